Background: an optimization exercise with open tools, aiming at small area, a short achievable clock period and few clock cycles per item. Do not read the settings as production practice.
At most, simulation tests tie the RTL to the original design; equivalence was not proved.
Order is by start time. A run may have started before the one above it ended, and the first run may already hold edits.
Not every run is shown, and edits may drop behaviour that the tests do not exercise.
Function not checked in runs 3 and 4: the RTL went through the layout flow alone.

<file path="flow/config.mk">
export PLATFORM = sky130hd
export DESIGN_NAME = MulDiv
export DESIGN_NICKNAME = MulDiv
export VERILOG_FILES = /design/flow/design.v
export SDC_FILE = /design/flow/constraint.sdc
export NUM_CORES = 4
export LEC_CHECK = 0
export CAP_MARGIN = 20
export CORE_MARGIN = 2
export CORE_UTILIZATION = 40
export SLEW_MARGIN = 20
</file>
<file path="flow/constraint.sdc">
create_clock -name core_clock -period 10.0 [get_ports {clk}]
set_input_delay 2.0000 -clock core_clock [delete_from_list [all_inputs] [get_ports {clk}]]
set_output_delay 2.0000 -clock core_clock [all_outputs]
set_load 0.01 [all_outputs]
</file>
<file path="flow/design.v">
module MulDiv(input clk, input reset,
    output io_req_ready,
    input  io_req_valid,
    input [3:0] io_req_bits_fn,
    input  io_req_bits_dw,
    input [63:0] io_req_bits_in1,
    input [63:0] io_req_bits_in2,
    input [4:0] io_req_bits_tag,
    input  io_kill,
    input  io_resp_ready,
    output io_resp_valid,
    output[63:0] io_resp_bits_data,
    output[4:0] io_resp_bits_tag
);
  reg [4:0] req_tag;
  wire[4:0] T0;
  wire T1;
  wire[63:0] T2;
  wire[63:0] T3;
  reg [129:0] remainder;
  wire[129:0] T4;
  wire[129:0] T5;
  wire[129:0] T6;
  wire[129:0] T7;
  wire[129:0] T8;
  wire[129:0] T9;
  wire[129:0] T10;
  wire[129:0] T188;
  wire[63:0] negated_remainder;
  wire[63:0] T126;
  wire T11;
  wire T12;
  reg  isMul;
  wire T13;
  wire cmdMul;
  wire T14;
  wire T15;
  wire[3:0] T16;
  wire T17;
  wire[3:0] T18;
  wire T19;
  wire T20;
  reg [2:0] state;
  wire[2:0] T189;
  wire[2:0] T21;
  wire[2:0] T22;
  wire[2:0] T23;
  wire[2:0] T24;
  wire[2:0] T25;
  wire[2:0] T26;
  wire[2:0] T27;
  wire[2:0] T28;
  reg  neg_out;
  wire T29;
  wire T30;
  wire T31;
  wire T32;
  wire T33;
  reg  isHi;
  wire T34;
  wire cmdHi;
  wire T35;
  wire T36;
  wire T37;
  wire[3:0] T38;
  wire T39;
  wire[3:0] T40;
  wire T41;
  wire T42;
  wire less;
  wire[64:0] subtractor;
  reg [64:0] divisor;
  wire[64:0] T43;
  wire[64:0] T44;
  wire T45;
  wire T46;
  wire T47;
  wire[64:0] T48;
  wire[63:0] rhs_in;
  wire[31:0] T49;
  wire[31:0] T50;
  wire[31:0] T51;
  wire[31:0] T190;
  wire[31:0] T52;
  wire T53;
  wire T54;
  wire rhs_sign;
  wire T55;
  wire T56;
  wire T57;
  wire T58;
  wire T59;
  wire rhsSigned;
  wire T60;
  wire T61;
  wire[3:0] T62;
  wire[64:0] T63;
  wire T64;
  reg [6:0] count;
  wire[6:0] T65;
  wire[6:0] T66;
  wire[6:0] T67;
  wire[6:0] T68;
  wire[6:0] T69;
  wire[6:0] T70;
  wire[6:0] T191;
  wire[5:0] T71;
  wire[5:0] T72;
  wire[5:0] T73;
  wire[5:0] T192;
  wire[5:0] T193;
  wire[5:0] T194;
  wire[5:0] T195;
  wire[5:0] T196;
  wire[5:0] T197;
  wire[5:0] T198;
  wire[5:0] T199;
  wire[5:0] T200;
  wire[5:0] T201;
  wire[5:0] T202;
  wire[5:0] T203;
  wire[5:0] T204;
  wire[5:0] T205;
  wire[5:0] T206;
  wire[5:0] T207;
  wire[5:0] T208;
  wire[5:0] T209;
  wire[5:0] T210;
  wire[5:0] T211;
  wire[5:0] T212;
  wire[5:0] T213;
  wire[5:0] T214;
  wire[5:0] T215;
  wire[5:0] T216;
  wire[5:0] T217;
  wire[5:0] T218;
  wire[5:0] T219;
  wire[5:0] T220;
  wire[5:0] T221;
  wire[5:0] T222;
  wire[5:0] T223;
  wire[4:0] T224;
  wire[4:0] T225;
  wire[4:0] T226;
  wire[4:0] T227;
  wire[4:0] T228;
  wire[4:0] T229;
  wire[4:0] T230;
  wire[4:0] T231;
  wire[4:0] T232;
  wire[4:0] T233;
  wire[4:0] T234;
  wire[4:0] T235;
  wire[4:0] T236;
  wire[4:0] T237;
  wire[4:0] T238;
  wire[4:0] T239;
  wire[3:0] T240;
  wire[3:0] T241;
  wire[3:0] T242;
  wire[3:0] T243;
  wire[3:0] T244;
  wire[3:0] T245;
  wire[3:0] T246;
  wire[3:0] T247;
  wire[2:0] T248;
  wire[2:0] T249;
  wire[2:0] T250;
  wire[2:0] T251;
  wire[1:0] T252;
  wire[1:0] T253;
  wire T254;
  wire[63:0] T75;
  wire[63:0] T76;
  wire T255;
  wire T256;
  wire T257;
  wire T258;
  wire T259;
  wire T260;
  wire T261;
  wire T262;
  wire T263;
  wire T264;
  wire T265;
  wire T266;
  wire T267;
  wire T268;
  wire T269;
  wire T270;
  wire T271;
  wire T272;
  wire T273;
  wire T274;
  wire T275;
  wire T276;
  wire T277;
  wire T278;
  wire T279;
  wire T280;
  wire T281;
  wire T282;
  wire T283;
  wire T284;
  wire T285;
  wire T286;
  wire T287;
  wire T288;
  wire T289;
  wire T290;
  wire T291;
  wire T292;
  wire T293;
  wire T294;
  wire T295;
  wire T296;
  wire T297;
  wire T298;
  wire T299;
  wire T300;
  wire T301;
  wire T302;
  wire T303;
  wire T304;
  wire T305;
  wire T306;
  wire T307;
  wire T308;
  wire T309;
  wire T310;
  wire T311;
  wire T312;
  wire T313;
  wire T314;
  wire T315;
  wire T316;
  wire[5:0] T77;
  wire[5:0] T317;
  wire[5:0] T318;
  wire[5:0] T319;
  wire[5:0] T320;
  wire[5:0] T321;
  wire[5:0] T322;
  wire[5:0] T323;
  wire[5:0] T324;
  wire[5:0] T325;
  wire[5:0] T326;
  wire[5:0] T327;
  wire[5:0] T328;
  wire[5:0] T329;
  wire[5:0] T330;
  wire[5:0] T331;
  wire[5:0] T332;
  wire[5:0] T333;
  wire[5:0] T334;
  wire[5:0] T335;
  wire[5:0] T336;
  wire[5:0] T337;
  wire[5:0] T338;
  wire[5:0] T339;
  wire[5:0] T340;
  wire[5:0] T341;
  wire[5:0] T342;
  wire[5:0] T343;
  wire[5:0] T344;
  wire[5:0] T345;
  wire[5:0] T346;
  wire[5:0] T347;
  wire[5:0] T348;
  wire[4:0] T349;
  wire[4:0] T350;
  wire[4:0] T351;
  wire[4:0] T352;
  wire[4:0] T353;
  wire[4:0] T354;
  wire[4:0] T355;
  wire[4:0] T356;
  wire[4:0] T357;
  wire[4:0] T358;
  wire[4:0] T359;
  wire[4:0] T360;
  wire[4:0] T361;
  wire[4:0] T362;
  wire[4:0] T363;
  wire[4:0] T364;
  wire[3:0] T365;
  wire[3:0] T366;
  wire[3:0] T367;
  wire[3:0] T368;
  wire[3:0] T369;
  wire[3:0] T370;
  wire[3:0] T371;
  wire[3:0] T372;
  wire[2:0] T373;
  wire[2:0] T374;
  wire[2:0] T375;
  wire[2:0] T376;
  wire[1:0] T377;
  wire[1:0] T378;
  wire T379;
  wire[63:0] T79;
  wire[63:0] T80;
  wire T380;
  wire T381;
  wire T382;
  wire T383;
  wire T384;
  wire T385;
  wire T386;
  wire T387;
  wire T388;
  wire T389;
  wire T390;
  wire T391;
  wire T392;
  wire T393;
  wire T394;
  wire T395;
  wire T396;
  wire T397;
  wire T398;
  wire T399;
  wire T400;
  wire T401;
  wire T402;
  wire T403;
  wire T404;
  wire T405;
  wire T406;
  wire T407;
  wire T408;
  wire T409;
  wire T410;
  wire T411;
  wire T412;
  wire T413;
  wire T414;
  wire T415;
  wire T416;
  wire T417;
  wire T418;
  wire T419;
  wire T420;
  wire T421;
  wire T422;
  wire T423;
  wire T424;
  wire T425;
  wire T426;
  wire T427;
  wire T428;
  wire T429;
  wire T430;
  wire T431;
  wire T432;
  wire T433;
  wire T434;
  wire T435;
  wire T436;
  wire T437;
  wire T438;
  wire T439;
  wire T440;
  wire T441;
  wire T81;
  wire T82;
  wire T83;
  wire T84;
  wire lhs_sign;
  wire T85;
  wire T86;
  wire T87;
  wire T88;
  wire T89;
  wire lhsSigned;
  wire T90;
  wire T91;
  wire[3:0] T92;
  wire T93;
  wire T94;
  wire[2:0] T95;
  wire T96;
  wire T97;
  wire T98;
  wire T99;
  wire T100;
  wire[63:0] T101;
  wire[63:0] T102;
  wire[63:0] T103;
  wire[64:0] T104;
  wire[5:0] T105;
  wire[10:0] T106;
  wire[63:0] T107;
  wire[128:0] T108;
  wire[63:0] T109;
  wire[64:0] T110;
  wire T111;
  wire T112;
  wire T113;
  wire T114;
  wire T115;
  wire[2:0] T116;
  wire[2:0] T117;
  wire T118;
  wire T119;
  wire T120;
  wire T121;
  wire[2:0] T122;
  wire T123;
  wire T124;
  wire T125;
  wire[129:0] T442;
  wire T127;
  wire[129:0] T443;
  wire[63:0] T128;
  wire T129;
  wire[129:0] T130;
  wire[64:0] T131;
  wire[63:0] T132;
  wire[128:0] T133;
  wire[63:0] T134;
  wire[128:0] T135;
  wire[128:0] T136;
  wire[128:0] T137;
  wire[55:0] T138;
  wire[72:0] T139;
  wire[72:0] T444;
  wire[64:0] T140;
  wire[64:0] T141;
  wire[7:0] T445;
  wire T446;
  wire[72:0] T142;
  wire[8:0] T143;
  wire[8:0] T144;
  wire[7:0] T145;
  wire[64:0] T146;
  wire[128:0] T147;
  wire[5:0] T148;
  wire[10:0] T149;
  wire[10:0] T150;
  wire[64:0] T151;
  wire[64:0] T152;
  wire T153;
  wire T154;
  wire[129:0] T447;
  wire[128:0] T155;
  wire[64:0] T156;
  wire T157;
  wire[63:0] T158;
  wire[63:0] T159;
  wire[63:0] T160;
  wire[63:0] T161;
  wire T162;
  wire T163;
  wire T164;
  wire[129:0] T448;
  wire[126:0] T165;
  wire[63:0] T166;
  wire T167;
  wire T168;
  wire T169;
  wire T170;
  wire T171;
  wire T172;
  wire[129:0] T449;
  wire[63:0] lhs_in;
  wire[31:0] T173;
  wire[31:0] T174;
  wire[31:0] T175;
  wire[31:0] T450;
  wire[31:0] T176;
  wire T177;
  wire T178;
  wire[63:0] T179;
  wire[31:0] T180;
  wire[31:0] T181;
  wire[31:0] T451;
  wire T182;
  wire T183;
  wire T184;
  reg  req_dw;
  wire T185;
  wire T186;
  wire T187;
  assign io_resp_bits_tag = req_tag;
  assign T0 = T1 ? io_req_bits_tag : req_tag;
  assign T1 = io_req_ready & io_req_valid;
  assign io_resp_bits_data = T2;
  assign T2 = T183 ? T179 : T3;
  assign T3 = remainder[63:0];
  assign T4 = T1 ? T449 : T5;
  assign T5 = T167 ? T448 : T6;
  assign T6 = T162 ? T447 : T7;
  assign T7 = T153 ? T130 : T8;
  assign T8 = T129 ? T443 : T9;
  assign T9 = T127 ? T442 : T10;
  assign T10 = T11 ? T188 : remainder;
  assign T188 = {66'h0, negated_remainder};
  assign negated_remainder = 64'h0 - T126;
  assign T126 = remainder[63:0];
  assign T11 = T20 & T12;
  assign T12 = T19 | isMul;
  assign T13 = T1 ? cmdMul : isMul;
  assign cmdMul = T14;
  assign T14 = T17 | T15;
  assign T15 = T16 == 4'h8;
  assign T16 = io_req_bits_fn & 4'h8;
  assign T17 = T18 == 4'h0;
  assign T18 = io_req_bits_fn & 4'h4;
  assign T19 = remainder[63];
  assign T20 = state == 3'h1;
  assign T189 = reset ? 3'h0 : T21;
  assign T21 = T1 ? T122 : T22;
  assign T22 = T120 ? 3'h0 : T23;
  assign T23 = T118 ? T116 : T24;
  assign T24 = T96 ? T95 : T25;
  assign T25 = T129 ? T28 : T26;
  assign T26 = T127 ? 3'h5 : T27;
  assign T27 = T20 ? 3'h2 : state;
  assign T28 = neg_out ? 3'h4 : 3'h5;
  assign T29 = T1 ? T82 : T30;
  assign T30 = T31 ? 1'h0 : neg_out;
  assign T31 = T162 & T32;
  assign T32 = T41 & T33;
  assign T33 = isHi ^ 1'h1;
  assign T34 = T1 ? cmdHi : isHi;
  assign cmdHi = T35;
  assign T35 = T36 | T15;
  assign T36 = T39 | T37;
  assign T37 = T38 == 4'h2;
  assign T38 = io_req_bits_fn & 4'h2;
  assign T39 = T40 == 4'h1;
  assign T40 = io_req_bits_fn & 4'h5;
  assign T41 = T64 & T42;
  assign T42 = less ^ 1'h1;
  assign less = subtractor[64];
  assign subtractor = T63 - divisor;
  assign T43 = T1 ? T48 : T44;
  assign T44 = T45 ? subtractor : divisor;
  assign T45 = T20 & T46;
  assign T46 = T47 | isMul;
  assign T47 = divisor[63];
  assign T48 = {rhs_sign, rhs_in};
  assign rhs_in = {T50, T49};
  assign T49 = io_req_bits_in2[31:0];
  assign T50 = T53 ? T52 : T51;
  assign T51 = 32'h0 - T190;
  assign T190 = {31'h0, rhs_sign};
  assign T52 = io_req_bits_in2[63:32];
  assign T53 = 1'h1 == T54;
  assign T54 = io_req_bits_dw & 1'h1;
  assign rhs_sign = rhsSigned & T55;
  assign T55 = T58 ? T57 : T56;
  assign T56 = io_req_bits_in2[31];
  assign T57 = io_req_bits_in2[63];
  assign T58 = 1'h1 == T59;
  assign T59 = io_req_bits_dw & 1'h1;
  assign rhsSigned = T60;
  assign T60 = T61 | T17;
  assign T61 = T62 == 4'h0;
  assign T62 = io_req_bits_fn & 4'h9;
  assign T63 = remainder[128:64];
  assign T64 = count == 7'h0;
  assign T65 = T1 ? 7'h0 : T66;
  assign T66 = T167 ? T191 : T67;
  assign T67 = T162 ? T70 : T68;
  assign T68 = T153 ? T69 : count;
  assign T69 = count + 7'h1;
  assign T70 = count + 7'h1;
  assign T191 = {1'h0, T71};
  assign T71 = T81 ? 6'h3f : T72;
  assign T72 = T73;
  assign T73 = T77 - T192;
  assign T192 = T316 ? 6'h3f : T193;
  assign T193 = T315 ? 6'h3e : T194;
  assign T194 = T314 ? 6'h3d : T195;
  assign T195 = T313 ? 6'h3c : T196;
  assign T196 = T312 ? 6'h3b : T197;
  assign T197 = T311 ? 6'h3a : T198;
  assign T198 = T310 ? 6'h39 : T199;
  assign T199 = T309 ? 6'h38 : T200;
  assign T200 = T308 ? 6'h37 : T201;
  assign T201 = T307 ? 6'h36 : T202;
  assign T202 = T306 ? 6'h35 : T203;
  assign T203 = T305 ? 6'h34 : T204;
  assign T204 = T304 ? 6'h33 : T205;
  assign T205 = T303 ? 6'h32 : T206;
  assign T206 = T302 ? 6'h31 : T207;
  assign T207 = T301 ? 6'h30 : T208;
  assign T208 = T300 ? 6'h2f : T209;
  assign T209 = T299 ? 6'h2e : T210;
  assign T210 = T298 ? 6'h2d : T211;
  assign T211 = T297 ? 6'h2c : T212;
  assign T212 = T296 ? 6'h2b : T213;
  assign T213 = T295 ? 6'h2a : T214;
  assign T214 = T294 ? 6'h29 : T215;
  assign T215 = T293 ? 6'h28 : T216;
  assign T216 = T292 ? 6'h27 : T217;
  assign T217 = T291 ? 6'h26 : T218;
  assign T218 = T290 ? 6'h25 : T219;
  assign T219 = T289 ? 6'h24 : T220;
  assign T220 = T288 ? 6'h23 : T221;
  assign T221 = T287 ? 6'h22 : T222;
  assign T222 = T286 ? 6'h21 : T223;
  assign T223 = T285 ? 6'h20 : T224;
  assign T224 = T284 ? 5'h1f : T225;
  assign T225 = T283 ? 5'h1e : T226;
  assign T226 = T282 ? 5'h1d : T227;
  assign T227 = T281 ? 5'h1c : T228;
  assign T228 = T280 ? 5'h1b : T229;
  assign T229 = T279 ? 5'h1a : T230;
  assign T230 = T278 ? 5'h19 : T231;
  assign T231 = T277 ? 5'h18 : T232;
  assign T232 = T276 ? 5'h17 : T233;
  assign T233 = T275 ? 5'h16 : T234;
  assign T234 = T274 ? 5'h15 : T235;
  assign T235 = T273 ? 5'h14 : T236;
  assign T236 = T272 ? 5'h13 : T237;
  assign T237 = T271 ? 5'h12 : T238;
  assign T238 = T270 ? 5'h11 : T239;
  assign T239 = T269 ? 5'h10 : T240;
  assign T240 = T268 ? 4'hf : T241;
  assign T241 = T267 ? 4'he : T242;
  assign T242 = T266 ? 4'hd : T243;
  assign T243 = T265 ? 4'hc : T244;
  assign T244 = T264 ? 4'hb : T245;
  assign T245 = T263 ? 4'ha : T246;
  assign T246 = T262 ? 4'h9 : T247;
  assign T247 = T261 ? 4'h8 : T248;
  assign T248 = T260 ? 3'h7 : T249;
  assign T249 = T259 ? 3'h6 : T250;
  assign T250 = T258 ? 3'h5 : T251;
  assign T251 = T257 ? 3'h4 : T252;
  assign T252 = T256 ? 2'h3 : T253;
  assign T253 = T255 ? 2'h2 : T254;
  assign T254 = T75[1];
  assign T75 = T76;
  assign T76 = remainder[63:0];
  assign T255 = T75[2];
  assign T256 = T75[3];
  assign T257 = T75[4];
  assign T258 = T75[5];
  assign T259 = T75[6];
  assign T260 = T75[7];
  assign T261 = T75[8];
  assign T262 = T75[9];
  assign T263 = T75[10];
  assign T264 = T75[11];
  assign T265 = T75[12];
  assign T266 = T75[13];
  assign T267 = T75[14];
  assign T268 = T75[15];
  assign T269 = T75[16];
  assign T270 = T75[17];
  assign T271 = T75[18];
  assign T272 = T75[19];
  assign T273 = T75[20];
  assign T274 = T75[21];
  assign T275 = T75[22];
  assign T276 = T75[23];
  assign T277 = T75[24];
  assign T278 = T75[25];
  assign T279 = T75[26];
  assign T280 = T75[27];
  assign T281 = T75[28];
  assign T282 = T75[29];
  assign T283 = T75[30];
  assign T284 = T75[31];
  assign T285 = T75[32];
  assign T286 = T75[33];
  assign T287 = T75[34];
  assign T288 = T75[35];
  assign T289 = T75[36];
  assign T290 = T75[37];
  assign T291 = T75[38];
  assign T292 = T75[39];
  assign T293 = T75[40];
  assign T294 = T75[41];
  assign T295 = T75[42];
  assign T296 = T75[43];
  assign T297 = T75[44];
  assign T298 = T75[45];
  assign T299 = T75[46];
  assign T300 = T75[47];
  assign T301 = T75[48];
  assign T302 = T75[49];
  assign T303 = T75[50];
  assign T304 = T75[51];
  assign T305 = T75[52];
  assign T306 = T75[53];
  assign T307 = T75[54];
  assign T308 = T75[55];
  assign T309 = T75[56];
  assign T310 = T75[57];
  assign T311 = T75[58];
  assign T312 = T75[59];
  assign T313 = T75[60];
  assign T314 = T75[61];
  assign T315 = T75[62];
  assign T316 = T75[63];
  assign T77 = 6'h3f + T317;
  assign T317 = T441 ? 6'h3f : T318;
  assign T318 = T440 ? 6'h3e : T319;
  assign T319 = T439 ? 6'h3d : T320;
  assign T320 = T438 ? 6'h3c : T321;
  assign T321 = T437 ? 6'h3b : T322;
  assign T322 = T436 ? 6'h3a : T323;
  assign T323 = T435 ? 6'h39 : T324;
  assign T324 = T434 ? 6'h38 : T325;
  assign T325 = T433 ? 6'h37 : T326;
  assign T326 = T432 ? 6'h36 : T327;
  assign T327 = T431 ? 6'h35 : T328;
  assign T328 = T430 ? 6'h34 : T329;
  assign T329 = T429 ? 6'h33 : T330;
  assign T330 = T428 ? 6'h32 : T331;
  assign T331 = T427 ? 6'h31 : T332;
  assign T332 = T426 ? 6'h30 : T333;
  assign T333 = T425 ? 6'h2f : T334;
  assign T334 = T424 ? 6'h2e : T335;
  assign T335 = T423 ? 6'h2d : T336;
  assign T336 = T422 ? 6'h2c : T337;
  assign T337 = T421 ? 6'h2b : T338;
  assign T338 = T420 ? 6'h2a : T339;
  assign T339 = T419 ? 6'h29 : T340;
  assign T340 = T418 ? 6'h28 : T341;
  assign T341 = T417 ? 6'h27 : T342;
  assign T342 = T416 ? 6'h26 : T343;
  assign T343 = T415 ? 6'h25 : T344;
  assign T344 = T414 ? 6'h24 : T345;
  assign T345 = T413 ? 6'h23 : T346;
  assign T346 = T412 ? 6'h22 : T347;
  assign T347 = T411 ? 6'h21 : T348;
  assign T348 = T410 ? 6'h20 : T349;
  assign T349 = T409 ? 5'h1f : T350;
  assign T350 = T408 ? 5'h1e : T351;
  assign T351 = T407 ? 5'h1d : T352;
  assign T352 = T406 ? 5'h1c : T353;
  assign T353 = T405 ? 5'h1b : T354;
  assign T354 = T404 ? 5'h1a : T355;
  assign T355 = T403 ? 5'h19 : T356;
  assign T356 = T402 ? 5'h18 : T357;
  assign T357 = T401 ? 5'h17 : T358;
  assign T358 = T400 ? 5'h16 : T359;
  assign T359 = T399 ? 5'h15 : T360;
  assign T360 = T398 ? 5'h14 : T361;
  assign T361 = T397 ? 5'h13 : T362;
  assign T362 = T396 ? 5'h12 : T363;
  assign T363 = T395 ? 5'h11 : T364;
  assign T364 = T394 ? 5'h10 : T365;
  assign T365 = T393 ? 4'hf : T366;
  assign T366 = T392 ? 4'he : T367;
  assign T367 = T391 ? 4'hd : T368;
  assign T368 = T390 ? 4'hc : T369;
  assign T369 = T389 ? 4'hb : T370;
  assign T370 = T388 ? 4'ha : T371;
  assign T371 = T387 ? 4'h9 : T372;
  assign T372 = T386 ? 4'h8 : T373;
  assign T373 = T385 ? 3'h7 : T374;
  assign T374 = T384 ? 3'h6 : T375;
  assign T375 = T383 ? 3'h5 : T376;
  assign T376 = T382 ? 3'h4 : T377;
  assign T377 = T381 ? 2'h3 : T378;
  assign T378 = T380 ? 2'h2 : T379;
  assign T379 = T79[1];
  assign T79 = T80;
  assign T80 = divisor[63:0];
  assign T380 = T79[2];
  assign T381 = T79[3];
  assign T382 = T79[4];
  assign T383 = T79[5];
  assign T384 = T79[6];
  assign T385 = T79[7];
  assign T386 = T79[8];
  assign T387 = T79[9];
  assign T388 = T79[10];
  assign T389 = T79[11];
  assign T390 = T79[12];
  assign T391 = T79[13];
  assign T392 = T79[14];
  assign T393 = T79[15];
  assign T394 = T79[16];
  assign T395 = T79[17];
  assign T396 = T79[18];
  assign T397 = T79[19];
  assign T398 = T79[20];
  assign T399 = T79[21];
  assign T400 = T79[22];
  assign T401 = T79[23];
  assign T402 = T79[24];
  assign T403 = T79[25];
  assign T404 = T79[26];
  assign T405 = T79[27];
  assign T406 = T79[28];
  assign T407 = T79[29];
  assign T408 = T79[30];
  assign T409 = T79[31];
  assign T410 = T79[32];
  assign T411 = T79[33];
  assign T412 = T79[34];
  assign T413 = T79[35];
  assign T414 = T79[36];
  assign T415 = T79[37];
  assign T416 = T79[38];
  assign T417 = T79[39];
  assign T418 = T79[40];
  assign T419 = T79[41];
  assign T420 = T79[42];
  assign T421 = T79[43];
  assign T422 = T79[44];
  assign T423 = T79[45];
  assign T424 = T79[46];
  assign T425 = T79[47];
  assign T426 = T79[48];
  assign T427 = T79[49];
  assign T428 = T79[50];
  assign T429 = T79[51];
  assign T430 = T79[52];
  assign T431 = T79[53];
  assign T432 = T79[54];
  assign T433 = T79[55];
  assign T434 = T79[56];
  assign T435 = T79[57];
  assign T436 = T79[58];
  assign T437 = T79[59];
  assign T438 = T79[60];
  assign T439 = T79[61];
  assign T440 = T79[62];
  assign T441 = T79[63];
  assign T81 = T192 < T317;
  assign T82 = T94 & T83;
  assign T83 = cmdHi ? lhs_sign : T84;
  assign T84 = lhs_sign != rhs_sign;
  assign lhs_sign = lhsSigned & T85;
  assign T85 = T88 ? T87 : T86;
  assign T86 = io_req_bits_in1[31];
  assign T87 = io_req_bits_in1[63];
  assign T88 = 1'h1 == T89;
  assign T89 = io_req_bits_dw & 1'h1;
  assign lhsSigned = T90;
  assign T90 = T93 | T91;
  assign T91 = T92 == 4'h0;
  assign T92 = io_req_bits_fn & 4'h3;
  assign T93 = T61 | T17;
  assign T94 = cmdMul ^ 1'h1;
  assign T95 = isHi ? 3'h3 : 3'h5;
  assign T96 = T153 & T97;
  assign T97 = T99 | T98;
  assign T98 = count == 7'h7;
  assign T99 = 1'h0;  
  assign T100 = T101 == 64'h0;
  assign T101 = T107 & T102;
  assign T102 = ~ T103;
  assign T103 = T104[63:0];
  assign T104 = $signed(65'h10000000000000000) >>> T105;
  assign T105 = T106[5:0];
  assign T106 = count * 4'h8;
  assign T107 = T108[63:0];
  assign T108 = {T110, T109};
  assign T109 = remainder[63:0];
  assign T110 = remainder[129:65];
  assign T111 = T113 & T112;
  assign T112 = isHi ^ 1'h1;
  assign T113 = T115 & T114;
  assign T114 = count != 7'h0;
  assign T115 = count != 7'h7;
  assign T116 = isHi ? 3'h3 : T117;
  assign T117 = neg_out ? 3'h4 : 3'h5;
  assign T118 = T162 & T119;
  assign T119 = count == 7'h40;
  assign T120 = T121 | io_kill;
  assign T121 = io_resp_ready & io_resp_valid;
  assign T122 = T123 ? 3'h1 : 3'h2;
  assign T123 = lhs_sign | T124;
  assign T124 = rhs_sign & T125;
  assign T125 = cmdMul ^ 1'h1;
  assign T442 = {66'h0, negated_remainder};
  assign T127 = state == 3'h4;
  assign T443 = {66'h0, T128};
  assign T128 = remainder[128:65];
  assign T129 = state == 3'h3;
  assign T130 = {T152, T131};
  assign T131 = {1'h0, T132};
  assign T132 = T133[63:0];
  assign T133 = {T151, T134};
  assign T134 = T135[63:0];
  assign T135 = T99 ? T147 : T136;
  assign T136 = T137;
  assign T137 = {T139, T138};
  assign T138 = T107[63:8];
  assign T139 = T142 + T444;
  assign T444 = {T445, T140};
  assign T140 = T141;
  assign T141 = T108[128:64];
  assign T445 = T446 ? 8'hff : 8'h0;
  assign T446 = T140[64];
  assign T142 = $signed(T146) * $signed(T143);
  assign T143 = T144;
  assign T144 = {1'h0, T145};
  assign T145 = T107[7:0];
  assign T146 = divisor;
  assign T147 = T108 >> T148;
  assign T148 = T149[5:0];
  assign T149 = 11'h40 - T150;
  assign T150 = count * 4'h8;
  assign T151 = T136[128:64];
  assign T152 = T133 >> 7'h40;
  assign T153 = T154 & isMul;
  assign T154 = state == 3'h2;
  assign T447 = {1'h0, T155};
  assign T155 = {T159, T156};
  assign T156 = {T158, T157};
  assign T157 = less ^ 1'h1;
  assign T158 = remainder[63:0];
  assign T159 = less ? T161 : T160;
  assign T160 = subtractor[63:0];
  assign T161 = remainder[127:64];
  assign T162 = T164 & T163;
  assign T163 = isMul ^ 1'h1;
  assign T164 = state == 3'h2;
  assign T448 = {3'h0, T165};
  assign T165 = T166 << T71;
  assign T166 = remainder[63:0];
  assign T167 = 1'h0;  
  assign T168 = T171 & T169;
  assign T169 = T170 | T81;
  assign T170 = 6'h0 < T73;
  assign T171 = T172 & less;
  assign T172 = count == 7'h0;
  assign T449 = {66'h0, lhs_in};
  assign lhs_in = {T174, T173};
  assign T173 = io_req_bits_in1[31:0];
  assign T174 = T177 ? T176 : T175;
  assign T175 = 32'h0 - T450;
  assign T450 = {31'h0, lhs_sign};
  assign T176 = io_req_bits_in1[63:32];
  assign T177 = 1'h1 == T178;
  assign T178 = io_req_bits_dw & 1'h1;
  assign T179 = {T181, T180};
  assign T180 = remainder[31:0];
  assign T181 = 32'h0 - T451;
  assign T451 = {31'h0, T182};
  assign T182 = remainder[31];
  assign T183 = 1'h0 == T184;
  assign T184 = req_dw & 1'h1;
  assign T185 = T1 ? io_req_bits_dw : req_dw;
  assign io_resp_valid = T186;
  assign T186 = state == 3'h5;
  assign io_req_ready = T187;
  assign T187 = state == 3'h0;
  always @(posedge clk) begin
    if(T1) begin
      req_tag <= io_req_bits_tag;
    end
    if(T1) begin
      remainder <= T449;
    end else if(T167) begin
      remainder <= T448;
    end else if(T162) begin
      remainder <= T447;
    end else if(T153) begin
      remainder <= T130;
    end else if(T129) begin
      remainder <= T443;
    end else if(T127) begin
      remainder <= T442;
    end else if(T11) begin
      remainder <= T188;
    end
    if(T1) begin
      isMul <= cmdMul;
    end
    if(reset) begin
      state <= 3'h0;
    end else if(T1) begin
      state <= T122;
    end else if(T120) begin
      state <= 3'h0;
    end else if(T118) begin
      state <= T116;
    end else if(T96) begin
      state <= T95;
    end else if(T129) begin
      state <= T28;
    end else if(T127) begin
      state <= 3'h5;
    end else if(T20) begin
      state <= 3'h2;
    end
    if(T1) begin
      neg_out <= T82;
    end else if(T31) begin
      neg_out <= 1'h0;
    end
    if(T1) begin
      isHi <= cmdHi;
    end
    if(T1) begin
      divisor <= T48;
    end else if(T45) begin
      divisor <= subtractor;
    end
    if(T1) begin
      count <= 7'h0;
    end else if(T167) begin
      count <= T191;
    end else if(T162) begin
      count <= T70;
    end else if(T153) begin
      count <= T69;
    end
    if(T1) begin
      req_dw <= io_req_bits_dw;
    end
  end
endmodule
</file>
<file path="flow/run.sh">
#!/bin/bash
# synth_recipe.tcl (not shown) runs the flow's synth.tcl, then flattens the netlist and writes it again
# the make line also repeats each setting of config.mk as NAME=value (left out here)
make -C /OpenROAD-flow-scripts/flow DESIGN_CONFIG=/design/flow/config.mk WORK_HOME=/design/flow/orfs CLKGATE_MAP_FILE= SYNTH_SCRIPT=/design/flow/synth_recipe.tcl finish
</file>
==> flow_summary.yaml, run 1 <==
run_status:
  status: "timing/DRC/antenna clean"
drt:
  vias: 32000
  vias_per_cell: 5.68
  dr.pass1.iters: 6
  postRouteAntennaNets: 0
  wl_um: 128000
  wl_per_cell_um: 22.7
  drt-initial-drc-count: 3036
  drc_errors: 0
yosys:
  ys_types: 79
  ys_ff_latch: 214
  synth_enable_flop_cells: 138
  yosysTopAreaCell: "fa_1"
  syn_nets: 5258
  synth_async_sr_flop_share: 0
  synth_xor_area_frac: 0.0470
  synth_area_leaders: "fa_1 26%, edfxtp_1 11%, ha_1 7.5%"
  yosysTopAreaCellShare: 0.255
  synth_top_family_by_area: "adder cells"
  synth.area.mux_share: 0.0267
  synth_commonest_cells: "645 x inv_1, 596 x nand2_1, 463 x fa_1"
  synth_compound_area_frac: 0.161
  syn_inst: 4433
  synth_area_um2: 36300
  syn_avg_cell_area_um2: 8.19
  synth.yosys.warnings: 1
  synth.most_common_cell: "inv_1"
  synthAdderAreaFrac: 0.331
  yosysSeqAreaShare: 0.156
  synth-simple-area-share: 0.178
  synth_ff_type: "edfxtp_1"
timing:
  clock_skew_ps: 11.8
  worst_slew_pin_slew_ps: 1060
  rsz0062_at_grt: "false"
  setup_viol: 0
  fin_crit_ps: 7840
  slew_headroom: 0.289
  final-hold-violation-count: 0
  period_share: 0.784
  fin_setup_tns_ps: 0
  fmax_mhz: 128
  finalMaxSlewViolations: 0
clock_tree:
  root_buffer: "clkbuf_16"
  cts_tree: "yes"
  numCtsBuffers: 31
  cts_hold_buffers: 0
  postCtsSetupBuffers: 0
  clockBufferDepth: 3
  clock-sinks: 214
  htreeDepth: 1
  cts-resized-gates: 0
  clk_pin_slew_worst_paths_ps: 70
  clk-insertion-delay-late_ps: 620
job:
  max_cap_viol_count: 0
global_routing:
  grt_pass1_wl_um: 199000
  grt_pass1_vias: 32300
  grt_max_degree: 83
  overflow: 0
  antenna_found_initial: 2
  globalRouteTotalUtil: 0.273
floorplanning:
  initial_core_util: 0.403
  num_rows: 110
  die_w_um: 305
  die-height_um: 305
  pin_count: 214
  die-area_um2: 93200
  core_area_um2: 90000
critical_path:
  path_cells: "buf_4 -> nand2_1 -> fa_1 -> inv_1 -> fa_1 -> fa_1 -> fa_1 -> inv_1 -> fa_1 -> inv_1 -> ha_1 -> a21oi_1 -> inv_1 -> a211o_1 -> a21o_1 -> a2111oi_0 -> o21ai_0 -> a2111oi_0 -> nor2_1 -> a21boi_0 -> xor2_1 -> o22ai_1"
  slowest_delay_ps: 700
  end_kind: "flop"
  path_buf_inv: 5
  crit_family: "adder cells"
  worstPathArrival_ps: 8310
  required_ps: 10470
  cp_slowest_cell: "a2111oi_0"
  worstSetupStartpointType: "flop"
  path_common_cell: "fa_1"
  critPathMaxFanout: 35
  worstSetupPathType: "flop to flop"
layout:
  final_area_um2: 40100
  fin_nets: 5261
  nFillCells: 9111
  areaGrowthSynthToFinish_pct: 10.5
  stdcell_count: 5638
  drive_above_1_share: 0.0330
placement:
  dp_hpwl_um: 101000
  place.gp.congestion: 0.978
  placed_area_um2: 39100
  dp.cells: 5578
  port_buffers: 213
worst_hold_path:
  min_path_type: "flop to flop"
## per-stage QoR
step | util | worst slack, ps | hold slack (ps)
finish | 0.446 | 2160 | 512
global route | 0.446 | 1550 | 555
CTS | 0.446 | 1950 | 503
detailed placement | 0.434 | 1970 | 494
global placement | 0.434 | 2220 | 482
floorplan | - | 159 | 459
## sequential cells by signal, indices dropped and copies added (netlist names)
signal	count
req_tag	5
state	3
req_dw	1
count	7
isHi	1
divisor	65
isMul	1
neg_out	1
remainder	130
## per-layer routing
layer  GRT usage  vias up  share of wire
met1       0.387    15800           0.44
li1            -    14600              -
met2       0.426     1421           0.45
met4      0.0705        2          0.028
met5           0        -        0.00013
met3      0.0519      181          0.088
## tightest hold or removal path, stage by stage, from the launching register on
cell and delay [ps]:
dfxtp_1 310, inv_1 70, o21ai_0 80
## logic make-up (layout without fill, tap and decap cells)
family / Yosys count / after routing
and+or+nand+nor: 1375 / 1375
AOI/OAI and AO/OA: 942 / 942
buffers and inverters: 930 / 958
adders and majority gates: 682 / 682
DFF: 214 / 214
xor gates and xnor gates: 195 / 195
muxes: 95 / 95
other: 0 / 1
## layout make-up
class,count,area (um^2),share of cell area
timing repair buffer,255,2470,0.0614
clock inverter,21,220,0.00549
clock buffer,37,798,0.0199
antenna,1,2.50,0.0000624
inverter,645,2430,0.0604
tap,1176,1470,0.0367
multi-input combinational,3289,27100,0.675
sequential,214,5670,0.141
## worst paths after layout
kind / startpoint / end / slack, ps / cells past startpoint
max: remainder[0] / remainder[119] / 2160 / 22
min: remainder[64] / remainder[64] / 510 / 2
min reg2reg: remainder[64] / remainder[64] / 510 / 2
max reg2reg: remainder[0] / remainder[119] / 2160 / 22
## placed cells by master, fill, tap and decap left out, drive strengths merged, types with 16 or more instances in the layout
cell type / count
xnor2: 117
buf: 43
mux2: 16
a31oi: 24
nor2b: 19
fa: 463
edfxtp: 138
clkdlybuf4s50: 212
a21o: 54
a221oi: 19
nand4: 48
dfxtp: 76
nand3: 25
a21oi: 354
a222oi: 32
o21ai: 199
ha: 219
nand2: 597
nand2b: 23
nor2: 267
and2: 267
o21a: 22
clkbuf: 37
xor2: 78
a22oi: 22
nor3: 50
o21bai: 37
o211ai: 65
or3: 20
a211oi: 17
mux2i: 79
inv: 646
Testbench counts, summed over its fixed seeds: cycles 533,606, ops 16,000.
Power of run 1 is not shown: default switching activity piles up to over one toggle a cycle in this logic, so the estimate is an artifact.
==> inputs of run 2 (changes only) <==
==> flow/design.v (replaced) <==
module MulDiv(input clk, input reset,
    output io_req_ready,
    input  io_req_valid,
    input [3:0] io_req_bits_fn,
    input  io_req_bits_dw,
    input [63:0] io_req_bits_in1,
    input [63:0] io_req_bits_in2,
    input [4:0] io_req_bits_tag,
    input  io_kill,
    input  io_resp_ready,
    output io_resp_valid,
    output[63:0] io_resp_bits_data,
    output[4:0] io_resp_bits_tag
);
  localparam S_IDLE = 3'd0, S_MUL = 3'd1, S_MFIN = 3'd2, S_MCOR = 3'd3,
             S_NORM = 3'd4, S_DIV = 3'd5, S_FIX = 3'd6, S_DONE = 3'd7;
  reg [2:0] state;
  reg [65:0] R;      
  reg [65:0] C;      
  reg [64:0] D;      
  reg [63:0] Q;      
  reg [6:0] cnt;
  reg [4:0] tag;
  reg cl;            
  reg mprev;         
  reg isHi, isW, mulW, corr, negA, negB, divCin, outQ, needFix;
  reg [6:0] la, lb;   
  wire [3:0] fn = io_req_bits_fn;
  wire dw = io_req_bits_dw;
  wire cmdMul = fn[3] | ~fn[2];
  wire cmdHi = ((fn & 4'h5) == 4'h1) | fn[1] | fn[3];
  wire rhsSigned = ((fn & 4'h9) == 4'h0) | ~fn[2];
  wire lhsSigned = rhsSigned | ((fn & 4'h3) == 4'h0);
  wire [63:0] a_ext = dw ? io_req_bits_in1 : {{32{lhsSigned & io_req_bits_in1[31]}}, io_req_bits_in1[31:0]};
  wire [63:0] b_ext = dw ? io_req_bits_in2 : {{32{rhsSigned & io_req_bits_in2[31]}}, io_req_bits_in2[31:0]};
  wire sA = lhsSigned & a_ext[63];
  wire sB = rhsSigned & b_ext[63];
  function [6:0] bitlen;
    input [63:0] x;
    reg [31:0] v1, p1; reg [15:0] v2; reg [31:0] p2; reg [7:0] v3; reg [23:0] p3;
    reg [3:0] v4; reg [15:0] p4; reg [1:0] v5; reg [9:0] p5; reg [5:0] p6;
    integer i;
    begin
      for (i = 0; i < 32; i = i + 1) begin v1[i] = x[2*i+1] | x[2*i]; p1[i] = x[2*i+1]; end
      for (i = 0; i < 16; i = i + 1) begin
        v2[i] = v1[2*i+1] | v1[2*i];
        p2[2*i+1] = v1[2*i+1]; p2[2*i] = v1[2*i+1] ? p1[2*i+1] : p1[2*i];
      end
      for (i = 0; i < 8; i = i + 1) begin
        v3[i] = v2[2*i+1] | v2[2*i];
        p3[3*i+2] = v2[2*i+1]; p3[3*i+:2] = v2[2*i+1] ? p2[4*i+2+:2] : p2[4*i+:2];
      end
      for (i = 0; i < 4; i = i + 1) begin
        v4[i] = v3[2*i+1] | v3[2*i];
        p4[4*i+3] = v3[2*i+1]; p4[4*i+:3] = v3[2*i+1] ? p3[6*i+3+:3] : p3[6*i+:3];
      end
      for (i = 0; i < 2; i = i + 1) begin
        v5[i] = v4[2*i+1] | v4[2*i];
        p5[5*i+4] = v4[2*i+1]; p5[5*i+:4] = v4[2*i+1] ? p4[8*i+4+:4] : p4[8*i+:4];
      end
      p6 = {v5[1], v5[1] ? p5[9:5] : p5[4:0]};
      bitlen = (v5[1] | v5[0]) ? {1'b0, p6} + 7'd1 : 7'd0;
    end
  endfunction
  wire [6:0] laIn = bitlen(a_ext ^ {64{sA}}) + {6'd0, sA};
  wire [6:0] lbIn = bitlen(b_ext ^ {64{sB}});
  wire done = state == S_DONE;
  assign io_req_ready = (state == S_IDLE) | (done & io_resp_ready);
  assign io_resp_valid = done;
  wire fire = io_req_valid & io_req_ready;
  wire [66:0] Dx = {D[64], D[64], D};    
  wire [8:0] mb = {Q[7:0], mprev};
  reg [73:0] pp [0:3];
  reg [73:0] nk;
  integer k;
  always @* begin
    nk = 74'd0;
    nk[65] = 1'b1; nk[67] = 1'b1; nk[69] = 1'b1; nk[71] = 1'b1;    
    for (k = 0; k < 4; k = k + 1) begin : booth
      reg b0, b1, b2, one, two;
      reg [66:0] mag, row;
      b0 = mb[2*k]; b1 = mb[2*k+1]; b2 = mb[2*k+2];
      one = b1 ^ b0;
      two = (b2 & ~b1 & ~b0) | (~b2 & b1 & b0);
      mag = one ? Dx : (two ? {Dx[65:0], 1'b0} : 67'd0);
      row = mag ^ {67{b2}};
      row[66] = ~row[66];
      pp[k] = {7'd0, row} << (2*k);
      nk[2*k] = b2;
    end
  end
  function [147:0] csa;    
    input [73:0] a, b, c;
    begin
      csa[73:0] = a ^ b ^ c;
      csa[147:74] = {((a & b) | (a & c) | (b & c)), 1'b0};
    end
  endfunction
  wire [147:0] l1a = csa({8'd0, R}, {8'd0, C}, nk);
  wire [147:0] l1b = csa(pp[0], pp[1], pp[2]);
  wire [147:0] l2a = csa(l1a[73:0], l1a[147:74], pp[3]);
  wire [147:0] l3a = csa(l2a[73:0], l2a[147:74], l1b[73:0]);
  wire [147:0] l4a = csa(l3a[73:0], l3a[147:74], l1b[147:74]);
  wire [73:0] S  = l4a[73:0];
  wire [73:0] Cy = l4a[147:74];
  wire [8:0] lowsum = {1'b0, S[7:0]} + {1'b0, Cy[7:0]} + {8'd0, cl};
  wire mulLast = mulW ? (cnt[2:0] == 3'd3) : (cnt[2:0] == 3'd7);
  wire selC = state == S_MFIN;
  wire [64:0] addY = selC ? {1'b0, C[63:0]} : D;
  wire addCin = (state == S_DIV) ? divCin : (selC & cl);
  wire [64:0] t = {1'b0, R[63:0]} + addY + {64'd0, addCin};
  wire ge = ~t[64];
  wire [63:0] nIn = (state == S_FIX & outQ) ? Q : R[63:0];
  wire [63:0] nOut = 64'd0 - nIn;
  wire [6:0] sh = la - lb;
  wire bZero = D[63:0] == 64'd0;
  wire qZero = la < lb;
  wire [64:0] Dsh = D << sh;
  always @(posedge clk) begin
    if (reset) begin
      state <= S_IDLE;
    end else if (fire) begin
      state <= cmdMul ? S_MUL : S_NORM;
    end else if (io_kill) begin
      state <= S_IDLE;
    end else begin
      case (state)
        S_MUL:  if (mulLast) state <= isHi ? S_MFIN : S_DONE;
        S_MFIN: state <= corr ? S_MCOR : S_DONE;
        S_MCOR: state <= S_DONE;
        S_NORM: if (bZero | qZero) state <= (isHi ? negA : 1'b0) ? S_FIX : S_DONE;
                else state <= S_DIV;
        S_DIV:  if (cnt == 7'd0) state <= needFix ? S_FIX : S_DONE;
        S_FIX:  state <= S_DONE;
        S_DONE: if (io_resp_ready) state <= S_IDLE;
        default: state <= S_IDLE;
      endcase
    end
    if (fire) begin
      tag <= io_req_bits_tag;
      isHi <= cmdHi;
      isW <= ~dw;
      mulW <= cmdMul & ~dw;
      corr <= cmdMul & cmdHi & ~rhsSigned & io_req_bits_in2[63];
      negA <= sA;
      negB <= sB;
      divCin <= ~sB;
      la <= laIn;
      lb <= lbIn;
      needFix <= ~cmdMul & (cmdHi ? sA : (sA ^ sB));
      outQ <= ~cmdHi;
      cnt <= 7'd0;
      cl <= 1'b0;
      mprev <= 1'b0;
      if (cmdMul) begin
        R <= 66'h20000000000000000;    
        C <= 66'd0;
        D <= {lhsSigned & io_req_bits_in1[63], io_req_bits_in1};
      end else begin
        R <= {2'b0, a_ext};
        D <= {sB, b_ext};
      end
      Q <= io_req_bits_in2;
    end else begin
      case (state)
        S_MUL: begin
          R <= S[73:8];
          C <= Cy[73:8];
          Q <= {lowsum[7:0], Q[63:8]};
          cl <= lowsum[8];
          mprev <= Q[7];
          cnt <= cnt + 7'd1;
        end
        S_MFIN, S_MCOR: begin
          R <= {2'b0, t[63:0]};
        end
        S_NORM: begin
          if (negA) R <= {2'b0, nOut};
          D <= negB ? Dsh : ~Dsh;
          cnt <= sh;
          Q <= {64{bZero}};
          if (bZero) needFix <= ~outQ & negA;
        end
        S_DIV: begin
          if (ge) R <= {2'b0, t[63:0]};
          Q <= {Q[62:0], ge};
          D <= {D[64], D[64:1]};
          cnt <= cnt - 7'd1;
        end
        S_FIX: begin
          R <= {2'b0, nOut};
          outQ <= 1'b0;
        end
        default: ;
      endcase
    end
  end
  wire [63:0] x = outQ ? Q : R[63:0];
  wire [31:0] x32 = mulW ? Q[63:32] : x[31:0];
  assign io_resp_bits_data = isW ? {{32{x32[31]}}, x32} : x;
  assign io_resp_bits_tag = tag;
endmodule
--- a/flow/config.mk
+++ b/flow/config.mk
@@ -8,4 +8,5 @@
 export CAP_MARGIN = 20
 export CORE_MARGIN = 2
 export CORE_UTILIZATION = 40
+export SETUP_SLACK_MARGIN = 5
 export SLEW_MARGIN = 20
==> flow_summary.yaml, run 2 <==
run_status:
  status: "timing/DRC/antenna clean"
timing:
  rsz0062_at_grt: "true"
  clock_skew_ps: 39.2
  worst_slew_pin_slew_ps: 1310
  setup_viol: 0
  finalMaxSlewViolations: 0
  fin_setup_tns_ps: 0
  final-hold-violation-count: 0
  fin_crit_ps: 5150
  slew_headroom: 0.129
  fmax_mhz: 194
  period_share: 0.515
drt:
  dr.pass1.iters: 13
  wl_per_cell_um: 33.3
  vias: 53200
  vias_per_cell: 6.86
  drt-initial-drc-count: 9439
  postRouteAntennaNets: 0
  drc_errors: 0
  wl_met1_um: 95400
  met2_length_um: 101000
  wl_um: 259000
  met3_length_um: 39700
  routed.top_layer: "met5"
job:
  max_cap_viol_count: 0
layout:
  areaGrowthSynthToFinish_pct: 15.6
  seq_area_um2: 8900
  largest_reg_flops: 66
  nFillCells: 11600
  final_common_cell: "nand2_1"
  most-common-layout-cells: "848 x nand2_1, 631 x o21ai_0, 451 x a21oi_1"
  largestRegisters: "R: 66 flops, C: 65 flops, D: 65 flops"
  drive_above_1_share: 0.111
  fin_nets: 6757
  multiInputGateArea_um2: 36100
  largest-register: "R"
yosys:
  yosysTopAreaCell: "edfxtp_1"
  synth_xor_area_frac: 0.0393
  yosysTopAreaCellShare: 0.181
  ys_ff_latch: 300
  synth.yosys.warnings: 2
  synth_area_um2: 47700
  synthAdderAreaFrac: 0.169
  syn_inst: 6258
  synth.most_common_cell: "nand2_1"
  syn_avg_cell_area_um2: 7.62
  ys_types: 98
  synth.area.mux_share: 0.0858
  synth_enable_flop_cells: 288
  yosysSeqAreaShare: 0.186
  syn_nets: 6833
  synth_commonest_cells: "863 x nand2_1, 654 x o21ai_0, 537 x clkbuf_1"
  synth_top_family_by_area: "compound AO/OA/AOI/OAI gates"
  synth_async_sr_flop_share: 0
  synth_area_leaders: "edfxtp_1 18%, fa_1 11%, o21ai_0 6.9%"
  synth_compound_area_frac: 0.254
  synth_ff_type: "edfxtp_1"
  synth-simple-area-share: 0.181
clock_tree:
  cts_hold_buffers: 0
  clockBufferDepth: 3
  clk-insertion-delay-late_ps: 640
  clk_pin_slew_worst_paths_ps: 60
  htreeDepth: 2
  numCtsBuffers: 41
  root_buffer: "clkbuf_16"
  cts_tree: "yes"
  clock-sinks: 300
worst_hold_path:
  min_path_type: "flop to flop"
  hold_start: "cnt[5]"
floorplanning:
  die_w_um: 349
  num_rows: 126
  die-height_um: 349
  core_area_um2: 118000
  die-area_um2: 122000
  pin_count: 214
  initial_core_util: 0.404
critical_path:
  end_kind: "flop"
  r2r-start: "state[2]"
  critPathMaxFanout: 7
  worstSetupPathType: "input pin to flop"
  worstPathArrival_ps: 5490
  startpoint: "io_req_bits_dw"
  worstSetupStartpointType: "input pin"
  required_ps: 10340
placement:
  place.gp.congestion: 1.09
  dp_hpwl_um: 177000
  port_buffers: 213
global_routing:
  grt_pass1_vias: 47800
  antenna_found_initial: 26
  grt_pass1_wl_um: 357000
  overflow: 0
  globalRouteTotalUtil: 0.403
  grt_max_degree: 94
==> run 2: cell types whose count changed after synthesis, sizes merged, moves of 191 or more <==
cell,change
fa,-197
a22oi,+191
nand2,+266
clkbuf,+307
o21ai,+463
inv,-221
==> run 2: per-layer routing <==
metal / GRT usage / vias to the layer above
met2: 0.548 / 4351
met1: 0.519 / 25700
met4: 0.275 / 18
met5: 0 / -
met3: 0.158 / 910
li1: - / 22200
==> run 2: cells by family after synthesis <==
| group | count (synthesis) |
|---|---|
| buffers and inverters | 1052 |
| AO/OA/AOI/OAI | 1941 |
| adder cells (fa/ha/maj) | 498 |
| multiplexers | 338 |
| XOR/XNOR | 214 |
| AND/OR/NAND/NOR | 1915 |
| flip-flops | 300 |
==> run 2: final cells by class <==
class | instances | area share
clock inverter | 24 | 0.00411
sequential | 300 | 0.162
clock buffer | 50 | 0.0200
antenna | 14 | 0.000635
multi-input combinational | 4919 | 0.655
timing repair inverter | 1 | 0.000159
inverter | 426 | 0.0298
tap | 1536 | 0.0349
timing repair buffer | 493 | 0.0943
==> run 2: what timing repair did <==
action	in CTS	in global routing
gates resized for setup	200	153
cloned	19	12
pin swaps	24	33
setup endpoints to repair	391	286
buffers inserted	74	45
==> run 2: critical path: stages <==
cell and delay, ps:
buf_12 100, buf_12 120, buf_12 130, nor2b_4 130, or4_4 660, buf_8 210, a41oi_1 470, inv_1 170
a21oi_1 320, o32ai_2 170, buf_4 170, nand3_2 80, xor2_1 400, nand4_1 170, xor2_1 170
==> run 2: worst paths after layout <==
| check | slack (ps) | end | cells after the start |
|---|---|---|---|
| hold reg to reg | 500 | cnt[5] | 2 |
| setup / recovery | 4850 | la[5] | 15 |
| setup reg to reg | 4880 | R[3] | 23 |
| hold / removal | 500 | cnt[5] | 2 |
==> run 2: per-stage QoR <==
stage	cell area, um^2	setup slack [ps]	util	cells	hold WS, ps
final	55100	4850	0.467	7763	496
after CTS	53800	4790	0.456	7690	495
after global placement	50800	2350	0.430	7522	473
after detailed placement	50800	2300	0.430	7523	482
after floorplan	48000	4410	-	6258	455
after global routing	55100	4780	0.467	7753	521
Testbench counts for the RTL of run 2, summed over its fixed seeds: cycles 154,199, ops 16,000.
Power of run 2 is not shown: the default activity estimate is doubtful for this run.
==> inputs of run 3 (changes only) <==
--- a/flow/design.v
+++ b/flow/design.v
@@ -17,7 +17,7 @@
   reg [2:0] state;
   reg [65:0] R;      
   reg [65:0] C;      
-  reg [64:0] D;      
+  reg [65:0] D;      
   reg [63:0] Q;      
   reg [6:0] cnt;
   reg [4:0] tag;
@@ -68,7 +68,7 @@
   assign io_req_ready = (state == S_IDLE) | (done & io_resp_ready);
   assign io_resp_valid = done;
   wire fire = io_req_valid & io_req_ready;
-  wire [66:0] Dx = {D[64], D[64], D};    
+  wire [66:0] Dx = {D[64], D[64], D[64:0]};    
   wire [8:0] mb = {Q[7:0], mprev};
   reg [73:0] pp [0:3];
   reg [73:0] nk;
@@ -106,16 +106,20 @@
   wire [8:0] lowsum = {1'b0, S[7:0]} + {1'b0, Cy[7:0]} + {8'd0, cl};
   wire mulLast = mulW ? (cnt[2:0] == 3'd3) : (cnt[2:0] == 3'd7);
   wire selC = state == S_MFIN;
-  wire [64:0] addY = selC ? {1'b0, C[63:0]} : D;
+  wire [65:0] addY = selC ? {2'b0, C[63:0]} : D;
   wire addCin = (state == S_DIV) ? divCin : (selC & cl);
-  wire [64:0] t = {1'b0, R[63:0]} + addY + {64'd0, addCin};
-  wire ge = ~t[64];
+  wire [65:0] t = {2'b0, R[63:0]} + addY + {65'd0, addCin};
+  wire ge = ~t[65];
+  wire [63:0] R1 = ge ? t[63:0] : R[63:0];
+  wire [65:0] t2 = {2'b0, R1} + {D[65], D[65:1]} + {65'd0, divCin};
+  wire ge2 = ~t2[65];
   wire [63:0] nIn = (state == S_FIX & outQ) ? Q : R[63:0];
   wire [63:0] nOut = 64'd0 - nIn;
-  wire [6:0] sh = la - lb;
+  wire [6:0] sh0 = la - lb;
+  wire [6:0] sh = sh0 | 7'd1;    
   wire bZero = D[63:0] == 64'd0;
   wire qZero = la < lb;
-  wire [64:0] Dsh = D << sh;
+  wire [65:0] Dsh = D << sh;
   always @(posedge clk) begin
     if (reset) begin
       state <= S_IDLE;
@@ -155,10 +159,10 @@
       if (cmdMul) begin
         R <= 66'h20000000000000000;    
         C <= 66'd0;
-        D <= {lhsSigned & io_req_bits_in1[63], io_req_bits_in1};
+        D <= {{2{lhsSigned & io_req_bits_in1[63]}}, io_req_bits_in1};
       end else begin
         R <= {2'b0, a_ext};
-        D <= {sB, b_ext};
+        D <= {sB, sB, b_ext};
       end
       Q <= io_req_bits_in2;
     end else begin
@@ -177,14 +181,14 @@
         S_NORM: begin
           if (negA) R <= {2'b0, nOut};
           D <= negB ? Dsh : ~Dsh;
-          cnt <= sh;
+          cnt <= {1'b0, sh[6:1]};
           Q <= {64{bZero}};
           if (bZero) needFix <= ~outQ & negA;
         end
         S_DIV: begin
-          if (ge) R <= {2'b0, t[63:0]};
-          Q <= {Q[62:0], ge};
-          D <= {D[64], D[64:1]};
+          R <= {2'b0, ge2 ? t2[63:0] : R1};
+          Q <= {Q[61:0], ge, ge2};
+          D <= {D[65], D[65], D[65:2]};
           cnt <= cnt - 7'd1;
         end
         S_FIX: begin
==> flow_summary.yaml, run 3 <==
floorplanning:
  die_w_um: 368
  die-height_um: 368
  die-area_um2: 135000
  pin_count: 214
  initial_core_util: 0.403
  core_area_um2: 131000
  num_rows: 133
drt:
  wl_um: 313000
  drc_errors: 0
  vias: 60800
  drt-initial-drc-count: 8669
  wl_per_cell_um: 34.1
  postRouteAntennaNets: 0
  dr.pass1.iters: 8
  vias_per_cell: 6.64
clock_tree:
  htreeDepth: 2
  clk_pin_slew_worst_paths_ps: 60
  root_buffer: "clkbuf_16"
  clk-insertion-delay-late_ps: 670
  cts_tree: "yes"
  numCtsBuffers: 46
  clockBufferDepth: 3
  clock-sinks: 301
  cts_hold_buffers: 0
critical_path:
  worstSetupStartpointType: "flop"
  worstSetupPathType: "flop to flop"
  critPathMaxFanout: 14
  slowest_delay_ps: 350
  r2r_slack_ps: 2400
  end_kind: "flop"
  rr_worst_depth: 38
  worstPathArrival_ps: 8020
  cp_slowest_cell: "a311oi_2"
  r2r-start: "state[2]"
  r2r-end: "R[50]"
  required_ps: 10420
placement:
  place.gp.congestion: 1.05
  port_buffers: 213
  dp_hpwl_um: 229000
  dp.cells: 8833
layout:
  stdcell_count: 9164
  nFillCells: 13000
  fin_nets: 8007
  drive_above_1_share: 0.159
  final_common_cell: "nand2_1"
  areaGrowthSynthToFinish_pct: 21.8
  largestRegisters: "D: 66 flops, R: 66 flops, C: 65 flops"
  most-common-layout-cells: "1039 x nand2_1, 685 x o21ai_0, 590 x a21oi_1"
  post-route-util: 0.491
timing:
  finalMaxSlewViolations: 0
  setup_viol: 0
  fin_crit_ps: 7600
  worst_slew_pin_slew_ps: 1220
  period_share: 0.760
  final-hold-violation-count: 0
  clock_skew_ps: 41.8
  slew_headroom: 0.183
  fmax_mhz: 132
  fin_setup_tns_ps: 0
  rsz0062_at_grt: "true"
global_routing:
  grt_max_degree: 173
  globalRouteTotalUtil: 0.443
  grt_pass1_wl_um: 432000
  grt_pass1_vias: 56900
  overflow: 0
  antenna_found_initial: 15
yosys:
  yosysSeqAreaShare: 0.168
  synth.yosys.warnings: 2
  ys_types: 100
  ys_ff_latch: 301
  syn_nets: 7971
  synth_area_um2: 53000
  syn_avg_cell_area_um2: 7.23
  synth_commonest_cells: "1082 x nand2_1, 781 x o21ai_0, 652 x a21oi_1"
  yosysTopAreaCellShare: 0.164
  syn_inst: 7330
  synth_ff_type: "edfxtp_1"
  synth_async_sr_flop_share: 0
  synth_area_leaders: "edfxtp_1 16%, fa_1 10%, nand2_1 7.7%"
  synth.most_common_cell: "nand2_1"
  synth_enable_flop_cells: 289
  yosysTopAreaCell: "edfxtp_1"
worst_hold_path:
  hold_start: "cnt[3]"
  min_path_type: "flop to flop"
  whs_path_depth: 2
  hold_end: "cnt[3]"
run_status:
  status: "timing/DRC/antenna clean"
job:
  max_cap_viol_count: 0
run 3: cell count changes in the layout (fill, tap and decap cells not counted), sizes merged, moves of 37 or more:
| cell | before | now |
|---|---|---|
| buf | 273 | 468 |
| xor2 | 89 | 133 |
| a21oi | 459 | 653 |
| nor3 | 80 | 130 |
| o21ai | 662 | 791 |
| a31oi | 65 | 104 |
| mux2i | 219 | 280 |
| a211oi | 39 | 76 |
| mux4 | 48 | 0 |
| nand3 | 112 | 162 |
| nand2 | 867 | 1085 |
| nor2 | 444 | 537 |
| ha | 166 | 230 |
| a221oi | 78 | 28 |
run 3: cell families (layout without fill, tap and decap cells):
kind of cell | Yosys count | after routing | share of synthesized area
xor+xnor | 284 | 285 | 0.0469
other cells | 0 | 7 | 0
flops | 301 | 301 | 0.168
mux | 370 | 370 | 0.0720
fa+ha+maj | 564 | 564 | 0.168
buf+inv | 1125 | 1190 | 0.0805
simple gates | 2375 | 2380 | 0.200
compound gates | 2311 | 2312 | 0.265
run 3: routing by layer:
metal,global-route usage,wire length [um]
met5,0,111
met4,0.345,30400
met1,0.547,115000
met3,0.0907,31800
met2,0.674,136000
run 3: worst max-delay path, delay by kind of cell (launching register included):
family / cells / cell delay, ps
AOI/OAI and AO/OA: 16 / 3570
xor gates and xnor gates: 2 / 400
buffers and inverters: 9 / 1240
and+or+nand+nor: 8 / 810
adders and majority gates: 2 / 620
DFF: 1 / 320
muxes: 1 / 320
run 3: stage by stage:
stage / hold slack [ps] / cell area (um^2) / setup slack [ps]
2_1_floorplan: 434 / 53800 / 3180
3_3_place_gp: 492 / 57300 / 1750
3_5_place_dp: 493 / 57300 / 1590
4_1_cts: 499 / 62700 / 2530
5_1_grt: 514 / 64500 / 2220
6_report: 505 / 64600 / 2400
run 3: worst max-delay path by stage:
stage             start  depth (start not counted)    end
2_1_floorplan  state[2]                         37  R[62]
3_3_place_gp   state[2]                         31  R[51]
3_5_place_dp   state[2]                         31  R[62]
4_1_cts        state[2]                         36  R[62]
5_1_grt        state[2]                         38  R[62]
6_report       state[2]                         38  R[50]
run 3: repair_timing:
item | 4_1_cts | 5_1_grt
endpoints found under the setup margin | 243 | 122
pin swaps | 109 | 112
gates resized for setup | 549 | 270
setup buffers | 145 | 66
cloned | 24 | 4
run 3: area by class of cell:
| class | count | area (um^2) | share of cell area |
|---|---|---|---|
| multi-input combinational | 5911 | 43400 | 0.672 |
| sequential | 301 | 8930 | 0.138 |
| timing repair buffer | 682 | 6790 | 0.105 |
| tap | 1755 | 2200 | 0.0340 |
| inverter | 423 | 1620 | 0.0251 |
| clock buffer | 48 | 1180 | 0.0183 |
| clock inverter | 36 | 417 | 0.00645 |
| antenna | 7 | 17.5 | 0.000271 |
| timing repair inverter | 1 | 8.76 | 0.000136 |
Power of run 3 is left out: the tool's default activity adds up to more than one toggle a clock period on the data nets, which glitch-free logic cannot reach.
==> inputs of run 4 (changes only) <==
--- a/flow/design.v
+++ b/flow/design.v
@@ -17,14 +17,15 @@
   reg [2:0] state;
   reg [65:0] R;      
   reg [65:0] C;      
-  reg [65:0] D;      
+  reg [64:0] D;      
   reg [63:0] Q;      
+  reg [7:0] CL;      
   reg [6:0] cnt;
   reg [4:0] tag;
   reg cl;            
-  reg mprev;         
+  reg [3:0] bOne, bTwo, bNeg;    
   reg isHi, isW, mulW, corr, negA, negB, divCin, outQ, needFix;
-  reg [6:0] la, lb;   
+  reg [6:0] la, lb;  
   wire [3:0] fn = io_req_bits_fn;
   wire dw = io_req_bits_dw;
   wire cmdMul = fn[3] | ~fn[2];
@@ -64,12 +65,24 @@
   endfunction
   wire [6:0] laIn = bitlen(a_ext ^ {64{sA}}) + {6'd0, sA};
   wire [6:0] lbIn = bitlen(b_ext ^ {64{sB}});
+  function [11:0] bdec;    
+    input [8:0] mb;        
+    integer k;
+    reg b0, b1, b2;
+    begin
+      for (k = 0; k < 4; k = k + 1) begin
+        b0 = mb[2*k]; b1 = mb[2*k+1]; b2 = mb[2*k+2];
+        bdec[k] = b1 ^ b0;
+        bdec[4+k] = (b2 & ~b1 & ~b0) | (~b2 & b1 & b0);
+        bdec[8+k] = b2 & ~(b1 & b0);
+      end
+    end
+  endfunction
   wire done = state == S_DONE;
   assign io_req_ready = (state == S_IDLE) | (done & io_resp_ready);
   assign io_resp_valid = done;
   wire fire = io_req_valid & io_req_ready;
-  wire [66:0] Dx = {D[64], D[64], D[64:0]};    
-  wire [8:0] mb = {Q[7:0], mprev};
+  wire [66:0] Dx = {D[64], D[64], D};    
   reg [73:0] pp [0:3];
   reg [73:0] nk;
   integer k;
@@ -77,16 +90,12 @@
     nk = 74'd0;
     nk[65] = 1'b1; nk[67] = 1'b1; nk[69] = 1'b1; nk[71] = 1'b1;    
     for (k = 0; k < 4; k = k + 1) begin : booth
-      reg b0, b1, b2, one, two;
       reg [66:0] mag, row;
-      b0 = mb[2*k]; b1 = mb[2*k+1]; b2 = mb[2*k+2];
-      one = b1 ^ b0;
-      two = (b2 & ~b1 & ~b0) | (~b2 & b1 & b0);
-      mag = one ? Dx : (two ? {Dx[65:0], 1'b0} : 67'd0);
-      row = mag ^ {67{b2}};
+      mag = Dx ^ {67{bNeg[k]}};
+      row = ({67{bOne[k]}} & mag) | ({67{bTwo[k]}} & {mag[65:0], bNeg[k]});
       row[66] = ~row[66];
       pp[k] = {7'd0, row} << (2*k);
-      nk[2*k] = b2;
+      nk[2*k] = bNeg[k];
     end
   end
   function [147:0] csa;    
@@ -103,23 +112,40 @@
   wire [147:0] l4a = csa(l3a[73:0], l3a[147:74], l1b[147:74]);
   wire [73:0] S  = l4a[73:0];
   wire [73:0] Cy = l4a[147:74];
-  wire [8:0] lowsum = {1'b0, S[7:0]} + {1'b0, Cy[7:0]} + {8'd0, cl};
+  wire [8:0] lowfix = {1'b0, Q[63:56]} + {1'b0, CL} + {8'd0, cl};
   wire mulLast = mulW ? (cnt[2:0] == 3'd3) : (cnt[2:0] == 3'd7);
+  function [65:0] add66;
+    input [65:0] a, b;
+    input ci;
+    reg [66:0] g, p, G, P, G2, P2;
+    integer i, d;
+    begin
+      g[0] = ci; p[0] = 1'b0;
+      for (i = 0; i < 66; i = i + 1) begin g[i+1] = a[i] & b[i]; p[i+1] = a[i] ^ b[i]; end
+      G = g; P = p;
+      for (d = 1; d < 67; d = d * 2) begin
+        G2 = G; P2 = P;
+        for (i = 0; i < 67; i = i + 1)
+          if ((i / d) % 2 == 1) begin
+            G2[i] = G[i] | (P[i] & G[(i/d)*d - 1]);
+            P2[i] = P[i] & P[(i/d)*d - 1];
+          end
+        G = G2; P = P2;
+      end
+      for (i = 0; i < 66; i = i + 1) add66[i] = p[i+1] ^ G[i];
+    end
+  endfunction
   wire selC = state == S_MFIN;
-  wire [65:0] addY = selC ? {2'b0, C[63:0]} : D;
-  wire addCin = (state == S_DIV) ? divCin : (selC & cl);
-  wire [65:0] t = {2'b0, R[63:0]} + addY + {65'd0, addCin};
-  wire ge = ~t[65];
-  wire [63:0] R1 = ge ? t[63:0] : R[63:0];
-  wire [65:0] t2 = {2'b0, R1} + {D[65], D[65:1]} + {65'd0, divCin};
-  wire ge2 = ~t2[65];
+  wire [65:0] addY = selC ? {2'b0, C[63:0]} : {D[64], D};
+  wire addCin = (state == S_DIV) ? divCin : (selC & lowfix[8]);
+  wire [65:0] t = add66({2'b0, R[63:0]}, addY, addCin);
+  wire ge = ~t[64];
   wire [63:0] nIn = (state == S_FIX & outQ) ? Q : R[63:0];
   wire [63:0] nOut = 64'd0 - nIn;
-  wire [6:0] sh0 = la - lb;
-  wire [6:0] sh = sh0 | 7'd1;    
+  wire [6:0] sh = la - lb;
   wire bZero = D[63:0] == 64'd0;
   wire qZero = la < lb;
-  wire [65:0] Dsh = D << sh;
+  wire [64:0] Dsh = D << sh;
   always @(posedge clk) begin
     if (reset) begin
       state <= S_IDLE;
@@ -155,14 +181,15 @@
       outQ <= ~cmdHi;
       cnt <= 7'd0;
       cl <= 1'b0;
-      mprev <= 1'b0;
+      CL <= 8'd0;
+      {bNeg, bTwo, bOne} <= bdec({io_req_bits_in2[7:0], 1'b0});
       if (cmdMul) begin
         R <= 66'h20000000000000000;    
         C <= 66'd0;
-        D <= {{2{lhsSigned & io_req_bits_in1[63]}}, io_req_bits_in1};
+        D <= {lhsSigned & io_req_bits_in1[63], io_req_bits_in1};
       end else begin
         R <= {2'b0, a_ext};
-        D <= {sB, sB, b_ext};
+        D <= {sB, b_ext};
       end
       Q <= io_req_bits_in2;
     end else begin
@@ -170,9 +197,10 @@
         S_MUL: begin
           R <= S[73:8];
           C <= Cy[73:8];
-          Q <= {lowsum[7:0], Q[63:8]};
-          cl <= lowsum[8];
-          mprev <= Q[7];
+          Q <= {S[7:0], lowfix[7:0], Q[55:8]};
+          CL <= Cy[7:0];
+          cl <= lowfix[8];
+          {bNeg, bTwo, bOne} <= bdec(Q[15:7]);
           cnt <= cnt + 7'd1;
         end
         S_MFIN, S_MCOR: begin
@@ -181,14 +209,14 @@
         S_NORM: begin
           if (negA) R <= {2'b0, nOut};
           D <= negB ? Dsh : ~Dsh;
-          cnt <= {1'b0, sh[6:1]};
+          cnt <= sh;
           Q <= {64{bZero}};
           if (bZero) needFix <= ~outQ & negA;
         end
         S_DIV: begin
-          R <= {2'b0, ge2 ? t2[63:0] : R1};
-          Q <= {Q[61:0], ge, ge2};
-          D <= {D[65], D[65], D[65:2]};
+          if (ge) R <= {2'b0, t[63:0]};
+          Q <= {Q[62:0], ge};
+          D <= {D[64], D[64:1]};
           cnt <= cnt - 7'd1;
         end
         S_FIX: begin
@@ -199,8 +227,9 @@
       endcase
     end
   end
-  wire [63:0] x = outQ ? Q : R[63:0];
-  wire [31:0] x32 = mulW ? Q[63:32] : x[31:0];
+  wire [63:0] Qf = {lowfix[7:0], Q[55:0]};
+  wire [63:0] x = outQ ? Qf : R[63:0];
+  wire [31:0] x32 = mulW ? Qf[63:32] : x[31:0];
   assign io_resp_bits_data = isW ? {{32{x32[31]}}, x32} : x;
   assign io_resp_bits_tag = tag;
 endmodule
==> flow_summary.yaml, run 4 <==
floorplanning:
  die_w_um: 340
  initial_core_util: 0.402
  core_area_um2: 112000
  pin_count: 214
  num_rows: 123
  die-height_um: 340
  die-area_um2: 115000
critical_path:
  r2r-end: "R[15]"
  path_buf_inv: 3
  cp_slowest_cell: "edfxtp_1"
  worstPathArrival_ps: 6330
  rr_worst_depth: 27
  r2r-start: "Q[56]"
  end_kind: "flop"
  r2r_slack_ps: 4010
  required_ps: 10350
  path_common_cell: "a21oi_2"
  critPathMaxFanout: 5
  crit_family: "compound AO/OA/AOI/OAI gates"
  worstSetupPathType: "flop to flop"
  slowest_delay_ps: 450
  worstSetupStartpointType: "flop"
global_routing:
  grt_pass1_vias: 43300
  globalRouteTotalUtil: 0.383
  antenna_found_initial: 10
  overflow: 0
  grt_pass1_wl_um: 323000
  grt_max_degree: 193
yosys:
  synth_commonest_cells: "541 x nand2_1, 399 x inv_1, 397 x clkbuf_1"
  syn_inst: 5392
  syn_avg_cell_area_um2: 8.36
  synth_enable_flop_cells: 300
  synth.most_common_cell: "nand2_1"
  ys_types: 120
  synth_ff_type: "edfxtp_1"
  syn_nets: 5978
  yosysTopAreaCell: "edfxtp_1"
  yosysTopAreaCellShare: 0.200
  yosysSeqAreaShare: 0.207
  synth_area_leaders: "edfxtp_1 20%, fa_1 12%, mux2i_1 6.6%"
  ys_ff_latch: 317
  synth.yosys.warnings: 2
  synth_async_sr_flop_share: 0
  synth_area_um2: 45100
drt:
  vias: 46500
  dr.pass1.iters: 7
  wl_um: 229000
  wl_per_cell_um: 33.3
  vias_per_cell: 6.75
  drt-initial-drc-count: 7181
  drc_errors: 0
  postRouteAntennaNets: 0
placement:
  dp_hpwl_um: 171000
  port_buffers: 213
  place.gp.congestion: 1.05
timing:
  finalMaxSlewViolations: 0
  slew_headroom: 0.153
  worst_slew_pin_slew_ps: 1260
  final-hold-violation-count: 0
  fin_setup_tns_ps: 0
  fmax_mhz: 167
  period_share: 0.599
  fin_crit_ps: 5990
  setup_viol: 0
  clock_skew_ps: 43.2
  rsz0062_at_grt: "true"
clock_tree:
  htreeDepth: 2
  clk_pin_slew_worst_paths_ps: 70
  clk-insertion-delay-late_ps: 640
  clock-sinks: 317
  clockBufferDepth: 3
  numCtsBuffers: 45
  cts_tree: "yes"
  root_buffer: "clkbuf_16"
job:
  max_cap_viol_count: 0
layout:
  nFillCells: 11000
  most-common-layout-cells: "531 x nand2_1, 392 x inv_1, 339 x a21oi_1"
  fin_nets: 5937
  largestRegisters: "R: 66 flops, C: 65 flops, D: 65 flops"
  largest_reg_flops: 66
  areaGrowthSynthToFinish_pct: 14.1
  largest-register: "R"
  drive_above_1_share: 0.114
  final_common_cell: "nand2_1"
worst_hold_path:
  hold_start: "CL[4]"
  whs_path_depth: 2
  min_path_type: "flop to flop"
  hold_end: "CL[4]"
run_status:
  status: "timing/DRC/antenna clean"
[run 4: cell types whose count changed in the layout (fill, tap and decap cells not counted), sizes merged, moves of 58 or more]
cell   change
nand2    -544
o21ai    -484
a21oi    -302
nor2     -217
buf      -208
a221o    +112
nor2b     -81
maj3      -66
nand3     -65
xor2      +62
ha        -58
[run 4: logic make-up after synthesis]
kind of cell    count (synthesis)  share of synthesized area
compound gates               1606                      0.248
simple gates                 1381                      0.143
buf+inv                       940                     0.0813
fa+ha+maj                     443                      0.168
mux                           383                     0.0891
xor+xnor                      322                     0.0627
flops                         317                      0.207
[run 4: worst min-delay path, cell delays in order (launching register included)]
cell	delay, ps
dfxtp_1	320
nand2_1	50
o21ai_0	60
[run 4: repair_timing]
item,4_1_cts,5_1_grt
setup endpoints to repair,267,160
gates cloned,13,3
hold buffers,0,0
buffers inserted,57,20
pin swaps,21,28
resized for setup,313,116
[run 4: routing by layer]
metal	routed length, um	global-route usage	vias to the layer above
met5	30	0	-
met4	18700	0.256	6
li1	-	-	19600
met1	84200	0.483	22700
met3	28700	0.109	698
met2	97700	0.569	3472
[run 4: area by class of cell]
| cell class | instances | area, um^2 | area share |
|---|---|---|---|
| clock inverters | 27 | 337 | 0.00654 |
| multi-input cells | 4136 | 32900 | 0.640 |
| repair inverters | 1 | 5.00 | 0.0000973 |
| repair buffers | 442 | 4140 | 0.0805 |
| clock buffers | 56 | 1220 | 0.0237 |
| flip-flops and latches | 317 | 9360 | 0.182 |
| well taps | 1500 | 1880 | 0.0365 |
| inverters | 408 | 1570 | 0.0304 |
| diodes | 5 | 12.5 | 0.000243 |
[run 4: worst max-delay path by stage]
stage	startpoint	end	slack, ps	cells after the start
floorplan	Q[56]	R[0]	4030	24
global placement	state[1]	R[10]	2480	21
detailed placement	state[1]	R[17]	2320	21
CTS	Q[56]	R[11]	3970	27
global route	Q[56]	R[19]	3970	27
finish	Q[56]	R[15]	4010	27
[run 4: metrics by stage]
stage,hold WS [ps],area [um^2],util,setup slack (ps),instances
3_5_place_dp,466,48300,0.431,2320,6711
5_1_grt,499,51400,0.458,3970,6887
4_1_cts,475,50900,0.454,3970,6864
2_1_floorplan,440,45200,-,4030,5392
6_report,479,51400,0.459,4010,6892
3_3_place_gp,455,48300,0.431,2480,6711
Power of run 4 is not shown: the default activity estimate is doubtful for this run.
==> inputs of run 5 (changes only) <==
--- a/flow/design.v
+++ b/flow/design.v
@@ -12,9 +12,10 @@
     output[63:0] io_resp_bits_data,
     output[4:0] io_resp_bits_tag
 );
-  localparam S_IDLE = 3'd0, S_MUL = 3'd1, S_MFIN = 3'd2, S_MCOR = 3'd3,
-             S_NORM = 3'd4, S_DIV = 3'd5, S_FIX = 3'd6, S_DONE = 3'd7;
-  reg [2:0] state;
+  localparam S_IDLE = 4'd0, S_MUL = 4'd1, S_MFIN = 4'd2, S_MCOR = 4'd3,
+             S_NORM = 4'd4, S_DIV = 4'd5, S_FIX = 4'd6, S_DONE = 4'd7,
+             S_MRES = 4'd8;
+  reg [3:0] state;
   reg [65:0] R;      
   reg [65:0] C;      
   reg [64:0] D;      
@@ -137,7 +138,7 @@
   endfunction
   wire selC = state == S_MFIN;
   wire [65:0] addY = selC ? {2'b0, C[63:0]} : {D[64], D};
-  wire addCin = (state == S_DIV) ? divCin : (selC & lowfix[8]);
+  wire addCin = (state == S_DIV) ? divCin : (selC & cl);
   wire [65:0] t = add66({2'b0, R[63:0]}, addY, addCin);
   wire ge = ~t[64];
   wire [63:0] nIn = (state == S_FIX & outQ) ? Q : R[63:0];
@@ -155,7 +156,8 @@
       state <= S_IDLE;
     end else begin
       case (state)
-        S_MUL:  if (mulLast) state <= isHi ? S_MFIN : S_DONE;
+        S_MUL:  if (mulLast) state <= isHi ? S_MRES : S_DONE;
+        S_MRES: state <= S_MFIN;
         S_MFIN: state <= corr ? S_MCOR : S_DONE;
         S_MCOR: state <= S_DONE;
         S_NORM: if (bZero | qZero) state <= (isHi ? negA : 1'b0) ? S_FIX : S_DONE;
@@ -203,6 +205,11 @@
           {bNeg, bTwo, bOne} <= bdec(Q[15:7]);
           cnt <= cnt + 7'd1;
         end
+        S_MRES: begin
+          Q[63:56] <= lowfix[7:0];
+          CL <= 8'd0;
+          cl <= lowfix[8];
+        end
         S_MFIN, S_MCOR: begin
           R <= {2'b0, t[63:0]};
         end
==> flow_summary.yaml, run 5 <==
layout:
  fin_nets: 6174
  most-common-layout-cells: "615 x nand2_1, 413 x a21oi_1, 391 x inv_1"
  largest-register: "R"
  drive_above_1_share: 0.128
  stdcell_count: 7140
  nFillCells: 11300
  multiInputGateArea_um2: 34100
  largest_reg_flops: 66
  final_area_um2: 52800
  final_common_cell: "nand2_1"
  seq_area_um2: 9390
  largestRegisters: "R: 66 flops, C: 65 flops, D: 65 flops"
  areaGrowthSynthToFinish_pct: 14.6
yosys:
  synth_commonest_cells: "622 x nand2_1, 478 x clkbuf_1, 423 x a21oi_1"
  ys_types: 99
  syn_nets: 6207
  synth.most_common_cell: "nand2_1"
  syn_avg_cell_area_um2: 8.19
  yosysSeqAreaShare: 0.203
  synth_area_um2: 46000
  syn_inst: 5621
  yosysTopAreaCellShare: 0.196
  synth_ff_type: "edfxtp_1"
  ys_ff_latch: 318
  yosysTopAreaCell: "edfxtp_1"
  synth_area_leaders: "edfxtp_1 20%, fa_1 12%, mux2i_1 6.5%"
  synth_enable_flop_cells: 300
  synth_async_sr_flop_share: 0
  synth.yosys.warnings: 2
job:
  max_cap_viol_count: 0
placement:
  port_buffers: 213
  place.gp.congestion: 1.06
  placed_area_um2: 49500
  dp_hpwl_um: 189000
  dp.cells: 6924
timing:
  fin_crit_ps: 5510
  final-hold-violation-count: 0
  clock_skew_ps: 66.1
  fmax_mhz: 181
  setup_viol: 0
  fin_setup_tns_ps: 0
  slew_headroom: 0.159
  worst_slew_pin_slew_ps: 1260
  period_share: 0.551
  finalMaxSlewViolations: 0
  rsz0062_at_grt: "true"
drt:
  drt-initial-drc-count: 7822
  drc_errors: 0
  wl_um: 256000
  dr.pass1.iters: 6
  vias_per_cell: 6.86
  postRouteAntennaNets: 0
  vias: 49000
  wl_per_cell_um: 35.8
clock_tree:
  numCtsBuffers: 43
  root_buffer: "clkbuf_16"
  clock-sinks: 318
  cts_tree: "yes"
  clk-insertion-delay-late_ps: 660
  htreeDepth: 2
  clockBufferDepth: 3
  cts_hold_buffers: 0
  clk_pin_slew_worst_paths_ps: 70
global_routing:
  antenna_found_initial: 23
  globalRouteTotalUtil: 0.420
  grt_pass1_vias: 45500
  overflow: 0
  grt_pass1_wl_um: 352000
  grt_max_degree: 149
critical_path:
  worstPathArrival_ps: 5830
  cp_slowest_cell: "a2111o_1"
  path_cells: "buf_12 -> or2_4 -> nor2_4 -> buf_6 -> mux2_2 -> ha_1 -> a21o_1 -> a2111o_1 -> nor3_2 -> o21ai_2 -> inv_2 -> a211oi_4 -> buf_6 -> o211ai_1 -> a211oi_2 -> a31oi_2 -> o21bai_1 -> a21o_1 -> fa_2 -> xor2_2 -> o211ai_1 -> buf_6 -> nand2_8"
  slowest_delay_ps: 480
  critPathMaxFanout: 8
  worstSetupPathType: "flop to flop"
  required_ps: 10320
  worstSetupStartpointType: "flop"
  path_common_cell: "buf_6"
  end_kind: "flop"
floorplanning:
  die_w_um: 343
  pin_count: 214
  die-area_um2: 118000
  initial_core_util: 0.403
  core_area_um2: 114000
  die-height_um: 343
  num_rows: 124
run_status:
  status: "timing/DRC/antenna clean"
worst_hold_path:
  min_path_type: "flop to flop"
[run 5: layout make-up]
type / instances / area share
inverters: 405 / 0.0290
well taps: 1512 / 0.0358
clock inverters: 29 / 0.00571
diodes: 7 / 0.000332
clock buffers: 49 / 0.0208
multi-input cells: 4316 / 0.646
flip-flops and latches: 318 / 0.178
repair buffers: 504 / 0.0839
[run 5: path summary, 6_finish.rpt]
path / from / to / slack (ps) / cells after the start
worst max-delay path: state[0] / R[8] / 4490 / 23
worst min-delay path: CL[7] / CL[7] / 470 / 2
worst max register to register: state[0] / R[8] / 4490 / 23
worst min register to register: CL[7] / CL[7] / 470 / 2
[run 5: layer usage]
metal	part of all wire	track usage	vias to the layer above
met2	0.42	0.611	3723
li1	-	-	20600
met1	0.35	0.507	23800
met3	0.13	0.139	908
met5	0.00091	0.00601	-
met4	0.099	0.334	20
[run 5: kinds of logic after synthesis]
logic type,count (synthesis),share of synthesized area
flops,318,0.203
buf+inv,995,0.0820
simple gates,1495,0.149
mux,387,0.0882
xor+xnor,261,0.0496
compound gates,1722,0.263
fa+ha+maj,443,0.165
[run 5: timing repair]
| item | CTS | global route |
|---|---|---|
| endpoints found under the setup margin | 374 | 217 |
| pin swaps | 49 | 42 |
| resized for setup | 370 | 195 |
| gates cloned | 16 | 2 |
| buffers inserted | 78 | 35 |
[run 5: per-stage QoR]
step	util	setup slack, ps	hold WS [ps]
floorplan	-	4720	440
detailed placement	0.433	2990	458
CTS	0.457	4580	467
global placement	0.433	2680	456
global route	0.462	4420	499
finish	0.462	4490	468
[run 5: worst max-delay path: cells and delay by family, from the launching register on]
kind            cells  cell delay (ps)
compound gates     10             2100
buf+inv             5              800
fa+ha+maj           2              670
simple gates        4              730
flops               1              350
xor+xnor            1              180
mux                 1              370
Testbench counts for the RTL of run 5, summed over its fixed seeds: cycles 156,599, ops 16,000.
Power of run 5 is not shown: the default activity estimate is doubtful for this run.
==> inputs of run 6 (changes only) <==
--- a/flow/design.v
+++ b/flow/design.v
@@ -27,6 +27,9 @@
   reg [3:0] bOne, bTwo, bNeg;    
   reg isHi, isW, mulW, corr, negA, negB, divCin, outQ, needFix;
   reg [6:0] la, lb;  
+  reg held;          
+  reg [63:0] O;
+  reg [4:0] Otag;
   wire [3:0] fn = io_req_bits_fn;
   wire dw = io_req_bits_dw;
   wire cmdMul = fn[3] | ~fn[2];
@@ -80,9 +83,10 @@
     end
   endfunction
   wire done = state == S_DONE;
-  assign io_req_ready = (state == S_IDLE) | (done & io_resp_ready);
-  assign io_resp_valid = done;
+  assign io_req_ready = ~held & ((state == S_IDLE) | done);
+  assign io_resp_valid = held | done;
   wire fire = io_req_valid & io_req_ready;
+  wire [63:0] result;
   wire [66:0] Dx = {D[64], D[64], D};    
   reg [73:0] pp [0:3];
   reg [73:0] nk;
@@ -148,6 +152,17 @@
   wire qZero = la < lb;
   wire [64:0] Dsh = D << sh;
   always @(posedge clk) begin
+    if (reset) begin
+      held <= 1'b0;
+    end else if (fire & done & ~io_resp_ready & ~io_kill) begin
+      held <= 1'b1;
+    end else if (io_kill | io_resp_ready) begin
+      held <= 1'b0;
+    end
+    if (fire & done) begin
+      O <= result;
+      Otag <= tag;
+    end
     if (reset) begin
       state <= S_IDLE;
     end else if (fire) begin
@@ -164,7 +179,7 @@
                 else state <= S_DIV;
         S_DIV:  if (cnt == 7'd0) state <= needFix ? S_FIX : S_DONE;
         S_FIX:  state <= S_DONE;
-        S_DONE: if (io_resp_ready) state <= S_IDLE;
+        S_DONE: if (io_resp_ready & ~held) state <= S_IDLE;
         default: state <= S_IDLE;
       endcase
     end
@@ -237,6 +252,7 @@
   wire [63:0] Qf = {lowfix[7:0], Q[55:0]};
   wire [63:0] x = outQ ? Qf : R[63:0];
   wire [31:0] x32 = mulW ? Qf[63:32] : x[31:0];
-  assign io_resp_bits_data = isW ? {{32{x32[31]}}, x32} : x;
-  assign io_resp_bits_tag = tag;
+  assign result = isW ? {{32{x32[31]}}, x32} : x;
+  assign io_resp_bits_data = held ? O : result;
+  assign io_resp_bits_tag = held ? Otag : tag;
 endmodule
==> flow/flow/run.sh (new file) <==
#!/bin/bash
set -euo pipefail
bash standard.sh SETUP_SLACK_MARGIN=6 finish > flow_make.log 2>&1
==> flow/standard.sh (new file) <==
#!/bin/bash
# synth_recipe.tcl (not shown) runs the flow's synth.tcl, then flattens the netlist and writes it again
# the make line also repeats each setting of config.mk as NAME=value (left out here)
make -C /OpenROAD-flow-scripts/flow DESIGN_CONFIG=/design/flow/config.mk WORK_HOME=/design/flow/orfs CLKGATE_MAP_FILE= SYNTH_SCRIPT=/design/flow/synth_recipe.tcl "${@:-finish}"
removed: flow/run.sh
==> flow_summary.yaml, run 6 <==
run_status:
  status: "timing/DRC/antenna clean"
global_routing:
  globalRouteTotalUtil: 0.407
  grt_pass1_vias: 48900
  grt_pass1_wl_um: 367000
  overflow: 0
  grt_max_degree: 106
  antenna_found_initial: 16
yosys:
  yosysSeqAreaShare: 0.234
  synth_area_um2: 49000
  yosysTopAreaCellShare: 0.226
  syn_nets: 6380
  ys_ff_latch: 388
  synth.yosys.warnings: 2
  synth_async_sr_flop_share: 0
  yosysTopAreaCell: "edfxtp_1"
  ys_types: 92
  syn_inst: 5794
  synth_enable_flop_cells: 369
  synth.most_common_cell: "nand2_1"
  syn_avg_cell_area_um2: 8.45
  synth_ff_type: "edfxtp_1"
  synth_area_leaders: "edfxtp_1 23%, fa_1 11%, mux2i_1 6.1%"
  synth_commonest_cells: "614 x nand2_1, 490 x clkbuf_1, 457 x a21oi_1"
clock_tree:
  numCtsBuffers: 51
  htreeDepth: 2
  root_buffer: "clkbuf_16"
  clk_pin_slew_worst_paths_ps: 60
  cts_hold_buffers: 0
  cts_tree: "yes"
  clock-sinks: 388
  clk-insertion-delay-late_ps: 680
  clockBufferDepth: 3
layout:
  drive_above_1_share: 0.226
  largestRegisters: "R: 66 flops, C: 65 flops, D: 65 flops"
  fin_nets: 6556
  largest-register: "R"
  most-common-layout-cells: "600 x nand2_1, 384 x a21oi_1, 373 x inv_1"
  areaGrowthSynthToFinish_pct: 26.7
  final_common_cell: "nand2_1"
  largest_reg_flops: 66
  nFillCells: 11200
drt:
  postRouteAntennaNets: 0
  wl_um: 268000
  vias_per_cell: 6.92
  drt-initial-drc-count: 9082
  drc_errors: 0
  vias: 52900
  met2_length_um: 108000
  dr.pass1.iters: 10
  wl_per_cell_um: 35.1
  routed.top_layer: "met5"
  wl_met1_um: 94100
  met3_length_um: 38900
critical_path:
  end_kind: "flop"
  worstSetupPathType: "flop to flop"
  rr_worst_depth: 25
  r2r-start: "state[0]"
  r2r_slack_ps: 4300
  required_ps: 10380
  worstSetupStartpointType: "flop"
  r2r-end: "R[39]"
  worstPathArrival_ps: 6090
  critPathMaxFanout: 6
placement:
  port_buffers: 213
  place.gp.congestion: 1.09
  dp_hpwl_um: 184000
  pre_cts_ws_ps: 2750
timing:
  slew_headroom: 0.146
  worst_slew_pin_slew_ps: 1270
  period_share: 0.570
  rsz0062_at_grt: "true"
  finalMaxSlewViolations: 0
  fin_setup_tns_ps: 0
  fmax_mhz: 175
  setup_viol: 0
  clock_skew_ps: 22.3
  final-hold-violation-count: 0
  fin_crit_ps: 5700
  timing.final.ws_setup_ps: 4300
floorplanning:
  initial_core_util: 0.403
  die-height_um: 354
  die_w_um: 354
  die-area_um2: 125000
  num_rows: 128
  pin_count: 214
  core_area_um2: 122000
worst_hold_path:
  hold_start: "tag[4]"
  whs_path_depth: 0
  hold_end: "Otag[4]"
  min_path_type: "flop to flop"
job:
  max_cap_viol_count: 0
run 6: layout make-up:
type / count / area (um^2) / share of cell area
diodes: 8 / 20.0 / 0.000323
clock buffers: 56 / 1290 / 0.0209
clock inverters: 34 / 419 / 0.00676
inverters: 395 / 1550 / 0.0250
multi-input cells: 4406 / 37300 / 0.602
flip-flops and latches: 388 / 11500 / 0.185
well taps: 1625 / 2030 / 0.0328
repair buffers: 727 / 7880 / 0.127
repair inverters: 1 / 8.76 / 0.000141
run 6: metal layers:
layer,vias up,global-route usage
met5,-,0.0147
met4,8,0.317
met3,1114,0.151
met2,4384,0.576
met1,25700,0.495
li1,21700,-
run 6: kinds of logic (layout without fill, tap and decap cells):
| kind of cell | count (synthesis) | in the layout | share of synthesized area |
|---|---|---|---|
| muxes | 456 | 456 | 0.0989 |
| xor gates and xnor gates | 263 | 263 | 0.0470 |
| AOI/OAI and AO/OA | 1728 | 1729 | 0.243 |
| and+or+nand+nor | 1511 | 1515 | 0.144 |
| buffers and inverters | 1005 | 1213 | 0.0780 |
| DFF | 388 | 388 | 0.234 |
| other | 0 | 8 | 0 |
| adders and majority gates | 443 | 443 | 0.155 |
run 6: repair_timing:
| action | 4_1_cts | 5_1_grt |
|---|---|---|
| resized for setup | 977 | 416 |
| pin swaps | 136 | 157 |
| setup endpoints to repair | 521 | 291 |
| buffers inserted | 207 | 102 |
| gates cloned | 39 | 8 |
run 6: worst max-delay path by stage:
stage,from,end,slack [ps],cells past startpoint
2_1_floorplan,state[1],R[0],4270,22
3_3_place_gp,state[1],R[45],2850,19
3_5_place_dp,state[1],R[41],2750,19
4_1_cts,Q[59],io_resp_bits_data[32],4390,13
5_1_grt,Q[58],io_resp_bits_data[39],4240,18
6_report,state[0],R[39],4300,25
run 6: worst max-delay path, cell delays in order, from the launching register on:
cell and delay, ps:
dfxtp_4 350, buf_12 120, nor3_4 220, buf_4 150
buf_8 120, buf_12 110, buf_16 130, mux2_2 340
ha_1 320, and4_1 240, a211o_1 290, a221o_1 400
a211o_4 330, a31oi_4 220, o21ai_4 90, a21oi_2 170
o21ai_2 70, fa_2 390, xnor2_4 330, o22ai_4 130
a21oi_4 250, buf_6 140, buf_6 100, buf_8 130
buf_12 110, buf_12 110
run 6: per-stage QoR:
stage	std cells	hold slack, ps	instance area [um^2]	utilization
2_1_floorplan	5794	422	49800	-
4_1_cts	7522	450	59400	0.489
5_1_grt	7634	459	62000	0.510
6_report	7640	451	62000	0.510
3_5_place_dp	7186	435	52800	0.434
3_3_place_gp	7186	426	52800	0.434
Testbench counts for the RTL of run 6, summed over its fixed seeds: cycles 156,599, ops 16,000.
Power of run 6 is not shown: the default activity estimate is doubtful for this run.
==> inputs of run 7 (changes only) <==
--- a/flow/design.v
+++ b/flow/design.v
@@ -14,7 +14,7 @@
 );
   localparam S_IDLE = 4'd0, S_MUL = 4'd1, S_MFIN = 4'd2, S_MCOR = 4'd3,
              S_NORM = 4'd4, S_DIV = 4'd5, S_FIX = 4'd6, S_DONE = 4'd7,
-             S_MRES = 4'd8;
+             S_MRES = 4'd8, S_NORM2 = 4'd9;
   reg [3:0] state;
   reg [65:0] R;      
   reg [65:0] C;      
@@ -26,7 +26,8 @@
   reg cl;            
   reg [3:0] bOne, bTwo, bNeg;    
   reg isHi, isW, mulW, corr, negA, negB, divCin, outQ, needFix;
-  reg [6:0] la, lb;  
+  reg [6:0] shr;     
+  reg bZr, qZr;      
   reg held;          
   reg [63:0] O;
   reg [4:0] Otag;
@@ -67,8 +68,6 @@
       bitlen = (v5[1] | v5[0]) ? {1'b0, p6} + 7'd1 : 7'd0;
     end
   endfunction
-  wire [6:0] laIn = bitlen(a_ext ^ {64{sA}}) + {6'd0, sA};
-  wire [6:0] lbIn = bitlen(b_ext ^ {64{sB}});
   function [11:0] bdec;    
     input [8:0] mb;        
     integer k;
@@ -140,17 +139,15 @@
       for (i = 0; i < 66; i = i + 1) add66[i] = p[i+1] ^ G[i];
     end
   endfunction
-  wire selC = state == S_MFIN;
-  wire [65:0] addY = selC ? {2'b0, C[63:0]} : {D[64], D};
-  wire addCin = (state == S_DIV) ? divCin : (selC & cl);
+  wire [65:0] addY = {D[64], D};
+  wire addCin = (state == S_DIV) ? divCin : ((state == S_MFIN) & cl);
   wire [65:0] t = add66({2'b0, R[63:0]}, addY, addCin);
   wire ge = ~t[64];
   wire [63:0] nIn = (state == S_FIX & outQ) ? Q : R[63:0];
   wire [63:0] nOut = 64'd0 - nIn;
-  wire [6:0] sh = la - lb;
-  wire bZero = D[63:0] == 64'd0;
-  wire qZero = la < lb;
-  wire [64:0] Dsh = D << sh;
+  wire [6:0] la = bitlen(R[63:0] ^ {64{negA}}) + {6'd0, negA};
+  wire [6:0] lb = bitlen(D[63:0] ^ {64{negB}});
+  wire [64:0] Dsh = D << shr;
   always @(posedge clk) begin
     if (reset) begin
       held <= 1'b0;
@@ -171,12 +168,13 @@
       state <= S_IDLE;
     end else begin
       case (state)
-        S_MUL:  if (mulLast) state <= isHi ? S_MRES : S_DONE;
-        S_MRES: state <= S_MFIN;
-        S_MFIN: state <= corr ? S_MCOR : S_DONE;
-        S_MCOR: state <= S_DONE;
-        S_NORM: if (bZero | qZero) state <= (isHi ? negA : 1'b0) ? S_FIX : S_DONE;
-                else state <= S_DIV;
+        S_MUL:  if (mulLast) state <= S_MRES;
+        S_MRES: state <= isHi ? (corr ? S_MCOR : S_MFIN) : S_DONE;
+        S_MCOR: state <= S_MFIN;
+        S_MFIN: state <= S_DONE;
+        S_NORM: state <= S_NORM2;
+        S_NORM2: if (bZr | qZr) state <= (isHi ? negA : 1'b0) ? S_FIX : S_DONE;
+                 else state <= S_DIV;
         S_DIV:  if (cnt == 7'd0) state <= needFix ? S_FIX : S_DONE;
         S_FIX:  state <= S_DONE;
         S_DONE: if (io_resp_ready & ~held) state <= S_IDLE;
@@ -192,8 +190,6 @@
       negA <= sA;
       negB <= sB;
       divCin <= ~sB;
-      la <= laIn;
-      lb <= lbIn;
       needFix <= ~cmdMul & (cmdHi ? sA : (sA ^ sB));
       outQ <= ~cmdHi;
       cnt <= 7'd0;
@@ -221,19 +217,30 @@
           cnt <= cnt + 7'd1;
         end
         S_MRES: begin
-          Q[63:56] <= lowfix[7:0];
+          if (mulW) Q <= {{32{lowfix[7]}}, lowfix[7:0], Q[55:32]};
+          else Q[63:56] <= lowfix[7:0];
           CL <= 8'd0;
           cl <= lowfix[8];
-        end
-        S_MFIN, S_MCOR: begin
+          if (~corr) D <= C[64:0];
+        end
+        S_MCOR: begin
+          R <= {2'b0, t[63:0]};
+          D <= C[64:0];
+        end
+        S_MFIN: begin
           R <= {2'b0, t[63:0]};
         end
         S_NORM: begin
           if (negA) R <= {2'b0, nOut};
+          shr <= la - lb;
+          bZr <= D[63:0] == 64'd0;
+          qZr <= la < lb;
+        end
+        S_NORM2: begin
           D <= negB ? Dsh : ~Dsh;
-          cnt <= sh;
-          Q <= {64{bZero}};
-          if (bZero) needFix <= ~outQ & negA;
+          cnt <= shr;
+          Q <= {64{bZr}};
+          if (bZr) needFix <= ~outQ & negA;
         end
         S_DIV: begin
           if (ge) R <= {2'b0, t[63:0]};
@@ -249,10 +256,9 @@
       endcase
     end
   end
-  wire [63:0] Qf = {lowfix[7:0], Q[55:0]};
+  wire [63:0] Qf = Q;
   wire [63:0] x = outQ ? Qf : R[63:0];
-  wire [31:0] x32 = mulW ? Qf[63:32] : x[31:0];
-  assign result = isW ? {{32{x32[31]}}, x32} : x;
+  assign result = (isW & ~mulW) ? {{32{x[31]}}, x[31:0]} : x;
   assign io_resp_bits_data = held ? O : result;
   assign io_resp_bits_tag = held ? Otag : tag;
 endmodule
==> flow_summary.yaml, run 7 <==
layout:
  stdcell_count: 7312
  post-route-util: 0.487
  largest_reg_flops: 66
  fin_nets: 6247
  final_common_cell: "nand2_1"
  largest-register: "R"
  largestRegisters: "R: 66 flops, C: 65 flops, D: 65 flops"
  most-common-layout-cells: "578 x nand2_1, 375 x inv_1, 364 x edfxtp_1"
  areaGrowthSynthToFinish_pct: 21.0
  drive_above_1_share: 0.185
yosys:
  yosysTopAreaCellShare: 0.227
  yosysTopAreaCell: "edfxtp_1"
  synth_enable_flop_cells: 364
  syn_nets: 6151
  synth_commonest_cells: "597 x nand2_1, 468 x clkbuf_1, 381 x a21oi_1, 381 x inv_1, 364 x edfxtp_1"
  synth.yosys.warnings: 2
  synth_ff_type: "edfxtp_1"
  ys_types: 91
  synth.most_common_cell: "nand2_1"
  ys_ff_latch: 383
  yosysSeqAreaShare: 0.234
  synth_async_sr_flop_share: 0
  synth_area_leaders: "edfxtp_1 23%, fa_1 11%, a221o_1 5.1%"
  syn_avg_cell_area_um2: 8.67
  synth_area_um2: 48200
  syn_inst: 5565
drt:
  dr.pass1.iters: 12
  drc_errors: 0
  postRouteAntennaNets: 0
  vias_per_cell: 6.86
  drt-initial-drc-count: 8096
  wl_per_cell_um: 32.7
  vias: 50200
  wl_um: 239000
clock_tree:
  clock-sinks: 383
  clk_pin_slew_worst_paths_ps: 60
  cts_hold_buffers: 0
  root_buffer: "clkbuf_16"
  clk-insertion-delay-late_ps: 660
  clockBufferDepth: 3
  htreeDepth: 2
  numCtsBuffers: 48
  cts_tree: "yes"
floorplanning:
  initial_core_util: 0.403
  pin_count: 214
  die-height_um: 351
  die_w_um: 351
  core_area_um2: 120000
  die-area_um2: 123000
  num_rows: 127
timing:
  clock_skew_ps: 44.4
  period_share: 0.515
  worst_slew_pin_slew_ps: 1260
  rsz0062_at_grt: "true"
  timing.final.ws_setup_ps: 4850
  finalMaxSlewViolations: 0
  fmax_mhz: 194
  final-hold-violation-count: 0
  fin_crit_ps: 5150
  fin_setup_tns_ps: 0
  setup_viol: 0
  slew_headroom: 0.161
critical_path:
  startpoint: "D[14]"
  r2r-end: "R[2]"
  r2r-start: "D[14]"
  end_kind: "flop"
  cp_slowest_cell: "edfxtp_1"
  worstSetupStartpointType: "flop"
  rr_worst_depth: 19
  slowest_delay_ps: 710
  path_cells: "ha_1 -> a21oi_1 -> o21ai_0 -> nor2_1 -> a21boi_4 -> buf_12 -> o2111ai_4 -> a21oi_2 -> o21a_4 -> a311o_1 -> a21o_1 -> a21oi_2 -> fa_2 -> xor2_4 -> o22ai_2 -> a21oi_4 -> buf_4 -> buf_12 -> clkbuf_16"
  r2r_slack_ps: 4850
  critPathMaxFanout: 13
  worstPathArrival_ps: 5490
  crit_end: "R[2]"
  worstSetupPathType: "flop to flop"
  required_ps: 10340
global_routing:
  globalRouteTotalUtil: 0.369
  antenna_found_initial: 12
  overflow: 0
  grt_pass1_wl_um: 332000
  grt_pass1_vias: 45600
  grt_max_degree: 132
placement:
  dp.cells: 6935
  place.gp.congestion: 1.06
  pre_cts_ws_ps: 3070
  dp_hpwl_um: 163000
  port_buffers: 213
job:
  max_cap_viol_count: 0
run_status:
  status: "timing/DRC/antenna clean"
worst_hold_path:
  min_path_type: "flop to flop"
run 7: through the flow:
| stage | hold WS, ps | instance area, um^2 |
|---|---|---|
| after global placement | 430 | 51500 |
| after global routing | 460 | 58400 |
| after detailed placement | 437 | 51500 |
| after floorplan | 422 | 48500 |
| final | 452 | 58400 |
| after CTS | 451 | 56200 |
run 7: final cells by class:
cell class	instances	area (um^2)
fillers	11300	61400
multi-input cells	4205	35300
flip-flops and latches	383	11300
repair buffers	632	6630
well taps	1612	2020
inverters	388	1530
clock buffers	59	1250
clock inverters	29	313
repair inverters	3	22.5
diodes	1	2.50
run 7: layer usage:
metal | up-vias | wire (um) | global-route usage
met2 | 4042 | 101000 | 0.543
met5 | - | 58 | 0
met1 | 24400 | 86000 | 0.471
li1 | 20800 | - | -
met3 | 910 | 30900 | 0.0969
met4 | 10 | 21400 | 0.253
run 7: worst min-delay path by stage:
stage	from	end	cells after the start
CTS	tag[3]	Otag[3]	0
floorplan	tag[0]	Otag[0]	0
finish	tag[3]	Otag[3]	0
global route	tag[2]	Otag[2]	0
detailed placement	tag[3]	Otag[3]	0
global placement	tag[2]	Otag[2]	0
run 7: cells by family after synthesis:
family,share of synthesized area
XOR/XNOR,0.0514
buffers and inverters,0.0768
AO/OA/AOI/OAI,0.246
flip-flops,0.234
multiplexers,0.0961
adder cells (fa/ha/maj),0.157
AND/OR/NAND/NOR,0.138
run 7: worst max-delay path, delay by kind of cell, from the launching register on:
family / cells / cell delay [ps]
and+or+nand+nor: 1 / 360
xor gates and xnor gates: 1 / 270
buffers and inverters: 4 / 600
adders and majority gates: 2 / 640
AOI/OAI and AO/OA: 11 / 2280
DFF: 1 / 710
run 7: repair_timing:
| item | in CTS | in global routing |
|---|---|---|
| resized for setup | 615 | 322 |
| pin swaps | 36 | 49 |
| cloned | 21 | 6 |
| setup buffers | 167 | 94 |
| setup endpoints to repair | 554 | 434 |
Testbench counts for the RTL of run 7, summed over its fixed seeds: cycles 170,199, ops 16,000.
Power of run 7 is not shown: the default activity estimate is doubtful for this run.
==> inputs of run 8 (changes only) <==
==> flow/run.sh (new file) <==
#!/bin/bash
# synth_recipe.tcl (not shown) runs the flow's synth.tcl, then flattens the netlist and writes it again
# the make line also repeats each setting of config.mk as NAME=value (left out here)
make -C /OpenROAD-flow-scripts/flow DESIGN_CONFIG=/design/flow/config.mk WORK_HOME=/design/flow/orfs CLKGATE_MAP_FILE= SYNTH_SCRIPT=/design/flow/synth_recipe.tcl finish
removed: flow/flow/run.sh
removed: flow/standard.sh
==> flow_summary.yaml, run 8 <==
run_status:
  status: "timing/DRC/antenna clean"
yosys:
  synth.most_common_cell: "nand2_1"
  ys_ff_latch: 383
  synth_area_um2: 48200
  yosysTopAreaCellShare: 0.227
  synth-simple-area-share: 0.138
  syn_nets: 6151
  yosysTopAreaCell: "edfxtp_1"
  synth_top_family_by_area: "compound AO/OA/AOI/OAI gates"
  ys_types: 91
  synth_compound_area_frac: 0.246
  synth.yosys.warnings: 2
  yosysSeqAreaShare: 0.234
  syn_avg_cell_area_um2: 8.67
  synth_async_sr_flop_share: 0
  synth_commonest_cells: "597 x nand2_1, 468 x clkbuf_1, 381 x a21oi_1, 381 x inv_1, 364 x edfxtp_1"
  synth_area_leaders: "edfxtp_1 23%, fa_1 11%, a221o_1 5.1%"
  synth_enable_flop_cells: 364
  synthAdderAreaFrac: 0.157
  syn_inst: 5565
  synth_xor_area_frac: 0.0514
  synth.area.mux_share: 0.0961
  synth_ff_type: "edfxtp_1"
critical_path:
  critPathMaxFanout: 10
  path_common_cell: "buf_12"
  worstSetupStartpointType: "flop"
  end_kind: "flop"
  required_ps: 10340
  slowest_delay_ps: 620
  path_cells: "buf_12 -> ha_4 -> nand4_1 -> or4_4 -> a2111oi_4 -> a21boi_4 -> buf_12 -> o2111ai_4 -> a21oi_4 -> o21a_4 -> a311o_1 -> a21o_1 -> a21oi_2 -> fa_2 -> xor2_4 -> o22ai_4 -> a21oi_4 -> buf_12 -> buf_12 -> buf_16"
  cp_slowest_cell: "or4_4"
  worstSetupPathType: "flop to flop"
  worstPathArrival_ps: 5340
layout:
  most-common-layout-cells: "593 x nand2_1, 378 x inv_1, 377 x a21oi_1"
  final_common_cell: "nand2_1"
  multiInputGateArea_um2: 33800
  fin_nets: 6102
  drive_above_1_share: 0.123
  areaGrowthSynthToFinish_pct: 13.5
  nFillCells: 11800
  largest-register: "R"
  largestRegisters: "R: 66 flops, C: 65 flops, D: 65 flops"
  stdcell_count: 7168
  seq_area_um2: 11300
  largest_reg_flops: 66
timing:
  whs_ps: 453
  fin_setup_tns_ps: 0
  clock_skew_ps: 44.2
  final-hold-violation-count: 0
  fmax_mhz: 200
  timing.final.ws_setup_ps: 5000
  period_share: 0.500
  rsz0062_at_grt: "true"
  finalMaxSlewViolations: 0
  worst_slew_pin_slew_ps: 1140
  setup_viol: 0
  slew_headroom: 0.236
  fin_crit_ps: 5000
drt:
  vias_per_cell: 6.82
  dr.pass1.iters: 6
  wl_per_cell_um: 32.2
  wl_um: 231000
  drc_errors: 0
  drt-initial-drc-count: 7363
  vias: 48900
  postRouteAntennaNets: 0
placement:
  dp.cells: 6951
  place.gp.congestion: 1.02
  pre_cts_ws_ps: 2540
  port_buffers: 213
  dp_hpwl_um: 165000
global_routing:
  overflow: 0
  grt_pass1_vias: 44700
  grt_max_degree: 144
  grt_pass1_wl_um: 326000
  antenna_found_initial: 14
  globalRouteTotalUtil: 0.362
clock_tree:
  htreeDepth: 2
  clk_pin_slew_worst_paths_ps: 60
  numCtsBuffers: 48
  clk-insertion-delay-late_ps: 660
  clock-sinks: 383
  cts_tree: "yes"
  root_buffer: "clkbuf_16"
  clockBufferDepth: 3
  cts_hold_buffers: 0
floorplanning:
  pin_count: 214
  initial_core_util: 0.403
  die-area_um2: 123000
  die_w_um: 351
  num_rows: 127
  die-height_um: 351
  core_area_um2: 120000
job:
  max_cap_viol_count: 0
worst_hold_path:
  min_path_type: "flop to flop"
run 8: cell counts after synthesis:
No cell type changed its count.
run 8: stage by stage:
step                 util  cell area [um^2]
global route        0.457             54700
finish              0.457             54700
CTS                 0.450             53900
detailed placement  0.430             51500
floorplan               -             48400
global placement    0.430             51500
run 8: kinds of logic after synthesis:
group / Yosys count
AND/OR/NAND/NOR: 1453
XOR/XNOR: 283
AO/OA/AOI/OAI: 1660
multiplexers: 362
flip-flops: 383
buffers and inverters: 981
adder cells (fa/ha/maj): 443
run 8: cell type report:
cell class                 count  area share
multi-input combinational   4204       0.618
inverter                     388      0.0269
timing repair buffer         491      0.0841
antenna                        5    0.000229
tap                         1612      0.0368
clock buffer                  59      0.0227
clock inverter                26     0.00457
sequential                   383       0.207
run 8: what timing repair did:
item	4_1_cts	5_1_grt
endpoints found under the hold margin	0	0
cloned	8	4
setup buffers	54	61
setup endpoints to repair	116	133
gates resized for setup	64	59
pin swaps	14	7
run 8: worst paths after layout:
check / cells after the start / slack (ps) / to / from
setup / recovery: 20 / 5000 / R[50] / D[22]
hold / removal: 0 / 450 / Otag[4] / tag[4]
setup reg to reg: 20 / 5000 / R[50] / D[22]
hold reg to reg: 0 / 450 / Otag[4] / tag[4]
run 8: critical path: cells and delay by family, from the launching register on:
kind                     cells  cell delay [ps]
adder cells (fa/ha/maj)      2              710
XOR/XNOR                     1              210
flip-flops                   1              450
buffers and inverters        5              720
AO/OA/AOI/OAI               10             1790
AND/OR/NAND/NOR              2              800
run 8: per-layer routing:
metal  up-vias  track usage  routed length, um
met3       746       0.0855              27400
met4        10        0.232              18500
li1      20500            -                  -
met5         -            0                 54
met2      3592        0.541              98800
met1     24100        0.468              86100
Power of run 8 is not shown: the default activity estimate is doubtful for this run.
==> inputs of run 9 (changes only) <==
--- a/flow/design.v
+++ b/flow/design.v
@@ -14,7 +14,7 @@
 );
   localparam S_IDLE = 4'd0, S_MUL = 4'd1, S_MFIN = 4'd2, S_MCOR = 4'd3,
              S_NORM = 4'd4, S_DIV = 4'd5, S_FIX = 4'd6, S_DONE = 4'd7,
-             S_MRES = 4'd8, S_NORM2 = 4'd9;
+             S_MRES = 4'd8;
   reg [3:0] state;
   reg [65:0] R;      
   reg [65:0] C;      
@@ -25,12 +25,8 @@
   reg [4:0] tag;
   reg cl;            
   reg [3:0] bOne, bTwo, bNeg;    
-  reg isHi, isW, mulW, corr, negA, negB, divCin, outQ, needFix;
-  reg [6:0] shr;     
-  reg bZr, qZr;      
-  reg held;          
-  reg [63:0] O;
-  reg [4:0] Otag;
+  reg isHi, isW, mulW, corr, negA, negB, cinR, outQ, needFix;
+  reg [6:0] la, lb;  
   wire [3:0] fn = io_req_bits_fn;
   wire dw = io_req_bits_dw;
   wire cmdMul = fn[3] | ~fn[2];
@@ -68,6 +64,8 @@
       bitlen = (v5[1] | v5[0]) ? {1'b0, p6} + 7'd1 : 7'd0;
     end
   endfunction
+  wire [6:0] laIn = bitlen(a_ext ^ {64{sA}}) + {6'd0, sA};
+  wire [6:0] lbIn = bitlen(b_ext ^ {64{sB}});
   function [11:0] bdec;    
     input [8:0] mb;        
     integer k;
@@ -82,10 +80,9 @@
     end
   endfunction
   wire done = state == S_DONE;
-  assign io_req_ready = ~held & ((state == S_IDLE) | done);
-  assign io_resp_valid = held | done;
+  assign io_req_ready = (state == S_IDLE) | (done & io_resp_ready);
+  assign io_resp_valid = done;
   wire fire = io_req_valid & io_req_ready;
-  wire [63:0] result;
   wire [66:0] Dx = {D[64], D[64], D};    
   reg [73:0] pp [0:3];
   reg [73:0] nk;
@@ -139,27 +136,15 @@
       for (i = 0; i < 66; i = i + 1) add66[i] = p[i+1] ^ G[i];
     end
   endfunction
-  wire [65:0] addY = {D[64], D};
-  wire addCin = (state == S_DIV) ? divCin : ((state == S_MFIN) & cl);
-  wire [65:0] t = add66({2'b0, R[63:0]}, addY, addCin);
+  wire [65:0] t = add66({2'b0, R[63:0]}, {D[64], D}, cinR);
   wire ge = ~t[64];
   wire [63:0] nIn = (state == S_FIX & outQ) ? Q : R[63:0];
   wire [63:0] nOut = 64'd0 - nIn;
-  wire [6:0] la = bitlen(R[63:0] ^ {64{negA}}) + {6'd0, negA};
-  wire [6:0] lb = bitlen(D[63:0] ^ {64{negB}});
-  wire [64:0] Dsh = D << shr;
+  wire [6:0] sh = la - lb;
+  wire bZero = D[63:0] == 64'd0;
+  wire qZero = la < lb;
+  wire [64:0] Dsh = D << sh;
   always @(posedge clk) begin
-    if (reset) begin
-      held <= 1'b0;
-    end else if (fire & done & ~io_resp_ready & ~io_kill) begin
-      held <= 1'b1;
-    end else if (io_kill | io_resp_ready) begin
-      held <= 1'b0;
-    end
-    if (fire & done) begin
-      O <= result;
-      Otag <= tag;
-    end
     if (reset) begin
       state <= S_IDLE;
     end else if (fire) begin
@@ -168,16 +153,15 @@
       state <= S_IDLE;
     end else begin
       case (state)
-        S_MUL:  if (mulLast) state <= S_MRES;
-        S_MRES: state <= isHi ? (corr ? S_MCOR : S_MFIN) : S_DONE;
+        S_MUL:  if (mulLast) state <= isHi ? S_MRES : S_DONE;
+        S_MRES: state <= corr ? S_MCOR : S_MFIN;
         S_MCOR: state <= S_MFIN;
         S_MFIN: state <= S_DONE;
-        S_NORM: state <= S_NORM2;
-        S_NORM2: if (bZr | qZr) state <= (isHi ? negA : 1'b0) ? S_FIX : S_DONE;
-                 else state <= S_DIV;
+        S_NORM: if (bZero | qZero) state <= (isHi ? negA : 1'b0) ? S_FIX : S_DONE;
+                else state <= S_DIV;
         S_DIV:  if (cnt == 7'd0) state <= needFix ? S_FIX : S_DONE;
         S_FIX:  state <= S_DONE;
-        S_DONE: if (io_resp_ready & ~held) state <= S_IDLE;
+        S_DONE: if (io_resp_ready) state <= S_IDLE;
         default: state <= S_IDLE;
       endcase
     end
@@ -189,7 +173,9 @@
       corr <= cmdMul & cmdHi & ~rhsSigned & io_req_bits_in2[63];
       negA <= sA;
       negB <= sB;
-      divCin <= ~sB;
+      cinR <= ~sB;
+      la <= laIn;
+      lb <= lbIn;
       needFix <= ~cmdMul & (cmdHi ? sA : (sA ^ sB));
       outQ <= ~cmdHi;
       cnt <= 7'd0;
@@ -217,30 +203,26 @@
           cnt <= cnt + 7'd1;
         end
         S_MRES: begin
-          if (mulW) Q <= {{32{lowfix[7]}}, lowfix[7:0], Q[55:32]};
-          else Q[63:56] <= lowfix[7:0];
+          Q[63:56] <= lowfix[7:0];
           CL <= 8'd0;
-          cl <= lowfix[8];
+          cl <= 1'b0;
+          cinR <= lowfix[8];
           if (~corr) D <= C[64:0];
         end
         S_MCOR: begin
           R <= {2'b0, t[63:0]};
           D <= C[64:0];
+          cinR <= 1'b0;
         end
         S_MFIN: begin
           R <= {2'b0, t[63:0]};
         end
         S_NORM: begin
           if (negA) R <= {2'b0, nOut};
-          shr <= la - lb;
-          bZr <= D[63:0] == 64'd0;
-          qZr <= la < lb;
-        end
-        S_NORM2: begin
           D <= negB ? Dsh : ~Dsh;
-          cnt <= shr;
-          Q <= {64{bZr}};
-          if (bZr) needFix <= ~outQ & negA;
+          cnt <= sh;
+          Q <= {64{bZero}};
+          if (bZero) needFix <= ~outQ & negA;
         end
         S_DIV: begin
           if (ge) R <= {2'b0, t[63:0]};
@@ -256,9 +238,9 @@
       endcase
     end
   end
-  wire [63:0] Qf = Q;
+  wire [63:0] Qf = {lowfix[7:0], Q[55:0]};
   wire [63:0] x = outQ ? Qf : R[63:0];
-  assign result = (isW & ~mulW) ? {{32{x[31]}}, x[31:0]} : x;
-  assign io_resp_bits_data = held ? O : result;
-  assign io_resp_bits_tag = held ? Otag : tag;
+  wire [31:0] x32 = mulW ? Qf[63:32] : x[31:0];
+  assign io_resp_bits_data = isW ? {{32{x32[31]}}, x32} : x;
+  assign io_resp_bits_tag = tag;
 endmodule
==> flow_summary.yaml, run 9 <==
yosys:
  yosysTopAreaCellShare: 0.193
  synth.most_common_cell: "nand2_1"
  syn_nets: 6318
  syn_inst: 5732
  synth_area_um2: 46600
  ys_ff_latch: 318
  yosysSeqAreaShare: 0.201
  synth_area_leaders: "edfxtp_1 19%, fa_1 12%, mux2i_1 6.1%"
  yosysTopAreaCell: "edfxtp_1"
  syn_avg_cell_area_um2: 8.14
  synth.yosys.warnings: 2
  synth_commonest_cells: "593 x nand2_1, 500 x clkbuf_1, 483 x a21oi_1"
  synth_enable_flop_cells: 300
  synth_ff_type: "edfxtp_1"
  ys_types: 94
  synth_async_sr_flop_share: 0
floorplanning:
  die_w_um: 345
  initial_core_util: 0.402
  num_rows: 125
  die-area_um2: 119000
  die-height_um: 345
  pin_count: 214
  core_area_um2: 116000
global_routing:
  globalRouteTotalUtil: 0.413
  grt_pass1_wl_um: 357000
  grt_max_degree: 133
  antenna_found_initial: 23
  overflow: 0
  grt_pass1_vias: 46100
critical_path:
  r2r_slack_ps: 5080
  critPathMaxFanout: 5
  required_ps: 8000
  slowest_delay_ps: 450
  path_cells: "ha_4 -> a31oi_4 -> nor2b_1 -> o21a_1 -> o21ai_1 -> nand2b_1 -> a21oi_2 -> xnor2_2 -> nand2b_4 -> o211ai_1 -> buf_4 -> clkbuf_16 -> buf_4 -> o21ai_4 -> buf_6"
  rr_worst_depth: 12
  worstSetupStartpointType: "flop"
  path_common_cell: "buf_4"
  path_buf_inv: 4
  end_kind: "output port"
  r2r-start: "lb[0]"
  r2r-end: "D[59]"
  worstPathArrival_ps: 3290
  crit_family: "compound AO/OA/AOI/OAI gates"
  worstSetupPathType: "flop to output port"
  cp_slowest_cell: "edfxtp_1"
placement:
  placed_area_um2: 49800
  place.gp.congestion: 1.02
  port_buffers: 213
  dp_hpwl_um: 188000
worst_hold_path:
  whs_path_depth: 2
  hold_end: "CL[4]"
  hold_start: "CL[4]"
  min_path_type: "flop to flop"
drt:
  drt-initial-drc-count: 7757
  vias_per_cell: 6.96
  wl_per_cell_um: 35.7
  dr.pass1.iters: 8
  wl_um: 257000
  postRouteAntennaNets: 0
  drc_errors: 0
  vias: 50100
layout:
  final_area_um2: 52700
  nFillCells: 11700
  areaGrowthSynthToFinish_pct: 13.0
  largestRegisters: "R: 66 flops, C: 65 flops, D: 65 flops"
  drive_above_1_share: 0.101
  largest-register: "R"
  post-route-util: 0.455
  largest_reg_flops: 66
  final_common_cell: "nand2_1"
  fin_nets: 6212
  most-common-layout-cells: "584 x nand2_1, 473 x a21oi_1, 379 x inv_1"
clock_tree:
  root_buffer: "clkbuf_16"
  htreeDepth: 2
  clk_pin_slew_worst_paths_ps: 70
  clockBufferDepth: 3
  cts_tree: "yes"
  numCtsBuffers: 43
  cts_hold_buffers: 0
  clk-insertion-delay-late_ps: 620
  clock-sinks: 318
timing:
  setup_viol: 0
  fmax_mhz: 189
  period_share: 0.529
  rsz0062_at_grt: "true"
  fin_crit_ps: 5290
  slew_headroom: 0.158
  clock_skew_ps: 31.1
  final-hold-violation-count: 0
  fin_setup_tns_ps: 0
  worst_slew_pin_slew_ps: 1260
  finalMaxSlewViolations: 0
job:
  max_cap_viol_count: 0
run_status:
  status: "timing/DRC/antenna clean"
[run 9: cell families (layout without fill, tap and decap cells)]
family / count (synthesis) / in the layout / share of synthesized area
flops: 318 / 318 / 0.201
mux: 336 / 336 / 0.0812
fa+ha+maj: 443 / 443 / 0.162
buf+inv: 1004 / 928 / 0.0816
simple gates: 1564 / 1564 / 0.157
other cells: 0 / 16 / 0
compound gates: 1802 / 1802 / 0.267
xor+xnor: 265 / 265 / 0.0498
[run 9: worst max path at each step]
stage	start	to	slack, ps	cells after the start
6_report	Q[58]	io_resp_bits_data[46]	4710	15
3_3_place_gp	io_req_bits_fn[2]	la[5]	2490	14
2_1_floorplan	R[0]	R[0]	5000	17
4_1_cts	Q[58]	io_resp_bits_data[31]	4750	13
3_5_place_dp	io_req_bits_fn[2]	la[5]	2570	14
5_1_grt	Q[59]	io_resp_bits_data[46]	4610	14
[run 9: timing repair]
action	4_1_cts	5_1_grt
setup endpoints to repair	302	165
setup buffers	46	42
gates cloned	5	2
resized for setup	336	137
pin swaps	12	8
[run 9: layout make-up]
class                   count  area, um^2  area share
well taps                1524        1910      0.0362
repair buffers            459        4190      0.0795
inverters                 394        1520      0.0288
flip-flops and latches    318        9370       0.178
multi-input cells        4410       34400       0.652
clock inverters            22         166     0.00316
clock buffers              53        1160      0.0219
diodes                     16        40.0    0.000760
[run 9: layer usage]
layer,track usage,share of wire,vias up
li1,-,-,20900
met1,0.526,0.38,24800
met2,0.625,0.43,3631
met3,0.0935,0.11,761
met4,0.277,0.082,8
met5,0,0.00019,-
[run 9: tightest hold or removal path, cell delays in order (launching register included)]
cell,delay (ps)
dfxtp_1,310
nand3_1,60
a21oi_1,60
[run 9: metrics by stage]
step,instances,hold slack [ps],setup slack [ps]
6_report,7196,474,4710
5_1_grt,7186,496,4610
4_1_cts,7135,478,4750
3_5_place_dp,7009,470,2570
3_3_place_gp,7008,466,2490
2_1_floorplan,5732,452,5000
Testbench counts for the RTL of run 9, summed over its fixed seeds: cycles 156,599, ops 16,000.
Power of run 9 is not shown: the default activity estimate is doubtful for this run.
==> inputs of run 10 (changes only) <==
--- a/flow/design.v
+++ b/flow/design.v
@@ -12,15 +12,13 @@
     output[63:0] io_resp_bits_data,
     output[4:0] io_resp_bits_tag
 );
-  localparam S_IDLE = 4'd0, S_MUL = 4'd1, S_MFIN = 4'd2, S_MCOR = 4'd3,
-             S_NORM = 4'd4, S_DIV = 4'd5, S_FIX = 4'd6, S_DONE = 4'd7,
-             S_MRES = 4'd8;
-  reg [3:0] state;
+  localparam S_IDLE = 3'd0, S_MUL = 3'd1, S_MFIN = 3'd2, S_MCOR = 3'd3,
+             S_NORM = 3'd4, S_DIV = 3'd5, S_FIX = 3'd6, S_DONE = 3'd7;
+  reg [2:0] state;
   reg [65:0] R;      
   reg [65:0] C;      
   reg [64:0] D;      
   reg [63:0] Q;      
-  reg [7:0] CL;      
   reg [6:0] cnt;
   reg [4:0] tag;
   reg cl;            
@@ -113,7 +111,7 @@
   wire [147:0] l4a = csa(l3a[73:0], l3a[147:74], l1b[147:74]);
   wire [73:0] S  = l4a[73:0];
   wire [73:0] Cy = l4a[147:74];
-  wire [8:0] lowfix = {1'b0, Q[63:56]} + {1'b0, CL} + {8'd0, cl};
+  wire [8:0] lowsum = {1'b0, S[7:0]} + {1'b0, Cy[7:0]} + {8'd0, cl};
   wire mulLast = mulW ? (cnt[2:0] == 3'd3) : (cnt[2:0] == 3'd7);
   function [65:0] add66;
     input [65:0] a, b;
@@ -153,8 +151,7 @@
       state <= S_IDLE;
     end else begin
       case (state)
-        S_MUL:  if (mulLast) state <= isHi ? S_MRES : S_DONE;
-        S_MRES: state <= corr ? S_MCOR : S_MFIN;
+        S_MUL:  if (mulLast) state <= isHi ? (corr ? S_MCOR : S_MFIN) : S_DONE;
         S_MCOR: state <= S_MFIN;
         S_MFIN: state <= S_DONE;
         S_NORM: if (bZero | qZero) state <= (isHi ? negA : 1'b0) ? S_FIX : S_DONE;
@@ -180,7 +177,6 @@
       outQ <= ~cmdHi;
       cnt <= 7'd0;
       cl <= 1'b0;
-      CL <= 8'd0;
       {bNeg, bTwo, bOne} <= bdec({io_req_bits_in2[7:0], 1'b0});
       if (cmdMul) begin
         R <= 66'h20000000000000000;    
@@ -196,18 +192,12 @@
         S_MUL: begin
           R <= S[73:8];
           C <= Cy[73:8];
-          Q <= {S[7:0], lowfix[7:0], Q[55:8]};
-          CL <= Cy[7:0];
-          cl <= lowfix[8];
+          Q <= {lowsum[7:0], Q[63:8]};
+          cl <= lowsum[8];
+          cinR <= lowsum[8];
+          if (mulLast & ~corr) D <= Cy[72:8];
           {bNeg, bTwo, bOne} <= bdec(Q[15:7]);
           cnt <= cnt + 7'd1;
-        end
-        S_MRES: begin
-          Q[63:56] <= lowfix[7:0];
-          CL <= 8'd0;
-          cl <= 1'b0;
-          cinR <= lowfix[8];
-          if (~corr) D <= C[64:0];
         end
         S_MCOR: begin
           R <= {2'b0, t[63:0]};
@@ -238,7 +228,7 @@
       endcase
     end
   end
-  wire [63:0] Qf = {lowfix[7:0], Q[55:0]};
+  wire [63:0] Qf = Q;
   wire [63:0] x = outQ ? Qf : R[63:0];
   wire [31:0] x32 = mulW ? Qf[63:32] : x[31:0];
   assign io_resp_bits_data = isW ? {{32{x32[31]}}, x32} : x;
==> flow_summary.yaml, run 10 <==
run_status:
  status: "timing/DRC/antenna clean"
clock_tree:
  clk_pin_slew_worst_paths_ps: 60
  clock-sinks: 311
  root_buffer: "clkbuf_16"
  clockBufferDepth: 3
  numCtsBuffers: 41
  htreeDepth: 2
  clk-insertion-delay-late_ps: 630
  cts_hold_buffers: 0
  cts_tree: "yes"
drt:
  postRouteAntennaNets: 0
  dr.pass1.iters: 9
  wl_um: 265000
  vias: 52700
  vias_per_cell: 7.27
  drc_errors: 0
  wl_per_cell_um: 36.6
  drt-initial-drc-count: 9672
floorplanning:
  core_area_um2: 117000
  die-area_um2: 121000
  die_w_um: 347
  die-height_um: 347
  initial_core_util: 0.404
  pin_count: 214
  num_rows: 125
layout:
  fin_nets: 6280
  drive_above_1_share: 0.106
  most-common-layout-cells: "565 x nand2_1, 442 x o21ai_0, 413 x inv_1"
  post-route-util: 0.466
  largest_reg_flops: 66
  seq_area_um2: 9230
  largest-register: "R"
  nFillCells: 11300
  multiInputGateArea_um2: 34900
  areaGrowthSynthToFinish_pct: 15.2
  largestRegisters: "R: 66 flops, C: 65 flops, D: 65 flops"
  final_common_cell: "nand2_1"
timing:
  rsz0062_at_grt: "true"
  period_share: 0.513
  slew_headroom: 0.143
  finalMaxSlewViolations: 0
  fmax_mhz: 195
  whs_ps: 490
  fin_crit_ps: 5130
  timing.final.ws_setup_ps: 4870
  fin_setup_tns_ps: 0
  worst_slew_pin_slew_ps: 1270
  final-hold-violation-count: 0
  clock_skew_ps: 40.0
  setup_viol: 0
critical_path:
  worstPathArrival_ps: 3130
  critPathMaxFanout: 21
  required_ps: 8000
  r2r_slack_ps: 4900
  r2r-start: "state[0]"
  end_kind: "output port"
  worstSetupPathType: "flop to output port"
  rr_worst_depth: 11
  r2r-end: "R[61]"
  worstSetupStartpointType: "flop"
yosys:
  syn_avg_cell_area_um2: 8.12
  ys_ff_latch: 311
  synth.most_common_cell: "nand2_1"
  syn_nets: 6392
  yosysSeqAreaShare: 0.196
  syn_inst: 5806
  yosysTopAreaCellShare: 0.191
  synth_ff_type: "edfxtp_1"
  ys_types: 94
  synth_area_leaders: "edfxtp_1 19%, fa_1 12%, a221o_1 5.4%"
  synth_area_um2: 47100
  synth_commonest_cells: "577 x nand2_1, 516 x clkbuf_1, 460 x o21ai_0"
  synth.yosys.warnings: 2
  synth_enable_flop_cells: 300
  yosysTopAreaCell: "edfxtp_1"
  synth_async_sr_flop_share: 0
placement:
  pre_cts_ws_ps: 2980
  place.gp.congestion: 1.08
  dp_hpwl_um: 179000
  port_buffers: 213
worst_hold_path:
  whs_path_depth: 2
  min_path_type: "flop to flop"
  hold_end: "cl"
  hold_start: "cl"
global_routing:
  grt_pass1_wl_um: 359000
  grt_pass1_vias: 48100
  globalRouteTotalUtil: 0.406
  grt_max_degree: 133
  antenna_found_initial: 18
  overflow: 0
job:
  max_cap_viol_count: 0
==> run 10: cell count changes in the layout (fill, tap and decap cells not counted), moves of 38 or more <==
cell / previous run / this run
a21oi_1: 473 / 407
a221o_1: 198 / 255
a22oi_1: 78 / 12
clkdlybuf4s50_1: 124 / 176
mux2i_1: 284 / 185
mux4_2: 32 / 70
o211ai_1: 51 / 103
o21ai_0: 288 / 442
o22ai_1: 14 / 117
xor2_1: 129 / 56
==> run 10: cell type report <==
cell class	count	area share
inverters	426	0.0312
clock buffers	44	0.0195
clock inverters	29	0.00634
repair inverters	2	0.000438
well taps	1524	0.0351
flip-flops and latches	311	0.170
multi-input cells	4429	0.643
repair buffers	483	0.0946
diodes	6	0.000276
==> run 10: repair_timing <==
action | 4_1_cts | 5_1_grt
buffers inserted | 57 | 51
resized for setup | 194 | 129
pin swaps | 13 | 20
cloned | 12 | 16
setup endpoints to repair | 244 | 216
==> run 10: worst max path at each step <==
stage / from / endpoint / depth (start not counted)
floorplan: io_resp_ready / Q[0] / 7
global placement: io_req_bits_in1[63] / la[5] / 12
detailed placement: io_req_bits_dw / la[5] / 15
CTS: state[0] / R[61] / 11
global route: R[4] / Q[0] / 15
finish: outQ / io_resp_bits_data[3] / 5
==> run 10: logic make-up (layout without fill, tap and decap cells) <==
kind of cell    after synthesis  count (layout)  synth area share
flops                       311             311             0.196
xor+xnor                    188             188            0.0349
buf+inv                    1071             984            0.0859
other cells                   0               6                 0
fa+ha+maj                   443             443             0.161
mux                         293             293            0.0814
compound gates             1970            1971             0.289
simple gates               1530            1534             0.152
==> run 10: stage by stage <==
step	instance area (um^2)	std cells
after floorplan	47200	5806
after global placement	50100	7039
after detailed placement	50100	7039
after CTS	52900	7181
after global routing	54300	7249
final	54300	7254
==> run 10: critical path: stages, from the launching register on <==
cell             delay, ps
edfxtp_1               440
buf_12                 200
buf_16                 190
mux2i_2                310
o21ai_1                620
clkdlybuf4s50_1        680
==> run 10: per-layer routing <==
layer,share of wire,vias up,global-route usage
met2,0.40,4791,0.587
met3,0.15,1149,0.130
met1,0.35,25300,0.506
met4,0.097,14,0.298
li1,-,21400,-
met5,0.00033,-,0
Testbench counts for the RTL of run 10, summed over its fixed seeds: cycles 154,199, ops 16,000.
Power of run 10 is not shown: default switching activity piles up to over one toggle a cycle in this logic, so the estimate is an artifact.
==> inputs of run 11 (changes only) <==
--- a/flow/config.mk
+++ b/flow/config.mk
@@ -7,6 +7,7 @@
 export LEC_CHECK = 0
 export CAP_MARGIN = 20
 export CORE_MARGIN = 2
-export CORE_UTILIZATION = 40
+export CORE_UTILIZATION = 55
+export PLACE_DENSITY = 0.65
 export SETUP_SLACK_MARGIN = 5
 export SLEW_MARGIN = 20
==> flow_summary.yaml, run 11 <==
run_status:
  status: "timing/DRC/antenna clean"
drt:
  vias: 52600
  wl_um: 243000
  dr.pass1.iters: 15
  drt-initial-drc-count: 10500
  wl_per_cell_um: 35.7
  vias_per_cell: 7.72
  drc_errors: 0
  postRouteAntennaNets: 0
floorplanning:
  core_area_um2: 85000
  num_rows: 107
  initial_core_util: 0.554
  die-area_um2: 88000
  die-height_um: 297
  die_w_um: 297
  pin_count: 214
global_routing:
  overflow: 0
  grt_pass1_wl_um: 345000
  grt_pass1_vias: 48000
  globalRouteTotalUtil: 0.528
  grt_max_degree: 143
  antenna_found_initial: 22
layout:
  multiInputGateArea_um2: 34700
  seq_area_um2: 9230
  nFillCells: 7504
  largestRegisters: "R: 66 flops, C: 65 flops, D: 65 flops"
  largest-register: "R"
  stdcell_count: 6818
  fin_nets: 6210
  final_common_cell: "nand2_1"
  areaGrowthSynthToFinish_pct: 11.1
  largest_reg_flops: 66
  drive_above_1_share: 0.0916
  most-common-layout-cells: "564 x nand2_1, 446 x o21ai_0, 413 x inv_1"
yosys:
  synth_area_um2: 47100
  yosysTopAreaCellShare: 0.191
  synth_area_leaders: "edfxtp_1 19%, fa_1 12%, a221o_1 5.4%"
  syn_inst: 5806
  yosysTopAreaCell: "edfxtp_1"
  synth.most_common_cell: "nand2_1"
  synth_ff_type: "edfxtp_1"
  yosysSeqAreaShare: 0.196
  synth_commonest_cells: "577 x nand2_1, 516 x clkbuf_1, 460 x o21ai_0"
  ys_ff_latch: 311
  syn_avg_cell_area_um2: 8.12
  synth.yosys.warnings: 2
  syn_nets: 6392
  ys_types: 94
  synth_async_sr_flop_share: 0
  synth_enable_flop_cells: 300
timing:
  clock_skew_ps: 50.4
  rsz0062_at_grt: "false"
  setup_viol: 0
  slew_headroom: 0.112
  fin_crit_ps: 5100
  period_share: 0.510
  finalMaxSlewViolations: 0
  fin_setup_tns_ps: 0
  final-hold-violation-count: 0
  worst_slew_pin_slew_ps: 1320
  fmax_mhz: 196
critical_path:
  r2r-start: "lb[2]"
  worstPathArrival_ps: 5440
  r2r-end: "D[54]"
  critPathMaxFanout: 25
  rr_worst_depth: 13
  r2r_slack_ps: 4900
  worstSetupStartpointType: "flop"
  required_ps: 10340
  end_kind: "flop"
  worstSetupPathType: "flop to flop"
worst_hold_path:
  hold_end: "cl"
  whs_path_depth: 2
  min_path_type: "flop to flop"
  hold_start: "cl"
placement:
  dp_hpwl_um: 172000
  port_buffers: 213
  place.gp.congestion: 1.08
  dp.cells: 6644
clock_tree:
  cts_tree: "yes"
  clk_pin_slew_worst_paths_ps: 70
  htreeDepth: 2
  clockBufferDepth: 3
  numCtsBuffers: 42
  clock-sinks: 311
  clk-insertion-delay-late_ps: 630
  root_buffer: "clkbuf_16"
  cts_hold_buffers: 0
job:
  max_cap_viol_count: 0
[run 11: cell counts after synthesis]
No cell type changed its count.
[run 11: worst max-delay path by stage]
stage,endpoint,cells after the start,slack (ps),startpoint
2_1_floorplan,Q[0],7,5000,io_resp_ready
3_3_place_gp,R[7],16,3390,D[10]
3_5_place_dp,R[7],16,3240,D[2]
4_1_cts,R[57],15,5000,D[2]
5_1_grt,R[35],18,4970,D[51]
6_report,D[54],13,4900,lb[2]
[run 11: worst max-delay path: stages (launching register included)]
cell and delay, ps:
edfxtp_1 430, inv_1 70, ha_1 510, o21a_1 520, o21a_1 170, buf_4 290
o311a_1 680, nor2_2 260, buf_4 330, and3_1 200, a311oi_1 330, xnor2_1 170
a21oi_1 760, a21oi_1 90
[run 11: metal layers]
metal / share of wire / wire length (um) / up-vias / track usage
met4: 0.093 / 22500 / 24 / 0.368
li1: - / - / 21300 / -
met2: 0.40 / 96000 / 5168 / 0.731
met1: 0.34 / 82800 / 24900 / 0.656
met5: 0.0022 / 526 / - / 0.0373
met3: 0.17 / 41200 / 1222 / 0.227
[run 11: area by class of cell]
cell class                      instances  share of cell area
Inverter                              426              0.0310
Antenna cell                           16            0.000765
Sequential cell                       311               0.176
Clock buffer                           50              0.0206
Clock inverter                         28             0.00559
Timing Repair Buffer                  418              0.0760
Multi-Input combinational cell       4425               0.662
Tap cell                             1144              0.0273
[run 11: cells by family (layout without fill, tap and decap cells)]
group | after synthesis | count (layout) | synth area share
and+or+nand+nor | 1530 | 1530 | 0.152
other | 0 | 16 | 0
buffers and inverters | 1071 | 922 | 0.0859
xor gates and xnor gates | 188 | 188 | 0.0349
AOI/OAI and AO/OA | 1970 | 1971 | 0.289
muxes | 293 | 293 | 0.0814
DFF | 311 | 311 | 0.196
adders and majority gates | 443 | 443 | 0.161
[run 11: timing repair]
action                     in CTS  in global routing
cloned                          1                  2
buffers inserted               43                 34
setup endpoints to repair     326                193
pin swaps                       9                 13
gates resized for setup       127                101
[run 11: metrics by stage]
step / hold slack (ps) / area, um^2 / util / setup WS, ps
after floorplan: 450 / 47200 / - / 5000
after global routing: 540 / 52300 / 0.616 / 4970
after global placement: 487 / 49400 / 0.582 / 3390
final: 504 / 52400 / 0.616 / 4900
after CTS: 499 / 51600 / 0.607 / 5000
after detailed placement: 490 / 49400 / 0.582 / 3240
Power of run 11 is left out for the same reason.
==> inputs of run 12 (changes only) <==
==> flow/design.v: back to that of run 9 <==
==> flow_summary.yaml, run 12 <==
drt:
  drc_errors: 0
  postRouteAntennaNets: 0
  routed.top_layer: "met5"
  vias_per_cell: 7.59
  drt-initial-drc-count: 9561
  wl_per_cell_um: 35.8
  wl_um: 244000
  met2_length_um: 97400
  vias: 51800
  wl_met1_um: 80400
  met3_length_um: 38900
  dr.pass1.iters: 9
placement:
  dp_hpwl_um: 171000
  port_buffers: 213
  place.gp.congestion: 1.10
timing:
  slew_headroom: 0.151
  period_share: 0.525
  clock_skew_ps: 37.5
  finalMaxSlewViolations: 0
  worst_slew_pin_slew_ps: 1270
  setup_viol: 0
  rsz0062_at_grt: "true"
  final-hold-violation-count: 0
  fin_setup_tns_ps: 0
  fmax_mhz: 190
  fin_crit_ps: 5250
yosys:
  synth_ff_type: "edfxtp_1"
  yosysSeqAreaShare: 0.201
  syn_nets: 6318
  ys_ff_latch: 318
  syn_avg_cell_area_um2: 8.14
  synth_area_leaders: "edfxtp_1 19%, fa_1 12%, mux2i_1 6.1%"
  synth_async_sr_flop_share: 0
  syn_inst: 5732
  yosysTopAreaCellShare: 0.193
  ys_types: 94
  synth.most_common_cell: "nand2_1"
  synth.yosys.warnings: 2
  synth_enable_flop_cells: 300
  synth_area_um2: 46600
  synth_commonest_cells: "593 x nand2_1, 500 x clkbuf_1, 483 x a21oi_1"
  yosysTopAreaCell: "edfxtp_1"
critical_path:
  rr_worst_depth: 11
  r2r-end: "R[50]"
  end_kind: "output port"
  worstSetupPathType: "flop to output port"
  critPathMaxFanout: 5
  worstPathArrival_ps: 3250
  r2r-start: "state[0]"
  worstSetupStartpointType: "flop"
  required_ps: 8000
  r2r_slack_ps: 4910
layout:
  nFillCells: 7617
  largestRegisters: "R: 66 flops, C: 65 flops, D: 65 flops"
  multiInputGateArea_um2: 34300
  final_common_cell: "nand2_1"
  fin_nets: 6228
  areaGrowthSynthToFinish_pct: 12.2
  most-common-layout-cells: "586 x nand2_1, 472 x a21oi_1, 378 x inv_1"
  largest_reg_flops: 66
  largest-register: "R"
  seq_area_um2: 9370
  drive_above_1_share: 0.104
floorplanning:
  initial_core_util: 0.556
  pin_count: 214
  die_w_um: 295
  die-height_um: 295
  num_rows: 106
  die-area_um2: 87100
  core_area_um2: 83800
global_routing:
  overflow: 0
  antenna_found_initial: 25
  grt_pass1_wl_um: 341000
  grt_max_degree: 197
  grt_pass1_vias: 46700
  globalRouteTotalUtil: 0.544
job:
  max_cap_viol_count: 0
worst_hold_path:
  min_path_type: "flop to flop"
  hold_end: "CL[5]"
  whs_path_depth: 2
  hold_start: "CL[5]"
clock_tree:
  htreeDepth: 2
  root_buffer: "clkbuf_16"
  clockBufferDepth: 3
  clk-insertion-delay-late_ps: 610
  clk_pin_slew_worst_paths_ps: 60
  cts_hold_buffers: 0
  clock-sinks: 318
  numCtsBuffers: 42
  cts_tree: "yes"
run_status:
  status: "timing/DRC/antenna clean"
run 12: cell types whose count changed in the layout (fill, tap and decap cells not counted), moves of 67 or more:
| cell | before | now |
|---|---|---|
| a21oi_1 | 402 | 472 |
| xor2_1 | 56 | 129 |
| o21ai_0 | 446 | 298 |
| a22oi_1 | 12 | 79 |
| o22ai_1 | 118 | 14 |
| mux2i_1 | 205 | 284 |
| buf_4 | 164 | 235 |
run 12: cells by family (layout without fill, tap and decap cells):
group	after synthesis	after routing	share of synthesized area
other	0	14	0
adder cells (fa/ha/maj)	443	443	0.162
flip-flops	318	318	0.201
AO/OA/AOI/OAI	1802	1802	0.267
AND/OR/NAND/NOR	1564	1564	0.157
XOR/XNOR	265	265	0.0498
multiplexers	336	336	0.0812
buffers and inverters	1004	946	0.0816
run 12: area by class of cell:
class                      count  area share
timing repair buffer         476      0.0822
multi-input combinational   4410       0.655
clock inverter                29     0.00552
clock buffer                  47      0.0210
tap                         1134      0.0271
inverter                     394      0.0290
sequential                   318       0.179
antenna                       14    0.000669
run 12: worst max-delay path by stage:
stage                       from                    end  cells after the start
2_1_floorplan               R[0]                   R[0]                     17
3_3_place_gp   io_req_bits_fn[2]                  la[5]                     14
3_5_place_dp   io_req_bits_fn[2]                  la[5]                     14
4_1_cts                    Q[59]  io_resp_bits_data[63]                     15
5_1_grt                    Q[58]  io_resp_bits_data[57]                     16
6_report                   Q[58]  io_resp_bits_data[57]                     16
run 12: metrics by stage:
| step | hold slack (ps) | util | area (um^2) | worst slack (ps) | instances |
|---|---|---|---|---|---|
| 2_1_floorplan | 452 | - | 46700 | 5000 | 5732 |
| 3_3_place_gp | 469 | 0.585 | 49000 | 2900 | 6584 |
| 3_5_place_dp | 469 | 0.585 | 49000 | 2900 | 6584 |
| 4_1_cts | 477 | 0.608 | 51000 | 4750 | 6715 |
| 5_1_grt | 502 | 0.624 | 52300 | 4630 | 6810 |
| 6_report | 477 | 0.624 | 52300 | 4750 | 6822 |
run 12: worst max-delay path: stages (launching register included):
cell	delay, ps
edfxtp_1	430
ha_4	250
a31oi_4	170
nor2b_1	60
o21a_1	190
o21ai_1	120
nand2b_1	80
a21oi_2	160
xnor2_1	130
buf_4	150
nand2b_4	110
o211ai_1	90
buf_4	180
buf_8	130
buf_12	130
o21ai_0	80
buf_4	190
run 12: layer usage:
metal,vias up,global-route usage
met5,-,0.00111
met4,20,0.441
met3,1420,0.223
met2,4904,0.765
met1,24500,0.650
li1,20900,-
run 12: what timing repair did:
item,in CTS,in global routing
resized for setup,266,156
setup buffers,51,84
pin swaps,13,16
setup endpoints to repair,242,252
cloned,4,5
Testbench counts for the RTL of run 12, summed over its fixed seeds: cycles 156,599, ops 16,000.
Power of run 12 is not shown: the default activity estimate is doubtful for this run.

-- port drivers added, routing unchanged --
The results above use ideal ports. As a check the final layouts listed here were re-extracted and re-timed, cells and wires unchanged. Step 1 sets driving cells, clkbuf_16 on the clock port and buf_2 on the other inputs (assumed; they add their load-dependent delay and slew). Step 2 adds t to the input delays and takes it off the output delays; t is the mean of the earliest and latest rising clock arrival at the registers after step 1. Input paths then give back, and output paths get back, about the clock's delay inside the block. Slacks: ideal ports / drivers / drivers and shift; pairs: ideal ports / drivers.
| run | t, ns | setup WS [ns] | worst setup path after step 2 | pins driven straight from the clock port |
|---|---|---|---|---|
| run 1 | 0.684 | 2.159 / 2.159 / 2.159 | register to register | 1 |
| run 2 | 0.692 | 4.848 / 4.785 / 4.094 | input to register | 1 |
| run 3 | 0.740 | 2.400 / 2.400 / 2.400 | register to register | 1 |
| run 4 | 0.697 | 4.011 / 4.011 / 4.011 | register to register | 1 |
| run 5 | 0.703 | 4.489 / 4.489 / 4.258 | input to register | 1 |
| run 6 | 0.748 | 4.298 / 4.262 / 4.298 | register to register | 1 |
| run 7 | 0.702 | 4.850 / 4.836 / 4.850 | register to register | 1 |
| run 8 | 0.711 | 5.000 / 4.950 / 4.532 | input to register | 1 |
| run 9 | 0.676 | 4.714 / 4.643 / 4.331 | input to register | 1 |
| run 10 | 0.692 | 4.865 / 4.787 / 4.341 | input to register | 1 |
| run 11 | 0.676 | 4.900 / 4.847 / 4.437 | input to register | 1 |
| run 12 | 0.667 | 4.749 / 4.671 / 4.333 | input to register | 1 |
After both steps every run listed still meets setup and hold. For run 2, which loses most, drivers alone change the setup slack by -0.063 ns; drivers and shift together by -0.754 ns.
